This is an optimization exercise on Yosys and OpenROAD, whose aim is small area, not a production implementation. Where RTL was checked, it was by simulation tests only, not by an equivalence proof against the original. The runs stand in the order in which they began. Some may have run side by side, so a run need not build on the results above it, and the first need not be the original design. Some runs may be left out. An edit can pass the tests and still lose a function that they never use. Only the layout flow was run in runs 4, 11, 12, 14 and 27; the RTL was not checked for function there. The clock port is modelled as an ideal driver, which makes a skipped or thinned clock tree look cheaper than it is; a real chip needs a root buffer or a tree.

**design/flow/run.sh**
```bash
#!/bin/bash
# synth_recipe.tcl (not shown) runs the flow's synth.tcl, then flattens the netlist and writes it again
# the make line also repeats each setting of config.mk as NAME=value (left out here)
make -C /OpenROAD-flow-scripts/flow DESIGN_CONFIG=/design/flow/config.mk WORK_HOME=/design/flow/orfs CLKGATE_MAP_FILE= SYNTH_SCRIPT=/design/flow/synth_recipe.tcl finish
```
**design/flow/config.mk**
```make
export PLATFORM = sky130hd
export DESIGN_NAME = lcd_controller
export DESIGN_NICKNAME = lcd_controller
export VERILOG_FILES = /design/flow/design.v
export SDC_FILE = /design/flow/constraint.sdc
export NUM_CORES = 4
export LEC_CHECK = 0
export CAP_MARGIN = 20
export CORE_MARGIN = 2
export CORE_UTILIZATION = 40
export SLEW_MARGIN = 20
```
**design/flow/constraint.sdc**
```tcl
create_clock -name core_clock -period 10.0 [get_ports {clk}]
set_input_delay 2.0000 -clock core_clock [delete_from_list [all_inputs] [get_ports {clk}]]
set_output_delay 2.0000 -clock core_clock [all_outputs]
set_load 0.01 [all_outputs]
```
**design/flow/design.v**
```verilog
`timescale 1ns / 1ps
module lcd_controller(
    input rst,
    input clk,
    input rs_in,
	 input [7:0] data_in,
    input strobe_in,
    input [7:0] period_clk_ns,
    output lcd_e,
    output [3:0] lcd_nibble,
    output lcd_rs,
    output lcd_rw,
    output disable_flash,
    output reg done
    );
	localparam lcd_init_rst = 1;
	localparam lcd_init_wait = 2;	
	localparam lcd_init_write_03_01 = 3;
	localparam lcd_init_wait_4ms = 4;
	localparam lcd_init_write_03_02 = 5;
	localparam lcd_init_wait_100us = 6;
	localparam lcd_init_write_03_03 = 7;
	localparam lcd_init_wait_40us = 8;
	localparam lcd_init_write_02 = 9;
	localparam lcd_init_wait_50us = 10;
	localparam lcd_init_state_done = 11;
	localparam lcd_init_strobe = 12;
	reg [3:0] lcd_init_states, lcd_init_state_next;  
	reg [23:0] counter_wait_lcd_init;	
	reg [8:0] counter_wait_strobe_lcd_init, counter_wait_stabilize_lcd_init;
	reg [23:0] time_wait_lcd_init;
	reg [3:0] lcd_init_data_out;   
	reg lcd_init_e_out;            
	reg lcd_init_done;
	localparam lcd_data_rst = 1;
	localparam lcd_data_wait_1us = 2;
	localparam lcd_data_wr_nibble_high = 3;
	localparam lcd_data_wr_nibble_low = 4;	
	localparam lcd_data_strobe = 5;
	localparam lcd_data_wait_40us = 6;
	localparam lcd_data_done = 7;
	reg [19:0] time_wait_lcd_data;
	reg [19:0] counter_wait_lcd_data;	
	reg [8:0] counter_wait_strobe_lcd_data, counter_wait_stabilize_lcd_data;
	reg [3:0] lcd_data_states, lcd_data_state_next;	 
	reg [3:0] lcd_data_data_out;	 
	reg lcd_data_e_out;				 
	always @ (posedge clk)
	begin
		if (rst)	 
			begin
				lcd_init_states <= lcd_init_rst;
				counter_wait_lcd_init <= 0;
				counter_wait_strobe_lcd_init <= 0;
				counter_wait_stabilize_lcd_init <= 0;
				lcd_init_e_out <= 0;
				lcd_init_done <= 0;
				lcd_init_data_out <= 0;
			end
		else
			begin
				case (lcd_init_states)
					lcd_init_rst:
						begin
							time_wait_lcd_init <= 15000000;
							lcd_init_states <= lcd_init_wait;
							lcd_init_state_next <= lcd_init_write_03_01;
						end
					lcd_init_wait:
						begin
							counter_wait_lcd_init <= counter_wait_lcd_init + period_clk_ns;
							if (counter_wait_lcd_init >= time_wait_lcd_init)
								begin
									lcd_init_states <= lcd_init_state_next;
									counter_wait_lcd_init <= 0;
								end
						end
					lcd_init_strobe:
						begin
							counter_wait_stabilize_lcd_init <= counter_wait_stabilize_lcd_init + period_clk_ns;
							if (counter_wait_stabilize_lcd_init >= 40)
								begin
									lcd_init_e_out <= 1;
									counter_wait_strobe_lcd_init <= counter_wait_strobe_lcd_init + period_clk_ns;
									if (counter_wait_strobe_lcd_init >= 240)
										begin
											lcd_init_states <= lcd_init_state_next;
											counter_wait_stabilize_lcd_init <= 0;
											counter_wait_strobe_lcd_init <= 0;
											lcd_init_e_out <= 0;
										end
								end																			
						end
					lcd_init_write_03_01:
						begin
							lcd_init_data_out <= 4'h3;
							lcd_init_states <= lcd_init_strobe;	 
							lcd_init_state_next <= lcd_init_wait_4ms;							
						end
					lcd_init_wait_4ms:
						begin
							time_wait_lcd_init <= 4100000;	 
							lcd_init_states <= lcd_init_wait;
							lcd_init_state_next <= lcd_init_write_03_02;
						end
					lcd_init_write_03_02:
						begin
							lcd_init_data_out <= 4'h3;
							lcd_init_states <= lcd_init_strobe;	 
							lcd_init_state_next <= lcd_init_wait_100us;							
						end
					lcd_init_wait_100us:
						begin
							time_wait_lcd_init <= 100000;	 
							lcd_init_states <= lcd_init_wait;
							lcd_init_state_next <= lcd_init_write_03_03;
						end
					lcd_init_write_03_03:
						begin
							lcd_init_data_out <= 4'h3;
							lcd_init_states <= lcd_init_strobe;	 
							lcd_init_state_next <= lcd_init_wait_40us;							
						end
					lcd_init_wait_40us:
						begin
							time_wait_lcd_init <= 40000;	 
							lcd_init_states <= lcd_init_wait;
							lcd_init_state_next <= lcd_init_write_02;
						end
					lcd_init_write_02:
						begin
							lcd_init_data_out <= 4'h2;
							lcd_init_states <= lcd_init_strobe;	 
							lcd_init_state_next <= lcd_init_wait_50us;							
						end
					lcd_init_wait_50us:
						begin
							time_wait_lcd_init <= 50000;	 
							lcd_init_states <= lcd_init_wait;
							lcd_init_state_next <= lcd_init_state_done;							
						end
					lcd_init_state_done:
						begin
							lcd_init_done <= 1;
							lcd_init_state_next <= lcd_init_state_done;
						end
				endcase
			end
	end
	assign lcd_rw = 0;
	assign lcd_rs = rs_in;
	assign disable_flash = 1;
	assign lcd_e = (!lcd_init_done) ? lcd_init_e_out : lcd_data_e_out;
	assign lcd_nibble = (!lcd_init_done) ? lcd_init_data_out : lcd_data_data_out ;	
	always @ (posedge clk)
	begin
		if (~lcd_init_done)
			begin
				lcd_data_e_out <= 0;
				lcd_data_data_out <= 0;
				lcd_data_states <= lcd_data_rst;
				done <= 0; 
				counter_wait_stabilize_lcd_data <= 0;
				counter_wait_lcd_data <= 0;
				counter_wait_strobe_lcd_data <= 0;
			end
		else
			begin
				case (lcd_data_states)
					lcd_data_rst:
						begin
							done <= 0;
							if (strobe_in == 1)
								begin
									lcd_data_states <= lcd_data_wr_nibble_high;
								end 
							else
								lcd_data_states <= lcd_data_rst;
						end
					lcd_data_wr_nibble_high:
						begin
							lcd_data_data_out <= data_in[7:4];
							lcd_data_states <= lcd_data_strobe;
							lcd_data_state_next <= lcd_data_wait_1us;							
						end
					lcd_data_strobe:
						begin
							counter_wait_stabilize_lcd_data <= counter_wait_stabilize_lcd_data + period_clk_ns;
							if (counter_wait_stabilize_lcd_data >= 40)
								begin
									lcd_data_e_out <= 1;
									counter_wait_strobe_lcd_data <= counter_wait_strobe_lcd_data + period_clk_ns;
									if (counter_wait_strobe_lcd_data >= 240)
										begin
											lcd_data_states <= lcd_data_state_next;
											counter_wait_stabilize_lcd_data <= 0;
											counter_wait_strobe_lcd_data <= 0;
											lcd_data_e_out <= 0;
										end
								end
						end
					lcd_data_wait_1us:
						begin
							counter_wait_lcd_data <= counter_wait_lcd_data + period_clk_ns;
							if (counter_wait_lcd_data >= 1000)
								begin
									lcd_data_states <= lcd_data_wr_nibble_low;
									counter_wait_lcd_data <= 0;
								end
						end
					lcd_data_wr_nibble_low:
						begin
							lcd_data_data_out <= data_in[3:0];
							lcd_data_states <= lcd_data_strobe;
							lcd_data_state_next <= lcd_data_wait_40us;							
						end
					lcd_data_wait_40us:
						begin
							counter_wait_lcd_data <= counter_wait_lcd_data + period_clk_ns;
							if (counter_wait_lcd_data >= 40000)
								begin
									lcd_data_states <= lcd_data_done;
									counter_wait_lcd_data <= 0;
								end
						end
					lcd_data_done:
						begin
							done <= 1;
							lcd_data_states <= lcd_data_rst;
						end
				endcase
			end
	end
endmodule
```
==> impl_metrics.py, run 1 <==
metrics = {
    "floorplan": {
        "start_util_pct": 40.7,
        "dieArea_sq_um": 19300,
        "coreArea_sq_um": 17900,
        "die_w_um": 139,
        "fp.dieH_um": 139,
        "io-pin-count": 29,
        "std_cell_rows": 49,
    },
    "drt": {
        "drc": 0,
        "drt_pass1_iterations": 4,
        "routed_wl_um": 16200,
        "drt_iter0_markers": 342,
        "vias": 5976,
        "ant_nets": 0,
        "vias_per_cell": 5.45,
        "wl_per_cell_um": 14.8,
    },
    "setup_path": {
        "crit_arrival_ns": 4.84,
        "crit_start": "period_clk_ns[1]",
        "required_ns": 10.35,
        "path_class": "in -> reg",
        "cp-start-kind": "primary input",
        "end_kind": "flip-flop",
        "critPathMaxFanout": 10,
        "r2r_start": "time_wait_lcd_init[20]",
    },
    "grt": {
        "antenna_found_initial": 0,
        "overflow": 0,
        "first_global_vias": 5762,
        "grt.total_usage_pct": 17.3,
        "grt_pass1_wl_um": 27700,
        "grt_max_degree": 40,
    },
    "yosys": {
        "synthCells": 844,
        "synth_top_family_by_area": "compound AO/OA/AOI/OAI gates",
        "synth-edff-count": 19,
        "yosysWarnings": 1,
        "ys_seq_area_share_pct": 34.5,
        "synthFlopType": "dfxtp_1",
        "synthSimpleGateAreaFrac_pct": 20.6,
        "synth_compound_area_share_pct": 20.9,
        "synth.distinct_cells": 68,
        "synthMuxAreaShare_pct": 2.09,
        "synthAdderAreaFrac_pct": 13.3,
        "synth_xor_area_share_pct": 4.32,
        "ys_seq_elements": 116,
        "synthArstFlopShare_pct": 0,
        "avgSynthCellArea_sq_um": 8.64,
        "synth_top_area_cell": "dfxtp_1",
        "yosysTopAreaCellShare_pct": 26.6,
        "synthTopCellsByArea": "dfxtp_1 (27%), ha_1 (11%), edfxtp_1 (7.8%), nor2_1 (4.6%), a21oi_1 (4.5%)",
        "syn_area_sq_um": 7290,
    },
    "sta": {
        "tightestPinTransition_ns": 0.914,
        "slew_headroom_pct": 39.0,
        "final.setup_skew_ns": 0.00689,
        "slew_viol_final": 0,
        "min_period_over_period_pct": 44.9,
        "final-setup-viol-count": 0,
        "tns_ns": 0,
        "hold_violations": 0,
        "fmax_mhz": 223,
        "period_minus_slack_ns": 4.49,
        "rsz0062_at_grt": "no",
    },
    "finish": {
        "final_nets": 949,
        "area_growth_pct": 13.9,
        "antennaDiodeCount": 0,
        "fillers": 1754,
        "drive_gt1_share_pct": 7.03,
    },
    "clocking": {
        "clkSinkCount": 116,
        "clk_latency_ns": 0.41,
        "cts_hold_buf": 0,
        "cts-root-buf": "clkbuf_16",
        "htreeDepth": 4,
        "clk_pin_slew_worst_paths_ns": 0.05,
        "cts_tree": "yes",
        "cts_buffer_depth": 2,
        "cts_resized": 0,
        "post-cts-setup-buffers": 0,
        "cts_buffers": 17,
    },
    "worst_hold_path": {
        "hold_class": "reg -> reg",
        "hp-start": "counter_wait_strobe_lcd_data[0]",
    },
    "outcome": {
        "outcome": "finished clean",
    },
    "placed_design": {
        "io_buffers": 24,
        "place_congestion": 0.805,
        "place_hpwl_um": 11400,
    },
    "flow_run": {
        "drv_cap": 0,
    },
}
metrics by stage:
| step | std cells | utilization, % | setup WS (ns) | hold WS [ns] | cell area [sq um] |
|---|---|---|---|---|---|
| 5_1_grt | 1097 | 46.4 | 5.25 | 0.478 | 8300 |
| 3_3_place_gp | 1066 | 43.0 | 5.05 | 0.442 | 7690 |
| 4_1_cts | 1097 | 46.4 | 5.48 | 0.459 | 8300 |
| 2_1_floorplan | 844 | - | 5.88 | 0.426 | 7290 |
| 3_5_place_dp | 1066 | 43.0 | 5.05 | 0.451 | 7690 |
| 6_report | 1097 | 46.4 | 5.51 | 0.458 | 8300 |
routing by layer:
layer,wire [um],vias up,part of all wire (%),GRT usage (%)
met5,0,-,0,0
met4,287,0,1.8,5.90
met3,449,21,2.8,3.31
met2,7480,64,46,28.7
met1,7990,2787,49,22.6
li1,-,3104,-,-
cell usage in the layout (no fill, tap or decap), types with 18 or more instances in the layout:
cell             instances
a21o_1                  20
a21oi_1                 65
a22oi_1                 21
clkbuf_16               18
clkdlybuf4s50_1         24
dfxtp_1                 97
edfxtp_1                19
ha_1                    67
inv_1                   43
nand2_1                 62
nand3_1                 31
nor2_1                  89
o21ai_0                 36
xnor2_1                 25
cell usage after synthesis (5+ instances only):
cell type / n
dfxtp_1: 97
nor2_1: 90
ha_1: 67
a21oi_1: 65
nand2_1: 62
inv_1: 43
o21ai_0: 37
nand3_1: 31
clkbuf_1: 25
xnor2_1: 25
a22oi_1: 21
a21o_1: 20
edfxtp_1: 19
nor3_1: 16
mux2i_1: 13
o211ai_1: 13
nand4_1: 12
nand2b_1: 11
xor2_1: 11
a211oi_1: 9
and2_1: 9
nor2b_1: 9
or3_1: 9
and3_1: 8
or2_2: 8
a31oi_1: 7
a41oi_1: 6
and4_1: 6
fa_1: 6
nand3b_1: 6
buf_2: 5
o21bai_1: 5
state kept, by name, summed over array words and instances (netlist names):
| signal | flops |
|---|---|
| lcd_data_states | 3 |
| time_wait_lcd_init | 14 |
| lcd_data_e_out | 1 |
| lcd_data_state_next | 1 |
| counter_wait_strobe_lcd_data | 9 |
| lcd_init_e_out | 1 |
| counter_wait_strobe_lcd_init | 9 |
| counter_wait_lcd_init | 24 |
| lcd_init_states | 4 |
| counter_wait_stabilize_lcd_data | 9 |
| counter_wait_lcd_data | 20 |
| done | 1 |
| counter_wait_stabilize_lcd_init | 9 |
| lcd_init_state_next | 4 |
| lcd_init_done | 1 |
| lcd_init_data_out | 2 |
| lcd_data_data_out | 4 |
critical path, cell delays in order:
cell and delay (ns):
clkdlybuf4s50_1 0.78, inv_1 0.24, fa_1 0.51, nor2b_1 0.17, o2111ai_1 0.15, nand3b_1 0.30
nand3_1 0.18, or4_1 0.41, nand3_1 0.09
layout make-up:
| class | count | area [sq um] | share of cell area (%) |
|---|---|---|---|
| Tap cell | 229 | 287 | 3.45 |
| Clock buffer | 24 | 513 | 6.18 |
| Clock inverter | 7 | 95.1 | 1.15 |
| Timing Repair Buffer | 27 | 263 | 3.17 |
| Multi-Input combinational cell | 651 | 4470 | 53.9 |
| Inverter | 43 | 161 | 1.94 |
| Sequential cell | 116 | 2510 | 30.3 |
cell families (layout without fill, tap and decap cells):
kind of cell | count (synthesis) | in the layout
compound gates | 225 | 225
xor+xnor | 36 | 36
fa+ha+maj | 74 | 74
buf+inv | 77 | 101
flops | 116 | 116
mux | 15 | 15
other cells | 2 | 2
simple gates | 299 | 299
worst paths after layout:
kind                                     endpoint  slack (ns)  cells after the start
hold / removal    counter_wait_strobe_lcd_data[0]        0.46                      2
hold reg to reg   counter_wait_strobe_lcd_data[0]        0.46                      2
setup / recovery        counter_wait_lcd_init[14]        5.51                      9
setup reg to reg         counter_wait_lcd_init[8]        7.19                      8
Power of run 1 is not shown: the default activity estimate is doubtful for this run.
==> inputs of run 2 (changes only) <==
==> design/flow/design.v (replaced) <==
`timescale 1ns / 1ps
module lcd_controller(
    input rst,
    input clk,
    input rs_in,
    input [7:0] data_in,
    input strobe_in,
    input [7:0] period_clk_ns,
    output lcd_e,
    output [3:0] lcd_nibble,
    output lcd_rs,
    output lcd_rw,
    output disable_flash,
    output reg done
    );
    localparam PH_WAIT = 2'd0, PH_WR = 2'd1, PH_STB = 2'd2, PH_LD = 2'd3;
    reg [2:0] idx;
    reg [1:0] ph;
    reg [24:0] cnt;      
    reg [8:0] hold;      
    reg [3:0] nib;
    reg e;
    wire [8:0] stab = cnt[8:0];
    wire active = (stab >= 9'd40);
    wire hold_done = (hold >= 9'd240);
    wire stb_exit = active & hold_done;
    wire wait_done = ~cnt[24];
    assign lcd_rw = 1'b0;
    assign lcd_rs = rs_in;
    assign disable_flash = 1'b1;
    assign lcd_e = e;
    assign lcd_nibble = nib;
    reg [24:0] k;
    always @* begin
        case (ph)
            PH_LD:
                case (idx)
                    3'd0: k = -25'd15000000;
                    3'd1: k = -25'd4100000;
                    3'd2: k = -25'd100000;
                    3'd3: k = -25'd40000;
                    default: k = -25'd50000;
                endcase
            PH_STB: k = (idx[0]) ? -25'd1000 : -25'd40000;
            default: k = 25'd0;
        endcase
    end
    wire load = (ph == PH_LD) | (ph == PH_WR) | ((ph == PH_STB) & stb_exit);
    always @(posedge clk) begin
        done <= (idx == 3'd7) & (ph == PH_WR);
        cnt <= load ? k : cnt + {17'd0, period_clk_ns};
        hold <= (ph == PH_STB) ? hold + (active ? {1'b0, period_clk_ns} : 9'd0) : 9'd0;
        if (rst) begin
            idx <= 3'd0;
            ph <= PH_LD;
            nib <= 4'd0;
            e <= 1'b0;
        end else begin
            case (ph)
                PH_LD:
                    if (idx != 3'd5)
                        ph <= PH_WAIT;
                    else if (strobe_in)
                        ph <= PH_WR;
                PH_WAIT:
                    if (wait_done)
                        ph <= PH_WR;
                PH_WR: begin
                    case (idx)
                        3'd0, 3'd1, 3'd2: nib <= 4'h3;
                        3'd3: nib <= 4'h2;
                        3'd4: nib <= 4'h0;
                        3'd5: nib <= data_in[7:4];
                        3'd6: nib <= data_in[3:0];
                        default: ;
                    endcase
                    if (idx == 3'd4 || idx == 3'd7) begin
                        idx <= 3'd5;
                        ph <= PH_LD;
                    end else
                        ph <= PH_STB;
                end
                PH_STB:
                    if (active) begin
                        e <= 1'b1;
                        if (hold_done) begin
                            e <= 1'b0;
                            idx <= idx + 3'd1;
                            ph <= (idx[2]) ? PH_WAIT : PH_LD;
                        end
                    end
            endcase
        end
    end
endmodule
==> run 2 against run 1 <==
Effect of this change:
- non-clock buffer count fell by 3
- synthesized cell count down 60%
- clock-buffer cell count decreased by 18
- synthesized area is 61% lower
- worst hold slack better by 0.021 ns
- clock skew up 0.00090 ns
- cell count down 59%
- global-route usage rose by 0.62 points
- first-iteration DRC count fell by 72%
==> impl_metrics.py, run 2 <==
metrics = {
    "placed_design": {
        "place_hpwl_um": 4850,
        "place_congestion": 0.872,
        "io_buffers": 24,
    },
    "grt": {
        "grt.total_usage_pct": 17.9,
        "first_global_vias": 2438,
        "antenna_found_initial": 0,
        "grt_max_degree": 30,
        "grt_pass1_wl_um": 11100,
        "overflow": 0,
    },
    "setup_path": {
        "crit_arrival_ns": 4.51,
        "worstRegToRegCells": 10,
        "cp-start-kind": "primary input",
        "r2r-end": "hold[8]",
        "path_cells": "clkdlybuf4s50_1, ha_1, inv_1, fa_1, nand2b_1, a21o_1, a211o_4, or4_1, nand3_1",
        "slowest_delay_ns": 0.48,
        "r2r_start": "cnt[8]",
        "critPathMaxFanout": 8,
        "end_kind": "flip-flop",
        "r2r_slack_ns": 7.34,
        "worst_path_max_delay_cell": "clkdlybuf4s50_1",
        "path_class": "in -> reg",
        "required_ns": 10.24,
    },
    "floorplan": {
        "io-pin-count": 29,
        "coreArea_sq_um": 6870,
        "dieArea_sq_um": 7870,
        "fp.dieH_um": 88.7,
        "std_cell_rows": 30,
        "die_w_um": 88.7,
        "start_util_pct": 41.8,
    },
    "yosys": {
        "synthFlopType": "dfxtp_1",
        "yosysMostFrequentCell": "dfxtp_1",
        "synth_top_area_cell": "dfxtp_1",
        "synth.distinct_cells": 58,
        "avgSynthCellArea_sq_um": 8.54,
        "synth-edff-count": 0,
        "synthCells": 336,
        "yosysWarnings": 1,
        "ys_seq_elements": 45,
        "yosys-top-cells-count": "dfxtp_1 (45), nor2_1 (30), o21ai_0 (23)",
        "synthTopCellsByArea": "dfxtp_1 (31%), ha_1 (9.6%), o211ai_1 (4.7%), o21ai_0 (4.0%), xor2_1 (4.0%)",
        "ys_seq_area_share_pct": 31.4,
        "synthArstFlopShare_pct": 0,
        "yosysTopAreaCellShare_pct": 31.4,
        "syn_area_sq_um": 2870,
    },
    "sta": {
        "final.setup_skew_ns": 0.00779,
        "slew_viol_final": 0,
        "period_minus_slack_ns": 4.27,
        "min_period_over_period_pct": 42.7,
        "fmax_mhz": 234,
        "slew_headroom_pct": 46.7,
        "tightestPinTransition_ns": 0.799,
        "rsz0062_at_grt": "no",
        "final-setup-viol-count": 0,
        "hold_violations": 0,
        "tns_ns": 0,
    },
    "clocking": {
        "cts_resized": 0,
        "cts-root-buf": "clkbuf_8",
        "htreeDepth": 2,
        "cts_buffers": 5,
        "cts_buffer_depth": 2,
        "clk_pin_slew_worst_paths_ns": 0.09,
        "clkSinkCount": 45,
        "post-cts-setup-buffers": 0,
        "cts_tree": "yes",
        "cts_hold_buf": 0,
        "clk_latency_ns": 0.30,
    },
    "finish": {
        "largest_reg_flops": 25,
        "seq_area_sq_um": 901,
        "area_growth_pct": 13.0,
        "final_nets": 393,
        "largest-register": "cnt",
        "multi_input_area_sq_um": 1820,
        "fillers": 725,
        "drive_gt1_share_pct": 5.43,
        "antennaDiodeCount": 0,
        "final_cell_mix": "dfxtp_1 (45), nor2_1 (30), clkdlybuf4s50_1 (24)",
        "top_regs": "cnt: 25 flops, hold: 9 flops, nib: 4 flops",
        "final_common_cell": "dfxtp_1",
    },
    "drt": {
        "vias": 2494,
        "drc": 0,
        "drt_pass1_iterations": 4,
        "wl_per_cell_um": 14.9,
        "routed_wl_um": 6630,
        "drt_iter0_markers": 96,
        "ant_nets": 0,
        "vias_per_cell": 5.59,
    },
    "worst_hold_path": {
        "hold_end": "nib[0]",
        "hold_class": "reg -> reg",
        "whs_path_depth": 2,
        "hp-start": "nib[0]",
    },
    "flow_run": {
        "drv_cap": 0,
    },
    "outcome": {
        "outcome": "finished clean",
    },
}
-- run 2: cell count changes in the layout (fill, tap and decap cells not counted), moves of 18 or more --
cell,delta
edfxtp_1,-19
ha_1,-45
dfxtp_1,-52
nor2_1,-59
a22oi_1,-20
nand3_1,-22
clkbuf_16,-18
inv_1,-30
a21oi_1,-47
nand2_1,-47
-- run 2: routing by layer --
| layer | part of all wire [%] | global-route usage, % | vias to the layer above | wire length [um] |
|---|---|---|---|---|
| li1 | - | - | 1247 | - |
| met1 | 48 | 23.3 | 1191 | 3210 |
| met2 | 47 | 30.1 | 49 | 3140 |
| met3 | 3.3 | 3.26 | 7 | 216 |
| met4 | 1.0 | 5.51 | 0 | 67 |
| met5 | 0 | 0 | - | 0 |
-- run 2: final cells by class --
| class | instances | area share, % |
|---|---|---|
| clock buffer | 6 | 2.24 |
| tap | 96 | 3.70 |
| timing repair buffer | 24 | 7.40 |
| sequential | 45 | 27.8 |
| clock inverter | 2 | 1.20 |
| multi-input combinational | 260 | 56.2 |
| inverter | 13 | 1.50 |
-- run 2: worst max path at each step --
stage / from / to / slack [ns] / depth (start not counted)
5_1_grt: period_clk_ns[0] / cnt[24] / 5.66 / 9
3_3_place_gp: period_clk_ns[0] / cnt[24] / 5.49 / 9
2_1_floorplan: rs_in / lcd_rs / 5.88 / 1
6_report: period_clk_ns[0] / cnt[24] / 5.73 / 9
3_5_place_dp: period_clk_ns[0] / cnt[24] / 5.44 / 9
4_1_cts: period_clk_ns[0] / cnt[24] / 5.73 / 9
-- run 2: logic make-up after synthesis --
| logic type | after synthesis | synth area share (%) |
|---|---|---|
| compound gates | 110 | 26.2 |
| xor+xnor | 24 | 7.32 |
| fa+ha+maj | 24 | 11.0 |
| buf+inv | 31 | 5.10 |
| flops | 45 | 31.4 |
| mux | 3 | 1.09 |
| other cells | 2 | 0.262 |
| simple gates | 97 | 17.7 |
-- run 2: stage by stage --
step	setup WS, ns	hold slack, ns	std cells	utilization, %	area (sq um)
after detailed placement	5.44	0.460	438	45.6	3130
after global routing	5.66	0.521	446	47.2	3240
after CTS	5.73	0.482	446	47.2	3240
final	5.73	0.478	446	47.2	3240
after floorplan	5.88	0.442	336	-	2870
after global placement	5.49	0.457	438	45.6	3130
-- run 2: worst max-delay path, delay by kind of cell --
kind,cells,cell delay (ns)
AND/OR/NAND/NOR,3,0.73
AO/OA/AOI/OAI,2,0.63
adder cells (fa/ha/maj),2,0.58
buffers and inverters,2,0.55
Power of run 2 is not shown: the default activity estimate is doubtful for this run.
==> inputs of run 3 (changes only) <==
--- a/design/flow/design.v
+++ b/design/flow/design.v
@@ -16,40 +16,38 @@
     localparam PH_WAIT = 2'd0, PH_WR = 2'd1, PH_STB = 2'd2, PH_LD = 2'd3;
     reg [2:0] idx;
     reg [1:0] ph;
-    reg [24:0] cnt;      
-    reg [8:0] hold;      
+    reg [23:0] cnt;
     reg [3:0] nib;
     reg e;
     wire [8:0] stab = cnt[8:0];
+    wire [8:0] hold = cnt[17:9];
     wire active = (stab >= 9'd40);
     wire hold_done = (hold >= 9'd240);
+    wire stb = (ph == PH_STB);
+    wire [9:0] lo_sum = {1'b0, stab} + {2'b0, period_clk_ns};
+    wire [7:0] hi_add = (stb & active) ? period_clk_ns : {7'd0, lo_sum[9] & ~stb};
+    wire [14:0] hi_sum = cnt[23:9] + {7'd0, hi_add};
     wire stb_exit = active & hold_done;
-    wire wait_done = ~cnt[24];
+    reg wait_done;
+    always @* begin
+        case (idx)
+            3'd0: wait_done = (cnt[23] & (cnt[22] & (cnt[21] & (cnt[18] & (cnt[15] & (cnt[14] & (cnt[13] & (cnt[9] | (cnt[8] & (cnt[7] & cnt[6]))))))))));
+            3'd1: wait_done = (cnt[21] & (cnt[20] & (cnt[19] & (cnt[18] & (cnt[17] & (cnt[15] & (cnt[12] | (cnt[11] & (cnt[10] & (cnt[9] & (cnt[8] & (cnt[7] & (cnt[6] | cnt[5])))))))))))));
+            3'd2: wait_done = (cnt[16] & (cnt[15] & (cnt[10] & (cnt[9] & (cnt[8] | (cnt[7] & (cnt[6] | cnt[5])))))));
+            3'd3, 3'd7: wait_done = (cnt[15] & (cnt[12] & (cnt[11] & (cnt[10] & (cnt[8] | (cnt[7] | cnt[6]))))));
+            3'd4: wait_done = (cnt[15] & (cnt[14] & (cnt[10] | (cnt[9] & (cnt[8] & (cnt[7] | (cnt[6] & (cnt[5] | cnt[4]))))))));
+            default: wait_done = (cnt[10] | (cnt[9] & (cnt[8] & (cnt[7] & (cnt[6] & (cnt[5] & (cnt[4] | cnt[3])))))));
+        endcase
+    end
     assign lcd_rw = 1'b0;
     assign lcd_rs = rs_in;
     assign disable_flash = 1'b1;
     assign lcd_e = e;
     assign lcd_nibble = nib;
-    reg [24:0] k;
-    always @* begin
-        case (ph)
-            PH_LD:
-                case (idx)
-                    3'd0: k = -25'd15000000;
-                    3'd1: k = -25'd4100000;
-                    3'd2: k = -25'd100000;
-                    3'd3: k = -25'd40000;
-                    default: k = -25'd50000;
-                endcase
-            PH_STB: k = (idx[0]) ? -25'd1000 : -25'd40000;
-            default: k = 25'd0;
-        endcase
-    end
     wire load = (ph == PH_LD) | (ph == PH_WR) | ((ph == PH_STB) & stb_exit);
     always @(posedge clk) begin
         done <= (idx == 3'd7) & (ph == PH_WR);
-        cnt <= load ? k : cnt + {17'd0, period_clk_ns};
-        hold <= (ph == PH_STB) ? hold + (active ? {1'b0, period_clk_ns} : 9'd0) : 9'd0;
+        cnt <= load ? 24'd0 : {hi_sum, lo_sum[8:0]};
         if (rst) begin
             idx <= 3'd0;
             ph <= PH_LD;
==> run 3 against run 2 <==
Effect of this change:
- still clean on timing, DRC and antenna
- setup slack got worse by 0.66 ns
- synthesized area shrank 17%
- core utilization shrank 0.63 points
- first-iteration DRC count grew 8.3%
- sequential share of layout area decreased by 2.1 points
- die area down 16%
- cell count down 15%
- clock skew barely moved
- global-route usage is 0.53 points lower
- highest routed layer unchanged
==> impl_metrics.py, run 3 <==
metrics = {
    "setup_path": {
        "cp-start-kind": "primary input",
        "required_ns": 10.14,
        "path_class": "in -> reg",
        "critPathMaxFanout": 5,
        "end_kind": "flip-flop",
        "crit_arrival_ns": 5.07,
    },
    "clocking": {
        "cts_hold_buf": 0,
        "clk_pin_slew_worst_paths_ns": 0.08,
        "cts_buffer_depth": 2,
        "cts-root-buf": "clkbuf_8",
        "htreeDepth": 2,
        "post-cts-setup-buffers": 0,
        "clk_latency_ns": 0.29,
        "cts_buffers": 5,
        "cts_resized": 0,
        "cts_tree": "yes",
        "clkSinkCount": 35,
    },
    "finish": {
        "fillers": 575,
        "final_common_cell": "dfxtp_1",
        "top_regs": "cnt: 24 flops, nib: 4 flops, idx: 3 flops",
        "largest-register": "cnt",
        "largest_reg_flops": 24,
        "final_nets": 345,
        "antennaDiodeCount": 0,
        "area_growth_pct": 14.2,
        "drive_gt1_share_pct": 4.30,
        "final_cell_mix": "dfxtp_1 (35), nor2_1 (24), clkdlybuf4s50_1 (24)",
    },
    "yosys": {
        "synth.distinct_cells": 55,
        "ys_seq_area_share_pct": 29.4,
        "ys_seq_elements": 35,
        "synthTopCellsByArea": "dfxtp_1 (29%), ha_1 (12%), nor2_1 (3.8%), and2_1 (3.7%), a21oi_1 (3.6%)",
        "yosysWarnings": 1,
        "yosys-top-cells-count": "dfxtp_1 (35), nor2_1 (24), ha_1 (22)",
        "avgSynthCellArea_sq_um": 8.50,
        "yosysMostFrequentCell": "dfxtp_1",
        "synthArstFlopShare_pct": 0,
        "synthFlopType": "dfxtp_1",
        "synth_top_area_cell": "dfxtp_1",
        "synthCells": 281,
        "synth-edff-count": 0,
        "syn_area_sq_um": 2390,
        "yosysTopAreaCellShare_pct": 29.4,
    },
    "sta": {
        "whs_ns": 0.454,
        "final-setup-viol-count": 0,
        "tightestPinTransition_ns": 0.809,
        "min_period_over_period_pct": 49.3,
        "hold_violations": 0,
        "fmax_mhz": 203,
        "rsz0062_at_grt": "no",
        "final.setup_skew_ns": 0.00757,
        "worst_slack_ns": 5.07,
        "slew_viol_final": 0,
        "tns_ns": 0,
        "period_minus_slack_ns": 4.93,
        "slew_headroom_pct": 46.1,
    },
    "floorplan": {
        "start_util_pct": 40.8,
        "fp.dieH_um": 81.3,
        "io-pin-count": 29,
        "std_cell_rows": 28,
        "die_w_um": 81.3,
        "coreArea_sq_um": 5850,
        "dieArea_sq_um": 6600,
    },
    "grt": {
        "first_global_vias": 1851,
        "antenna_found_initial": 0,
        "grt_pass1_wl_um": 8780,
        "grt.total_usage_pct": 17.4,
        "overflow": 0,
        "grt_max_degree": 21,
    },
    "drt": {
        "routed_wl_um": 5450,
        "vias_per_cell": 5.43,
        "drt_iter0_markers": 104,
        "drt_pass1_iterations": 4,
        "vias": 2048,
        "wl_per_cell_um": 14.5,
        "drc": 0,
        "ant_nets": 0,
    },
    "placed_design": {
        "place_hpwl_um": 4110,
        "io_buffers": 24,
        "post-place-ws_ns": 4.78,
        "place_congestion": 0.807,
    },
    "outcome": {
        "outcome": "finished clean",
    },
    "flow_run": {
        "drv_cap": 0,
    },
    "worst_hold_path": {
        "hold_class": "reg -> reg",
    },
}
## run 3: changes by cell type after synthesis, sizes merged, moves of 5 or more
cell / before / now
and3: 8 / 3
dfxtp: 45 / 35
nor2: 30 / 24
nor3: 4 / 13
o211ai: 19 / 6
o21ai: 25 / 12
xnor2: 11 / 4
xor2: 13 / 8
## run 3: cells by family after synthesis
kind of cell,count (synthesis),share of synthesized area [%]
AO/OA/AOI/OAI,76,23.0
AND/OR/NAND/NOR,106,23.6
XOR/XNOR,12,4.40
multiplexers,2,0.839
adder cells (fa/ha/maj),24,13.2
flip-flops,35,29.4
buffers and inverters,24,5.24
other,2,0.315
## run 3: through the flow
step / instance area, sq um / cells / util (%)
5_1_grt: 2730 / 377 / 46.6
2_1_floorplan: 2390 / 281 / -
3_3_place_gp: 2650 / 369 / 45.2
4_1_cts: 2730 / 377 / 46.6
6_report: 2730 / 377 / 46.6
3_5_place_dp: 2650 / 369 / 45.2
## run 3: worst max-delay path, cell delays in order
cell and delay [ns]:
clkdlybuf4s50_1 0.44, ha_1 0.31, a21oi_1 0.19, o211ai_1 0.15, o211ai_1 0.26, o21ai_0 0.15, ha_1 0.24, fa_1 0.42
a21oi_1 0.24, o2111ai_1 0.27, nand4_1 0.19, xor2_1 0.16, nor2_1 0.05
## run 3: metal layers
metal | GRT usage [%] | routed length [um]
met1 | 23.5 | 2760
met2 | 28.0 | 2460
met3 | 3.33 | 187
met4 | 5.25 | 45
met5 | 0 | 0
## run 3: path summary, 6_finish.rpt
kind                     from      end  slack (ns)  cells past startpoint
max          period_clk_ns[1]  cnt[19]        5.07                     13
min                    nib[3]   nib[3]        0.45                      2
max reg2reg            cnt[6]  cnt[19]        6.85                     11
min reg2reg            nib[3]   nib[3]        0.45                      2
## run 3: area by class of cell
cell class / count / area, sq um / share of cell area, %
repair buffers: 24 / 240 / 8.81
flip-flops and latches: 35 / 701 / 25.7
well taps: 75 / 93.8 / 3.44
clock buffers: 7 / 76.3 / 2.80
clock inverters: 1 / 5.00 / 0.184
multi-input cells: 222 / 1560 / 57.3
inverters: 13 / 48.8 / 1.79
Power of run 3 is not shown: the default activity estimate is doubtful for this run.
==> inputs of run 4 (changes only) <==
--- a/design/flow/design.v
+++ b/design/flow/design.v
@@ -21,12 +21,35 @@
     reg e;
     wire [8:0] stab = cnt[8:0];
     wire [8:0] hold = cnt[17:9];
-    wire active = (stab >= 9'd40);
-    wire hold_done = (hold >= 9'd240);
+    wire active = stab[8] | stab[7] | stab[6] | (stab[5] & (stab[4] | stab[3]));
+    wire hold_done = hold[8] | (hold[7] & hold[6] & hold[5] & hold[4]);
     wire stb = (ph == PH_STB);
-    wire [9:0] lo_sum = {1'b0, stab} + {2'b0, period_clk_ns};
-    wire [7:0] hi_add = (stb & active) ? period_clk_ns : {7'd0, lo_sum[9] & ~stb};
-    wire [14:0] hi_sum = cnt[23:9] + {7'd0, hi_add};
+    wire [9:0] lo_c;
+    wire [8:0] lo_sum;
+    assign lo_c[0] = 1'b0;
+    genvar i;
+    generate
+        for (i = 0; i < 8; i = i + 1) begin : lo_fa
+            assign lo_sum[i] = stab[i] ^ period_clk_ns[i] ^ lo_c[i];
+            assign lo_c[i+1] = (stab[i] & period_clk_ns[i]) | (lo_c[i] & (stab[i] ^ period_clk_ns[i]));
+        end
+    endgenerate
+    assign lo_sum[8] = stab[8] ^ lo_c[8];
+    assign lo_c[9] = stab[8] & lo_c[8];
+    wire [7:0] hi_add = (stb & active) ? period_clk_ns : {7'd0, lo_c[9] & ~stb};
+    wire [15:0] hi_c;
+    wire [14:0] hi_sum;
+    assign hi_c[0] = 1'b0;
+    generate
+        for (i = 0; i < 8; i = i + 1) begin : hi_fa
+            assign hi_sum[i] = cnt[9+i] ^ hi_add[i] ^ hi_c[i];
+            assign hi_c[i+1] = (cnt[9+i] & hi_add[i]) | (hi_c[i] & (cnt[9+i] ^ hi_add[i]));
+        end
+        for (i = 8; i < 15; i = i + 1) begin : hi_ha
+            assign hi_sum[i] = cnt[9+i] ^ hi_c[i];
+            assign hi_c[i+1] = cnt[9+i] & hi_c[i];
+        end
+    endgenerate
     wire stb_exit = active & hold_done;
     reg wait_done;
     always @* begin
@@ -47,7 +70,7 @@
     wire load = (ph == PH_LD) | (ph == PH_WR) | ((ph == PH_STB) & stb_exit);
     always @(posedge clk) begin
         done <= (idx == 3'd7) & (ph == PH_WR);
-        cnt <= load ? 24'd0 : {hi_sum, lo_sum[8:0]};
+        cnt <= load ? 24'd0 : {hi_sum, lo_sum};
         if (rst) begin
             idx <= 3'd0;
             ph <= PH_LD;
--- a/design/flow/config.mk
+++ b/design/flow/config.mk
@@ -8,4 +8,7 @@
 export CAP_MARGIN = 20
 export CORE_MARGIN = 2
 export CORE_UTILIZATION = 40
+export CTS_BUF_LIST = sky130_fd_sc_hd__clkbuf_2 sky130_fd_sc_hd__clkbuf_4
+export CTS_CLUSTER_DIAMETER = 100
+export CTS_CLUSTER_SIZE = 40
 export SLEW_MARGIN = 20
==> run 4 against run 3 <==
Effect of this change:
- via count fell by 28%
- synthesized area shrank 16%
- cell count is 25% lower
- non-clock buffer count increased by 1
- worst hold slack better by 0.017 ns
- design area shrank 15%
- critical endpoint is now cnt[23]
- clock skew decreased by 0.0030 ns
- critical path type unchanged
==> impl_metrics.py, run 4 <==
metrics = {
    "yosys": {
        "synthTopCellsByArea": "dfxtp_1 (35%), fa_1 (14%), and2_1 (11%), ha_1 (9.4%), nor2_1 (2.4%)",
        "synth.distinct_cells": 44,
        "synthFlopType": "dfxtp_1",
        "synthArstFlopShare_pct": 0,
        "syn_area_sq_um": 2000,
        "ys_seq_elements": 35,
        "avgSynthCellArea_sq_um": 10.4,
        "synth-edff-count": 0,
        "synthCells": 193,
        "yosysTopAreaCellShare_pct": 35.0,
        "yosys-top-cells-count": "dfxtp_1 (35), and2_1 (34), ha_1 (15)",
        "yosysMostFrequentCell": "dfxtp_1",
        "ys_seq_area_share_pct": 35.0,
        "synth_top_area_cell": "dfxtp_1",
        "yosysWarnings": 1,
    },
    "drt": {
        "wl_met2_um": 1890,
        "ant_nets": 0,
        "drt_pass1_iterations": 4,
        "wl_per_cell_um": 14.1,
        "top_layer": "met4",
        "routed_wl_um": 3970,
        "drt-met1-wl_um": 1850,
        "vias": 1468,
        "drc": 0,
        "route.met3.wl_um": 185,
        "drt_iter0_markers": 47,
        "vias_per_cell": 5.22,
    },
    "grt": {
        "first_global_vias": 1445,
        "antenna_found_initial": 0,
        "grt_max_degree": 24,
        "grt.total_usage_pct": 15.6,
        "overflow": 0,
        "grt_pass1_wl_um": 6620,
    },
    "floorplan": {
        "fp.dieH_um": 74.7,
        "coreArea_sq_um": 4790,
        "dieArea_sq_um": 5590,
        "start_util_pct": 41.8,
        "std_cell_rows": 25,
        "io-pin-count": 29,
        "die_w_um": 74.7,
    },
    "clocking": {
        "cts_buffers": 5,
        "cts-root-buf": "clkbuf_4",
        "clkSinkCount": 35,
        "clk_latency_ns": 0.32,
        "clk_pin_slew_worst_paths_ns": 0.09,
        "post-cts-setup-buffers": 0,
        "cts_buffer_depth": 2,
        "htreeDepth": 2,
        "cts_tree": "yes",
    },
    "sta": {
        "period_minus_slack_ns": 9.68,
        "hold_violations": 0,
        "tns_ns": 0,
        "tightestPinTransition_ns": 0.531,
        "min_period_over_period_pct": 96.8,
        "rsz0062_at_grt": "no",
        "final.setup_skew_ns": 0.00460,
        "slew_viol_final": 0,
        "slew_headroom_pct": 64.6,
        "fmax_mhz": 103,
        "final-setup-viol-count": 0,
    },
    "setup_path": {
        "cp-start-kind": "primary input",
        "critPathBufInv": 2,
        "worst_path_max_delay_cell": "clkdlybuf4s50_1",
        "required_ns": 10.25,
        "r2r_slack_ns": 2.18,
        "critPathMaxFanout": 2,
        "end_kind": "flip-flop",
        "path_class": "in -> reg",
        "slowest_delay_ns": 0.45,
        "crit_arrival_ns": 9.93,
        "path_common_cell": "fa_1",
        "crit_family": "adder cells",
    },
    "finish": {
        "top_regs": "cnt: 24 flops, nib: 4 flops, idx: 3 flops",
        "antennaDiodeCount": 0,
        "seq_area_sq_um": 701,
        "largest-register": "cnt",
        "final_cell_mix": "dfxtp_1 (35), and2_1 (34), clkdlybuf4s50_1 (24)",
        "drive_gt1_share_pct": 7.94,
        "multi_input_area_sq_um": 1230,
        "area_growth_pct": 16.1,
        "largest_reg_flops": 24,
        "fillers": 451,
        "final_nets": 264,
        "final_common_cell": "dfxtp_1",
    },
    "outcome": {
        "outcome": "finished clean",
    },
    "placed_design": {
        "place_congestion": 0.890,
        "place_hpwl_um": 3100,
        "io_buffers": 24,
    },
    "flow_run": {
        "drv_cap": 0,
    },
    "worst_hold_path": {
        "hold_class": "reg -> reg",
    },
}
[run 4: repair_timing]
action,CTS,global route
hold buffers,0,0
resized for setup,0,4
setup endpoints to repair,0,2
[run 4: layout make-up]
class	count	share of cell area, %
Tap cell	67	3.61
Clock buffer	6	1.94
Sequential cell	35	30.2
Multi-Input combinational cell	144	53.0
Inverter	4	0.646
Timing Repair Buffer	25	10.7
[run 4: kinds of logic after synthesis]
logic type / share of synthesized area, %
AND/OR/NAND/NOR: 20.6
multiplexers: 1.50
XOR/XNOR: 0.438
AO/OA/AOI/OAI: 14.7
flip-flops: 35.0
adder cells (fa/ha/maj): 23.4
other: 0.375
buffers and inverters: 4.00
[run 4: worst paths after layout]
check                                       from  endpoint  cells after the start
worst max-delay path            period_clk_ns[0]   cnt[23]                     28
worst max register to register            cnt[0]   cnt[23]                     27
worst min-delay path                      nib[1]    nib[1]                      2
worst min register to register            nib[1]    nib[1]                      2
[run 4: through the flow]
step                      cells  hold slack (ns)  worst slack, ns  cell area [sq um]  util [%]
after floorplan             193            0.474            0.708               2000         -
final                       281            0.470            0.317               2320      48.5
after global placement      275            0.446           -0.111               2270      47.4
after detailed placement    275            0.463           -0.198               2270      47.4
after global routing        281            0.498          0.00269               2320      48.5
after CTS                   281            0.476            0.123               2310      48.3
[run 4: per-layer routing]
layer / GRT usage [%] / up-vias
li1: - / 719
met1: 19.7 / 710
met2: 25.2 / 34
met3: 4.15 / 5
met4: 6.75 / 0
met5: 0 / -
[run 4: worst register-to-register path: cells and delay by family, from the launching register on]
kind	cells	cell delay [ns]
fa+ha+maj	23	7.04
buf+inv	1	0.05
flops	1	0.31
xor+xnor	1	0.12
simple gates	1	0.13
compound gates	1	0.09
Power of run 4 is not shown: the default activity estimate is doubtful for this run.
==> inputs of run 5 (changes only) <==
--- a/design/flow/design.v
+++ b/design/flow/design.v
@@ -18,7 +18,6 @@
     reg [1:0] ph;
     reg [23:0] cnt;
     reg [3:0] nib;
-    reg e;
     wire [8:0] stab = cnt[8:0];
     wire [8:0] hold = cnt[17:9];
     wire active = stab[8] | stab[7] | stab[6] | (stab[5] & (stab[4] | stab[3]));
@@ -65,7 +64,7 @@
     assign lcd_rw = 1'b0;
     assign lcd_rs = rs_in;
     assign disable_flash = 1'b1;
-    assign lcd_e = e;
+    assign lcd_e = stb & (|hold);
     assign lcd_nibble = nib;
     wire load = (ph == PH_LD) | (ph == PH_WR) | ((ph == PH_STB) & stb_exit);
     always @(posedge clk) begin
@@ -75,7 +74,6 @@
             idx <= 3'd0;
             ph <= PH_LD;
             nib <= 4'd0;
-            e <= 1'b0;
         end else begin
             case (ph)
                 PH_LD:
@@ -102,13 +100,9 @@
                         ph <= PH_STB;
                 end
                 PH_STB:
-                    if (active) begin
-                        e <= 1'b1;
-                        if (hold_done) begin
-                            e <= 1'b0;
-                            idx <= idx + 3'd1;
-                            ph <= (idx[2]) ? PH_WAIT : PH_LD;
-                        end
+                    if (stb_exit) begin
+                        idx <= idx + 3'd1;
+                        ph <= (idx[2]) ? PH_WAIT : PH_LD;
                     end
             endcase
         end
==> design/flow/flow/run.sh (new file) <==
#!/bin/bash
# Standard layout, with 1x port buffers, ABC's buffers removed and power recovery
# (downsizing of gates off the critical path) after global routing.
set -euo pipefail
export BUFFER_PORTS_ARGS="-buffer_cell sky130_fd_sc_hd__buf_1"
bash standard.sh REMOVE_ABC_BUFFERS=1 RECOVER_POWER=100 finish > make_finish.log 2>&1
==> design/flow/standard.sh (new file) <==
#!/bin/bash
# synth_recipe.tcl (not shown) runs the flow's synth.tcl, then flattens the netlist and writes it again
# the make line also repeats each setting of config.mk as NAME=value (left out here)
make -C /OpenROAD-flow-scripts/flow DESIGN_CONFIG=/design/flow/config.mk WORK_HOME=/design/flow/orfs CLKGATE_MAP_FILE= SYNTH_SCRIPT=/design/flow/synth_recipe.tcl "${@:-finish}"
--- a/design/flow/config.mk
+++ b/design/flow/config.mk
@@ -8,7 +8,4 @@
 export CAP_MARGIN = 20
 export CORE_MARGIN = 2
 export CORE_UTILIZATION = 40
-export CTS_BUF_LIST = sky130_fd_sc_hd__clkbuf_2 sky130_fd_sc_hd__clkbuf_4
-export CTS_CLUSTER_DIAMETER = 100
-export CTS_CLUSTER_SIZE = 40
 export SLEW_MARGIN = 20
removed: design/flow/run.sh
==> run 5 against run 4 <==
Effect of this change:
- still clean
- clock skew increased by 0.0067 ns
- synthesized area down 1.3%
- design area shrank 5.6%
- core utilization down 2.4 points
- wire length is 3.6% lower
==> impl_metrics.py, run 5 <==
metrics = {
    "setup_path": {
        "end_kind": "flip-flop",
        "critPathMaxFanout": 2,
        "required_ns": 10.15,
        "worst_path_max_delay_cell": "fa_1",
        "crit_arrival_ns": 9.59,
        "worstRegToRegCells": 27,
        "r2r-end": "cnt[23]",
        "path_common_cell": "fa_1",
        "r2r_start": "cnt[0]",
        "slowest_delay_ns": 0.41,
        "cp-start-kind": "primary input",
        "crit_family": "adder cells",
        "critPathBufInv": 1,
        "r2r_slack_ns": 2.09,
        "path_class": "in -> reg",
    },
    "sta": {
        "slew_viol_final": 0,
        "min_period_over_period_pct": 94.4,
        "slew_headroom_pct": 49.6,
        "hold_violations": 0,
        "tns_ns": 0,
        "final.setup_skew_ns": 0.0113,
        "rsz0062_at_grt": "no",
        "tightestPinTransition_ns": 0.746,
        "period_minus_slack_ns": 9.44,
        "whs_ns": 0.471,
        "fmax_mhz": 106,
        "final-setup-viol-count": 0,
    },
    "yosys": {
        "synthTopCellsByArea": "dfxtp_1 (34%), fa_1 (14%), and2_1 (11%), ha_1 (9.5%), nor3_1 (2.3%)",
        "synthCells": 194,
        "ys_seq_area_share_pct": 34.5,
        "syn_area_sq_um": 1980,
        "synth_top_area_cell": "dfxtp_1",
        "synthArstFlopShare_pct": 0,
        "yosysWarnings": 1,
        "synthFlopType": "dfxtp_1",
        "yosysTopAreaCellShare_pct": 34.5,
        "yosys-top-cells-count": "and2_1 (34), dfxtp_1 (34), ha_1 (15)",
        "synth.distinct_cells": 44,
        "synth-edff-count": 0,
        "avgSynthCellArea_sq_um": 10.2,
        "ys_seq_elements": 34,
    },
    "finish": {
        "drive_gt1_share_pct": 5.56,
        "final_nets": 264,
        "seq_area_sq_um": 681,
        "final_cell_mix": "dfxtp_1 (34), and2_1 (26), buf_1 (23)",
        "stdcell_area_sq_um": 2190,
        "largest_reg_flops": 24,
        "area_growth_pct": 11.0,
        "antennaDiodeCount": 0,
        "fin_util_pct": 46.1,
        "multi_input_area_sq_um": 1220,
        "largest-register": "cnt",
        "fillers": 485,
        "final_common_cell": "dfxtp_1",
        "top_regs": "cnt: 24 flops, nib: 4 flops, idx: 3 flops",
    },
    "clocking": {
        "cts_resized": 0,
        "cts_buffer_depth": 2,
        "cts_tree": "yes",
        "clk_latency_ns": 0.28,
        "cts_hold_buf": 0,
        "post-cts-setup-buffers": 0,
        "clk_pin_slew_worst_paths_ns": 0.07,
        "clkSinkCount": 34,
        "cts_buffers": 5,
        "htreeDepth": 2,
        "cts-root-buf": "clkbuf_8",
    },
    "grt": {
        "grt_pass1_wl_um": 6720,
        "grt.total_usage_pct": 15.9,
        "antenna_found_initial": 0,
        "overflow": 0,
        "grt_max_degree": 24,
        "first_global_vias": 1392,
    },
    "drt": {
        "drt_iter0_markers": 148,
        "drt_pass1_iterations": 4,
        "drt-met1-wl_um": 1880,
        "wl_met2_um": 1800,
        "top_layer": "met4",
        "wl_per_cell_um": 13.5,
        "ant_nets": 0,
        "vias_per_cell": 5.10,
        "routed_wl_um": 3830,
        "route.met3.wl_um": 125,
        "vias": 1443,
        "drc": 0,
    },
    "floorplan": {
        "io-pin-count": 29,
        "start_util_pct": 41.6,
        "coreArea_sq_um": 4750,
        "die_w_um": 74.3,
        "fp.dieH_um": 74.3,
        "dieArea_sq_um": 5520,
        "std_cell_rows": 25,
    },
    "outcome": {
        "outcome": "finished clean",
    },
    "placed_design": {
        "place_congestion": 0.834,
        "placed_cell_area_sq_um": 2100,
        "io_buffers": 24,
        "place_hpwl_um": 2890,
    },
    "worst_hold_path": {
        "hp-start": "nib[0]",
        "whs_path_depth": 2,
        "hold_end": "nib[0]",
        "hold_class": "reg -> reg",
    },
    "flow_run": {
        "drv_cap": 0,
    },
}
-- run 5: changes by cell type in the layout (fill, tap and decap cells not counted), moves of 4 or more --
cell	change
clkdlybuf4s50_1	-24
and2_1	-8
clkbuf_4	-6
and2_0	+8
clkbuf_8	+6
nor3_1	+4
a22o_1	+4
buf_1	+23
-- run 5: metal layers --
metal | vias up | track usage [%]
met5 | - | 0
met4 | 0 | 4.17
met3 | 2 | 4.34
met2 | 18 | 23.8
met1 | 700 | 22.8
li1 | 723 | -
-- run 5: worst max-delay path by stage --
stage | cells past startpoint | to | from
after floorplan | 26 | cnt[22] | period_clk_ns[0]
after global placement | 28 | cnt[23] | period_clk_ns[0]
after detailed placement | 28 | cnt[23] | period_clk_ns[0]
after CTS | 28 | cnt[23] | period_clk_ns[0]
after global routing | 28 | cnt[23] | period_clk_ns[0]
final | 28 | cnt[23] | period_clk_ns[0]
-- run 5: worst min-delay path: cells and delay by family (launching register included) --
kind	cells	cell delay [ns]
compound gates	1	0.06
buf+inv	1	0.05
flops	1	0.31
-- run 5: cell families (layout without fill, tap and decap cells) --
family          count (synthesis)  count (layout)  share of synthesized area, %
compound gates                 36              36                          13.6
xor+xnor                        1               1                         0.443
fa+ha+maj                      29              29                          23.7
buf+inv                        15              37                          3.55
flops                          34              34                          34.5
other cells                     2               2                         0.380
simple gates                   77              77                          23.9
-- run 5: layout make-up --
type	instances	area share, %
Clock buffer	6	3.76
Clock inverter	2	0.570
Inverter	5	0.856
Multi-Input combinational cell	145	55.8
Sequential cell	34	31.0
Tap cell	67	3.82
Timing Repair Buffer	24	4.11
-- run 5: stage by stage --
step                setup slack [ns]  cells
floorplan                      0.706    184
global placement               0.289    275
detailed placement             0.233    275
CTS                            0.513    283
global route                   0.231    283
finish                         0.555    283
Power of run 5 is not shown: the default activity estimate is doubtful for this run.
==> inputs of run 6 (changes only) <==
--- a/design/flow/config.mk
+++ b/design/flow/config.mk
@@ -8,4 +8,7 @@
 export CAP_MARGIN = 20
 export CORE_MARGIN = 2
 export CORE_UTILIZATION = 40
+export CTS_BUF_LIST = sky130_fd_sc_hd__clkbuf_2 sky130_fd_sc_hd__clkbuf_4
+export CTS_CLUSTER_DIAMETER = 100
+export CTS_CLUSTER_SIZE = 40
 export SLEW_MARGIN = 20
==> run 6 against run 5 <==
Effect of this change:
- synthesized cell count is the same
- global-route usage grew 0.056 points
- worst hold slack gained 0.0059 ns
- flip-flop and latch count is the same
- via count grew 0.28%
- first-iteration DRC count shrank 6.1%
- die area is the same
- non-clock buffer count is the same
- design area shrank 1.9%
- register-to-register slack is essentially flat
- synthesized area is the same
- cell count is the same
- largest cell class unchanged
==> impl_metrics.py, run 6 <==
metrics = {
    "yosys": {
        "yosys-top-cells-count": "and2_1 (34), dfxtp_1 (34), ha_1 (15)",
        "synthCells": 194,
        "synthAdderAreaFrac_pct": 23.7,
        "synth_xor_area_share_pct": 0.443,
        "yosysWarnings": 1,
        "avgSynthCellArea_sq_um": 10.2,
        "synth_top_family_by_area": "simple AND/OR/NAND/NOR gates",
        "synthTopCellsByArea": "dfxtp_1 (34%), fa_1 (14%), and2_1 (11%), ha_1 (9.5%), nor3_1 (2.3%)",
        "synthFlopType": "dfxtp_1",
        "synth.distinct_cells": 44,
        "synthSimpleGateAreaFrac_pct": 23.9,
        "synthArstFlopShare_pct": 0,
        "ys_seq_elements": 34,
        "syn_area_sq_um": 1980,
        "synth-edff-count": 0,
        "synth_top_area_cell": "dfxtp_1",
        "synth_compound_area_share_pct": 13.6,
        "yosysTopAreaCellShare_pct": 34.5,
        "synthMuxAreaShare_pct": 0,
        "ys_seq_area_share_pct": 34.5,
    },
    "finish": {
        "largest-register": "cnt",
        "multi_input_area_sq_um": 1220,
        "drive_gt1_share_pct": 5.09,
        "antennaDiodeCount": 0,
        "final_nets": 264,
        "area_growth_pct": 8.93,
        "seq_area_sq_um": 681,
        "final_cell_mix": "dfxtp_1 (34), and2_1 (25), buf_1 (23)",
        "top_regs": "cnt: 24 flops, nib: 4 flops, idx: 3 flops",
        "fillers": 484,
        "final_common_cell": "dfxtp_1",
        "largest_reg_flops": 24,
    },
    "floorplan": {
        "io-pin-count": 29,
        "std_cell_rows": 25,
        "start_util_pct": 41.6,
        "dieArea_sq_um": 5520,
        "fp.dieH_um": 74.3,
        "coreArea_sq_um": 4750,
        "die_w_um": 74.3,
    },
    "sta": {
        "fmax_mhz": 106,
        "tightestPinTransition_ns": 0.750,
        "rsz0062_at_grt": "no",
        "hold_violations": 0,
        "final.setup_skew_ns": 0.0187,
        "min_period_over_period_pct": 93.9,
        "tns_ns": 0,
        "slew_viol_final": 0,
        "slew_headroom_pct": 49.4,
        "final-setup-viol-count": 0,
        "period_minus_slack_ns": 9.39,
    },
    "flow_run": {
        "drv_cap": 0,
    },
    "setup_path": {
        "path_common_cell": "fa_1",
        "path_class": "in -> reg",
        "worst_path_max_delay_cell": "fa_1",
        "cp-start-kind": "primary input",
        "required_ns": 10.24,
        "end_kind": "flip-flop",
        "crit_family": "adder cells",
        "crit_arrival_ns": 9.63,
        "critPathBufInv": 1,
        "slowest_delay_ns": 0.41,
        "critPathMaxFanout": 2,
    },
    "grt": {
        "grt_max_degree": 24,
        "grt_pass1_wl_um": 6710,
        "grt.total_usage_pct": 16.0,
        "antenna_found_initial": 0,
        "overflow": 0,
        "first_global_vias": 1401,
    },
    "drt": {
        "vias_per_cell": 5.11,
        "drc": 0,
        "drt_pass1_iterations": 4,
        "wl_per_cell_um": 13.5,
        "ant_nets": 0,
        "vias": 1447,
        "routed_wl_um": 3820,
        "drt_iter0_markers": 139,
    },
    "clocking": {
        "clk_pin_slew_worst_paths_ns": 0.11,
        "cts_resized": 0,
        "post-cts-setup-buffers": 0,
        "cts_buffers": 5,
        "cts_buffer_depth": 2,
        "cts_hold_buf": 0,
        "cts_tree": "yes",
        "clkSinkCount": 34,
        "cts-root-buf": "clkbuf_4",
        "clk_latency_ns": 0.33,
        "htreeDepth": 2,
    },
    "placed_design": {
        "place_hpwl_um": 2890,
        "io_buffers": 24,
        "place_congestion": 0.834,
    },
    "worst_hold_path": {
        "hold_class": "reg -> reg",
    },
    "outcome": {
        "outcome": "finished clean",
    },
}
run 6: tightest hold or removal path, cell delays in order (launching register included):
cell      delay (ns)
dfxtp_1         0.33
inv_1           0.05
a221oi_1        0.06
run 6: layout make-up:
cell class,instances,share of cell area (%)
Clock buffer,5,1.74
Clock inverter,3,0.756
Inverter,5,0.872
Multi-Input combinational cell,145,56.9
Sequential cell,34,31.6
Tap cell,67,3.90
Timing Repair Buffer,24,4.19
run 6: cell families (layout without fill, tap and decap cells):
family	after synthesis	in the layout
buffers and inverters	15	37
AND/OR/NAND/NOR	77	77
AO/OA/AOI/OAI	36	36
flip-flops	34	34
adder cells (fa/ha/maj)	29	29
XOR/XNOR	1	1
other	2	2
run 6: stage by stage:
step	worst slack [ns]	instances	hold slack, ns	cell area (sq um)	util, %
final	0.609	283	0.477	2150	45.3
after global routing	0.291	283	0.539	2150	45.3
after CTS	0.567	283	0.481	2150	45.3
after detailed placement	0.233	275	0.461	2100	44.1
after global placement	0.289	275	0.461	2100	44.1
after floorplan	0.706	184	0.481	1920	-
run 6: path summary, 6_finish.rpt:
| kind | cells after the start | slack, ns | start | endpoint |
|---|---|---|---|---|
| worst max register to register | 27 | 2.08 | cnt[0] | cnt[23] |
| worst min register to register | 2 | 0.48 | nib[0] | nib[0] |
| worst min-delay path | 2 | 0.48 | nib[0] | nib[0] |
| worst max-delay path | 28 | 0.61 | period_clk_ns[0] | cnt[23] |
run 6: per-layer routing:
layer | global-route usage, % | wire length [um]
met5 | 0 | 0
met4 | 4.17 | 22
met3 | 4.74 | 178
met2 | 23.8 | 1760
met1 | 22.7 | 1850
Power of run 6 is not shown: the default activity estimate is doubtful for this run.
==> inputs of run 7 (changes only) <==
==> design/flow/config.mk (replaced) <==
export PLATFORM = sky130hd
export DESIGN_NAME = lcd_controller
export DESIGN_NICKNAME = lcd_controller
export VERILOG_FILES = /design/flow/design.v
export SDC_FILE = /design/flow/constraint.sdc
export NUM_CORES = 4
export LEC_CHECK = 0
export CAP_MARGIN = 20
export CORE_MARGIN = 2
export CORE_UTILIZATION = 70
export CTS_BUF_LIST = sky130_fd_sc_hd__clkbuf_8
export CTS_CLUSTER_DIAMETER = 500
export CTS_CLUSTER_SIZE = 50
export SLEW_MARGIN = 20
==> run 7 against run 6 <==
Effect of this change:
- still clean on timing, DRC and antenna
- flip-flop and latch count did not move
- fmax down 0.78%
- global-route usage up 13 points
- register-to-register slack got worse by 0.02 ns
- wire length is 5.7% higher
- design area is 0.17% lower
- synthesized cell count did not move
- first-iteration DRC count fell by 51%
- largest cell class unchanged
==> impl_metrics.py, run 7 <==
metrics = {
    "finish": {
        "antennaDiodeCount": 0,
        "fillers": 189,
        "multi_input_area_sq_um": 1220,
        "seq_area_sq_um": 681,
        "largest-register": "cnt",
        "area_growth_pct": 8.74,
        "final_cell_mix": "dfxtp_1 (34), buf_1 (23), and2_1 (22)",
        "drive_gt1_share_pct": 5.56,
        "fin_util_pct": 79.3,
        "top_regs": "cnt: 24 flops, nib: 4 flops, idx: 3 flops",
        "final_nets": 264,
        "final_common_cell": "dfxtp_1",
        "largest_reg_flops": 24,
        "stdcell_area_sq_um": 2150,
    },
    "yosys": {
        "ys_seq_elements": 34,
        "syn_area_sq_um": 1980,
        "synth-edff-count": 0,
        "yosysWarnings": 1,
        "synthFlopType": "dfxtp_1",
        "synthArstFlopShare_pct": 0,
        "avgSynthCellArea_sq_um": 10.2,
        "synth.distinct_cells": 44,
        "synthCells": 194,
        "yosys-top-cells-count": "and2_1 (34), dfxtp_1 (34), ha_1 (15)",
        "synthTopCellsByArea": "dfxtp_1 (34%), fa_1 (14%), and2_1 (11%), ha_1 (9.5%), nor3_1 (2.3%)",
        "ys_seq_area_share_pct": 34.5,
        "synth_top_area_cell": "dfxtp_1",
        "yosysTopAreaCellShare_pct": 34.5,
    },
    "drt": {
        "ant_nets": 0,
        "wl_per_cell_um": 16.3,
        "drt_pass1_iterations": 4,
        "routed_wl_um": 4040,
        "vias": 1508,
        "vias_per_cell": 6.11,
        "drt_iter0_markers": 68,
        "drc": 0,
    },
    "sta": {
        "hold_violations": 0,
        "slew_viol_final": 0,
        "slew_headroom_pct": 54.6,
        "final-setup-viol-count": 0,
        "min_period_over_period_pct": 94.6,
        "tightestPinTransition_ns": 0.673,
        "rsz0062_at_grt": "no",
        "fmax_mhz": 106,
        "period_minus_slack_ns": 9.46,
        "tns_ns": 0,
        "final.setup_skew_ns": 0.00476,
    },
    "floorplan": {
        "coreArea_sq_um": 2710,
        "io-pin-count": 29,
        "start_util_pct": 72.9,
        "std_cell_rows": 19,
        "die_w_um": 57.1,
        "fp.dieH_um": 57.1,
        "dieArea_sq_um": 3260,
    },
    "clocking": {
        "clk_pin_slew_worst_paths_ns": 0.07,
        "cts_buffers": 5,
        "htreeDepth": 2,
        "cts_buffer_depth": 2,
        "clk_latency_ns": 0.29,
        "cts_tree": "yes",
        "cts_hold_buf": 0,
        "clkSinkCount": 34,
        "cts_resized": 0,
        "post-cts-setup-buffers": 0,
        "cts-root-buf": "clkbuf_8",
    },
    "setup_path": {
        "crit_arrival_ns": 9.68,
        "end_kind": "flip-flop",
        "crit_start": "period_clk_ns[0]",
        "critPathMaxFanout": 2,
        "worstRegToRegCells": 27,
        "cp-start-kind": "primary input",
        "r2r_start": "cnt[0]",
        "r2r_slack_ns": 2.06,
        "path_class": "in -> reg",
        "required_ns": 10.21,
    },
    "flow_run": {
        "drv_cap": 0,
    },
    "outcome": {
        "outcome": "finished clean",
    },
    "placed_design": {
        "io_buffers": 24,
        "place_hpwl_um": 3090,
        "placed_cell_area_sq_um": 2050,
        "place_congestion": 0.899,
    },
    "grt": {
        "grt_max_degree": 24,
        "first_global_vias": 1535,
        "antenna_found_initial": 0,
        "grt.total_usage_pct": 28.7,
        "grt_pass1_wl_um": 7110,
        "overflow": 0,
    },
    "worst_hold_path": {
        "hp-start": "nib[1]",
        "whs_path_depth": 2,
        "hold_class": "reg -> reg",
    },
}
-- run 7: cell counts after synthesis --
No cell type changed its count.
-- run 7: final cells by class --
| type | count | share of cell area [%] |
|---|---|---|
| clock inverters | 2 | 0.582 |
| well taps | 31 | 1.81 |
| inverters | 5 | 0.874 |
| repair buffers | 24 | 4.19 |
| clock buffers | 6 | 3.84 |
| flip-flops and latches | 34 | 31.7 |
| multi-input cells | 145 | 57.0 |
-- run 7: critical path: stages --
cell and delay, ns:
buf_1 0.09, ha_1 0.21, fa_1 0.38, fa_1 0.39
fa_1 0.39, fa_1 0.39, fa_1 0.39, fa_1 0.39
fa_1 0.38, ha_1 0.20, nand2_1 0.05, o21ai_0 0.10
ha_1 0.21, fa_1 0.38, fa_1 0.39, fa_1 0.38
fa_1 0.38, fa_1 0.40, fa_1 0.40, fa_1 0.38
ha_1 0.21, ha_1 0.18, ha_1 0.18, ha_1 0.18
ha_1 0.18, ha_1 0.18, xnor2_1 0.12, nor3_1 0.14
-- run 7: logic make-up (layout without fill, tap and decap cells) --
kind of cell	after synthesis	in the layout	share of synthesized area, %
other cells	2	2	0.380
fa+ha+maj	29	29	23.7
xor+xnor	1	1	0.443
compound gates	36	36	13.6
buf+inv	15	37	3.55
simple gates	77	77	23.9
flops	34	34	34.5
-- run 7: final timing paths --
check | end
min | nib[1]
max | cnt[23]
max reg2reg | cnt[23]
min reg2reg | nib[1]
-- run 7: metrics by stage --
| step | instances | hold slack (ns) | setup WS (ns) |
|---|---|---|---|
| 2_1_floorplan | 184 | 0.481 | 0.706 |
| 3_3_place_gp | 239 | 0.456 | 0.444 |
| 3_5_place_dp | 239 | 0.458 | 0.214 |
| 4_1_cts | 247 | 0.468 | 0.497 |
| 5_1_grt | 247 | 0.496 | 0.212 |
| 6_report | 247 | 0.468 | 0.535 |
-- run 7: metal layers --
layer  global-route usage, %  wire length (um)  vias to the layer above  part of all wire, %
li1                        -                 -                      720                    -
met1                    35.8              1680                      699                   42
met2                    44.5              1910                       78                   47
met3                    9.98               350                       11                  8.7
met4                    14.0                94                        0                  2.3
met5                       0                 0                        -                    0
Power of run 7 is not shown: the default activity estimate is doubtful for this run.
==> inputs of run 8 (changes only) <==
==> design/flow/flow/run.sh (replaced) <==
#!/bin/bash
# Standard layout, with 1x port buffers, ABC's buffers removed, an area re-map of the
# logic after floorplanning and power recovery (downsizing off the critical path).
set -euo pipefail
here=$(pwd)
export BUFFER_PORTS_ARGS="-buffer_cell sky130_fd_sc_hd__buf_1"
bash standard.sh REMOVE_ABC_BUFFERS=1 RECOVER_POWER=100 POST_FLOORPLAN_TCL=$here/flow/restructure.tcl finish > make_finish.log 2>&1
==> design/flow/flow/restructure.tcl (new file) <==
# Area recovery: re-map the combinational logic with ABC after floorplanning.
file mkdir $::env(LOG_DIR)/rmp
restructure -target area -liberty_file [lindex $::env(LIB_FILES) 0] \
  -tielo_port sky130_fd_sc_hd__conb_1/LO -tiehi_port sky130_fd_sc_hd__conb_1/HI \
  -work_dir $::env(LOG_DIR)/rmp -abc_logfile $::env(LOG_DIR)/rmp/abc.log
--- a/design/flow/config.mk
+++ b/design/flow/config.mk
@@ -8,7 +8,7 @@
 export CAP_MARGIN = 20
 export CORE_MARGIN = 2
 export CORE_UTILIZATION = 70
-export CTS_BUF_LIST = sky130_fd_sc_hd__clkbuf_8
-export CTS_CLUSTER_DIAMETER = 500
-export CTS_CLUSTER_SIZE = 50
+export CTS_BUF_LIST = sky130_fd_sc_hd__clkbuf_2 sky130_fd_sc_hd__clkbuf_4
+export CTS_CLUSTER_DIAMETER = 100
+export CTS_CLUSTER_SIZE = 40
 export SLEW_MARGIN = 20
==> run 8 against run 7 <==
Effect of this change:
- critical endpoint unchanged
- worst hold slack lost 0.0067 ns
- flip-flop and latch count unchanged
- critical path type unchanged
- setup slack improved by 1.7 ns
- fmax rose by 22%
- largest cell class unchanged
- sequential share of layout area grew 2.3 points
- clock skew up 0.0022 ns
==> impl_metrics.py, run 8 <==
metrics = {
    "placed_design": {
        "post-place-ws_ns": 2.05,
        "io_buffers": 24,
        "place_hpwl_um": 3120,
        "placedCellCount": 305,
        "place_congestion": 0.893,
    },
    "worst_hold_path": {
        "hold_class": "reg -> reg",
    },
    "yosys": {
        "synthCells": 194,
        "synth_top_area_cell": "dfxtp_1",
        "avgSynthCellArea_sq_um": 10.2,
        "synth-edff-count": 0,
        "yosys-top-cells-count": "and2_1 (34), dfxtp_1 (34), ha_1 (15)",
        "yosysWarnings": 1,
        "synth.distinct_cells": 44,
        "synthArstFlopShare_pct": 0,
        "synthFlopType": "dfxtp_1",
        "synthTopCellsByArea": "dfxtp_1 (34%), fa_1 (14%), and2_1 (11%), ha_1 (9.5%), nor3_1 (2.3%)",
        "syn_area_sq_um": 1980,
        "ys_seq_area_share_pct": 34.5,
        "yosysTopAreaCellShare_pct": 34.5,
        "ys_seq_elements": 34,
    },
    "grt": {
        "grt.total_usage_pct": 27.1,
        "antenna_found_initial": 0,
        "grt_pass1_wl_um": 6910,
        "overflow": 0,
        "grt_max_degree": 17,
        "first_global_vias": 1587,
    },
    "sta": {
        "rsz0062_at_grt": "no",
        "fmax_mhz": 128,
        "final-setup-viol-count": 0,
        "whs_ns": 0.461,
        "hold_violations": 0,
        "final.setup_skew_ns": 0.00700,
        "period_minus_slack_ns": 7.78,
        "tns_ns": 0,
        "worst_slack_ns": 2.22,
        "min_period_over_period_pct": 77.8,
        "slew_viol_final": 0,
    },
    "floorplan": {
        "io-pin-count": 29,
        "fp.dieH_um": 57.1,
        "die_w_um": 57.1,
        "coreArea_sq_um": 2710,
        "start_util_pct": 72.9,
        "std_cell_rows": 19,
        "dieArea_sq_um": 3260,
    },
    "clocking": {
        "clk_pin_slew_worst_paths_ns": 0.09,
        "cts_buffer_depth": 2,
        "cts_tree": "yes",
        "clk_latency_ns": 0.33,
        "cts-root-buf": "clkbuf_4",
        "cts_hold_buf": 0,
        "post-cts-setup-buffers": 0,
        "clkSinkCount": 34,
        "htreeDepth": 2,
        "cts_buffers": 5,
        "cts_resized": 0,
    },
    "finish": {
        "antennaDiodeCount": 0,
        "final_cell_mix": "clkinv_1 (38), nor2_1 (38), o21ai_0 (35)",
        "largest-register": "cnt",
        "drive_gt1_share_pct": 2.49,
        "final_nets": 301,
        "fin_cells": 312,
        "largest_reg_flops": 24,
        "top_regs": "cnt: 24 flops, nib: 4 flops, idx: 3 flops",
        "fillers": 245,
        "area_growth_pct": 1.46,
    },
    "drt": {
        "ant_nets": 0,
        "vias_per_cell": 5.91,
        "routed_wl_um": 4060,
        "wl_per_cell_um": 13.0,
        "drc": 0,
        "drt_iter0_markers": 143,
        "drt_pass1_iterations": 4,
        "vias": 1843,
    },
    "setup_path": {
        "end_kind": "flip-flop",
        "slowest_delay_ns": 0.33,
        "path_class": "in -> reg",
        "worst_path_max_delay_cell": "o32ai_1",
        "cp-start-kind": "primary input",
        "required_ns": 10.27,
        "path_common_cell": "o21ai_0",
        "critPathMaxFanout": 4,
        "crit_arrival_ns": 8.05,
    },
    "flow_run": {
        "drv_cap": 0,
    },
    "outcome": {
        "outcome": "finished clean",
    },
}
run 8: cell counts after synthesis:
Identical to the previous run, type by type.
run 8: metrics by stage:
stage	instance area [sq um]	utilization, %
2_1_floorplan	1920	-
3_3_place_gp	1960	72.2
3_5_place_dp	1960	72.2
4_1_cts	2010	74.1
5_1_grt	2000	74.0
6_report	2000	74.0
run 8: logic make-up after synthesis:
| family | count (synthesis) | synth area share (%) |
|---|---|---|
| flops | 34 | 34.5 |
| xor+xnor | 1 | 0.443 |
| buf+inv | 15 | 3.55 |
| fa+ha+maj | 29 | 23.7 |
| other cells | 2 | 0.380 |
| compound gates | 36 | 13.6 |
| simple gates | 77 | 23.9 |
run 8: layout make-up:
type	instances	area (sq um)	share of cell area, %
Multi-Input combinational cell	177	996	49.7
Clock buffer	7	52.6	2.62
Timing Repair Buffer	25	93.8	4.68
Inverter	38	143	7.12
Sequential cell	34	681	34.0
Tap cell	31	38.8	1.94
run 8: routing by layer:
layer | vias up | GRT usage [%] | part of all wire [%]
li1 | 973 | - | -
met5 | - | 0 | 0
met4 | 0 | 8.31 | 0.96
met3 | 5 | 6.80 | 6.0
met2 | 49 | 41.4 | 43
met1 | 816 | 38.1 | 50
run 8: final timing paths:
path	slack (ns)	endpoint	depth (start not counted)	start
max	2.22	cnt[23]	37	period_clk_ns[0]
min	0.46	cnt[23]	1	cnt[23]
max reg2reg	3.68	cnt[23]	36	cnt[0]
min reg2reg	0.46	cnt[23]	1	cnt[23]
run 8: critical path: cells and delay by family:
| family | cells | cell delay, ns |
|---|---|---|
| and+or+nand+nor | 18 | 3.29 |
| AOI/OAI and AO/OA | 18 | 2.62 |
| buffers and inverters | 1 | 0.11 |
Power of run 8 is not shown: the default activity estimate is doubtful for this run.
==> inputs of run 9 (changes only) <==
--- a/design/flow/config.mk
+++ b/design/flow/config.mk
@@ -7,7 +7,7 @@
 export LEC_CHECK = 0
 export CAP_MARGIN = 20
 export CORE_MARGIN = 2
-export CORE_UTILIZATION = 70
+export CORE_UTILIZATION = 40
 export CTS_BUF_LIST = sky130_fd_sc_hd__clkbuf_2 sky130_fd_sc_hd__clkbuf_4
 export CTS_CLUSTER_DIAMETER = 100
 export CTS_CLUSTER_SIZE = 40
==> run 9 against run 8 <==
Effect of this change:
- still clean on timing, DRC and antenna
- first-iteration DRC count decreased by 19%
- critical path depth unchanged
- core utilization fell by 30 points
- setup slack got worse by 0.046 ns
- sequential share of layout area decreased by 1.5 points
- via count is 1.5% lower
- non-clock buffer count is 1 lower
- clock skew grew 0.0063 ns
- clock-buffer cell count fell by 2
- wire length increased by 5.6%
==> impl_metrics.py, run 9 <==
metrics = {
    "sta": {
        "whs_ns": 0.467,
        "final-setup-viol-count": 0,
        "tns_ns": 0,
        "final.setup_skew_ns": 0.0133,
        "hold_violations": 0,
        "rsz0062_at_grt": "no",
        "tightestPinTransition_ns": 0.838,
        "period_minus_slack_ns": 7.83,
        "fmax_mhz": 128,
        "slew_headroom_pct": 43.9,
        "slew_viol_final": 0,
        "min_period_over_period_pct": 78.3,
    },
    "placed_design": {
        "placed_cell_area_sq_um": 1990,
        "placedCellCount": 340,
        "io_buffers": 24,
        "place_hpwl_um": 3180,
        "place_congestion": 0.860,
    },
    "setup_path": {
        "path_common_cell": "o21ai_0",
        "path_class": "in -> reg",
        "crit_arrival_ns": 8.12,
        "critPathMaxFanout": 4,
        "crit_family": "simple AND/OR/NAND/NOR gates",
        "cp-start-kind": "primary input",
        "end_kind": "flip-flop",
        "critPathBufInv": 1,
        "worst_path_max_delay_cell": "o32ai_1",
        "required_ns": 10.29,
        "slowest_delay_ns": 0.36,
    },
    "drt": {
        "wl_per_cell_um": 12.3,
        "drt_pass1_iterations": 4,
        "ant_nets": 0,
        "drc": 0,
        "vias": 1815,
        "routed_wl_um": 4290,
        "drt_iter0_markers": 116,
        "vias_per_cell": 5.22,
    },
    "clocking": {
        "clk_latency_ns": 0.35,
        "cts_buffers": 5,
        "clkSinkCount": 34,
        "cts_resized": 0,
        "htreeDepth": 2,
        "cts_tree": "yes",
        "cts-root-buf": "clkbuf_4",
        "cts_hold_buf": 0,
        "post-cts-setup-buffers": 0,
        "cts_buffer_depth": 2,
        "clk_pin_slew_worst_paths_ns": 0.12,
    },
    "yosys": {
        "synth_xor_area_share_pct": 0.443,
        "ys_seq_elements": 34,
        "synth_compound_area_share_pct": 13.6,
        "yosysTopAreaCellShare_pct": 34.5,
        "synth_top_area_cell": "dfxtp_1",
        "synth-edff-count": 0,
        "synthTopCellsByArea": "dfxtp_1 (34%), fa_1 (14%), and2_1 (11%), ha_1 (9.5%), nor3_1 (2.3%)",
        "yosysWarnings": 1,
        "synthSimpleGateAreaFrac_pct": 23.9,
        "ys_seq_area_share_pct": 34.5,
        "syn_area_sq_um": 1980,
        "synth.distinct_cells": 44,
        "yosys-top-cells-count": "and2_1 (34), dfxtp_1 (34), ha_1 (15)",
        "synthCells": 194,
        "synthFlopType": "dfxtp_1",
        "synthArstFlopShare_pct": 0,
        "synth_top_family_by_area": "simple AND/OR/NAND/NOR gates",
        "synthAdderAreaFrac_pct": 23.7,
        "synthMuxAreaShare_pct": 0,
        "avgSynthCellArea_sq_um": 10.2,
    },
    "grt": {
        "grt.total_usage_pct": 16.5,
        "first_global_vias": 1524,
        "antenna_found_initial": 0,
        "grt_max_degree": 17,
        "overflow": 0,
        "grt_pass1_wl_um": 6960,
    },
    "finish": {
        "final_cell_mix": "clkinv_1 (38), nor2_1 (38), o21ai_0 (35)",
        "top_regs": "cnt: 24 flops, nib: 4 flops, idx: 3 flops",
        "fin_cells": 348,
        "final_nets": 300,
        "fillers": 491,
        "drive_gt1_share_pct": 2.85,
        "stdcell_area_sq_um": 2100,
        "largest-register": "cnt",
        "antennaDiodeCount": 0,
        "largest_reg_flops": 24,
        "area_growth_pct": 6.27,
    },
    "floorplan": {
        "io-pin-count": 29,
        "std_cell_rows": 25,
        "dieArea_sq_um": 5520,
        "coreArea_sq_um": 4750,
        "fp.dieH_um": 74.3,
        "die_w_um": 74.3,
        "start_util_pct": 41.6,
    },
    "flow_run": {
        "drv_cap": 0,
    },
    "worst_hold_path": {
        "hold_class": "reg -> reg",
    },
    "outcome": {
        "outcome": "finished clean",
    },
}
[run 9: cell type report]
| cell class | count | area, sq um | area share [%] |
|---|---|---|---|
| Tap cell | 67 | 83.8 | 3.99 |
| Clock inverter | 3 | 68.8 | 3.28 |
| Clock buffer | 5 | 37.5 | 1.79 |
| Inverter | 38 | 143 | 6.79 |
| Timing Repair Buffer | 24 | 90.1 | 4.29 |
| Multi-Input combinational cell | 177 | 996 | 47.4 |
| Sequential cell | 34 | 681 | 32.4 |
[run 9: final timing paths]
check                    from      end  slack [ns]  depth (start not counted)
max          period_clk_ns[0]  cnt[23]        2.17                         37
min                   cnt[23]  cnt[23]        0.47                          1
max reg2reg            cnt[1]  cnt[23]        3.62                         36
min reg2reg           cnt[23]  cnt[23]        0.47                          1
[run 9: worst reg2reg max path: cells and delay by family (launching register included)]
kind / cells / cell delay (ns)
simple gates: 17 / 3.19
compound gates: 18 / 2.69
flops: 1 / 0.36
buf+inv: 1 / 0.08
[run 9: stage by stage]
stage / setup WS (ns) / utilization [%]
detailed placement: 1.87 / 41.9
global placement: 2.13 / 41.9
finish: 2.17 / 44.2
floorplan: 0.706 / -
CTS: 2.23 / 44.2
global route: 1.37 / 44.2
[run 9: cells by family after synthesis]
group	count (synthesis)
adder cells (fa/ha/maj)	29
AND/OR/NAND/NOR	77
XOR/XNOR	1
other	2
flip-flops	34
buffers and inverters	15
AO/OA/AOI/OAI	36
[run 9: routing by layer]
metal	global-route usage (%)	wire (um)	vias to the layer above
met5	0	0	-
met4	3.57	21	0
met3	5.28	131	2
met2	24.1	1860	24
met1	23.8	2280	825
li1	-	-	964
Power of run 9 is not shown: the default activity estimate is doubtful for this run.
==> inputs of run 10 (changes only) <==
--- a/design/flow/config.mk
+++ b/design/flow/config.mk
@@ -8,7 +8,7 @@
 export CAP_MARGIN = 20
 export CORE_MARGIN = 2
 export CORE_UTILIZATION = 40
-export CTS_BUF_LIST = sky130_fd_sc_hd__clkbuf_2 sky130_fd_sc_hd__clkbuf_4
+export CTS_BUF_LIST = sky130_fd_sc_hd__clkbuf_2 sky130_fd_sc_hd__clkbuf_4 sky130_fd_sc_hd__clkbuf_8
 export CTS_CLUSTER_DIAMETER = 100
 export CTS_CLUSTER_SIZE = 40
 export SLEW_MARGIN = 20
==> run 10 against run 9 <==
Effect of this change:
- still clean
- synthesized area unchanged
- register-to-register slack barely moved
- via count grew 0.28%
- synthesized cell count did not move
- die area unchanged
- wire length fell by 0.37%
- highest routed layer unchanged
==> impl_metrics.py, run 10 <==
metrics = {
    "outcome": {
        "outcome": "finished clean",
    },
    "clocking": {
        "cts_buffer_depth": 2,
        "cts_resized": 0,
        "htreeDepth": 2,
        "post-cts-setup-buffers": 0,
        "clk_latency_ns": 0.29,
        "clk_pin_slew_worst_paths_ns": 0.08,
        "cts_buffers": 5,
        "cts_tree": "yes",
        "cts_hold_buf": 0,
        "clkSinkCount": 34,
        "cts-root-buf": "clkbuf_8",
    },
    "drt": {
        "drt_iter0_markers": 117,
        "routed_wl_um": 4280,
        "drc": 0,
        "vias_per_cell": 5.23,
        "drt_pass1_iterations": 4,
        "wl_per_cell_um": 12.3,
        "ant_nets": 0,
        "vias": 1820,
    },
    "yosys": {
        "syn_area_sq_um": 1980,
        "synthArstFlopShare_pct": 0,
        "yosysWarnings": 1,
        "ys_seq_area_share_pct": 34.5,
        "synth_top_area_cell": "dfxtp_1",
        "avgSynthCellArea_sq_um": 10.2,
        "synthCells": 194,
        "ys_seq_elements": 34,
        "synth.distinct_cells": 44,
        "yosysTopAreaCellShare_pct": 34.5,
        "synthFlopType": "dfxtp_1",
        "synthTopCellsByArea": "dfxtp_1 (34%), fa_1 (14%), and2_1 (11%), ha_1 (9.5%), nor3_1 (2.3%)",
        "yosys-top-cells-count": "and2_1 (34), dfxtp_1 (34), ha_1 (15)",
        "synth-edff-count": 0,
    },
    "finish": {
        "final_cell_mix": "clkinv_1 (38), nor2_1 (38), o21ai_0 (35)",
        "antennaDiodeCount": 0,
        "largest_reg_flops": 24,
        "fillers": 488,
        "fin_util_pct": 44.8,
        "largest-register": "cnt",
        "area_growth_pct": 7.85,
        "final_nets": 300,
        "top_regs": "cnt: 24 flops, nib: 4 flops, idx: 3 flops",
        "drive_gt1_share_pct": 2.85,
    },
    "grt": {
        "grt_pass1_wl_um": 7020,
        "grt_max_degree": 17,
        "overflow": 0,
        "antenna_found_initial": 0,
        "grt.total_usage_pct": 16.6,
        "first_global_vias": 1541,
    },
    "sta": {
        "rsz0062_at_grt": "no",
        "tns_ns": 0,
        "final-setup-viol-count": 0,
        "tightestPinTransition_ns": 0.816,
        "slew_viol_final": 0,
        "hold_violations": 0,
        "fmax_mhz": 127,
        "period_minus_slack_ns": 7.89,
        "min_period_over_period_pct": 78.9,
        "slew_headroom_pct": 45.4,
        "final.setup_skew_ns": 0.0102,
    },
    "setup_path": {
        "slowest_delay_ns": 0.36,
        "end_kind": "flip-flop",
        "critPathBufInv": 1,
        "path_class": "in -> reg",
        "critPathMaxFanout": 4,
        "worst_path_max_delay_cell": "o32ai_1",
        "crit_arrival_ns": 8.12,
        "crit_family": "simple AND/OR/NAND/NOR gates",
        "required_ns": 10.23,
        "path_common_cell": "o21ai_0",
        "cp-start-kind": "primary input",
    },
    "flow_run": {
        "drv_cap": 0,
    },
    "floorplan": {
        "coreArea_sq_um": 4750,
        "std_cell_rows": 25,
        "die_w_um": 74.3,
        "dieArea_sq_um": 5520,
        "start_util_pct": 41.6,
        "io-pin-count": 29,
        "fp.dieH_um": 74.3,
    },
    "worst_hold_path": {
        "hold_class": "reg -> reg",
    },
    "placed_design": {
        "place_congestion": 0.860,
        "place_hpwl_um": 3180,
        "io_buffers": 24,
    },
}
==> run 10: cell counts after synthesis <==
Identical to the previous run, type by type.
==> run 10: final cells by class <==
| cell class | instances | area [sq um] | area share, % |
|---|---|---|---|
| Inverter | 38 | 143 | 6.69 |
| Clock inverter | 3 | 68.8 | 3.23 |
| Clock buffer | 5 | 68.8 | 3.23 |
| Sequential cell | 34 | 681 | 31.9 |
| Timing Repair Buffer | 24 | 90.1 | 4.23 |
| Tap cell | 67 | 83.8 | 3.93 |
| Multi-Input combinational cell | 177 | 996 | 46.7 |
==> run 10: worst reg2reg max path, delay by kind of cell, from the launching register on <==
| kind | cells | cell delay (ns) |
|---|---|---|
| compound gates | 18 | 2.68 |
| buf+inv | 1 | 0.08 |
| simple gates | 17 | 3.18 |
| flops | 1 | 0.35 |
==> run 10: worst paths after layout <==
kind / startpoint / endpoint / slack [ns] / depth (start not counted)
setup / recovery: period_clk_ns[0] / cnt[23] / 2.11 / 37
setup reg to reg: cnt[1] / cnt[23] / 3.63 / 36
hold / removal: cnt[23] / cnt[23] / 0.46 / 1
hold reg to reg: cnt[23] / cnt[23] / 0.46 / 1
==> run 10: per-stage QoR <==
step / cells / hold WS (ns) / worst slack [ns] / instance area, sq um
after floorplan: 184 / 0.481 / 0.706 / 1920
after global placement: 340 / 0.447 / 2.13 / 1990
after detailed placement: 340 / 0.445 / 1.87 / 1990
after CTS: 348 / 0.460 / 2.16 / 2130
after global routing: 348 / 0.488 / 1.30 / 2130
final: 348 / 0.461 / 2.11 / 2130
==> run 10: cell families after synthesis <==
kind of cell,after synthesis,synth area share [%]
AO/OA/AOI/OAI,36,13.6
AND/OR/NAND/NOR,77,23.9
XOR/XNOR,1,0.443
flip-flops,34,34.5
other,2,0.380
adder cells (fa/ha/maj),29,23.7
buffers and inverters,15,3.55
==> run 10: routing by layer <==
layer | GRT usage (%) | wire length (um) | vias to the layer above
li1 | - | - | 964
met1 | 24.1 | 2240 | 823
met2 | 24.2 | 1860 | 28
met3 | 4.07 | 138 | 5
met4 | 5.36 | 40 | 0
met5 | 0 | 0 | -
Power of run 10 is not shown: the default activity estimate is doubtful for this run.
==> inputs of run 11 (changes only) <==
--- a/design/flow/design.v
+++ b/design/flow/design.v
@@ -35,10 +35,10 @@
     endgenerate
     assign lo_sum[8] = stab[8] ^ lo_c[8];
     assign lo_c[9] = stab[8] & lo_c[8];
-    wire [7:0] hi_add = (stb & active) ? period_clk_ns : {7'd0, lo_c[9] & ~stb};
+    wire [7:0] hi_add = period_clk_ns & {8{stb & active}};
     wire [15:0] hi_c;
     wire [14:0] hi_sum;
-    assign hi_c[0] = 1'b0;
+    assign hi_c[0] = lo_c[9] & ~stb;
     generate
         for (i = 0; i < 8; i = i + 1) begin : hi_fa
             assign hi_sum[i] = cnt[9+i] ^ hi_add[i] ^ hi_c[i];
--- a/design/flow/config.mk
+++ b/design/flow/config.mk
@@ -8,7 +8,7 @@
 export CAP_MARGIN = 20
 export CORE_MARGIN = 2
 export CORE_UTILIZATION = 40
-export CTS_BUF_LIST = sky130_fd_sc_hd__clkbuf_2 sky130_fd_sc_hd__clkbuf_4 sky130_fd_sc_hd__clkbuf_8
+export CTS_BUF_LIST = sky130_fd_sc_hd__clkbuf_2 sky130_fd_sc_hd__clkbuf_4
 export CTS_CLUSTER_DIAMETER = 100
 export CTS_CLUSTER_SIZE = 40
 export SLEW_MARGIN = 20
==> run 11 against run 10 <==
Effect of this change:
- critical path depth increased by 4
- register-to-register slack got worse by 0.40 ns
- largest cell class unchanged
- sequential share of layout area increased by 0.93 points
- via count grew 2.0%
- wire length is 2.3% lower
- first-iteration DRC count fell by 16%
- worst hold slack gained 0.010 ns
- critical path type unchanged
- critical endpoint unchanged
==> impl_metrics.py, run 11 <==
metrics = {
    "yosys": {
        "synth.distinct_cells": 41,
        "syn_area_sq_um": 1980,
        "synth_top_area_cell": "dfxtp_1",
        "synthAdderAreaFrac_pct": 24.0,
        "synthMuxAreaShare_pct": 0,
        "synthCells": 202,
        "ys_seq_elements": 34,
        "synthFlopType": "dfxtp_1",
        "avgSynthCellArea_sq_um": 9.82,
        "yosys-top-cells-count": "dfxtp_1 (34), and2_1 (33), fa_1 (15)",
        "yosysWarnings": 1,
        "ys_seq_area_share_pct": 34.3,
        "synthSimpleGateAreaFrac_pct": 23.1,
        "yosysMostFrequentCell": "dfxtp_1",
        "synthTopCellsByArea": "dfxtp_1 (34%), fa_1 (15%), and2_1 (10%), ha_1 (8.8%), a211oi_1 (3.0%)",
        "synth_xor_area_share_pct": 0.442,
        "synth_top_family_by_area": "adder cells",
        "yosysTopAreaCellShare_pct": 34.3,
        "synth-edff-count": 0,
        "synthArstFlopShare_pct": 0,
        "synth_compound_area_share_pct": 13.6,
    },
    "clocking": {
        "cts-root-buf": "clkbuf_4",
        "cts_buffers": 5,
        "cts_hold_buf": 0,
        "cts_resized": 0,
        "post-cts-setup-buffers": 0,
        "htreeDepth": 2,
        "cts_tree": "yes",
        "clk_pin_slew_worst_paths_ns": 0.10,
        "clkSinkCount": 34,
        "cts_buffer_depth": 2,
        "clk_latency_ns": 0.33,
    },
    "finish": {
        "area_growth_pct": 4.42,
        "largest-register": "cnt",
        "largest_reg_flops": 24,
        "final_nets": 302,
        "top_regs": "cnt: 24 flops, nib: 4 flops, idx: 3 flops",
        "drive_gt1_share_pct": 2.47,
        "final_cell_mix": "clkinv_1 (43), o21ai_0 (40), nor2_1 (35)",
        "seq_area_sq_um": 681,
        "antennaDiodeCount": 0,
        "multi_input_area_sq_um": 1000,
        "fillers": 521,
        "final_common_cell": "clkinv_1",
    },
    "drt": {
        "wl_per_cell_um": 11.9,
        "drt_pass1_iterations": 4,
        "drc": 0,
        "drt_iter0_markers": 98,
        "vias_per_cell": 5.31,
        "vias": 1857,
        "ant_nets": 0,
        "routed_wl_um": 4180,
    },
    "setup_path": {
        "worst_path_max_delay_cell": "o32ai_1",
        "cp-start-kind": "primary input",
        "path_class": "in -> reg",
        "end_kind": "flip-flop",
        "crit_arrival_ns": 8.49,
        "critPathMaxFanout": 4,
        "critPathBufInv": 2,
        "r2r_slack_ns": 3.23,
        "required_ns": 10.27,
        "crit_family": "simple AND/OR/NAND/NOR gates",
        "path_common_cell": "o21ai_0",
        "slowest_delay_ns": 0.31,
    },
    "floorplan": {
        "fp.dieH_um": 74.4,
        "io-pin-count": 29,
        "coreArea_sq_um": 4750,
        "start_util_pct": 41.7,
        "die_w_um": 74.4,
        "std_cell_rows": 25,
        "dieArea_sq_um": 5540,
    },
    "placed_design": {
        "place_hpwl_um": 3270,
        "place_congestion": 0.839,
        "io_buffers": 24,
        "post-place-ws_ns": 1.61,
    },
    "sta": {
        "tightestPinTransition_ns": 0.635,
        "min_period_over_period_pct": 82.2,
        "period_minus_slack_ns": 8.22,
        "slew_viol_final": 0,
        "slew_headroom_pct": 57.6,
        "fmax_mhz": 122,
        "rsz0062_at_grt": "no",
        "tns_ns": 0,
        "final.setup_skew_ns": 0.00288,
        "worst_slack_ns": 1.78,
        "hold_violations": 0,
        "final-setup-viol-count": 0,
    },
    "worst_hold_path": {
        "hold_class": "reg -> reg",
    },
    "grt": {
        "grt.total_usage_pct": 17.1,
        "overflow": 0,
        "grt_pass1_wl_um": 7310,
        "grt_max_degree": 17,
        "first_global_vias": 1649,
        "antenna_found_initial": 0,
    },
    "flow_run": {
        "drv_cap": 0,
    },
    "outcome": {
        "outcome": "finished clean",
    },
}
==> run 11: path summary, 6_finish.rpt <==
check / start / endpoint / cells past startpoint
min reg2reg: cnt[23] / cnt[23] / 1
max: period_clk_ns[0] / cnt[23] / 41
max reg2reg: cnt[1] / cnt[23] / 40
min: cnt[23] / cnt[23] / 1
==> run 11: layout make-up <==
class	instances	area share (%)
Inverter	42	7.61
Timing Repair Buffer	25	4.53
Clock buffer	6	2.18
Multi-Input combinational cell	174	48.3
Clock inverter	2	0.423
Sequential cell	34	32.9
Tap cell	67	4.05
==> run 11: through the flow <==
step / utilization, % / hold WS (ns) / cell area (sq um) / instances
2_1_floorplan: - / 0.469 / 1920 / 192
3_3_place_gp: 42.5 / 0.457 / 2020 / 342
3_5_place_dp: 42.5 / 0.459 / 2020 / 342
4_1_cts: 43.6 / 0.476 / 2070 / 350
5_1_grt: 43.6 / 0.509 / 2070 / 350
6_report: 43.6 / 0.471 / 2070 / 350
==> run 11: cell families after synthesis <==
logic type / count (synthesis)
and+or+nand+nor: 79
AOI/OAI and AO/OA: 41
DFF: 34
adders and majority gates: 29
buffers and inverters: 16
other: 2
xor gates and xnor gates: 1
==> run 11: per-layer routing <==
layer	global-route usage, %	vias to the layer above	routed length (um)
li1	-	976	-
met1	23.5	839	2100
met2	26.5	36	1830
met3	3.66	6	192
met4	6.15	0	53
met5	0	-	0
Power of run 11 is not shown: the default activity estimate is doubtful for this run.
==> inputs of run 12 (changes only) <==
==> design/flow/design.v (replaced) <==
`timescale 1ns / 1ps
module lcd_controller(
    input rst,
    input clk,
    input rs_in,
    input [7:0] data_in,
    input strobe_in,
    input [7:0] period_clk_ns,
    output lcd_e,
    output [3:0] lcd_nibble,
    output lcd_rs,
    output lcd_rw,
    output disable_flash,
    output reg done
    );
    localparam PH_WAIT = 2'd0, PH_WR = 2'd1, PH_STB = 2'd2, PH_LD = 2'd3;
    reg [2:0] idx;
    reg [1:0] ph;
    reg [19:0] cnt;
    reg [3:0] nib;
    wire [23:0] wcnt = {nib, cnt};
    wire ready = idx[2] & (idx[1] | idx[0]);
    wire [8:0] stab = cnt[8:0];
    wire [8:0] hold = cnt[17:9];
    wire active = stab[8] | stab[7] | stab[6] | (stab[5] & (stab[4] | stab[3]));
    wire hold_done = hold[8] | (hold[7] & hold[6] & hold[5] & hold[4]);
    wire stb = (ph == PH_STB);
    wire [9:0] lo_c;
    wire [8:0] lo_sum;
    assign lo_c[0] = 1'b0;
    genvar i;
    generate
        for (i = 0; i < 8; i = i + 1) begin : lo_fa
            assign lo_sum[i] = stab[i] ^ period_clk_ns[i] ^ lo_c[i];
            assign lo_c[i+1] = (stab[i] & period_clk_ns[i]) | (lo_c[i] & (stab[i] ^ period_clk_ns[i]));
        end
    endgenerate
    assign lo_sum[8] = stab[8] ^ lo_c[8];
    assign lo_c[9] = stab[8] & lo_c[8];
    wire [7:0] hi_add = (stb & active) ? period_clk_ns : {7'd0, lo_c[9] & ~stb};
    wire [11:0] hi_c;
    wire [10:0] hi_sum;
    assign hi_c[0] = 1'b0;
    generate
        for (i = 0; i < 8; i = i + 1) begin : hi_fa
            assign hi_sum[i] = cnt[9+i] ^ hi_add[i] ^ hi_c[i];
            assign hi_c[i+1] = (cnt[9+i] & hi_add[i]) | (hi_c[i] & (cnt[9+i] ^ hi_add[i]));
        end
        for (i = 8; i < 11; i = i + 1) begin : hi_ha
            assign hi_sum[i] = cnt[9+i] ^ hi_c[i];
            assign hi_c[i+1] = cnt[9+i] & hi_c[i];
        end
    endgenerate
    wire stb_exit = active & hold_done;
    reg wait_done;
    always @* begin
        case (idx)
            3'd0: wait_done = (wcnt[23] & (wcnt[22] & (wcnt[21] & (wcnt[18] & (wcnt[15] & (wcnt[14] & (wcnt[13] & (wcnt[9] | (wcnt[8] & (wcnt[7] & wcnt[6]))))))))));
            3'd1: wait_done = (wcnt[21] & (wcnt[20] & (wcnt[19] & (wcnt[18] & (wcnt[17] & (wcnt[15] & (wcnt[12] | (wcnt[11] & (wcnt[10] & (wcnt[9] & (wcnt[8] & (wcnt[7] & (wcnt[6] | wcnt[5])))))))))))));
            3'd2: wait_done = (wcnt[16] & (wcnt[15] & (wcnt[10] & (wcnt[9] & (wcnt[8] | (wcnt[7] & (wcnt[6] | wcnt[5])))))));
            3'd3, 3'd7: wait_done = (wcnt[15] & (wcnt[12] & (wcnt[11] & (wcnt[10] & (wcnt[8] | (wcnt[7] | wcnt[6]))))));
            3'd4: wait_done = (wcnt[15] & (wcnt[14] & (wcnt[10] | (wcnt[9] & (wcnt[8] & (wcnt[7] | (wcnt[6] & (wcnt[5] | wcnt[4]))))))));
            default: wait_done = (wcnt[10] | (wcnt[9] & (wcnt[8] & (wcnt[7] & (wcnt[6] & (wcnt[5] & (wcnt[4] | wcnt[3])))))));
        endcase
    end
    assign lcd_rw = 1'b0;
    assign lcd_rs = rs_in;
    assign disable_flash = 1'b1;
    assign lcd_e = stb & (|hold);
    wire init_n1 = (idx != 3'd0) | stb;
    wire init_n0 = init_n1 & ~idx[2] & ~(idx[1] & idx[0] & stb);
    assign lcd_nibble = ready ? nib : {2'b00, init_n1, init_n0};
    wire load = (ph == PH_LD) | (ph == PH_WR) | ((ph == PH_STB) & stb_exit);
    always @(posedge clk) begin
        done <= (idx == 3'd7) & (ph == PH_WR);
        cnt <= load ? 20'd0 : {hi_sum, lo_sum};
        if (ph == PH_WR && ready) begin
            if (idx == 3'd5)
                nib <= data_in[7:4];
            else if (idx == 3'd6)
                nib <= data_in[3:0];
        end else if (~ready & load)
            nib <= 4'd0;
        else if (hi_c[11])
            nib <= nib + 4'd1;
        if (rst) begin
            idx <= 3'd0;
            ph <= PH_LD;
        end else begin
            case (ph)
                PH_LD:
                    if (idx != 3'd5)
                        ph <= PH_WAIT;
                    else if (strobe_in)
                        ph <= PH_WR;
                PH_WAIT:
                    if (wait_done)
                        ph <= PH_WR;
                PH_WR: begin
                    if (idx == 3'd4 || idx == 3'd7) begin
                        idx <= 3'd5;
                        ph <= PH_LD;
                    end else
                        ph <= PH_STB;
                end
                PH_STB:
                    if (stb_exit) begin
                        idx <= idx + 3'd1;
                        ph <= (idx[2]) ? PH_WAIT : PH_LD;
                    end
            endcase
        end
    end
endmodule
==> run 12 against run 11 <==
Effect of this change:
- sequential share of layout area decreased by 1.9 points
- via count rose by 0.70%
- die area is 0.54% lower
- cell count up 4.0%
- first-iteration DRC count is 8.2% lower
- critical path depth down 2
- flip-flop and latch count decreased by 4
- clock-buffer cell count decreased by 1
- register-to-register slack worse by 0.25 ns
- critical endpoint is now nib[0]
==> impl_metrics.py, run 12 <==
metrics = {
    "sta": {
        "whs_ns": 0.496,
        "tns_ns": 0,
        "fmax_mhz": 118,
        "min_period_over_period_pct": 84.9,
        "hold_violations": 0,
        "rsz0062_at_grt": "no",
        "worst_slack_ns": 1.51,
        "slew_headroom_pct": 56.8,
        "final.setup_skew_ns": 0.00516,
        "slew_viol_final": 0,
        "tightestPinTransition_ns": 0.647,
        "final-setup-viol-count": 0,
        "period_minus_slack_ns": 8.49,
    },
    "yosys": {
        "synthCells": 205,
        "syn_area_sq_um": 1970,
        "synthTopCellsByArea": "dfxtp_1 (26%), fa_1 (14%), and2_1 (9.5%), ha_1 (8.2%), edfxtp_1 (6.1%)",
        "ys_seq_area_share_pct": 32.5,
        "ys_seq_elements": 30,
        "yosysTopAreaCellShare_pct": 26.4,
        "yosys-top-cells-count": "and2_1 (30), dfxtp_1 (26), nand2_1 (15)",
        "synth-edff-count": 4,
        "synthArstFlopShare_pct": 0,
        "yosysWarnings": 1,
        "synth_top_area_cell": "dfxtp_1",
        "avgSynthCellArea_sq_um": 9.62,
        "synthFlopType": "dfxtp_1",
        "yosysMostFrequentCell": "and2_1",
        "synth.distinct_cells": 44,
    },
    "drt": {
        "drt_iter0_markers": 90,
        "routed_wl_um": 4500,
        "vias_per_cell": 5.14,
        "wl_per_cell_um": 12.4,
        "vias": 1870,
        "drt_pass1_iterations": 4,
        "ant_nets": 0,
        "drc": 0,
    },
    "finish": {
        "area_growth_pct": 4.89,
        "final_cell_mix": "nor2_1 (48), clkinv_1 (45), o21ai_0 (40)",
        "final_common_cell": "nor2_1",
        "final_nets": 316,
        "fillers": 513,
        "largest-register": "cnt",
        "largest_reg_flops": 20,
        "fin_util_pct": 43.8,
        "top_regs": "cnt: 20 flops, nib: 4 flops, idx: 3 flops",
        "antennaDiodeCount": 0,
        "drive_gt1_share_pct": 2.69,
    },
    "placed_design": {
        "post-place-ws_ns": 1.20,
        "place_hpwl_um": 3490,
        "place_congestion": 0.871,
        "io_buffers": 24,
    },
    "clocking": {
        "post-cts-setup-buffers": 0,
        "cts_buffers": 5,
        "htreeDepth": 2,
        "cts_hold_buf": 0,
        "cts_buffer_depth": 2,
        "cts-root-buf": "clkbuf_4",
        "cts_tree": "yes",
        "cts_resized": 0,
        "clkSinkCount": 30,
        "clk_pin_slew_worst_paths_ns": 0.10,
        "clk_latency_ns": 0.33,
    },
    "setup_path": {
        "cp-start-kind": "primary input",
        "end_kind": "flip-flop",
        "slowest_delay_ns": 0.47,
        "critPathMaxFanout": 4,
        "path_class": "in -> reg",
        "path_common_cell": "o21ai_0",
        "worst_path_max_delay_cell": "o21ai_0",
        "required_ns": 9.98,
        "crit_arrival_ns": 8.47,
    },
    "floorplan": {
        "dieArea_sq_um": 5510,
        "io-pin-count": 29,
        "fp.dieH_um": 74.2,
        "die_w_um": 74.2,
        "start_util_pct": 41.7,
        "std_cell_rows": 25,
        "coreArea_sq_um": 4720,
    },
    "grt": {
        "grt_max_degree": 17,
        "overflow": 0,
        "first_global_vias": 1683,
        "grt_pass1_wl_um": 7600,
        "antenna_found_initial": 0,
        "grt.total_usage_pct": 17.9,
    },
    "outcome": {
        "outcome": "finished clean",
    },
    "worst_hold_path": {
        "hold_class": "reg -> reg",
    },
    "flow_run": {
        "drv_cap": 0,
    },
}
==> run 12: worst paths after layout <==
check                                 startpoint      end  slack (ns)  cells after the start
worst max register to register            cnt[0]   nib[0]        2.98                     38
worst min-delay path                     cnt[18]  cnt[18]        0.50                      2
worst min register to register           cnt[18]  cnt[18]        0.50                      2
worst max-delay path            period_clk_ns[0]   nib[0]        1.51                     39
==> run 12: cell families after synthesis <==
| group | share of synthesized area [%] |
|---|---|
| compound gates | 14.8 |
| fa+ha+maj | 22.5 |
| flops | 32.5 |
| xor+xnor | 0.888 |
| buf+inv | 4.00 |
| other cells | 0.381 |
| mux | 0.508 |
| simple gates | 24.4 |
==> run 12: area by class of cell <==
type	count	area, sq um	area share, %
multi-input combinational	189	1000	48.5
sequential	30	641	31.0
inverter	45	169	8.17
timing repair buffer	25	93.8	4.54
tap	67	83.8	4.05
clock inverter	3	40.0	1.94
clock buffer	5	37.5	1.81
==> run 12: worst max-delay path, delay by kind of cell <==
family	cells	cell delay [ns]
AOI/OAI and AO/OA	18	3.51
and+or+nand+nor	17	2.53
buffers and inverters	4	0.41
==> run 12: routing by layer <==
metal | part of all wire (%) | global-route usage, %
met3 | 3.8 | 4.07
met2 | 44 | 26.8
met1 | 51 | 25.5
met4 | 1.7 | 6.15
met5 | 0 | 0
==> run 12: stage by stage <==
stage	area [sq um]	std cells
floorplan	1930	198
global placement	1990	356
detailed placement	1990	356
CTS	2070	364
global route	2070	364
finish	2070	364
Power of run 12 is not shown: the default activity estimate is doubtful for this run.
==> inputs of run 13 (changes only) <==
--- a/design/flow/design.v
+++ b/design/flow/design.v
@@ -37,10 +37,10 @@
     endgenerate
     assign lo_sum[8] = stab[8] ^ lo_c[8];
     assign lo_c[9] = stab[8] & lo_c[8];
-    wire [7:0] hi_add = (stb & active) ? period_clk_ns : {7'd0, lo_c[9] & ~stb};
+    wire [7:0] hi_add = period_clk_ns & {8{stb & active}};
     wire [11:0] hi_c;
     wire [10:0] hi_sum;
-    assign hi_c[0] = 1'b0;
+    assign hi_c[0] = lo_c[9] & ~stb;
     generate
         for (i = 0; i < 8; i = i + 1) begin : hi_fa
             assign hi_sum[i] = cnt[9+i] ^ hi_add[i] ^ hi_c[i];
==> design/flow/flow/filter_lib.py (new file) <==
#!/usr/bin/env python3
"""Write a copy of a Liberty file without the given don't-use cells (names or glob
patterns), for OpenROAD's restructure, which reads the Liberty file itself."""
import fnmatch, re, sys

src, dst = sys.argv[1], sys.argv[2]
pats = sys.argv[3:] + ["*lpflow*", "*probe*"]
text = open(src).read()
out = []
pos = 0
cell_re = re.compile(r'^\s*cell\s*\(\s*"?([\w]+)"?\s*\)\s*\{', re.M)
for m in cell_re.finditer(text):
    if m.start() < pos:
        continue
    name = m.group(1)
    if not any(fnmatch.fnmatch(name, p) for p in pats):
        continue
    # find the end of this cell group by brace matching
    depth = 0
    i = m.end() - 1
    while True:
        c = text[i]
        if c == '{':
            depth += 1
        elif c == '}':
            depth -= 1
            if depth == 0:
                break
        i += 1
    out.append(text[pos:m.start()])
    pos = i + 1
out.append(text[pos:])
open(dst, "w").write("".join(out))
==> design/flow/flow/restructure.tcl (replaced) <==
# Area recovery: re-map the combinational logic with ABC after floorplanning.
# restructure reads the Liberty file itself, so give it a copy without the
# platform's don't-use cells.
set rmp_dir $::env(LOG_DIR)/rmp
file mkdir $rmp_dir
set rmp_lib $::env(OBJECTS_DIR)/rmp_allowed.lib
exec python3 [file join [file dirname [info script]] filter_lib.py] \
  [lindex $::env(LIB_FILES) 0] $rmp_lib {*}$::env(DONT_USE_CELLS) >& $rmp_dir/filter_lib.log
restructure -target area -liberty_file $rmp_lib \
  -tielo_port sky130_fd_sc_hd__conb_1/LO -tiehi_port sky130_fd_sc_hd__conb_1/HI \
  -work_dir $rmp_dir -abc_logfile $rmp_dir/abc.log
==> run 13 against run 12 <==
Effect of this change:
- global-route usage fell by 2.1 points
- clock skew up 0.0031 ns
- worst hold slack gained 0.0084 ns
- wire length decreased by 3.5%
- synthesized area grew 5.3%
- highest routed layer unchanged
==> impl_metrics.py, run 13 <==
metrics = {
    "floorplan": {
        "start_util_pct": 40.9,
        "coreArea_sq_um": 5070,
        "io-pin-count": 29,
        "dieArea_sq_um": 5790,
        "std_cell_rows": 26,
        "fp.dieH_um": 76.1,
        "die_w_um": 76.1,
    },
    "placed_design": {
        "place_hpwl_um": 3430,
        "io_buffers": 24,
        "place_congestion": 0.868,
        "post-place-ws_ns": 1.58,
    },
    "drt": {
        "drc": 0,
        "drt_pass1_iterations": 4,
        "vias_per_cell": 5.15,
        "vias": 1873,
        "drt_iter0_markers": 90,
        "routed_wl_um": 4340,
        "wl_per_cell_um": 11.9,
        "ant_nets": 0,
    },
    "clocking": {
        "clk_latency_ns": 0.33,
        "cts_buffer_depth": 2,
        "clk_pin_slew_worst_paths_ns": 0.10,
        "htreeDepth": 2,
        "cts_hold_buf": 0,
        "cts_tree": "yes",
        "cts_resized": 0,
        "post-cts-setup-buffers": 0,
        "cts_buffers": 5,
        "cts-root-buf": "clkbuf_4",
        "clkSinkCount": 30,
    },
    "finish": {
        "final_nets": 313,
        "largest_reg_flops": 20,
        "top_regs": "cnt: 20 flops, nib: 4 flops, idx: 3 flops",
        "drive_gt1_share_pct": 2.72,
        "final_cell_mix": "nor2_1 (49), clkinv_1 (48), o21ai_0 (36)",
        "antennaDiodeCount": 0,
        "final_common_cell": "nor2_1",
        "largest-register": "cnt",
        "fillers": 568,
        "area_growth_pct": -0.843,
        "fin_util_pct": 40.6,
    },
    "setup_path": {
        "r2r-end": "nib[3]",
        "critPathMaxFanout": 4,
        "crit_arrival_ns": 8.08,
        "path_common_cell": "o21ai_0",
        "r2r_start": "cnt[1]",
        "worst_path_max_delay_cell": "a21oi_1",
        "r2r_slack_ns": 3.39,
        "end_kind": "flip-flop",
        "worstRegToRegCells": 35,
        "cp-start-kind": "primary input",
        "required_ns": 10.00,
        "path_class": "in -> reg",
        "slowest_delay_ns": 0.34,
    },
    "grt": {
        "grt.total_usage_pct": 15.8,
        "first_global_vias": 1673,
        "grt_pass1_wl_um": 7370,
        "grt_max_degree": 17,
        "overflow": 0,
        "antenna_found_initial": 0,
    },
    "yosys": {
        "synthArstFlopShare_pct": 0,
        "syn_area_sq_um": 2080,
        "yosys-top-cells-count": "dfxtp_1 (26), fa_1 (15), inv_1 (14)",
        "yosysWarnings": 1,
        "synthCells": 213,
        "yosysMostFrequentCell": "dfxtp_1",
        "ys_seq_area_share_pct": 30.8,
        "synthTopCellsByArea": "dfxtp_1 (25%), fa_1 (14%), ha_1 (7.2%), edfxtp_1 (5.8%), and2_1 (3.3%)",
        "yosysTopAreaCellShare_pct": 25.1,
        "ys_seq_elements": 30,
        "avgSynthCellArea_sq_um": 9.75,
        "synthFlopType": "dfxtp_1",
        "synth-edff-count": 4,
        "synth_top_area_cell": "dfxtp_1",
        "synth.distinct_cells": 53,
    },
    "worst_hold_path": {
        "hold_end": "cnt[18]",
        "hold_class": "reg -> reg",
        "hp-start": "cnt[18]",
        "whs_path_depth": 2,
    },
    "sta": {
        "min_period_over_period_pct": 80.8,
        "hold_violations": 0,
        "period_minus_slack_ns": 8.08,
        "final-setup-viol-count": 0,
        "tns_ns": 0,
        "fmax_mhz": 124,
        "slew_headroom_pct": 66.8,
        "worst_slack_ns": 1.92,
        "tightestPinTransition_ns": 0.495,
        "rsz0062_at_grt": "no",
        "slew_viol_final": 0,
        "final.setup_skew_ns": 0.00828,
    },
    "flow_run": {
        "drv_cap": 0,
    },
    "outcome": {
        "outcome": "finished clean",
    },
}
[run 13: cell count changes after synthesis, sizes merged, moves of 3 or more]
cell   before  now
inv        10   14
and3        4   20
nand2      15    9
and2       30   11
nor2       13   10
nand4       2    5
[run 13: cell type report]
cell class / count / area (sq um) / area share, %
Clock buffer: 6 / 45.0 / 2.19
Timing Repair Buffer: 25 / 97.6 / 4.74
Clock inverter: 2 / 8.76 / 0.425
Multi-Input combinational cell: 184 / 1000 / 48.7
Tap cell: 70 / 87.6 / 4.25
Inverter: 47 / 176 / 8.57
Sequential cell: 30 / 641 / 31.1
[run 13: per-stage QoR]
step	instance area, sq um	hold WS (ns)	instances
4_1_cts	2060	0.509	364
3_3_place_gp	2010	0.493	356
2_1_floorplan	2000	0.489	202
6_report	2060	0.504	364
3_5_place_dp	2010	0.489	356
5_1_grt	2060	0.535	364
[run 13: worst max-delay path: cells and delay by family]
family                 cells  cell delay [ns]
AOI/OAI and AO/OA         17             3.09
buffers and inverters      3             0.29
and+or+nand+nor           18             2.71
[run 13: worst max path at each step]
stage                          start  endpoint  cells past startpoint
floorplan           period_clk_ns[0]    nib[0]                     26
global placement    period_clk_ns[0]    nib[3]                     36
detailed placement  period_clk_ns[0]    nib[2]                     38
CTS                 period_clk_ns[0]    nib[2]                     38
global route        period_clk_ns[0]    nib[3]                     38
finish              period_clk_ns[0]    nib[3]                     38
[run 13: kinds of logic after synthesis]
group                    after synthesis  share of synthesized area [%]
buffers and inverters                 25                           6.14
other                                  2                          0.362
multiplexers                           2                           1.02
XOR/XNOR                               2                          0.844
adder cells (fa/ha/maj)               27                           21.7
AND/OR/NAND/NOR                       82                           23.7
AO/OA/AOI/OAI                         43                           15.4
flip-flops                            30                           30.8
[run 13: metal layers]
| layer | vias to the layer above | GRT usage, % | share of wire, % |
|---|---|---|---|
| li1 | 1011 | - | - |
| met1 | 824 | 20.2 | 50 |
| met2 | 30 | 25.7 | 45 |
| met3 | 8 | 4.15 | 3.2 |
| met4 | 0 | 5.82 | 1.9 |
| met5 | - | 0 | 0 |
Power of run 13 is not shown: the default activity estimate is doubtful for this run.
==> inputs of run 14 (changes only) <==
--- a/design/flow/design.v
+++ b/design/flow/design.v
@@ -37,10 +37,10 @@
     endgenerate
     assign lo_sum[8] = stab[8] ^ lo_c[8];
     assign lo_c[9] = stab[8] & lo_c[8];
-    wire [7:0] hi_add = period_clk_ns & {8{stb & active}};
+    wire [7:0] hi_add = (stb & active) ? period_clk_ns : {7'd0, lo_c[9] & ~stb};
     wire [11:0] hi_c;
     wire [10:0] hi_sum;
-    assign hi_c[0] = lo_c[9] & ~stb;
+    assign hi_c[0] = 1'b0;
     generate
         for (i = 0; i < 8; i = i + 1) begin : hi_fa
             assign hi_sum[i] = cnt[9+i] ^ hi_add[i] ^ hi_c[i];
==> design/flow/flow/run.sh (replaced) <==
#!/bin/bash
# Standard layout, with 1x port buffers, ABC's buffers removed, an area re-map of the
# logic after floorplanning, CTS without dummy loads, and power recovery (downsizing
# off the critical path).
set -euo pipefail
here=$(pwd)
export BUFFER_PORTS_ARGS="-buffer_cell sky130_fd_sc_hd__buf_1"
export CTS_ARGS="-sink_clustering_enable -repair_clock_nets -dont_use_dummy_load -buf_list {sky130_fd_sc_hd__clkbuf_2 sky130_fd_sc_hd__clkbuf_4} -sink_clustering_size 40 -sink_clustering_max_diameter 100"
bash standard.sh REMOVE_ABC_BUFFERS=1 RECOVER_POWER=100 POST_FLOORPLAN_TCL=$here/flow/restructure.tcl finish > make_finish.log 2>&1
==> run 14 against run 13 <==
Effect of this change:
- fmax down 5.3%
- non-clock buffer count unchanged
- design area down 1.5%
- worst hold slack worse by 0.013 ns
- register-to-register slack worse by 0.46 ns
- wire length up 3.9%
- synthesized cell count down 3.8%
- critical path type unchanged
- critical endpoint is now nib[0]
- largest cell class unchanged
==> impl_metrics.py, run 14 <==
metrics = {
    "outcome": {
        "outcome": "finished clean",
    },
    "finish": {
        "area_growth_pct": 2.86,
        "drive_gt1_share_pct": 1.70,
        "top_regs": "cnt: 20 flops, nib: 4 flops, idx: 3 flops",
        "largest-register": "cnt",
        "final_nets": 316,
        "largest_reg_flops": 20,
        "fin_util_pct": 42.9,
        "final_common_cell": "nor2_1",
        "antennaDiodeCount": 0,
        "final_cell_mix": "nor2_1 (48), clkinv_1 (45), o21ai_0 (40)",
    },
    "yosys": {
        "yosysMostFrequentCell": "and2_1",
        "synthAdderAreaFrac_pct": 22.5,
        "synth_top_area_cell": "dfxtp_1",
        "synthCells": 205,
        "yosysTopAreaCellShare_pct": 26.4,
        "yosys-top-cells-count": "and2_1 (30), dfxtp_1 (26), nand2_1 (15)",
        "synth_top_family_by_area": "simple AND/OR/NAND/NOR gates",
        "ys_seq_area_share_pct": 32.5,
        "synth.distinct_cells": 44,
        "synth_xor_area_share_pct": 0.888,
        "synthTopCellsByArea": "dfxtp_1 (26%), fa_1 (14%), and2_1 (9.5%), ha_1 (8.2%), edfxtp_1 (6.1%)",
        "yosysWarnings": 1,
        "synth_compound_area_share_pct": 14.8,
        "synthArstFlopShare_pct": 0,
        "synthSimpleGateAreaFrac_pct": 24.4,
        "ys_seq_elements": 30,
        "synth-edff-count": 4,
        "syn_area_sq_um": 1970,
        "synthFlopType": "dfxtp_1",
        "avgSynthCellArea_sq_um": 9.62,
        "synthMuxAreaShare_pct": 0.508,
    },
    "drt": {
        "routed_wl_um": 4510,
        "wl_per_cell_um": 12.5,
        "vias": 1877,
        "drc": 0,
        "drt_pass1_iterations": 4,
        "drt_iter0_markers": 123,
        "vias_per_cell": 5.20,
        "ant_nets": 0,
    },
    "sta": {
        "fmax_mhz": 117,
        "period_minus_slack_ns": 8.53,
        "tns_ns": 0,
        "hold_violations": 0,
        "final.setup_skew_ns": 0.0229,
        "whs_ns": 0.491,
        "final-setup-viol-count": 0,
        "min_period_over_period_pct": 85.3,
        "tightestPinTransition_ns": 0.648,
        "rsz0062_at_grt": "no",
        "slew_headroom_pct": 56.8,
        "slew_viol_final": 0,
    },
    "clocking": {
        "cts_resized": 0,
        "cts_buffers": 5,
        "htreeDepth": 2,
        "post-cts-setup-buffers": 0,
        "clk_latency_ns": 0.33,
        "cts-root-buf": "clkbuf_4",
        "cts_hold_buf": 0,
        "clk_pin_slew_worst_paths_ns": 0.07,
        "cts_buffer_depth": 2,
        "clkSinkCount": 30,
        "cts_tree": "yes",
    },
    "placed_design": {
        "io_buffers": 24,
        "place_hpwl_um": 3490,
        "place_congestion": 0.871,
    },
    "setup_path": {
        "r2r_slack_ns": 2.93,
        "cp-start-kind": "primary input",
        "required_ns": 9.95,
        "worstRegToRegCells": 38,
        "r2r_start": "cnt[0]",
        "crit_arrival_ns": 8.49,
        "end_kind": "flip-flop",
        "path_class": "in -> reg",
        "worst_path_max_delay_cell": "o21ai_0",
        "slowest_delay_ns": 0.47,
        "path_common_cell": "o21ai_0",
        "r2r-end": "nib[0]",
        "critPathMaxFanout": 4,
    },
    "grt": {
        "grt_max_degree": 17,
        "grt.total_usage_pct": 17.9,
        "grt_pass1_wl_um": 7580,
        "antenna_found_initial": 0,
        "overflow": 0,
        "first_global_vias": 1672,
    },
    "flow_run": {
        "drv_cap": 0,
    },
    "worst_hold_path": {
        "hp-start": "cnt[19]",
        "hold_end": "cnt[19]",
        "whs_path_depth": 1,
        "hold_class": "reg -> reg",
    },
    "floorplan": {
        "fp.dieH_um": 74.2,
        "dieArea_sq_um": 5510,
        "start_util_pct": 41.7,
        "io-pin-count": 29,
        "std_cell_rows": 25,
        "die_w_um": 74.2,
        "coreArea_sq_um": 4720,
    },
}
## run 14: layout make-up
cell class	instances	area, sq um
Inverter	45	169
Fill cell	511	2700
Sequential cell	30	641
Clock buffer	5	37.5
Tap cell	67	83.8
Multi-Input combinational cell	189	1000
Timing Repair Buffer	25	93.8
## run 14: cells by family (layout without fill, tap and decap cells)
group / Yosys count / after routing
simple gates: 87 / 93
compound gates: 39 / 92
flops: 30 / 30
fa+ha+maj: 27 / 0
buf+inv: 17 / 75
other cells: 2 / 2
xor+xnor: 2 / 2
mux: 1 / 0
## run 14: per-layer routing
| metal | wire length (um) | GRT usage [%] | up-vias |
|---|---|---|---|
| met5 | 0 | 0 | - |
| met4 | 79 | 6.15 | 0 |
| met3 | 197 | 4.07 | 8 |
| met2 | 1970 | 26.6 | 40 |
| met1 | 2270 | 25.7 | 820 |
| li1 | - | - | 1009 |
## run 14: metrics by stage
stage	setup WS, ns	cells	cell area, sq um
after floorplan	1.31	198	1930
after global placement	1.40	356	1990
after detailed placement	1.20	356	1990
after CTS	1.53	361	2030
after global routing	0.352	361	2030
final	1.47	361	2030
## run 14: worst max path at each step
stage / start / to / slack [ns]
after floorplan: period_clk_ns[0] / nib[0] / 1.31
after global placement: period_clk_ns[0] / nib[3] / 1.40
after detailed placement: period_clk_ns[0] / nib[3] / 1.20
after CTS: period_clk_ns[0] / nib[2] / 1.53
after global routing: period_clk_ns[0] / nib[0] / 0.35
final: period_clk_ns[0] / nib[0] / 1.47
## run 14: worst max-delay path: cells and delay by family
kind            cells  cell delay, ns
simple gates       17            2.54
compound gates     18            3.52
buf+inv             4            0.41
Power of run 14 is not shown: the default activity estimate is doubtful for this run.
==> inputs of run 15 (changes only) <==
--- a/design/flow/design.v
+++ b/design/flow/design.v
@@ -37,10 +37,10 @@
     endgenerate
     assign lo_sum[8] = stab[8] ^ lo_c[8];
     assign lo_c[9] = stab[8] & lo_c[8];
-    wire [7:0] hi_add = (stb & active) ? period_clk_ns : {7'd0, lo_c[9] & ~stb};
+    wire [7:0] hi_add = period_clk_ns & {8{stb & active}};
     wire [11:0] hi_c;
     wire [10:0] hi_sum;
-    assign hi_c[0] = 1'b0;
+    assign hi_c[0] = lo_c[9] & ~stb;
     generate
         for (i = 0; i < 8; i = i + 1) begin : hi_fa
             assign hi_sum[i] = cnt[9+i] ^ hi_add[i] ^ hi_c[i];
==> design/flow/flow/run.sh (replaced) <==
#!/bin/bash
# Standard layout, with 1x port buffers, ABC's buffers removed, an area re-map of the
# logic after floorplanning, CTS without dummy loads, and power recovery (downsizing
# off the critical path).
set -euo pipefail
here=$(pwd)
export BUFFER_PORTS_ARGS="-buffer_cell sky130_fd_sc_hd__buf_1"
export CTS_ARGS="-sink_clustering_enable -repair_clock_nets -dont_use_dummy_load -buf_list {sky130_fd_sc_hd__clkbuf_2 sky130_fd_sc_hd__clkbuf_4} -sink_clustering_size 50 -sink_clustering_max_diameter 500"
bash standard.sh REMOVE_ABC_BUFFERS=1 RECOVER_POWER=100 POST_FLOORPLAN_TCL=$here/flow/restructure.tcl finish > make_finish.log 2>&1
==> run 15 against run 14 <==
Effect of this change:
- core utilization decreased by 2.7 points
- via count shrank 1.2%
- fmax is 6.0% higher
- die area is 5.0% higher
- setup slack improved by 0.48 ns
- critical path depth down 1
- synthesized cell count is 3.9% higher
- sequential share of layout area is 0.23 points lower
- clock skew shrank 0.0095 ns
- largest cell class unchanged
==> impl_metrics.py, run 15 <==
metrics = {
    "clocking": {
        "htreeDepth": 2,
        "clk_latency_ns": 0.32,
        "cts_tree": "yes",
        "cts-root-buf": "clkbuf_4",
        "cts_buffer_depth": 2,
        "post-cts-setup-buffers": 0,
        "clkSinkCount": 30,
        "clk_pin_slew_worst_paths_ns": 0.08,
        "cts_hold_buf": 0,
        "cts_resized": 0,
        "cts_buffers": 5,
    },
    "yosys": {
        "yosysTopAreaCellShare_pct": 25.1,
        "synthArstFlopShare_pct": 0,
        "yosysMostFrequentCell": "dfxtp_1",
        "synth_top_area_cell": "dfxtp_1",
        "synthFlopType": "dfxtp_1",
        "avgSynthCellArea_sq_um": 9.75,
        "synthTopCellsByArea": "dfxtp_1 (25%), fa_1 (14%), ha_1 (7.2%), edfxtp_1 (5.8%), and2_1 (3.3%)",
        "ys_seq_elements": 30,
        "synthCells": 213,
        "synth.distinct_cells": 53,
        "yosysWarnings": 1,
        "syn_area_sq_um": 2080,
        "ys_seq_area_share_pct": 30.8,
        "yosys-top-cells-count": "dfxtp_1 (26), fa_1 (15), inv_1 (14)",
        "synth-edff-count": 4,
    },
    "grt": {
        "grt_pass1_wl_um": 7330,
        "grt_max_degree": 17,
        "first_global_vias": 1673,
        "overflow": 0,
        "grt.total_usage_pct": 15.8,
        "antenna_found_initial": 0,
    },
    "setup_path": {
        "cp-start-kind": "primary input",
        "end_kind": "flip-flop",
        "critPathBufInv": 3,
        "worst_path_max_delay_cell": "a21oi_1",
        "crit_family": "compound AO/OA/AOI/OAI gates",
        "path_class": "in -> reg",
        "path_common_cell": "o21ai_0",
        "slowest_delay_ns": 0.34,
        "critPathMaxFanout": 4,
        "crit_arrival_ns": 8.04,
        "required_ns": 9.99,
    },
    "floorplan": {
        "coreArea_sq_um": 5070,
        "start_util_pct": 40.9,
        "std_cell_rows": 26,
        "fp.dieH_um": 76.1,
        "io-pin-count": 29,
        "dieArea_sq_um": 5790,
        "die_w_um": 76.1,
    },
    "drt": {
        "drc": 0,
        "drt_iter0_markers": 70,
        "wl_per_cell_um": 11.9,
        "vias": 1854,
        "ant_nets": 0,
        "vias_per_cell": 5.14,
        "routed_wl_um": 4300,
        "drt_pass1_iterations": 4,
    },
    "finish": {
        "fillers": 570,
        "largest-register": "cnt",
        "final_nets": 313,
        "multi_input_area_sq_um": 1000,
        "seq_area_sq_um": 641,
        "drive_gt1_share_pct": 2.06,
        "top_regs": "cnt: 20 flops, nib: 4 flops, idx: 3 flops",
        "area_growth_pct": -1.63,
        "largest_reg_flops": 20,
        "final_cell_mix": "nor2_1 (49), clkinv_1 (47), o21ai_0 (36)",
        "antennaDiodeCount": 0,
        "fin_cells": 361,
        "final_common_cell": "nor2_1",
    },
    "sta": {
        "tns_ns": 0,
        "slew_viol_final": 0,
        "final-setup-viol-count": 0,
        "min_period_over_period_pct": 80.5,
        "tightestPinTransition_ns": 0.498,
        "fmax_mhz": 124,
        "period_minus_slack_ns": 8.05,
        "hold_violations": 0,
        "rsz0062_at_grt": "no",
        "slew_headroom_pct": 66.5,
        "final.setup_skew_ns": 0.0134,
    },
    "flow_run": {
        "drv_cap": 0,
    },
    "worst_hold_path": {
        "hold_class": "reg -> reg",
    },
    "placed_design": {
        "io_buffers": 24,
        "place_congestion": 0.868,
        "placedCellCount": 356,
        "place_hpwl_um": 3430,
    },
    "outcome": {
        "outcome": "finished clean",
    },
}
-- run 15: cell count changes in the layout (fill, tap and decap cells not counted), sizes merged, moves of 2 or more --
cell	previous run	this run
o22ai	10	12
clkinv	45	47
a211oi	5	7
o21ai	40	36
a221oi	2	0
xor2	2	0
a21oi	14	10
nand3	3	0
nand2	11	9
-- run 15: cell type report --
cell class                 instances  area share [%]
multi-input combinational        184            49.1
sequential                        30            31.4
inverter                          47            8.63
timing repair buffer              25            4.78
tap                               70            4.29
clock buffer                       5            1.84
-- run 15: path summary, 6_finish.rpt --
| check | from | to | slack (ns) | cells past startpoint |
|---|---|---|---|---|
| hold reg to reg | cnt[18] | cnt[18] | 0.50 | 2 |
| hold / removal | cnt[18] | cnt[18] | 0.50 | 2 |
| setup reg to reg | cnt[1] | nib[2] | 3.43 | 35 |
| setup / recovery | period_clk_ns[0] | nib[2] | 1.95 | 38 |
-- run 15: stage by stage --
| step | setup WS (ns) | area (sq um) | util (%) | hold slack, ns |
|---|---|---|---|---|
| 2_1_floorplan | 1.06 | 2000 | - | 0.489 |
| 4_1_cts | 1.94 | 2040 | 40.3 | 0.505 |
| 3_5_place_dp | 1.58 | 2010 | 39.5 | 0.489 |
| 3_3_place_gp | 1.85 | 2010 | 39.5 | 0.493 |
| 5_1_grt | 0.860 | 2040 | 40.3 | 0.533 |
| 6_report | 1.95 | 2040 | 40.3 | 0.501 |
-- run 15: cell families (layout without fill, tap and decap cells) --
logic type	count (synthesis)	count (layout)	synth area share, %
buffers and inverters	25	77	6.14
multiplexers	2	0	1.02
flip-flops	30	30	30.8
other	2	2	0.362
adder cells (fa/ha/maj)	27	0	21.7
XOR/XNOR	2	0	0.844
AO/OA/AOI/OAI	43	92	15.4
AND/OR/NAND/NOR	82	90	23.7
-- run 15: routing by layer --
layer,track usage [%],share of wire [%],vias to the layer above
met5,0,0,-
met4,5.27,0.63,0
met3,4.50,3.2,2
met2,25.6,46,31
met1,20.1,50,810
li1,-,-,1011
-- run 15: worst min-delay path, stage by stage, from the launching register on --
cell,delay (ns)
dfxtp_1,0.32
clkinv_1,0.07
a211oi_1,0.07
Power of run 15 is not shown: the default activity estimate is doubtful for this run.
==> inputs of run 16 (changes only) <==
==> design/flow/flow/run.sh (replaced) <==
#!/bin/bash
# Standard layout, with 1x port buffers, ABC's buffers removed, an area re-map of the
# logic after floorplanning, CTS without dummy loads, and power recovery (downsizing
# off the critical path).
set -euo pipefail
here=$(pwd)
export BUFFER_PORTS_ARGS="-buffer_cell sky130_fd_sc_hd__buf_1"
export CTS_ARGS="-sink_clustering_enable -repair_clock_nets -dont_use_dummy_load -buf_list {sky130_fd_sc_hd__clkbuf_2 sky130_fd_sc_hd__clkbuf_4} -sink_clustering_size 40 -sink_clustering_max_diameter 100"
bash standard.sh REMOVE_ABC_BUFFERS=1 RECOVER_POWER=100 POST_FLOORPLAN_TCL=$here/flow/restructure.tcl finish > make_finish.log 2>&1
==> run 16 against run 15 <==
Effect of this change:
- critical path type unchanged
- flip-flop and latch count unchanged
- wire length unchanged
- critical path depth unchanged
- still clean
- clock skew unchanged
- non-clock buffer count unchanged
- cell count unchanged
==> impl_metrics.py, run 16 <==
metrics = {
    "sta": {
        "tightestPinTransition_ns": 0.498,
        "tns_ns": 0,
        "rsz0062_at_grt": "no",
        "hold_violations": 0,
        "final-setup-viol-count": 0,
        "slew_headroom_pct": 66.5,
        "slew_viol_final": 0,
        "period_minus_slack_ns": 8.05,
        "final.setup_skew_ns": 0.0134,
        "min_period_over_period_pct": 80.5,
        "fmax_mhz": 124,
    },
    "finish": {
        "area_growth_pct": -1.63,
        "drive_gt1_share_pct": 2.06,
        "fillers": 570,
        "largest-register": "cnt",
        "largest_reg_flops": 20,
        "final_nets": 313,
        "top_regs": "cnt: 20 flops, nib: 4 flops, idx: 3 flops",
        "antennaDiodeCount": 0,
        "final_common_cell": "nor2_1",
        "stdcell_area_sq_um": 2040,
        "final_cell_mix": "nor2_1 (49), clkinv_1 (47), o21ai_0 (36)",
        "multi_input_area_sq_um": 1000,
        "seq_area_sq_um": 641,
    },
    "setup_path": {
        "required_ns": 9.99,
        "path_class": "in -> reg",
        "cp-start-kind": "primary input",
        "crit_arrival_ns": 8.04,
        "critPathMaxFanout": 4,
        "slowest_delay_ns": 0.34,
        "end_kind": "flip-flop",
        "worst_path_max_delay_cell": "a21oi_1",
        "path_common_cell": "o21ai_0",
    },
    "clocking": {
        "cts_buffers": 5,
        "cts_buffer_depth": 2,
        "post-cts-setup-buffers": 0,
        "clkSinkCount": 30,
        "cts-root-buf": "clkbuf_4",
        "clk_pin_slew_worst_paths_ns": 0.08,
        "cts_resized": 0,
        "clk_latency_ns": 0.32,
        "cts_hold_buf": 0,
        "cts_tree": "yes",
        "htreeDepth": 2,
    },
    "outcome": {
        "outcome": "finished clean",
    },
    "yosys": {
        "synthSimpleGateAreaFrac_pct": 23.7,
        "ys_seq_area_share_pct": 30.8,
        "synthTopCellsByArea": "dfxtp_1 (25%), fa_1 (14%), ha_1 (7.2%), edfxtp_1 (5.8%), and2_1 (3.3%)",
        "yosysMostFrequentCell": "dfxtp_1",
        "yosysTopAreaCellShare_pct": 25.1,
        "synthMuxAreaShare_pct": 1.02,
        "ys_seq_elements": 30,
        "synth_top_family_by_area": "simple AND/OR/NAND/NOR gates",
        "synth-edff-count": 4,
        "synthAdderAreaFrac_pct": 21.7,
        "yosys-top-cells-count": "dfxtp_1 (26), fa_1 (15), inv_1 (14)",
        "synth_xor_area_share_pct": 0.843,
        "synth_top_area_cell": "dfxtp_1",
        "synth.distinct_cells": 53,
        "syn_area_sq_um": 2080,
        "avgSynthCellArea_sq_um": 9.75,
        "synthArstFlopShare_pct": 0,
        "yosysWarnings": 1,
        "synthCells": 213,
        "synth_compound_area_share_pct": 15.4,
        "synthFlopType": "dfxtp_1",
    },
    "grt": {
        "first_global_vias": 1673,
        "grt_pass1_wl_um": 7330,
        "grt.total_usage_pct": 15.8,
        "grt_max_degree": 17,
        "overflow": 0,
        "antenna_found_initial": 0,
    },
    "floorplan": {
        "start_util_pct": 40.9,
        "coreArea_sq_um": 5070,
        "dieArea_sq_um": 5790,
        "std_cell_rows": 26,
        "die_w_um": 76.1,
        "io-pin-count": 29,
        "fp.dieH_um": 76.1,
    },
    "worst_hold_path": {
        "hold_class": "reg -> reg",
    },
    "drt": {
        "drt_iter0_markers": 70,
        "wl_per_cell_um": 11.9,
        "ant_nets": 0,
        "vias_per_cell": 5.14,
        "drt_pass1_iterations": 4,
        "vias": 1854,
        "drc": 0,
        "routed_wl_um": 4300,
    },
    "placed_design": {
        "place_congestion": 0.868,
        "io_buffers": 24,
        "place_hpwl_um": 3430,
        "placed_cell_area_sq_um": 2010,
    },
    "flow_run": {
        "drv_cap": 0,
    },
}
## run 16: cell counts after synthesis
No cell type changed its count.
## run 16: path summary, 6_finish.rpt
check / to / cells past startpoint / slack (ns) / start
worst max-delay path: nib[2] / 38 / 1.95 / period_clk_ns[0]
worst min-delay path: cnt[18] / 2 / 0.50 / cnt[18]
worst max register to register: nib[2] / 35 / 3.43 / cnt[1]
worst min register to register: cnt[18] / 2 / 0.50 / cnt[18]
## run 16: layer usage
| metal | global-route usage, % | vias up | part of all wire (%) |
|---|---|---|---|
| li1 | - | 1011 | - |
| met1 | 20.1 | 810 | 50 |
| met2 | 25.6 | 31 | 46 |
| met3 | 4.50 | 2 | 3.2 |
| met4 | 5.27 | 0 | 0.63 |
| met5 | 0 | - | 0 |
## run 16: through the flow
step           worst slack (ns)  utilization [%]  cells  hold slack, ns
2_1_floorplan              1.06                -    202           0.489
3_3_place_gp               1.85             39.5    356           0.493
3_5_place_dp               1.58             39.5    356           0.489
4_1_cts                    1.94             40.3    361           0.505
5_1_grt                   0.860             40.3    361           0.533
6_report                   1.95             40.3    361           0.501
## run 16: final cells by class
class                           instances  share of cell area [%]
Multi-Input combinational cell        184                    49.1
Sequential cell                        30                    31.4
Clock buffer                            5                    1.84
Timing Repair Buffer                   25                    4.78
Tap cell                               70                    4.29
Inverter                               47                    8.63
## run 16: cells by family after synthesis
logic type               after synthesis
other                                  2
AO/OA/AOI/OAI                         43
flip-flops                            30
adder cells (fa/ha/maj)               27
buffers and inverters                 25
XOR/XNOR                               2
multiplexers                           2
AND/OR/NAND/NOR                       82
## run 16: worst max-delay path, delay by kind of cell
family	cells	cell delay, ns
and+or+nand+nor	18	2.69
buffers and inverters	3	0.29
AOI/OAI and AO/OA	17	3.06
Power of run 16 is not shown: the default activity estimate is doubtful for this run.
==> inputs of run 17 (changes only) <==
==> design/flow/flow/run.sh (replaced) <==
#!/bin/bash
# Standard layout, with 1x port buffers, ABC's buffers removed, an area re-map of the
# logic after floorplanning, CTS without dummy loads, and power recovery (downsizing
# off the critical path).
set -euo pipefail
here=$(pwd)
export BUFFER_PORTS_ARGS="-buffer_cell sky130_fd_sc_hd__buf_1"
export CTS_ARGS="-sink_clustering_enable -repair_clock_nets -dont_use_dummy_load -buf_list {sky130_fd_sc_hd__clkbuf_8} -root_buf sky130_fd_sc_hd__clkbuf_8 -sink_clustering_size 50 -sink_clustering_max_diameter 500"
bash standard.sh REMOVE_ABC_BUFFERS=1 RECOVER_POWER=100 POST_FLOORPLAN_TCL=$here/flow/restructure.tcl finish > make_finish.log 2>&1
==> run 17 against run 16 <==
Effect of this change:
- synthesized cell count stayed put
- flip-flop and latch count stayed put
- critical path type unchanged
- global-route usage is 0.15 points lower
- synthesized area stayed put
- die area stayed put
==> impl_metrics.py, run 17 <==
metrics = {
    "sta": {
        "fmax_mhz": 123,
        "min_period_over_period_pct": 81.4,
        "slew_viol_final": 0,
        "whs_ns": 0.498,
        "tightestPinTransition_ns": 0.501,
        "hold_violations": 0,
        "tns_ns": 0,
        "rsz0062_at_grt": "no",
        "period_minus_slack_ns": 8.14,
        "slew_headroom_pct": 66.3,
        "final-setup-viol-count": 0,
        "final.setup_skew_ns": 0.00758,
    },
    "yosys": {
        "synth_top_area_cell": "dfxtp_1",
        "synth_compound_area_share_pct": 15.4,
        "avgSynthCellArea_sq_um": 9.75,
        "synth_top_family_by_area": "simple AND/OR/NAND/NOR gates",
        "synthAdderAreaFrac_pct": 21.7,
        "yosysWarnings": 1,
        "synthArstFlopShare_pct": 0,
        "syn_area_sq_um": 2080,
        "synthSimpleGateAreaFrac_pct": 23.7,
        "synthCells": 213,
        "ys_seq_elements": 30,
        "yosys-top-cells-count": "dfxtp_1 (26), fa_1 (15), inv_1 (14)",
        "yosysMostFrequentCell": "dfxtp_1",
        "synthTopCellsByArea": "dfxtp_1 (25%), fa_1 (14%), ha_1 (7.2%), edfxtp_1 (5.8%), and2_1 (3.3%)",
        "synth_xor_area_share_pct": 0.843,
        "yosysTopAreaCellShare_pct": 25.1,
        "synth.distinct_cells": 53,
        "ys_seq_area_share_pct": 30.8,
        "synth-edff-count": 4,
        "synthMuxAreaShare_pct": 1.02,
        "synthFlopType": "dfxtp_1",
    },
    "setup_path": {
        "worst_path_max_delay_cell": "a21oi_1",
        "slowest_delay_ns": 0.34,
        "crit_arrival_ns": 8.07,
        "path_class": "in -> reg",
        "path_common_cell": "o21ai_0",
        "end_kind": "flip-flop",
        "cp-start-kind": "primary input",
        "r2r_start": "cnt[1]",
        "required_ns": 9.93,
        "crit_start": "period_clk_ns[0]",
        "critPathMaxFanout": 4,
    },
    "placed_design": {
        "place_congestion": 0.868,
        "io_buffers": 24,
        "place_hpwl_um": 3430,
        "placed_cell_area_sq_um": 2010,
    },
    "floorplan": {
        "io-pin-count": 29,
        "std_cell_rows": 26,
        "die_w_um": 76.1,
        "coreArea_sq_um": 5070,
        "start_util_pct": 40.9,
        "fp.dieH_um": 76.1,
        "dieArea_sq_um": 5790,
    },
    "drt": {
        "vias": 1862,
        "drt_iter0_markers": 92,
        "ant_nets": 0,
        "drc": 0,
        "wl_per_cell_um": 11.9,
        "drt_pass1_iterations": 4,
        "vias_per_cell": 5.16,
        "routed_wl_um": 4300,
    },
    "clocking": {
        "cts-root-buf": "clkbuf_8",
        "clk_latency_ns": 0.27,
        "post-cts-setup-buffers": 0,
        "cts_resized": 0,
        "cts_buffer_depth": 2,
        "cts_tree": "yes",
        "clk_pin_slew_worst_paths_ns": 0.05,
        "cts_buffers": 5,
        "htreeDepth": 2,
        "cts_hold_buf": 0,
        "clkSinkCount": 30,
    },
    "finish": {
        "stdcell_area_sq_um": 2070,
        "antennaDiodeCount": 0,
        "largest_reg_flops": 20,
        "drive_gt1_share_pct": 2.06,
        "final_cell_mix": "nor2_1 (49), clkinv_1 (47), o21ai_0 (36)",
        "top_regs": "cnt: 20 flops, nib: 4 flops, idx: 3 flops",
        "largest-register": "cnt",
        "final_nets": 313,
        "area_growth_pct": -0.120,
        "final_common_cell": "nor2_1",
    },
    "grt": {
        "grt_pass1_wl_um": 7310,
        "overflow": 0,
        "first_global_vias": 1673,
        "grt.total_usage_pct": 15.6,
        "grt_max_degree": 17,
        "antenna_found_initial": 0,
    },
    "outcome": {
        "outcome": "finished clean",
    },
    "worst_hold_path": {
        "hp-start": "cnt[18]",
        "hold_class": "reg -> reg",
    },
    "flow_run": {
        "drv_cap": 0,
    },
}
run 17: cell counts after synthesis:
Identical to the previous run, type by type.
run 17: kinds of logic after synthesis:
group | Yosys count
AO/OA/AOI/OAI | 43
multiplexers | 2
flip-flops | 30
buffers and inverters | 25
other | 2
adder cells (fa/ha/maj) | 27
XOR/XNOR | 2
AND/OR/NAND/NOR | 82
run 17: critical path, delay by kind of cell:
| kind | cells | cell delay (ns) |
|---|---|---|
| AND/OR/NAND/NOR | 18 | 2.70 |
| AO/OA/AOI/OAI | 17 | 3.09 |
| buffers and inverters | 3 | 0.29 |
run 17: final timing paths:
path,endpoint,slack (ns),cells past startpoint
setup / recovery,nib[2],1.86,38
hold / removal,cnt[18],0.50,2
setup reg to reg,nib[2],3.40,35
hold reg to reg,cnt[18],0.50,2
run 17: layer usage:
metal	global-route usage (%)	share of wire [%]
met3	3.79	3.4
met4	5.27	0.67
met1	20.2	50
met5	0	0
met2	25.5	46
run 17: area by class of cell:
class / count / area, sq um
Clock buffer: 5 / 68.8
Fill cell: 573 / 3000
Inverter: 47 / 176
Multi-Input combinational cell: 184 / 1000
Sequential cell: 30 / 641
Tap cell: 70 / 87.6
Timing Repair Buffer: 25 / 97.6
run 17: per-stage QoR:
stage | std cells | utilization [%] | setup WS (ns)
floorplan | 202 | - | 1.06
global placement | 356 | 39.5 | 1.85
detailed placement | 356 | 39.5 | 1.58
CTS | 361 | 40.9 | 1.88
global route | 361 | 40.9 | 0.787
finish | 361 | 40.9 | 1.86
Power of run 17 is not shown: the default activity estimate is doubtful for this run.
==> inputs of run 18 (changes only) <==
==> design/flow/flow/run.sh (replaced) <==
#!/bin/bash
# Standard layout, with 1x port buffers, ABC's buffers removed, an area re-map of the
# logic after floorplanning, CTS without dummy loads, and power recovery (downsizing
# off the critical path).
set -euo pipefail
here=$(pwd)
export BUFFER_PORTS_ARGS="-buffer_cell sky130_fd_sc_hd__buf_1"
export CTS_ARGS="-sink_clustering_enable -repair_clock_nets -dont_use_dummy_load -buf_list {sky130_fd_sc_hd__clkbuf_2 sky130_fd_sc_hd__clkbuf_4} -root_buf sky130_fd_sc_hd__clkbuf_4 -sink_clustering_size 16 -sink_clustering_max_diameter 60"
bash standard.sh REMOVE_ABC_BUFFERS=1 RECOVER_POWER=100 POST_FLOORPLAN_TCL=$here/flow/restructure.tcl finish > make_finish.log 2>&1
==> run 18 against run 17 <==
Effect of this change:
- register-to-register slack better by 0.03 ns
- first-iteration DRC count shrank 24%
- global-route usage grew 0.15 points
- highest routed layer unchanged
- die area did not move
- worst hold slack improved by 0.0028 ns
- setup slack gained 0.084 ns
- wire length is essentially flat
- core utilization decreased by 0.62 points
- design area fell by 1.5%
- clock-buffer cell count did not move
- critical path depth did not move
- synthesized area unchanged
==> impl_metrics.py, run 18 <==
metrics = {
    "placed_design": {
        "post-place-ws_ns": 1.58,
        "placed_cell_area_sq_um": 2010,
        "place_hpwl_um": 3430,
        "io_buffers": 24,
        "place_congestion": 0.868,
    },
    "drt": {
        "drc": 0,
        "ant_nets": 0,
        "routed_wl_um": 4300,
        "wl_per_cell_um": 11.9,
        "vias_per_cell": 5.14,
        "drt_pass1_iterations": 4,
        "drt_iter0_markers": 70,
        "vias": 1854,
    },
    "grt": {
        "grt.total_usage_pct": 15.8,
        "overflow": 0,
        "first_global_vias": 1673,
        "grt_max_degree": 17,
        "grt_pass1_wl_um": 7330,
        "antenna_found_initial": 0,
    },
    "sta": {
        "worst_slack_ns": 1.95,
        "fmax_mhz": 124,
        "rsz0062_at_grt": "no",
        "tns_ns": 0,
        "period_minus_slack_ns": 8.05,
        "tightestPinTransition_ns": 0.498,
        "final-setup-viol-count": 0,
        "slew_headroom_pct": 66.5,
        "final.setup_skew_ns": 0.0134,
        "hold_violations": 0,
        "min_period_over_period_pct": 80.5,
        "slew_viol_final": 0,
    },
    "finish": {
        "fillers": 570,
        "largest-register": "cnt",
        "fin_util_pct": 40.3,
        "stdcell_area_sq_um": 2040,
        "final_nets": 313,
        "final_cell_mix": "nor2_1 (49), clkinv_1 (47), o21ai_0 (36)",
        "final_common_cell": "nor2_1",
        "top_regs": "cnt: 20 flops, nib: 4 flops, idx: 3 flops",
        "largest_reg_flops": 20,
        "area_growth_pct": -1.63,
        "drive_gt1_share_pct": 2.06,
        "antennaDiodeCount": 0,
    },
    "clocking": {
        "clk_latency_ns": 0.32,
        "cts_resized": 0,
        "post-cts-setup-buffers": 0,
        "cts-root-buf": "clkbuf_4",
        "cts_buffer_depth": 2,
        "cts_tree": "yes",
        "htreeDepth": 2,
        "cts_buffers": 5,
        "clk_pin_slew_worst_paths_ns": 0.08,
        "cts_hold_buf": 0,
        "clkSinkCount": 30,
    },
    "outcome": {
        "outcome": "finished clean",
    },
    "setup_path": {
        "r2r_slack_ns": 3.43,
        "crit_arrival_ns": 8.04,
        "worstRegToRegCells": 35,
        "path_common_cell": "o21ai_0",
        "r2r_start": "cnt[1]",
        "cp-start-kind": "primary input",
        "critPathCapture": "nib[2]",
        "r2r-end": "nib[2]",
        "critPathMaxFanout": 4,
        "slowest_delay_ns": 0.34,
        "required_ns": 9.99,
        "path_class": "in -> reg",
        "end_kind": "flip-flop",
        "crit_start": "period_clk_ns[0]",
        "worst_path_max_delay_cell": "a21oi_1",
    },
    "yosys": {
        "ys_seq_elements": 30,
        "synth.distinct_cells": 53,
        "syn_area_sq_um": 2080,
        "yosysWarnings": 1,
        "synth_top_area_cell": "dfxtp_1",
        "yosys-top-cells-count": "dfxtp_1 (26), fa_1 (15), inv_1 (14)",
        "synthCells": 213,
        "synthTopCellsByArea": "dfxtp_1 (25%), fa_1 (14%), ha_1 (7.2%), edfxtp_1 (5.8%), and2_1 (3.3%)",
        "yosysTopAreaCellShare_pct": 25.1,
        "synth-edff-count": 4,
        "synthFlopType": "dfxtp_1",
        "synthArstFlopShare_pct": 0,
        "avgSynthCellArea_sq_um": 9.75,
        "yosysMostFrequentCell": "dfxtp_1",
        "ys_seq_area_share_pct": 30.8,
    },
    "floorplan": {
        "io-pin-count": 29,
        "coreArea_sq_um": 5070,
        "fp.dieH_um": 76.1,
        "die_w_um": 76.1,
        "start_util_pct": 40.9,
        "dieArea_sq_um": 5790,
        "std_cell_rows": 26,
    },
    "worst_hold_path": {
        "hold_class": "reg -> reg",
        "hp-start": "cnt[18]",
    },
    "flow_run": {
        "drv_cap": 0,
    },
}
-- run 18: cell counts after synthesis --
No cell type changed its count.
-- run 18: logic make-up after synthesis --
kind of cell,Yosys count,share of synthesized area (%)
flops,30,30.8
mux,2,1.02
xor+xnor,2,0.844
buf+inv,25,6.14
fa+ha+maj,27,21.7
simple gates,82,23.7
compound gates,43,15.4
other cells,2,0.362
-- run 18: critical path: cells and delay by family --
| family | cells | cell delay, ns |
|---|---|---|
| AO/OA/AOI/OAI | 17 | 3.06 |
| AND/OR/NAND/NOR | 18 | 2.69 |
| buffers and inverters | 3 | 0.29 |
-- run 18: layout make-up --
cell class	instances	area, sq um	area share (%)
well taps	70	87.6	4.29
flip-flops and latches	30	641	31.4
inverters	47	176	8.63
multi-input cells	184	1000	49.1
clock buffers	5	37.5	1.84
repair buffers	25	97.6	4.78
-- run 18: per-layer routing --
layer | vias to the layer above | GRT usage [%] | wire [um]
met5 | - | 0 | 0
met4 | 0 | 5.27 | 27
met3 | 2 | 4.50 | 139
met2 | 31 | 25.6 | 1980
met1 | 810 | 20.1 | 2150
li1 | 1011 | - | -
-- run 18: stage by stage --
| step | std cells | hold slack [ns] |
|---|---|---|
| after floorplan | 202 | 0.489 |
| after global placement | 356 | 0.493 |
| after detailed placement | 356 | 0.489 |
| after CTS | 361 | 0.505 |
| after global routing | 361 | 0.533 |
| final | 361 | 0.501 |
-- run 18: worst min path at each step --
| stage | cells after the start | to |
|---|---|---|
| 2_1_floorplan | 1 | idx[0] |
| 3_3_place_gp | 2 | cnt[0] |
| 3_5_place_dp | 2 | cnt[18] |
| 4_1_cts | 2 | cnt[18] |
| 5_1_grt | 2 | cnt[18] |
| 6_report | 2 | cnt[18] |
Power of run 18 is not shown: the default activity estimate is doubtful for this run.
==> inputs of run 19 (changes only) <==
==> design/flow/flow/run.sh (replaced) <==
#!/bin/bash
# Standard layout, with 1x port buffers, ABC's buffers removed, an area re-map of the
# logic after floorplanning, CTS without dummy loads, and power recovery (downsizing
# off the critical path).
set -euo pipefail
here=$(pwd)
export BUFFER_PORTS_ARGS="-buffer_cell sky130_fd_sc_hd__buf_1"
export CTS_ARGS="-sink_clustering_enable -repair_clock_nets -dont_use_dummy_load -buf_list {sky130_fd_sc_hd__clkbuf_2 sky130_fd_sc_hd__clkbuf_4} -sink_clustering_size 40 -sink_clustering_max_diameter 100"
bash standard.sh REMOVE_ABC_BUFFERS=1 RECOVER_POWER=100 POST_FLOORPLAN_TCL=$here/flow/restructure.tcl finish > make_finish.log 2>&1
==> design/flow/flow/restructure.tcl (replaced) <==
# Area recovery: re-map the combinational logic with ABC after floorplanning.
# The full and half adders that synthesis mapped are kept as they are.
# restructure reads the Liberty file itself, so give it a copy without the
# platform's don't-use cells.
set rmp_dir $::env(LOG_DIR)/rmp
file mkdir $rmp_dir
set rmp_lib $::env(OBJECTS_DIR)/rmp_allowed.lib
exec python3 [file join [file dirname [info script]] filter_lib.py] \
  [lindex $::env(LIB_FILES) 0] $rmp_lib {*}$::env(DONT_USE_CELLS) >& $rmp_dir/filter_lib.log
set adders [get_cells -quiet -filter "ref_name =~ sky130_fd_sc_hd__fa_* || ref_name =~ sky130_fd_sc_hd__ha_*"]
puts "Keeping [llength $adders] adder cells"
if {[llength $adders]} { set_dont_touch $adders }
restructure -target area -liberty_file $rmp_lib \
  -tielo_port sky130_fd_sc_hd__conb_1/LO -tiehi_port sky130_fd_sc_hd__conb_1/HI \
  -work_dir $rmp_dir -abc_logfile $rmp_dir/abc.log
if {[llength $adders]} { unset_dont_touch $adders }
==> run 19 against run 18 <==
Effect of this change:
- the flow now stops in floorplan (2_1_floorplan)
- synthesized area is the same
- synthesized cell count is the same
==> impl_metrics.py, run 19 <==
metrics = {
    "floorplan": {
        "die_w_um": 76.1,
        "std_cell_rows": 26,
        "fp.dieH_um": 76.1,
        "start_util_pct": 40.9,
    },
    "outcome": {
        "outcome": "stopped before the end",
        "toolErrorMsg": "[ERROR ODB-0370] Attempt to disconnect term A of dont_touch instance _335_",
        "stop_stage": "floorplan (2_1_floorplan)",
    },
    "yosys": {
        "synthArstFlopShare_pct": 0,
        "synth.distinct_cells": 53,
        "synthFlopType": "dfxtp_1",
        "ys_seq_area_share_pct": 30.8,
        "synth_top_area_cell": "dfxtp_1",
        "synthSimpleGateAreaFrac_pct": 23.7,
        "synthAdderAreaFrac_pct": 21.7,
        "yosysTopAreaCellShare_pct": 25.1,
        "synthCells": 213,
        "ys_seq_elements": 30,
        "syn_area_sq_um": 2080,
        "synth-edff-count": 4,
        "synth_top_family_by_area": "simple AND/OR/NAND/NOR gates",
        "synthTopCellsByArea": "dfxtp_1 (25%), fa_1 (14%), ha_1 (7.2%), edfxtp_1 (5.8%), and2_1 (3.3%)",
        "synth_compound_area_share_pct": 15.4,
        "synth_xor_area_share_pct": 0.843,
        "yosys-top-cells-count": "dfxtp_1 (26), fa_1 (15), inv_1 (14)",
        "yosysMostFrequentCell": "dfxtp_1",
        "synthMuxAreaShare_pct": 1.02,
        "yosysWarnings": 1,
        "avgSynthCellArea_sq_um": 9.75,
    },
}
==> run 19: cell counts after synthesis <==
Identical to the previous run, type by type.
==> run 19: kinds of logic after synthesis <==
group / count (synthesis)
other cells: 2
xor+xnor: 2
mux: 2
flops: 30
buf+inv: 25
compound gates: 43
fa+ha+maj: 27
simple gates: 82
==> inputs of run 20 (changes only) <==
--- a/design/flow/flow/run.sh
+++ b/design/flow/flow/run.sh
@@ -6,4 +6,4 @@
 here=$(pwd)
 export BUFFER_PORTS_ARGS="-buffer_cell sky130_fd_sc_hd__buf_1"
 export CTS_ARGS="-sink_clustering_enable -repair_clock_nets -dont_use_dummy_load -buf_list {sky130_fd_sc_hd__clkbuf_2 sky130_fd_sc_hd__clkbuf_4} -sink_clustering_size 40 -sink_clustering_max_diameter 100"
-bash standard.sh REMOVE_ABC_BUFFERS=1 RECOVER_POWER=100 POST_FLOORPLAN_TCL=$here/flow/restructure.tcl finish > make_finish.log 2>&1
+bash standard.sh REMOVE_ABC_BUFFERS=1 RECOVER_POWER=100 finish > make_finish.log 2>&1
==> design/flow/flow/restructure.tcl (replaced) <==
# Area recovery: re-map the combinational logic with ABC after floorplanning.
# restructure reads the Liberty file itself, so give it a copy without the
# platform's don't-use cells.
set rmp_dir $::env(LOG_DIR)/rmp
file mkdir $rmp_dir
set rmp_lib $::env(OBJECTS_DIR)/rmp_allowed.lib
exec python3 [file join [file dirname [info script]] filter_lib.py] \
  [lindex $::env(LIB_FILES) 0] $rmp_lib {*}$::env(DONT_USE_CELLS) >& $rmp_dir/filter_lib.log
restructure -target area -liberty_file $rmp_lib \
  -tielo_port sky130_fd_sc_hd__conb_1/LO -tiehi_port sky130_fd_sc_hd__conb_1/HI \
  -work_dir $rmp_dir -abc_logfile $rmp_dir/abc.log
==> run 20 against run 19 <==
Effect of this change:
- now clean on timing, DRC and antenna
- synthesized cell count unchanged
- synthesized area unchanged
==> impl_metrics.py, run 20 <==
metrics = {
    "sta": {
        "rsz0062_at_grt": "no",
        "final-setup-viol-count": 0,
        "tns_ns": 0,
        "min_period_over_period_pct": 90.6,
        "final.setup_skew_ns": 0.0337,
        "period_minus_slack_ns": 9.06,
        "hold_violations": 0,
        "slew_headroom_pct": 55.8,
        "slew_viol_final": 0,
        "tightestPinTransition_ns": 0.662,
        "fmax_mhz": 110,
    },
    "setup_path": {
        "critPathMaxFanout": 4,
        "path_class": "in -> reg",
        "required_ns": 10.08,
        "crit_family": "adder cells",
        "r2r-end": "nib[0]",
        "end_kind": "flip-flop",
        "r2r_slack_ns": 2.39,
        "worst_path_max_delay_cell": "fa_1",
        "r2r_start": "cnt[0]",
        "slowest_delay_ns": 0.41,
        "crit_arrival_ns": 9.14,
        "worstRegToRegCells": 26,
        "cp-start-kind": "primary input",
        "path_common_cell": "fa_1",
        "critPathBufInv": 5,
    },
    "yosys": {
        "synthFlopType": "dfxtp_1",
        "ys_seq_area_share_pct": 30.8,
        "synthTopCellsByArea": "dfxtp_1 (25%), fa_1 (14%), ha_1 (7.2%), edfxtp_1 (5.8%), and2_1 (3.3%)",
        "yosys-top-cells-count": "dfxtp_1 (26), fa_1 (15), inv_1 (14)",
        "synthCells": 213,
        "synth-edff-count": 4,
        "synthArstFlopShare_pct": 0,
        "avgSynthCellArea_sq_um": 9.75,
        "yosysWarnings": 1,
        "yosysTopAreaCellShare_pct": 25.1,
        "yosysMostFrequentCell": "dfxtp_1",
        "synth_top_area_cell": "dfxtp_1",
        "syn_area_sq_um": 2080,
        "synth.distinct_cells": 53,
        "ys_seq_elements": 30,
    },
    "drt": {
        "drt_iter0_markers": 104,
        "drt-met1-wl_um": 2250,
        "ant_nets": 0,
        "wl_per_cell_um": 14.9,
        "top_layer": "met4",
        "vias": 1608,
        "drt_pass1_iterations": 5,
        "routed_wl_um": 4490,
        "route.met3.wl_um": 181,
        "wl_met2_um": 1980,
        "drc": 0,
        "vias_per_cell": 5.34,
    },
    "finish": {
        "largest-register": "cnt",
        "drive_gt1_share_pct": 10.8,
        "antennaDiodeCount": 0,
        "multi_input_area_sq_um": 1310,
        "final_common_cell": "dfxtp_1",
        "final_cell_mix": "dfxtp_1 (26), buf_1 (24), fa_1 (15)",
        "area_growth_pct": 6.75,
        "top_regs": "cnt: 20 flops, nib: 4 flops, idx: 3 flops",
        "seq_area_sq_um": 641,
        "fillers": 539,
        "largest_reg_flops": 20,
        "final_nets": 280,
    },
    "grt": {
        "antenna_found_initial": 0,
        "grt.total_usage_pct": 17.2,
        "overflow": 0,
        "first_global_vias": 1599,
        "grt_max_degree": 24,
        "grt_pass1_wl_um": 7960,
    },
    "clocking": {
        "cts_hold_buf": 0,
        "cts_tree": "yes",
        "clkSinkCount": 30,
        "cts_resized": 0,
        "cts_buffer_depth": 2,
        "clk_latency_ns": 0.35,
        "post-cts-setup-buffers": 0,
        "cts-root-buf": "clkbuf_4",
        "clk_pin_slew_worst_paths_ns": 0.09,
        "htreeDepth": 2,
        "cts_buffers": 5,
    },
    "floorplan": {
        "std_cell_rows": 26,
        "start_util_pct": 40.9,
        "die_w_um": 76.1,
        "coreArea_sq_um": 5070,
        "io-pin-count": 29,
        "fp.dieH_um": 76.1,
        "dieArea_sq_um": 5790,
    },
    "placed_design": {
        "place_hpwl_um": 3290,
        "io_buffers": 24,
        "place_congestion": 0.823,
    },
    "worst_hold_path": {
        "hold_end": "idx[0]",
        "hold_class": "reg -> reg",
        "whs_path_depth": 1,
        "hp-start": "idx[0]",
    },
    "outcome": {
        "outcome": "finished clean",
    },
    "flow_run": {
        "drv_cap": 0,
    },
}
## run 20: cell counts after synthesis
Identical to the previous run, type by type.
## run 20: cells by family (layout without fill, tap and decap cells)
group                      Yosys count  count (layout)  share of synthesized area, %
buffers and inverters               25              43                          6.14
xor gates and xnor gates             2               2                         0.844
and+or+nand+nor                     82              82                          23.7
DFF                                 30              30                          30.8
muxes                                2               2                          1.02
other                                2               2                         0.362
AOI/OAI and AO/OA                   43              43                          15.4
adders and majority gates           27              27                          21.7
## run 20: layer usage
metal  GRT usage [%]  vias to the layer above
met5               0                        -
li1                -                      803
met4            7.27                        0
met1            24.6                      761
met3            3.91                        8
met2            25.2                       36
## run 20: worst max path at each step
stage | slack (ns) | start | endpoint | cells past startpoint
finish | 0.94 | period_clk_ns[0] | nib[0] | 27
global placement | 0.66 | period_clk_ns[0] | nib[0] | 27
CTS | 0.91 | period_clk_ns[0] | nib[3] | 27
detailed placement | 0.56 | period_clk_ns[0] | nib[3] | 27
global route | 0.60 | period_clk_ns[0] | nib[0] | 27
floorplan | 1.06 | period_clk_ns[0] | nib[0] | 26
## run 20: cell type report
class / instances / share of cell area [%]
clock buffer: 5 / 1.69
multi-input combinational: 158 / 59.0
timing repair buffer: 24 / 4.06
sequential: 30 / 28.9
inverter: 14 / 2.37
tap: 70 / 3.95
## run 20: through the flow
| step | util [%] | hold slack (ns) | worst slack (ns) | cells | instance area, sq um |
|---|---|---|---|---|---|
| after global routing | 43.7 | 0.576 | 0.603 | 301 | 2220 |
| after detailed placement | 42.9 | 0.543 | 0.556 | 296 | 2180 |
| after CTS | 43.7 | 0.549 | 0.905 | 301 | 2220 |
| final | 43.7 | 0.547 | 0.941 | 301 | 2220 |
| after floorplan | - | 0.489 | 1.06 | 202 | 2000 |
| after global placement | 42.9 | 0.536 | 0.663 | 296 | 2180 |
Power of run 20 is not shown: the default activity estimate is doubtful for this run.
==> inputs of run 21 (changes only) <==
==> design/flow/flow/run.sh (replaced) <==
#!/bin/bash
# Standard layout, with 1x port buffers, ABC's buffers removed, an area re-map of the
# logic after floorplanning, CTS without dummy loads, and power recovery (downsizing
# off the critical path).
set -euo pipefail
here=$(pwd)
export BUFFER_PORTS_ARGS="-buffer_cell sky130_fd_sc_hd__buf_1"
export CTS_ARGS="-sink_clustering_enable -repair_clock_nets -dont_use_dummy_load -buf_list {sky130_fd_sc_hd__clkbuf_4 sky130_fd_sc_hd__clkbuf_8} -sink_clustering_size 40 -sink_clustering_max_diameter 100 -sink_buffer_max_cap_derate 1.0"
bash standard.sh REMOVE_ABC_BUFFERS=1 RECOVER_POWER=100 POST_FLOORPLAN_TCL=$here/flow/restructure.tcl finish > make_finish.log 2>&1
==> run 21 against run 20 <==
Effect of this change:
- register-to-register slack gained 1.0 ns
- worst hold slack lost 0.046 ns
- flip-flop and latch count is the same
- global-route usage shrank 1.5 points
- first-iteration DRC count shrank 33%
- clock-buffer cell count is the same
- wire length shrank 4.3%
- design area shrank 7.8%
- sequential share of layout area grew 2.5 points
- largest cell class unchanged
- highest routed layer unchanged
==> impl_metrics.py, run 21 <==
metrics = {
    "outcome": {
        "outcome": "finished clean",
    },
    "drt": {
        "drt_iter0_markers": 70,
        "wl_per_cell_um": 11.9,
        "vias_per_cell": 5.14,
        "drt_pass1_iterations": 4,
        "ant_nets": 0,
        "vias": 1854,
        "routed_wl_um": 4300,
        "drc": 0,
    },
    "sta": {
        "tightestPinTransition_ns": 0.498,
        "final-setup-viol-count": 0,
        "slew_viol_final": 0,
        "min_period_over_period_pct": 80.5,
        "fmax_mhz": 124,
        "period_minus_slack_ns": 8.05,
        "final.setup_skew_ns": 0.0134,
        "tns_ns": 0,
        "slew_headroom_pct": 66.5,
        "hold_violations": 0,
        "rsz0062_at_grt": "no",
    },
    "finish": {
        "area_growth_pct": -1.63,
        "final_cell_mix": "nor2_1 (49), clkinv_1 (47), o21ai_0 (36)",
        "antennaDiodeCount": 0,
        "final_common_cell": "nor2_1",
        "top_regs": "cnt: 20 flops, nib: 4 flops, idx: 3 flops",
        "final_nets": 313,
        "drive_gt1_share_pct": 2.06,
        "largest_reg_flops": 20,
        "largest-register": "cnt",
        "fin_cells": 361,
    },
    "floorplan": {
        "die_w_um": 76.1,
        "dieArea_sq_um": 5790,
        "start_util_pct": 40.9,
        "std_cell_rows": 26,
        "fp.dieH_um": 76.1,
        "coreArea_sq_um": 5070,
        "io-pin-count": 29,
    },
    "setup_path": {
        "path_common_cell": "o21ai_0",
        "required_ns": 9.99,
        "r2r_slack_ns": 3.43,
        "crit_start": "period_clk_ns[0]",
        "worst_path_max_delay_cell": "a21oi_1",
        "path_class": "in -> reg",
        "slowest_delay_ns": 0.34,
        "crit_arrival_ns": 8.04,
        "r2r_start": "cnt[1]",
        "cp-start-kind": "primary input",
        "end_kind": "flip-flop",
        "critPathMaxFanout": 4,
    },
    "clocking": {
        "post-cts-setup-buffers": 0,
        "clkSinkCount": 30,
        "cts_buffers": 5,
        "clk_pin_slew_worst_paths_ns": 0.08,
        "cts_hold_buf": 0,
        "cts_buffer_depth": 2,
        "cts-root-buf": "clkbuf_4",
        "clk_latency_ns": 0.32,
        "htreeDepth": 2,
        "cts_resized": 0,
        "cts_tree": "yes",
    },
    "yosys": {
        "avgSynthCellArea_sq_um": 9.75,
        "yosys-top-cells-count": "dfxtp_1 (26), fa_1 (15), inv_1 (14)",
        "synthFlopType": "dfxtp_1",
        "synth-edff-count": 4,
        "ys_seq_elements": 30,
        "yosysTopAreaCellShare_pct": 25.1,
        "synth_top_area_cell": "dfxtp_1",
        "synthCells": 213,
        "yosysWarnings": 1,
        "synthTopCellsByArea": "dfxtp_1 (25%), fa_1 (14%), ha_1 (7.2%), edfxtp_1 (5.8%), and2_1 (3.3%)",
        "yosysMostFrequentCell": "dfxtp_1",
        "ys_seq_area_share_pct": 30.8,
        "syn_area_sq_um": 2080,
        "synthArstFlopShare_pct": 0,
        "synth.distinct_cells": 53,
    },
    "grt": {
        "grt_max_degree": 17,
        "first_global_vias": 1673,
        "grt_pass1_wl_um": 7330,
        "grt.total_usage_pct": 15.8,
        "overflow": 0,
        "antenna_found_initial": 0,
    },
    "worst_hold_path": {
        "hp-start": "cnt[18]",
        "hold_class": "reg -> reg",
    },
    "placed_design": {
        "place_congestion": 0.868,
        "io_buffers": 24,
        "place_hpwl_um": 3430,
        "placedCellCount": 356,
    },
    "flow_run": {
        "drv_cap": 0,
    },
}
## run 21: cell counts after synthesis
No cell type changed its count.
## run 21: area by class of cell
type / count / area, sq um
well taps: 70 / 87.6
clock buffers: 5 / 37.5
flip-flops and latches: 30 / 641
multi-input cells: 184 / 1000
fillers: 570 / 3030
repair buffers: 25 / 97.6
inverters: 47 / 176
## run 21: kinds of logic after synthesis
group	Yosys count	share of synthesized area [%]
AND/OR/NAND/NOR	82	23.7
AO/OA/AOI/OAI	43	15.4
flip-flops	30	30.8
adder cells (fa/ha/maj)	27	21.7
buffers and inverters	25	6.14
other	2	0.362
XOR/XNOR	2	0.844
multiplexers	2	1.02
## run 21: final timing paths
check,end,cells after the start
max reg2reg,nib[2],35
min reg2reg,cnt[18],2
max,nib[2],38
min,cnt[18],2
## run 21: critical path, delay by kind of cell
kind                   cells  cell delay [ns]
buffers and inverters      3             0.29
AOI/OAI and AO/OA         17             3.06
and+or+nand+nor           18             2.69
## run 21: layer usage
layer / track usage, % / up-vias / routed length [um]
met5: 0 / - / 0
met4: 5.27 / 0 / 27
met3: 4.50 / 2 / 139
met2: 25.6 / 31 / 1980
met1: 20.1 / 810 / 2150
li1: - / 1011 / -
## run 21: through the flow
stage | instance area, sq um | setup slack (ns) | hold slack (ns) | util (%)
floorplan | 2000 | 1.06 | 0.489 | -
global placement | 2010 | 1.85 | 0.493 | 39.5
detailed placement | 2010 | 1.58 | 0.489 | 39.5
CTS | 2040 | 1.94 | 0.505 | 40.3
global route | 2040 | 0.860 | 0.533 | 40.3
finish | 2040 | 1.95 | 0.501 | 40.3
Power of run 21 is not shown: the default activity estimate is doubtful for this run.
==> inputs of run 22 (changes only) <==
--- a/design/flow/design.v
+++ b/design/flow/design.v
@@ -11,7 +11,7 @@
     output lcd_rs,
     output lcd_rw,
     output disable_flash,
-    output reg done
+    output done
     );
     localparam PH_WAIT = 2'd0, PH_WR = 2'd1, PH_STB = 2'd2, PH_LD = 2'd3;
     reg [2:0] idx;
@@ -70,10 +70,12 @@
     wire init_n1 = (idx != 3'd0) | stb;
     wire init_n0 = init_n1 & ~idx[2] & ~(idx[1] & idx[0] & stb);
     assign lcd_nibble = ready ? nib : {2'b00, init_n1, init_n0};
+    wire ddone = (idx == 3'd7) & (ph == PH_WR);
+    assign done = cnt[19] & (ph == PH_LD) & ~idx[1] & (idx[2] == idx[0]);
     wire load = (ph == PH_LD) | (ph == PH_WR) | ((ph == PH_STB) & stb_exit);
     always @(posedge clk) begin
-        done <= (idx == 3'd7) & (ph == PH_WR);
-        cnt <= load ? 20'd0 : {hi_sum, lo_sum};
+        cnt[18:0] <= load ? 19'd0 : {hi_sum[9:0], lo_sum};
+        cnt[19] <= ddone | (~rst & ~load & hi_sum[10]);
         if (ph == PH_WR && ready) begin
             if (idx == 3'd5)
                 nib <= data_in[7:4];
==> design/flow/flow/run.sh (replaced) <==
#!/bin/bash
# Standard layout, with 1x port buffers, ABC's buffers removed, an area re-map of the
# logic after floorplanning, CTS without dummy loads, and power recovery (downsizing
# off the critical path).
set -euo pipefail
here=$(pwd)
export BUFFER_PORTS_ARGS="-buffer_cell sky130_fd_sc_hd__buf_1"
export CTS_ARGS="-sink_clustering_enable -repair_clock_nets -dont_use_dummy_load -buf_list {sky130_fd_sc_hd__clkbuf_2 sky130_fd_sc_hd__clkbuf_4} -sink_clustering_size 40 -sink_clustering_max_diameter 100"
bash standard.sh REMOVE_ABC_BUFFERS=1 RECOVER_POWER=100 POST_FLOORPLAN_TCL=$here/flow/restructure.tcl finish > make_finish.log 2>&1
==> run 22 against run 21 <==
Effect of this change:
- still clean
- sequential share of layout area is 0.79 points lower
- global-route usage is 1.3 points higher
- critical path type unchanged
- clock skew is 0.00063 ns lower
- via count is 1.7% higher
- design area is 0.61% lower
==> impl_metrics.py, run 22 <==
metrics = {
    "yosys": {
        "synthFlopType": "dfxtp_1",
        "yosysTopAreaCellShare_pct": 23.9,
        "yosys-top-cells-count": "dfxtp_1 (25), and2_1 (19), ha_1 (16), inv_1 (16), fa_1 (15)",
        "syn_area_sq_um": 2090,
        "yosysWarnings": 1,
        "synthCells": 214,
        "avgSynthCellArea_sq_um": 9.77,
        "synthArstFlopShare_pct": 0,
        "synth-edff-count": 4,
        "synth.distinct_cells": 49,
        "synthTopCellsByArea": "dfxtp_1 (24%), fa_1 (14%), ha_1 (9.6%), edfxtp_1 (5.7%), and2_1 (5.7%)",
        "ys_seq_area_share_pct": 29.7,
        "synth_top_area_cell": "dfxtp_1",
        "ys_seq_elements": 29,
        "yosysMostFrequentCell": "dfxtp_1",
    },
    "setup_path": {
        "slowest_delay_ns": 0.39,
        "path_common_cell": "o21ai_0",
        "end_kind": "flip-flop",
        "critPathBufInv": 2,
        "path_class": "in -> reg",
        "worst_path_max_delay_cell": "o32ai_1",
        "required_ns": 10.03,
        "crit_arrival_ns": 8.00,
        "critPathMaxFanout": 4,
        "crit_family": "simple AND/OR/NAND/NOR gates",
        "cp-start-kind": "primary input",
    },
    "flow_run": {
        "drv_cap": 0,
    },
    "sta": {
        "tightestPinTransition_ns": 0.832,
        "tns_ns": 0,
        "final.setup_skew_ns": 0.0127,
        "slew_viol_final": 0,
        "rsz0062_at_grt": "no",
        "hold_violations": 0,
        "fmax_mhz": 125,
        "min_period_over_period_pct": 79.7,
        "final-setup-viol-count": 0,
        "period_minus_slack_ns": 7.97,
        "slew_headroom_pct": 44.4,
    },
    "grt": {
        "antenna_found_initial": 0,
        "first_global_vias": 1723,
        "grt_pass1_wl_um": 8100,
        "grt.total_usage_pct": 17.1,
        "overflow": 0,
        "grt_max_degree": 17,
    },
    "finish": {
        "drive_gt1_share_pct": 1.75,
        "antennaDiodeCount": 0,
        "top_regs": "cnt: 20 flops, nib: 4 flops, idx: 3 flops",
        "largest-register": "cnt",
        "largest_reg_flops": 20,
        "final_nets": 307,
        "final_cell_mix": "clkinv_1 (46), nor2_1 (40), o21ai_0 (39)",
        "final_common_cell": "clkinv_1",
        "area_growth_pct": -2.87,
    },
    "floorplan": {
        "dieArea_sq_um": 5820,
        "io-pin-count": 29,
        "fp.dieH_um": 76.3,
        "die_w_um": 76.3,
        "coreArea_sq_um": 5070,
        "std_cell_rows": 26,
        "start_util_pct": 41.2,
    },
    "drt": {
        "drc": 0,
        "vias_per_cell": 5.31,
        "ant_nets": 0,
        "drt_iter0_markers": 142,
        "drt_pass1_iterations": 4,
        "routed_wl_um": 4560,
        "vias": 1886,
        "wl_per_cell_um": 12.8,
    },
    "worst_hold_path": {
        "hold_class": "reg -> reg",
    },
    "clocking": {
        "clkSinkCount": 29,
        "post-cts-setup-buffers": 0,
        "cts_buffers": 5,
        "cts_hold_buf": 0,
        "cts-root-buf": "clkbuf_4",
        "clk_latency_ns": 0.33,
        "cts_tree": "yes",
        "cts_buffer_depth": 2,
        "htreeDepth": 2,
        "cts_resized": 0,
        "clk_pin_slew_worst_paths_ns": 0.08,
    },
    "placed_design": {
        "io_buffers": 24,
        "place_hpwl_um": 3570,
        "place_congestion": 0.836,
    },
    "outcome": {
        "outcome": "finished clean",
    },
}
## run 22: cell types whose count changed in the layout (fill, tap and decap cells not counted), sizes merged, moves of 3 or more
cell    previous run  this run
nand2              9        14
nand2b             4         0
nor2b              2         7
o22ai             12         3
o21ai             36        39
a21oi             10         5
a211oi             7        10
nor2              49        40
## run 22: worst paths after layout
kind / startpoint / to / slack [ns] / cells past startpoint
worst max-delay path: period_clk_ns[0] / nib[2] / 2.03 / 36
worst min-delay path: cnt[18] / cnt[18] / 0.49 / 2
worst max register to register: cnt[1] / nib[2] / 3.51 / 35
worst min register to register: cnt[18] / cnt[18] / 0.49 / 2
## run 22: cells by family after synthesis
| family | Yosys count | share of synthesized area (%) |
|---|---|---|
| simple gates | 78 | 20.7 |
| compound gates | 40 | 16.1 |
| fa+ha+maj | 31 | 23.9 |
| flops | 29 | 29.7 |
| buf+inv | 26 | 5.57 |
| mux | 5 | 2.39 |
| xor+xnor | 3 | 1.26 |
| other cells | 2 | 0.359 |
## run 22: metrics by stage
step / utilization [%] / cell area [sq um] / setup slack (ns) / hold slack, ns / std cells
after detailed placement: 39.3 / 1990 / 1.78 / 0.477 / 350
after global routing: 40.0 / 2030 / 0.943 / 0.533 / 355
final: 40.0 / 2030 / 2.03 / 0.490 / 355
after floorplan: - / 2040 / 1.19 / 0.516 / 205
after global placement: 39.3 / 1990 / 2.04 / 0.473 / 350
after CTS: 40.0 / 2030 / 2.13 / 0.493 / 355
## run 22: per-layer routing
| layer | vias to the layer above | wire (um) | GRT usage [%] |
|---|---|---|---|
| met5 | - | 0 | 0 |
| met4 | 0 | 59 | 6.18 |
| met3 | 6 | 240 | 4.98 |
| met2 | 47 | 2030 | 26.0 |
| met1 | 839 | 2230 | 23.0 |
| li1 | 994 | - | - |
## run 22: layout make-up
type / count / area (sq um)
clock buffer: 5 / 37.5
fill: 548 / 3040
inverter: 46 / 173
multi-input combinational: 181 / 1020
sequential: 29 / 621
tap: 70 / 87.6
timing repair buffer: 24 / 90.1
## run 22: worst register-to-register path: cells and delay by family, from the launching register on
| family | cells | cell delay (ns) |
|---|---|---|
| AND/OR/NAND/NOR | 16 | 2.95 |
| AO/OA/AOI/OAI | 17 | 2.69 |
| flip-flops | 1 | 0.35 |
| buffers and inverters | 2 | 0.21 |
Power of run 22 is not shown: the default activity estimate is doubtful for this run.
==> inputs of run 23 (changes only) <==
==> design/flow/flow/run.sh (replaced) <==
#!/bin/bash
# Standard layout, with 1x port buffers, ABC's buffers removed, an area re-map of the
# logic after floorplanning, CTS without dummy loads, and power recovery (downsizing
# off the critical path).
set -euo pipefail
here=$(pwd)
export BUFFER_PORTS_ARGS="-buffer_cell sky130_fd_sc_hd__buf_1"
export CTS_ARGS="-repair_clock_nets -dont_use_dummy_load -buf_list {sky130_fd_sc_hd__clkbuf_8} -root_buf sky130_fd_sc_hd__clkbuf_8"
bash standard.sh REMOVE_ABC_BUFFERS=1 RECOVER_POWER=100 POST_FLOORPLAN_TCL=$here/flow/restructure.tcl finish > make_finish.log 2>&1
==> run 23 against run 22 <==
Effect of this change:
- cell count unchanged
- design area increased by 1.5%
- clock-buffer cell count unchanged
- worst hold slack got worse by 0.0013 ns
- sequential share of layout area decreased by 0.46 points
- clock skew decreased by 0.0037 ns
- first-iteration DRC count increased by 24%
- core utilization increased by 0.62 points
- wire length increased by 1.2%
==> impl_metrics.py, run 23 <==
metrics = {
    "yosys": {
        "yosysTopAreaCellShare_pct": 23.9,
        "avgSynthCellArea_sq_um": 9.77,
        "yosys-top-cells-count": "dfxtp_1 (25), and2_1 (19), ha_1 (16), inv_1 (16), fa_1 (15)",
        "ys_seq_area_share_pct": 29.7,
        "synth_top_area_cell": "dfxtp_1",
        "syn_area_sq_um": 2090,
        "yosysMostFrequentCell": "dfxtp_1",
        "synthArstFlopShare_pct": 0,
        "synth-edff-count": 4,
        "synthTopCellsByArea": "dfxtp_1 (24%), fa_1 (14%), ha_1 (9.6%), edfxtp_1 (5.7%), and2_1 (5.7%)",
        "synthFlopType": "dfxtp_1",
        "ys_seq_elements": 29,
        "synthCells": 214,
        "yosysWarnings": 1,
        "synth.distinct_cells": 49,
    },
    "finish": {
        "largest_reg_flops": 20,
        "top_regs": "cnt: 20 flops, nib: 4 flops, idx: 3 flops",
        "antennaDiodeCount": 0,
        "final_common_cell": "clkinv_1",
        "final_cell_mix": "clkinv_1 (46), nor2_1 (40), o21ai_0 (39)",
        "area_growth_pct": -1.38,
        "largest-register": "cnt",
        "drive_gt1_share_pct": 1.75,
        "final_nets": 307,
    },
    "setup_path": {
        "path_class": "in -> reg",
        "worst_path_max_delay_cell": "o32ai_1",
        "critPathMaxFanout": 4,
        "cp-start-kind": "primary input",
        "end_kind": "flip-flop",
        "path_common_cell": "o21ai_0",
        "crit_arrival_ns": 8.03,
        "slowest_delay_ns": 0.38,
        "required_ns": 9.98,
    },
    "clocking": {
        "clk_pin_slew_worst_paths_ns": 0.06,
        "htreeDepth": 2,
        "cts_resized": 0,
        "cts_buffer_depth": 2,
        "clkSinkCount": 29,
        "cts_tree": "yes",
        "cts-root-buf": "clkbuf_8",
        "cts_hold_buf": 0,
        "clk_latency_ns": 0.28,
        "cts_buffers": 5,
        "post-cts-setup-buffers": 0,
    },
    "floorplan": {
        "dieArea_sq_um": 5820,
        "io-pin-count": 29,
        "std_cell_rows": 26,
        "die_w_um": 76.3,
        "fp.dieH_um": 76.3,
        "coreArea_sq_um": 5070,
        "start_util_pct": 41.2,
    },
    "outcome": {
        "outcome": "finished clean",
    },
    "sta": {
        "slew_headroom_pct": 46.7,
        "min_period_over_period_pct": 80.5,
        "slew_viol_final": 0,
        "hold_violations": 0,
        "final-setup-viol-count": 0,
        "tightestPinTransition_ns": 0.796,
        "period_minus_slack_ns": 8.05,
        "tns_ns": 0,
        "fmax_mhz": 124,
        "rsz0062_at_grt": "no",
        "final.setup_skew_ns": 0.00902,
    },
    "drt": {
        "ant_nets": 0,
        "wl_per_cell_um": 13.0,
        "drt_pass1_iterations": 5,
        "vias": 1875,
        "vias_per_cell": 5.28,
        "drc": 0,
        "drt_iter0_markers": 176,
        "routed_wl_um": 4620,
    },
    "placed_design": {
        "place_hpwl_um": 3570,
        "io_buffers": 24,
        "place_congestion": 0.836,
    },
    "worst_hold_path": {
        "hold_class": "reg -> reg",
    },
    "grt": {
        "overflow": 0,
        "first_global_vias": 1732,
        "grt.total_usage_pct": 17.2,
        "antenna_found_initial": 0,
        "grt_pass1_wl_um": 8170,
        "grt_max_degree": 17,
    },
    "flow_run": {
        "drv_cap": 0,
    },
}
## run 23: cell counts after synthesis
Identical to the previous run, type by type.
## run 23: area by class of cell
class,instances,area [sq um]
Multi-Input combinational cell,181,1020
Inverter,46,173
Fill cell,548,3010
Sequential cell,29,621
Clock buffer,5,68.8
Timing Repair Buffer,24,90.1
Tap cell,70,87.6
## run 23: worst paths after layout
path,cells past startpoint,startpoint,slack [ns],endpoint
min reg2reg,2,cnt[18],0.49,cnt[18]
max,36,period_clk_ns[0],1.95,nib[0]
max reg2reg,35,cnt[1],3.49,nib[0]
min,2,cnt[18],0.49,cnt[18]
## run 23: cells by family (layout without fill, tap and decap cells)
family	after synthesis	in the layout	synth area share, %
AOI/OAI and AO/OA	40	92	16.1
muxes	5	0	2.39
adders and majority gates	31	0	23.9
DFF	29	29	29.7
and+or+nand+nor	78	87	20.7
other	2	2	0.359
buffers and inverters	26	75	5.57
xor gates and xnor gates	3	0	1.26
## run 23: metrics by stage
step | util (%) | area (sq um) | instances | setup WS [ns] | hold slack [ns]
2_1_floorplan | - | 2040 | 205 | 1.19 | 0.516
3_3_place_gp | 39.3 | 1990 | 350 | 2.04 | 0.473
3_5_place_dp | 39.3 | 1990 | 350 | 1.78 | 0.477
4_1_cts | 40.6 | 2060 | 355 | 2.03 | 0.489
5_1_grt | 40.6 | 2060 | 355 | 0.847 | 0.529
6_report | 40.6 | 2060 | 355 | 1.95 | 0.489
## run 23: worst max-delay path: cells and delay by family
kind	cells	cell delay [ns]
buffers and inverters	2	0.26
AND/OR/NAND/NOR	17	3.11
AO/OA/AOI/OAI	17	2.69
## run 23: per-layer routing
metal | wire, um | track usage, %
met1 | 2340 | 23.2
met2 | 2070 | 26.3
met3 | 146 | 4.98
met4 | 57 | 6.18
met5 | 0 | 0
Power of run 23 is not shown: the default activity estimate is doubtful for this run.
==> inputs of run 24 (changes only) <==
==> design/flow/flow/run.sh (replaced) <==
#!/bin/bash
# Standard layout, with 1x port buffers, ABC's buffers removed, an area re-map of the
# logic after floorplanning, CTS without dummy loads, and power recovery (downsizing
# off the critical path).
set -euo pipefail
here=$(pwd)
export BUFFER_PORTS_ARGS="-buffer_cell sky130_fd_sc_hd__buf_1"
export CTS_ARGS="-sink_clustering_enable -sink_clustering_levels 1 -repair_clock_nets -dont_use_dummy_load -buf_list {sky130_fd_sc_hd__clkbuf_8} -root_buf sky130_fd_sc_hd__clkbuf_8 -sink_clustering_size 50 -sink_clustering_max_diameter 500"
bash standard.sh REMOVE_ABC_BUFFERS=1 RECOVER_POWER=100 POST_FLOORPLAN_TCL=$here/flow/restructure.tcl finish > make_finish.log 2>&1
==> run 24 against run 23 <==
Effect of this change:
- clock-buffer cell count is the same
- wire length stayed put
- die area unchanged
- register-to-register slack hardly changed
- cell count unchanged
- first-iteration DRC count stayed put
- flip-flop and latch count stayed put
- synthesized area did not move
==> impl_metrics.py, run 24 <==
metrics = {
    "outcome": {
        "outcome": "finished clean",
    },
    "placed_design": {
        "placedCellCount": 350,
        "post-place-ws_ns": 1.78,
        "place_hpwl_um": 3570,
        "place_congestion": 0.836,
        "io_buffers": 24,
    },
    "clocking": {
        "cts_tree": "yes",
        "clk_latency_ns": 0.28,
        "cts_resized": 0,
        "post-cts-setup-buffers": 0,
        "cts-root-buf": "clkbuf_8",
        "cts_buffers": 5,
        "clkSinkCount": 29,
        "clk_pin_slew_worst_paths_ns": 0.06,
        "htreeDepth": 2,
        "cts_buffer_depth": 2,
        "cts_hold_buf": 0,
    },
    "setup_path": {
        "end_kind": "flip-flop",
        "path_class": "in -> reg",
        "cp-start-kind": "primary input",
        "crit_arrival_ns": 8.03,
        "required_ns": 9.98,
        "slowest_delay_ns": 0.38,
        "critPathMaxFanout": 4,
        "worst_path_max_delay_cell": "o32ai_1",
        "path_common_cell": "o21ai_0",
    },
    "floorplan": {
        "coreArea_sq_um": 5070,
        "die_w_um": 76.3,
        "dieArea_sq_um": 5820,
        "start_util_pct": 41.2,
        "fp.dieH_um": 76.3,
        "std_cell_rows": 26,
        "io-pin-count": 29,
    },
    "yosys": {
        "ys_seq_area_share_pct": 29.7,
        "synth_top_area_cell": "dfxtp_1",
        "synthCells": 214,
        "yosysWarnings": 1,
        "synthArstFlopShare_pct": 0,
        "yosysMostFrequentCell": "dfxtp_1",
        "avgSynthCellArea_sq_um": 9.77,
        "synthTopCellsByArea": "dfxtp_1 (24%), fa_1 (14%), ha_1 (9.6%), edfxtp_1 (5.7%), and2_1 (5.7%)",
        "synthFlopType": "dfxtp_1",
        "synth-edff-count": 4,
        "synth.distinct_cells": 49,
        "yosysTopAreaCellShare_pct": 23.9,
        "yosys-top-cells-count": "dfxtp_1 (25), and2_1 (19), ha_1 (16), inv_1 (16), fa_1 (15)",
        "ys_seq_elements": 29,
        "syn_area_sq_um": 2090,
    },
    "finish": {
        "fillers": 548,
        "fin_cells": 355,
        "largest_reg_flops": 20,
        "final_nets": 307,
        "final_cell_mix": "clkinv_1 (46), nor2_1 (40), o21ai_0 (39)",
        "antennaDiodeCount": 0,
        "final_common_cell": "clkinv_1",
        "top_regs": "cnt: 20 flops, nib: 4 flops, idx: 3 flops",
        "drive_gt1_share_pct": 1.75,
        "area_growth_pct": -1.38,
        "largest-register": "cnt",
    },
    "grt": {
        "antenna_found_initial": 0,
        "overflow": 0,
        "grt.total_usage_pct": 17.2,
        "grt_max_degree": 17,
        "grt_pass1_wl_um": 8170,
        "first_global_vias": 1732,
        "use_met1_pct": 23.2,
        "grtUsageMet2_pct": 26.3,
        "use_met3_pct": 4.98,
        "busiest_layer": "met2",
    },
    "sta": {
        "slew_viol_final": 0,
        "min_period_over_period_pct": 80.5,
        "worst_slack_ns": 1.95,
        "period_minus_slack_ns": 8.05,
        "fmax_mhz": 124,
        "tns_ns": 0,
        "slew_headroom_pct": 46.7,
        "rsz0062_at_grt": "no",
        "tightestPinTransition_ns": 0.796,
        "final-setup-viol-count": 0,
        "hold_violations": 0,
        "final.setup_skew_ns": 0.00902,
    },
    "drt": {
        "routed_wl_um": 4620,
        "drc": 0,
        "wl_per_cell_um": 13.0,
        "drt_iter0_markers": 176,
        "vias_per_cell": 5.28,
        "vias": 1875,
        "drt_pass1_iterations": 5,
        "ant_nets": 0,
    },
    "flow_run": {
        "drv_cap": 0,
    },
    "worst_hold_path": {
        "hold_class": "reg -> reg",
    },
}
run 24: cell counts after synthesis:
Identical to the previous run, type by type.
run 24: layer usage:
metal | wire (um) | vias up | part of all wire (%)
met4 | 57 | 0 | 1.2
met5 | 0 | - | 0
met2 | 2070 | 35 | 45
li1 | - | 990 | -
met1 | 2340 | 845 | 51
met3 | 146 | 5 | 3.2
run 24: cell type report:
cell class	count	area, sq um	share of cell area, %
Clock buffer	5	68.8	3.34
Inverter	46	173	8.37
Multi-Input combinational cell	181	1020	49.6
Sequential cell	29	621	30.1
Tap cell	70	87.6	4.25
Timing Repair Buffer	24	90.1	4.37
run 24: cell families (layout without fill, tap and decap cells):
group | after synthesis | after routing | synth area share [%]
AO/OA/AOI/OAI | 40 | 92 | 16.1
XOR/XNOR | 3 | 0 | 1.26
adder cells (fa/ha/maj) | 31 | 0 | 23.9
buffers and inverters | 26 | 75 | 5.57
flip-flops | 29 | 29 | 29.7
multiplexers | 5 | 0 | 2.39
other | 2 | 2 | 0.359
AND/OR/NAND/NOR | 78 | 87 | 20.7
run 24: critical path, delay by kind of cell:
family                 cells  cell delay, ns
and+or+nand+nor           17            3.11
buffers and inverters      2            0.26
AOI/OAI and AO/OA         17            2.69
run 24: path summary, 6_finish.rpt:
kind,startpoint,to,slack (ns),depth (start not counted)
worst min-delay path,cnt[18],cnt[18],0.49,2
worst min register to register,cnt[18],cnt[18],0.49,2
worst max register to register,cnt[1],nib[0],3.49,35
worst max-delay path,period_clk_ns[0],nib[0],1.95,36
run 24: through the flow:
stage	hold slack [ns]	cell area [sq um]	util, %
after floorplan	0.516	2040	-
after global placement	0.473	1990	39.3
after detailed placement	0.477	1990	39.3
after CTS	0.489	2060	40.6
after global routing	0.529	2060	40.6
final	0.489	2060	40.6
Power of run 24 is not shown: the default activity estimate is doubtful for this run.
==> inputs of run 25 (changes only) <==
==> design/flow/flow/run.sh (replaced) <==
#!/bin/bash
# Standard layout, with 1x port buffers, ABC's buffers removed, an area re-map of the
# logic after floorplanning, a one-buffer clock tree, and power recovery (downsizing
# off the critical path).
set -euo pipefail
here=$(pwd)
export BUFFER_PORTS_ARGS="-buffer_cell sky130_fd_sc_hd__buf_1"
export CTS_ARGS="-sink_clustering_enable -repair_clock_nets -dont_use_dummy_load -buf_list {sky130_fd_sc_hd__clkbuf_2 sky130_fd_sc_hd__clkbuf_4} -sink_clustering_size 40 -sink_clustering_max_diameter 100"
export FLOW_CLOCK_PORT=clk
export FLOW_CLOCK_ROOT_CELL=sky130_fd_sc_hd__clkbuf_16
bash standard.sh REMOVE_ABC_BUFFERS=1 RECOVER_POWER=100 POST_FLOORPLAN_TCL=$here/flow/restructure.tcl POST_CTS_TCL=$here/flow/flatten_clock.tcl finish > make_finish.log 2>&1
==> design/flow/flow/flatten_clock.tcl (new file) <==
# After CTS: the design has few flip-flops, so drive them all from one clock
# buffer. The leaf buffers that CTS put under the root buffer are removed, their
# sinks moved onto the root buffer's net, and the root buffer resized.
set block [ord::get_db_block]
set clk_net [$block findNet $::env(FLOW_CLOCK_PORT)]
set roots {}
foreach it [$clk_net getITerms] {
  if {[$it isInputSignal]} { lappend roots [$it getInst] }
}
puts "flatten_clock: [llength $roots] cells on the clock port"
if {[llength $roots] == 1} {
  set root [lindex $roots 0]
  set root_out {}
  foreach it [$root getITerms] {
    if {[$it isOutputSignal]} { set root_out [$it getNet] }
  }
  set moved 0
  set removed 0
  foreach it [$root_out getITerms] {
    set inst [$it getInst]
    if {$inst == $root} { continue }
    if {![string match "*clkbuf*" [[$inst getMaster] getName]]} { continue }
    set leaf_out {}
    foreach lt [$inst getITerms] {
      if {[$lt isOutputSignal]} { set leaf_out [$lt getNet] }
    }
    if {$leaf_out == {}} { continue }
    foreach st [$leaf_out getITerms] {
      if {[$st getInst] == $inst} { continue }
      $st disconnect
      $st connect $root_out
      incr moved
    }
    foreach lt [$inst getITerms] { $lt disconnect }
    odb::dbInst_destroy $inst
    odb::dbNet_destroy $leaf_out
    incr removed
  }
  puts "flatten_clock: removed $removed leaf buffers, moved $moved sinks"
  replace_cell [$root getName] $::env(FLOW_CLOCK_ROOT_CELL)
  detailed_placement
  estimate_parasitics -placement
  report_clock_min_period
}
==> run 25 against run 24 <==
Effect of this change:
- still clean
- cell count decreased by 1.1%
- non-clock buffer count unchanged
- core utilization decreased by 0.86 points
- sequential share of layout area increased by 0.65 points
- die area unchanged
- global-route usage increased by 0.83 points
- clock skew decreased by 0.0057 ns
- design area decreased by 2.1%
- critical path type unchanged
==> impl_metrics.py, run 25 <==
metrics = {
    "yosys": {
        "ys_seq_area_share_pct": 29.7,
        "yosysMostFrequentCell": "dfxtp_1",
        "ys_seq_elements": 29,
        "synthTopCellsByArea": "dfxtp_1 (24%), fa_1 (14%), ha_1 (9.6%), edfxtp_1 (5.7%), and2_1 (5.7%)",
        "yosysWarnings": 1,
        "yosys-top-cells-count": "dfxtp_1 (25), and2_1 (19), ha_1 (16), inv_1 (16), fa_1 (15)",
        "yosysTopAreaCellShare_pct": 23.9,
        "synthFlopType": "dfxtp_1",
        "synth.distinct_cells": 49,
        "synth_top_area_cell": "dfxtp_1",
        "avgSynthCellArea_sq_um": 9.77,
        "syn_area_sq_um": 2090,
        "synthCells": 214,
        "synth-edff-count": 4,
        "synthArstFlopShare_pct": 0,
    },
    "finish": {
        "final_common_cell": "clkinv_1",
        "top_regs": "cnt: 20 flops, nib: 4 flops, idx: 3 flops",
        "final_nets": 303,
        "largest_reg_flops": 20,
        "final_cell_mix": "clkinv_1 (46), nor2_1 (40), o21ai_0 (39)",
        "largest-register": "cnt",
        "antennaDiodeCount": 0,
        "drive_gt1_share_pct": 0.356,
        "area_growth_pct": -3.47,
        "fin_util_pct": 39.8,
    },
    "setup_path": {
        "required_ns": 9.88,
        "cp-start-kind": "primary input",
        "critPathBufInv": 2,
        "worst_path_max_delay_cell": "o32ai_1",
        "crit_family": "simple AND/OR/NAND/NOR gates",
        "path_class": "in -> reg",
        "critPathMaxFanout": 4,
        "end_kind": "flip-flop",
        "path_common_cell": "o21ai_0",
        "slowest_delay_ns": 0.39,
        "crit_arrival_ns": 7.98,
    },
    "floorplan": {
        "fp.dieH_um": 76.3,
        "dieArea_sq_um": 5820,
        "die_w_um": 76.3,
        "start_util_pct": 41.2,
        "io-pin-count": 29,
        "std_cell_rows": 26,
        "coreArea_sq_um": 5070,
    },
    "drt": {
        "drt_iter0_markers": 207,
        "vias_per_cell": 5.33,
        "routed_wl_um": 4480,
        "wl_met2_um": 1930,
        "drt_pass1_iterations": 5,
        "top_layer": "met4",
        "route.met3.wl_um": 276,
        "wl_per_cell_um": 12.7,
        "vias": 1871,
        "ant_nets": 0,
        "drt-met1-wl_um": 2210,
        "drc": 0,
    },
    "sta": {
        "fmax_mhz": 123,
        "final-setup-viol-count": 0,
        "hold_violations": 0,
        "final.setup_skew_ns": 0.00332,
        "min_period_over_period_pct": 81.0,
        "slew_viol_final": 0,
        "period_minus_slack_ns": 8.10,
        "tns_ns": 0,
        "rsz0062_at_grt": "no",
        "tightestPinTransition_ns": 0.862,
        "slew_headroom_pct": 42.3,
    },
    "placed_design": {
        "place_hpwl_um": 3570,
        "io_buffers": 24,
        "place_congestion": 0.836,
    },
    "grt": {
        "overflow": 0,
        "grt_pass1_wl_um": 7930,
        "grt.total_usage_pct": 18.1,
        "first_global_vias": 1700,
        "antenna_found_initial": 0,
        "grt_max_degree": 30,
    },
    "clocking": {
        "clk_latency_ns": 0.17,
        "clkSinkCount": 29,
        "clk_pin_slew_worst_paths_ns": 0.11,
    },
    "outcome": {
        "outcome": "finished clean",
    },
    "flow_run": {
        "drv_cap": 0,
    },
    "worst_hold_path": {
        "hold_class": "reg -> reg",
    },
}
-- run 25: final cells by class --
class / instances / area [sq um]
inverter: 46 / 173
sequential: 29 / 621
tap: 70 / 87.6
clock buffer: 1 / 25.0
multi-input combinational: 181 / 1020
fill: 544 / 3060
timing repair buffer: 24 / 90.1
-- run 25: per-layer routing --
layer / up-vias / global-route usage (%)
met5: - / 0
li1: 984 / -
met1: 829 / 25.5
met3: 6 / 2.61
met2: 52 / 29.3
met4: 0 / 3.82
-- run 25: through the flow --
stage,cell area [sq um],hold WS (ns),setup WS (ns),instances
after floorplan,2040,0.516,1.19,205
after global placement,1990,0.473,2.04,350
after detailed placement,1990,0.477,1.78,350
after global routing,2020,0.536,0.783,351
final,2020,0.498,1.90,351
-- run 25: final timing paths --
path | start | to | slack [ns] | depth (start not counted)
min reg2reg | cnt[18] | cnt[18] | 0.50 | 2
max reg2reg | cnt[1] | nib[3] | 3.54 | 35
min | cnt[18] | cnt[18] | 0.50 | 2
max | period_clk_ns[0] | nib[3] | 1.90 | 36
-- run 25: logic make-up after synthesis --
family	Yosys count	share of synthesized area (%)
simple gates	78	20.7
compound gates	40	16.1
fa+ha+maj	31	23.9
flops	29	29.7
buf+inv	26	5.57
mux	5	2.39
xor+xnor	3	1.26
other cells	2	0.359
-- run 25: worst reg2reg max path: cells and delay by family, from the launching register on --
| kind | cells | cell delay, ns |
|---|---|---|
| compound gates | 17 | 2.69 |
| buf+inv | 2 | 0.21 |
| flops | 1 | 0.36 |
| simple gates | 16 | 2.92 |
Power of run 25 is not shown: the default activity estimate is doubtful for this run.
==> inputs of run 26 (changes only) <==
--- a/design/flow/flow/run.sh
+++ b/design/flow/flow/run.sh
@@ -6,6 +6,6 @@
 here=$(pwd)
 export BUFFER_PORTS_ARGS="-buffer_cell sky130_fd_sc_hd__buf_1"
 export CTS_ARGS="-sink_clustering_enable -repair_clock_nets -dont_use_dummy_load -buf_list {sky130_fd_sc_hd__clkbuf_2 sky130_fd_sc_hd__clkbuf_4} -sink_clustering_size 40 -sink_clustering_max_diameter 100"
-export FLOW_CLOCK_PORT=clk
-export FLOW_CLOCK_ROOT_CELL=sky130_fd_sc_hd__clkbuf_16
+export FLAT_CLOCK_PORT=clk
+export FLAT_CLOCK_CELL=sky130_fd_sc_hd__clkbuf_16
 bash standard.sh REMOVE_ABC_BUFFERS=1 RECOVER_POWER=100 POST_FLOORPLAN_TCL=$here/flow/restructure.tcl POST_CTS_TCL=$here/flow/flatten_clock.tcl finish > make_finish.log 2>&1
--- a/design/flow/flow/flatten_clock.tcl
+++ b/design/flow/flow/flatten_clock.tcl
@@ -2,7 +2,7 @@
 # buffer. The leaf buffers that CTS put under the root buffer are removed, their
 # sinks moved onto the root buffer's net, and the root buffer resized.
 set block [ord::get_db_block]
-set clk_net [$block findNet $::env(FLOW_CLOCK_PORT)]
+set clk_net [$block findNet $::env(FLAT_CLOCK_PORT)]
 set roots {}
 foreach it [$clk_net getITerms] {
   if {[$it isInputSignal]} { lappend roots [$it getInst] }
@@ -37,7 +37,7 @@
     incr removed
   }
   puts "flatten_clock: removed $removed leaf buffers, moved $moved sinks"
-  replace_cell [$root getName] $::env(FLOW_CLOCK_ROOT_CELL)
+  replace_cell [$root getName] $::env(FLAT_CLOCK_CELL)
   detailed_placement
   estimate_parasitics -placement
   report_clock_min_period
==> run 26 against run 25 <==
Effect of this change:
- synthesized area unchanged
- via count unchanged
- still clean on timing, DRC and antenna
- critical path type unchanged
- die area unchanged
- critical endpoint unchanged
- highest routed layer unchanged
- largest cell class unchanged
==> impl_metrics.py, run 26 <==
metrics = {
    "outcome": {
        "outcome": "finished clean",
    },
    "sta": {
        "rsz0062_at_grt": "no",
        "final.setup_skew_ns": 0.00332,
        "final-setup-viol-count": 0,
        "fmax_mhz": 123,
        "period_minus_slack_ns": 8.10,
        "min_period_over_period_pct": 81.0,
        "hold_violations": 0,
        "slew_headroom_pct": 42.3,
        "slew_viol_final": 0,
        "tns_ns": 0,
        "tightestPinTransition_ns": 0.862,
    },
    "setup_path": {
        "r2r_start": "cnt[1]",
        "crit_arrival_ns": 7.98,
        "path_class": "in -> reg",
        "crit_start": "period_clk_ns[0]",
        "r2r_slack_ns": 3.54,
        "path_common_cell": "o21ai_0",
        "cp-start-kind": "primary input",
        "r2r-end": "nib[3]",
        "required_ns": 9.88,
        "worstRegToRegCells": 35,
        "end_kind": "flip-flop",
        "critPathCapture": "nib[3]",
        "slowest_delay_ns": 0.39,
        "critPathMaxFanout": 4,
        "worst_path_max_delay_cell": "o32ai_1",
    },
    "grt": {
        "overflow": 0,
        "antenna_found_initial": 0,
        "grt_max_degree": 30,
        "grt.total_usage_pct": 18.1,
        "grt_pass1_wl_um": 7930,
        "first_global_vias": 1700,
    },
    "yosys": {
        "synth_compound_area_share_pct": 16.1,
        "synth_top_area_cell": "dfxtp_1",
        "ys_seq_elements": 29,
        "yosysMostFrequentCell": "dfxtp_1",
        "synthArstFlopShare_pct": 0,
        "syn_area_sq_um": 2090,
        "synth_xor_area_share_pct": 1.26,
        "yosys-top-cells-count": "dfxtp_1 (25), and2_1 (19), ha_1 (16), inv_1 (16), fa_1 (15)",
        "synthTopCellsByArea": "dfxtp_1 (24%), fa_1 (14%), ha_1 (9.6%), edfxtp_1 (5.7%), and2_1 (5.7%)",
        "synthFlopType": "dfxtp_1",
        "synthCells": 214,
        "avgSynthCellArea_sq_um": 9.77,
        "yosysWarnings": 1,
        "synthSimpleGateAreaFrac_pct": 20.7,
        "synth-edff-count": 4,
        "synthMuxAreaShare_pct": 2.39,
        "synth.distinct_cells": 49,
        "ys_seq_area_share_pct": 29.7,
        "synth_top_family_by_area": "adder cells",
        "yosysTopAreaCellShare_pct": 23.9,
        "synthAdderAreaFrac_pct": 23.9,
    },
    "drt": {
        "routed_wl_um": 4480,
        "drt_iter0_markers": 207,
        "vias": 1871,
        "vias_per_cell": 5.33,
        "drt_pass1_iterations": 5,
        "ant_nets": 0,
        "wl_per_cell_um": 12.7,
        "drc": 0,
    },
    "finish": {
        "fillers": 544,
        "final_nets": 303,
        "top_regs": "cnt: 20 flops, nib: 4 flops, idx: 3 flops",
        "antennaDiodeCount": 0,
        "area_growth_pct": -3.47,
        "final_common_cell": "clkinv_1",
        "largest_reg_flops": 20,
        "largest-register": "cnt",
        "final_cell_mix": "clkinv_1 (46), nor2_1 (40), o21ai_0 (39)",
        "drive_gt1_share_pct": 0.356,
    },
    "clocking": {
        "clkSinkCount": 29,
        "clk_pin_slew_worst_paths_ns": 0.11,
        "clk_latency_ns": 0.17,
    },
    "flow_run": {
        "drv_cap": 0,
    },
    "floorplan": {
        "start_util_pct": 41.2,
        "std_cell_rows": 26,
        "fp.dieH_um": 76.3,
        "coreArea_sq_um": 5070,
        "die_w_um": 76.3,
        "dieArea_sq_um": 5820,
        "io-pin-count": 29,
    },
    "worst_hold_path": {
        "hold_class": "reg -> reg",
        "hp-start": "cnt[18]",
    },
    "placed_design": {
        "place_hpwl_um": 3570,
        "io_buffers": 24,
        "place_congestion": 0.836,
    },
}
-- run 26: routing by layer --
metal | wire length (um) | track usage, % | up-vias
li1 | - | - | 984
met1 | 2210 | 25.5 | 829
met2 | 1930 | 29.3 | 52
met3 | 276 | 2.61 | 6
met4 | 59 | 3.82 | 0
met5 | 0 | 0 | -
-- run 26: final cells by class --
cell class              count  area, sq um  share of cell area, %
multi-input cells         181         1020                   50.7
inverters                  46          173                   8.56
repair buffers             24         90.1                   4.46
well taps                  70         87.6                   4.34
clock buffers               1         25.0                   1.24
flip-flops and latches     29          621                   30.8
-- run 26: critical path: cells and delay by family --
| family | cells | cell delay [ns] |
|---|---|---|
| and+or+nand+nor | 17 | 3.03 |
| AOI/OAI and AO/OA | 17 | 2.69 |
| buffers and inverters | 2 | 0.26 |
-- run 26: kinds of logic (layout without fill, tap and decap cells) --
kind of cell               after synthesis  in the layout
buffers and inverters                   26             71
adders and majority gates               31              0
DFF                                     29             29
and+or+nand+nor                         78             87
other                                    2              2
xor gates and xnor gates                 3              0
AOI/OAI and AO/OA                       40             92
muxes                                    5              0
-- run 26: worst min path at each step --
| stage | depth (start not counted) | end |
|---|---|---|
| final | 2 | cnt[18] |
| after global routing | 2 | cnt[18] |
| after detailed placement | 2 | cnt[18] |
| after global placement | 2 | cnt[18] |
| after floorplan | 2 | cnt[0] |
-- run 26: stage by stage --
stage / hold WS [ns] / instance area, sq um / utilization, % / instances / worst slack [ns]
2_1_floorplan: 0.516 / 2040 / - / 205 / 1.19
3_3_place_gp: 0.473 / 1990 / 39.3 / 350 / 2.04
3_5_place_dp: 0.477 / 1990 / 39.3 / 350 / 1.78
5_1_grt: 0.536 / 2020 / 39.8 / 351 / 0.783
6_report: 0.498 / 2020 / 39.8 / 351 / 1.90
Power of run 26 is not shown: the default activity estimate is doubtful for this run.
==> inputs of run 27 (changes only) <==
--- a/design/flow/design.v
+++ b/design/flow/design.v
@@ -16,7 +16,8 @@
     localparam PH_WAIT = 2'd0, PH_WR = 2'd1, PH_STB = 2'd2, PH_LD = 2'd3;
     reg [2:0] idx;
     reg [1:0] ph;
-    reg [19:0] cnt;
+    reg [19:0] cnt_n;    
+    wire [19:0] cnt = ~cnt_n;
     reg [3:0] nib;
     wire [23:0] wcnt = {nib, cnt};
     wire ready = idx[2] & (idx[1] | idx[0]);
@@ -74,8 +75,8 @@
     assign done = cnt[19] & (ph == PH_LD) & ~idx[1] & (idx[2] == idx[0]);
     wire load = (ph == PH_LD) | (ph == PH_WR) | ((ph == PH_STB) & stb_exit);
     always @(posedge clk) begin
-        cnt[18:0] <= load ? 19'd0 : {hi_sum[9:0], lo_sum};
-        cnt[19] <= ddone | (~rst & ~load & hi_sum[10]);
+        cnt_n[18:0] <= ~(load ? 19'd0 : {hi_sum[9:0], lo_sum});
+        cnt_n[19] <= ~(ddone | (~rst & ~load & hi_sum[10]));
         if (ph == PH_WR && ready) begin
             if (idx == 3'd5)
                 nib <= data_in[7:4];
==> run 27 against run 26 <==
Effect of this change:
- wire length decreased by 0.49%
- setup slack got worse by 0.55 ns
- flip-flop and latch count unchanged
- register-to-register slack got worse by 0.51 ns
- clock skew increased by 0.0038 ns
- design area decreased by 0.12%
- non-clock buffer count increased by 1
- fmax decreased by 6.4%
- via count increased by 5.1%
- global-route usage decreased by 0.26 points
- critical endpoint is now nib[0]
- largest cell class unchanged
==> impl_metrics.py, run 27 <==
metrics = {
    "worst_hold_path": {
        "hp-start": "cnt_n[0]",
        "hold_end": "cnt_n[0]",
        "hold_class": "reg -> reg",
        "whs_path_depth": 2,
    },
    "finish": {
        "fillers": 551,
        "largest-register": "cnt_n",
        "final_common_cell": "clkinv_1",
        "final_nets": 309,
        "top_regs": "cnt_n: 20 flops, nib: 4 flops, idx: 3 flops",
        "area_growth_pct": -2.42,
        "final_cell_mix": "clkinv_1 (51), nor2_1 (40), o21ai_0 (31)",
        "largest_reg_flops": 20,
        "fin_cells": 357,
        "drive_gt1_share_pct": 0.348,
        "antennaDiodeCount": 0,
        "seq_area_sq_um": 621,
        "multi_input_area_sq_um": 997,
    },
    "sta": {
        "rsz0062_at_grt": "no",
        "final-setup-viol-count": 0,
        "tightestPinTransition_ns": 0.944,
        "period_minus_slack_ns": 8.65,
        "hold_violations": 0,
        "tns_ns": 0,
        "slew_viol_final": 0,
        "min_period_over_period_pct": 86.5,
        "final.setup_skew_ns": 0.00713,
        "fmax_mhz": 116,
        "slew_headroom_pct": 37.1,
    },
    "yosys": {
        "synth-edff-count": 4,
        "yosysMostFrequentCell": "nand2_1",
        "syn_area_sq_um": 2070,
        "synthTopCellsByArea": "dfxtp_1 (24%), fa_1 (15%), ha_1 (9.7%), nand2_1 (6.0%), edfxtp_1 (5.8%)",
        "synthCells": 226,
        "ys_seq_area_share_pct": 30.0,
        "ys_seq_elements": 29,
        "synthArstFlopShare_pct": 0,
        "yosys-top-cells-count": "nand2_1 (33), inv_1 (31), dfxtp_1 (25)",
        "synthFlopType": "dfxtp_1",
        "yosysTopAreaCellShare_pct": 24.2,
        "synth_top_area_cell": "dfxtp_1",
        "yosysWarnings": 1,
        "avgSynthCellArea_sq_um": 9.14,
        "synth.distinct_cells": 49,
    },
    "setup_path": {
        "worst_path_max_delay_cell": "o32ai_1",
        "cp-start-kind": "primary input",
        "r2r_start": "cnt_n[0]",
        "path_class": "in -> reg",
        "crit_arrival_ns": 8.51,
        "slowest_delay_ns": 0.40,
        "end_kind": "flip-flop",
        "worstRegToRegCells": 36,
        "r2r_slack_ns": 3.03,
        "path_common_cell": "nor2_1",
        "r2r-end": "nib[0]",
        "required_ns": 9.86,
        "critPathMaxFanout": 4,
    },
    "drt": {
        "wl_per_cell_um": 12.5,
        "routed_wl_um": 4450,
        "drt_pass1_iterations": 5,
        "drc": 0,
        "drt_iter0_markers": 256,
        "vias": 1966,
        "ant_nets": 0,
        "vias_per_cell": 5.51,
    },
    "grt": {
        "grt_max_degree": 30,
        "antenna_found_initial": 0,
        "grt_pass1_wl_um": 7350,
        "overflow": 0,
        "grt.total_usage_pct": 17.8,
        "first_global_vias": 1635,
    },
    "placed_design": {
        "io_buffers": 24,
        "place_hpwl_um": 3430,
        "placedCellCount": 356,
        "place_congestion": 0.873,
    },
    "floorplan": {
        "io-pin-count": 29,
        "die_w_um": 75.9,
        "coreArea_sq_um": 5040,
        "dieArea_sq_um": 5760,
        "start_util_pct": 41.0,
        "fp.dieH_um": 75.9,
        "std_cell_rows": 26,
    },
    "clocking": {
        "clkSinkCount": 29,
        "clk_latency_ns": 0.17,
        "clk_pin_slew_worst_paths_ns": 0.12,
    },
    "outcome": {
        "outcome": "finished clean",
    },
    "flow_run": {
        "drv_cap": 0,
    },
}
run 27: cell types whose count changed after synthesis, moves of 3 or more:
cell / before / now
nand2_1: 12 / 33
nor3_1: 5 / 1
and2_1: 19 / 10
o21ai_2: 3 / 0
and3_1: 7 / 1
nand3_1: 9 / 6
o21ai_0: 2 / 8
inv_1: 16 / 31
nand2b_1: 1 / 5
nor2_1: 10 / 6
run 27: layout make-up:
cell class | instances | area share [%]
multi-input combinational | 181 | 49.5
sequential | 29 | 30.8
inverter | 51 | 9.50
timing repair buffer | 25 | 4.66
tap | 70 | 4.35
clock buffer | 1 | 1.24
run 27: worst max-delay path by stage:
| stage | startpoint | to | slack (ns) | cells after the start |
|---|---|---|---|---|
| after floorplan | period_clk_ns[0] | nib[0] | 1.14 | 26 |
| after global placement | period_clk_ns[0] | nib[0] | 1.38 | 38 |
| after detailed placement | period_clk_ns[0] | nib[3] | 1.22 | 38 |
| after global routing | period_clk_ns[0] | nib[0] | 0.09 | 38 |
| final | period_clk_ns[0] | nib[0] | 1.35 | 38 |
run 27: worst max-delay path, delay by kind of cell:
kind / cells / cell delay [ns]
and+or+nand+nor: 21 / 3.90
AOI/OAI and AO/OA: 14 / 2.33
buffers and inverters: 3 / 0.29
run 27: kinds of logic after synthesis:
| logic type | after synthesis | synth area share [%] |
|---|---|---|
| flops | 29 | 30.0 |
| simple gates | 76 | 18.6 |
| fa+ha+maj | 31 | 24.2 |
| mux | 4 | 1.94 |
| compound gates | 42 | 15.6 |
| xor+xnor | 3 | 1.27 |
| buf+inv | 39 | 7.99 |
| other cells | 2 | 0.364 |
run 27: per-stage QoR:
| stage | hold slack (ns) | utilization (%) | area [sq um] | setup slack, ns |
|---|---|---|---|---|
| after floorplan | 0.505 | - | 2020 | 1.14 |
| after global placement | 0.461 | 39.6 | 1990 | 1.38 |
| after detailed placement | 0.453 | 39.6 | 1990 | 1.22 |
| after global routing | 0.517 | 40.0 | 2020 | 0.0876 |
| final | 0.481 | 40.0 | 2020 | 1.35 |
run 27: per-layer routing:
layer | GRT usage (%) | vias to the layer above | wire [um]
met5 | 0 | - | 0
met4 | 2.53 | 0 | 41
met3 | 1.19 | 4 | 251
met2 | 27.6 | 52 | 1980
met1 | 27.4 | 891 | 2180
li1 | - | 1019 | -
Power of run 27 is not shown: the default activity estimate is doubtful for this run.
==> inputs of run 28 (changes only) <==
--- a/design/flow/design.v
+++ b/design/flow/design.v
@@ -16,8 +16,9 @@
     localparam PH_WAIT = 2'd0, PH_WR = 2'd1, PH_STB = 2'd2, PH_LD = 2'd3;
     reg [2:0] idx;
     reg [1:0] ph;
-    reg [19:0] cnt_n;    
-    wire [19:0] cnt = ~cnt_n;
+    reg [19:9] cnt_hi;
+    reg [8:0] cnt_lo_n;    
+    wire [19:0] cnt = {cnt_hi, ~cnt_lo_n};
     reg [3:0] nib;
     wire [23:0] wcnt = {nib, cnt};
     wire ready = idx[2] & (idx[1] | idx[0]);
@@ -75,8 +76,9 @@
     assign done = cnt[19] & (ph == PH_LD) & ~idx[1] & (idx[2] == idx[0]);
     wire load = (ph == PH_LD) | (ph == PH_WR) | ((ph == PH_STB) & stb_exit);
     always @(posedge clk) begin
-        cnt_n[18:0] <= ~(load ? 19'd0 : {hi_sum[9:0], lo_sum});
-        cnt_n[19] <= ~(ddone | (~rst & ~load & hi_sum[10]));
+        cnt_hi[18:9] <= load ? 10'd0 : hi_sum[9:0];
+        cnt_lo_n <= ~(load ? 9'd0 : lo_sum);
+        cnt_hi[19] <= ddone | (~rst & ~load & hi_sum[10]);
         if (ph == PH_WR && ready) begin
             if (idx == 3'd5)
                 nib <= data_in[7:4];
==> run 28 against run 27 <==
Effect of this change:
- still clean
- sequential share of layout area increased by 0.23 points
- clock skew decreased by 0.0035 ns
- cell count decreased by 2.5%
- via count decreased by 6.1%
- design area is 0.74% lower
- clock-buffer cell count unchanged
- global-route usage decreased by 1.4 points
- synthesized cell count is 3.5% lower
- flip-flop and latch count unchanged
- first-iteration DRC count decreased by 25%
- core utilization is 0.55 points lower
==> impl_metrics.py, run 28 <==
metrics = {
    "grt": {
        "grt.total_usage_pct": 16.4,
        "overflow": 0,
        "first_global_vias": 1645,
        "grt_max_degree": 30,
        "antenna_found_initial": 0,
        "grt_pass1_wl_um": 7190,
    },
    "finish": {
        "top_regs": "cnt_hi: 11 flops, cnt_lo_n: 9 flops, nib: 4 flops",
        "fin_cells": 348,
        "area_growth_pct": -3.85,
        "largest-register": "cnt_hi",
        "largest_reg_flops": 11,
        "antennaDiodeCount": 0,
        "final_nets": 300,
        "fillers": 567,
        "final_common_cell": "clkinv_1",
        "final_cell_mix": "clkinv_1 (47), o21ai_0 (39), nor2_1 (36)",
        "drive_gt1_share_pct": 0.360,
    },
    "yosys": {
        "synthArstFlopShare_pct": 0,
        "synthSimpleGateAreaFrac_pct": 21.1,
        "synth.distinct_cells": 55,
        "synthCells": 218,
        "synthMuxAreaShare_pct": 2.41,
        "yosysTopAreaCellShare_pct": 24.1,
        "yosysMostFrequentCell": "dfxtp_1",
        "yosys-top-cells-count": "dfxtp_1 (25), inv_1 (23), nand2_1 (20)",
        "ys_seq_elements": 29,
        "synthAdderAreaFrac_pct": 24.1,
        "ys_seq_area_share_pct": 29.8,
        "synth-edff-count": 4,
        "synthTopCellsByArea": "dfxtp_1 (24%), fa_1 (14%), ha_1 (9.6%), edfxtp_1 (5.8%), and2_1 (5.7%)",
        "synth_top_family_by_area": "adder cells",
        "synth_compound_area_share_pct": 14.7,
        "avgSynthCellArea_sq_um": 9.54,
        "yosysWarnings": 1,
        "syn_area_sq_um": 2080,
        "synth_xor_area_share_pct": 1.26,
        "synthFlopType": "dfxtp_1",
        "synth_top_area_cell": "dfxtp_1",
    },
    "placed_design": {
        "place_hpwl_um": 3400,
        "post-place-ws_ns": 1.65,
        "placedCellCount": 347,
        "io_buffers": 24,
        "place_congestion": 0.864,
    },
    "sta": {
        "rsz0062_at_grt": "no",
        "min_period_over_period_pct": 82.2,
        "slew_headroom_pct": 35.2,
        "tightestPinTransition_ns": 0.969,
        "period_minus_slack_ns": 8.22,
        "final-setup-viol-count": 0,
        "final.setup_skew_ns": 0.00366,
        "fmax_mhz": 122,
        "worst_slack_ns": 1.78,
        "tns_ns": 0,
        "slew_viol_final": 0,
        "hold_violations": 0,
    },
    "setup_path": {
        "required_ns": 9.88,
        "path_common_cell": "o21ai_0",
        "end_kind": "flip-flop",
        "slowest_delay_ns": 0.33,
        "worst_path_max_delay_cell": "o32ai_1",
        "path_class": "in -> reg",
        "critPathMaxFanout": 4,
        "r2r-end": "nib[2]",
        "cp-start-kind": "primary input",
        "r2r_start": "cnt_lo_n[0]",
        "r2r_slack_ns": 3.45,
        "worstRegToRegCells": 36,
        "crit_arrival_ns": 8.10,
    },
    "worst_hold_path": {
        "hold_end": "cnt_lo_n[0]",
        "hold_class": "reg -> reg",
        "whs_path_depth": 2,
        "hp-start": "cnt_lo_n[0]",
    },
    "floorplan": {
        "std_cell_rows": 26,
        "dieArea_sq_um": 5800,
        "start_util_pct": 41.0,
        "fp.dieH_um": 76.1,
        "io-pin-count": 29,
        "coreArea_sq_um": 5070,
        "die_w_um": 76.1,
    },
    "outcome": {
        "outcome": "finished clean",
    },
    "drt": {
        "drc": 0,
        "drt_iter0_markers": 192,
        "routed_wl_um": 4280,
        "wl_per_cell_um": 12.3,
        "vias": 1846,
        "vias_per_cell": 5.30,
        "drt_pass1_iterations": 5,
        "ant_nets": 0,
    },
    "flow_run": {
        "drv_cap": 0,
    },
    "clocking": {
        "clk_pin_slew_worst_paths_ns": 0.11,
        "clk_latency_ns": 0.17,
        "clkSinkCount": 29,
    },
}
run 28: changes by cell type after synthesis, moves of 3 or more:
cell / before / now
inv_1: 31 / 23
buf_2: 3 / 0
clkbuf_1: 1 / 4
nand2_1: 33 / 20
nor2_1: 6 / 10
nor3_1: 1 / 7
o21ai_0: 8 / 1
and2_1: 10 / 19
run 28: worst max-delay path by stage:
stage | from | to | slack (ns) | cells past startpoint
3_3_place_gp | period_clk_ns[0] | nib[3] | 1.82 | 38
5_1_grt | period_clk_ns[0] | nib[2] | 0.60 | 38
6_report | period_clk_ns[0] | nib[2] | 1.78 | 38
3_5_place_dp | period_clk_ns[0] | nib[3] | 1.65 | 38
2_1_floorplan | period_clk_ns[0] | nib[0] | 1.20 | 26
run 28: kinds of logic after synthesis:
| group | count (synthesis) |
|---|---|
| simple gates | 80 |
| xor+xnor | 3 |
| mux | 5 |
| compound gates | 36 |
| flops | 29 |
| fa+ha+maj | 31 |
| buf+inv | 32 |
| other cells | 2 |
run 28: layout make-up:
| class | count | area [sq um] | area share, % |
|---|---|---|---|
| Sequential cell | 29 | 621 | 31.0 |
| Timing Repair Buffer | 24 | 90.1 | 4.50 |
| Inverter | 47 | 176 | 8.82 |
| Clock buffer | 1 | 25.0 | 1.25 |
| Multi-Input combinational cell | 177 | 1000 | 50.0 |
| Tap cell | 70 | 87.6 | 4.38 |
run 28: critical path, delay by kind of cell:
kind	cells	cell delay, ns
and+or+nand+nor	18	3.18
buffers and inverters	3	0.28
AOI/OAI and AO/OA	17	2.64
run 28: stage by stage:
step	utilization (%)	hold WS [ns]	area [sq um]
after floorplan	-	0.507	2040
after global placement	38.9	0.451	1980
after detailed placement	38.9	0.460	1980
after global routing	39.4	0.535	2000
final	39.4	0.484	2000
run 28: layer usage:
metal	vias up	global-route usage, %	wire (um)
li1	981	-	-
met1	816	23.7	2150
met2	43	27.2	1940
met3	6	1.18	156
met4	0	3.09	38
met5	-	0	0
Power of run 28 is not shown: the default activity estimate is doubtful for this run.

## what the ideal ports hide
The flow's constraints put no driver on any port. The routed layouts listed below were extracted and timed again, unchanged, in two steps. Step 1 sets driving cells, clkbuf_16 on the clock port and buf_2 on the other inputs (assumed; they add their load-dependent delay and slew). Step 2 times the ports against the registers' clock, not the clock port: input delays grow and output delays shrink by t, the midpoint of the rising clock arrivals with the driver on. a / b / c = no drivers / after step 1 / after step 2; a / b = the first two.
run	t (ns)	slack for setup (ns)	worst hold slack (ns)
run 1	0.451	5.509 / 5.527 / 5.077	0.458 / 0.458 / 0.458
run 2	0.327	5.731 / 5.739 / 5.412	0.478 / 0.478 / 0.478
run 3	0.313	5.075 / 5.082 / 4.769	0.454 / 0.454 / 0.454
run 4	0.343	0.317 / 0.320 / -0.023	0.470 / 0.470 / 0.470
run 5	0.302	0.555 / 0.561 / 0.259	0.471 / 0.471 / 0.471
run 6	0.347	0.609 / 0.612 / 0.266	0.477 / 0.477 / 0.477
run 7	0.315	0.535 / 0.540 / 0.226	0.468 / 0.468 / 0.468
run 8	0.354	2.218 / 2.220 / 1.866	0.461 / 0.461 / 0.461
run 9	0.365	2.172 / 2.173 / 1.808	0.467 / 0.467 / 0.467
run 10	0.310	2.111 / 2.114 / 1.804	0.461 / 0.461 / 0.461
run 11	0.351	1.779 / 1.779 / 1.428	0.471 / 0.471 / 0.471
run 12	0.355	1.512 / 1.512 / 1.157	0.496 / 0.496 / 0.496
run 13	0.356	1.920 / 1.925 / 1.569	0.504 / 0.504 / 0.504
run 14	0.348	1.466 / 1.466 / 1.118	0.491 / 0.491 / 0.491
run 15	0.341	1.947 / 1.949 / 1.608	0.501 / 0.501 / 0.501
run 16	0.341	1.947 / 1.949 / 1.608	0.501 / 0.501 / 0.501
run 17	0.299	1.863 / 1.869 / 1.570	0.498 / 0.498 / 0.498
run 18	0.341	1.947 / 1.949 / 1.608	0.501 / 0.501 / 0.501
run 20	0.353	0.941 / 0.945 / 0.592	0.547 / 0.547 / 0.547
run 21	0.341	1.947 / 1.949 / 1.608	0.501 / 0.501 / 0.501
run 22	0.347	2.025 / 2.023 / 1.676	0.490 / 0.490 / 0.490
run 23	0.301	1.951 / 1.949 / 1.647	0.489 / 0.489 / 0.489
run 24	0.301	1.951 / 1.949 / 1.647	0.489 / 0.489 / 0.489
run 25	0.199	1.903 / 1.907 / 1.708	0.498 / 0.497 / 0.497
run 26	0.199	1.903 / 1.907 / 1.708	0.498 / 0.497 / 0.497
run 27	0.198	1.348 / 1.352 / 1.154	0.481 / 0.481 / 0.481
run 28	0.195	1.776 / 1.782 / 1.587	0.484 / 0.484 / 0.484
Met with ideal ports but missed after step 2: setup timing in run 4. For run 1, which loses most, drivers alone change the setup slack by +0.018 ns; drivers and shift together by -0.432 ns.
